Context: an optimization exercise on an open-source flow, tuned for small area. The choices shown serve that exercise and are no tape-out recipe.
At most, simulation tests tie the RTL to the original design; equivalence was not proved.
Runs are listed by start time; runs that overlapped did not see each other's results, and the first one shown may already differ from the original design.
Not every run is shown, and edits may drop behaviour that the tests do not exercise.
The RTL of runs 2, 4 to 12 and 22 was laid out without a check of its function.
The clock port is modelled as an ideal driver; clocking choices that lean on that would not hold on a real chip.
Power is estimated from default activity; no workload was simulated.

==> flow/design.v <==
module Module_HighPassFilter	(	qzt_clk,
					rst,
					clk_in,
					k,
					Vin,
					Vout);
input		qzt_clk;
input		rst;
input		clk_in;
input	[3:0]	k;
input	[19:0]	Vin;
output	[19:0]	Vout;
reg	[19:0]	Vout;
reg	[19:0]	tmp;
reg	[19:0]	old;
reg		clk_in_old;
always @(posedge qzt_clk) begin
	if (rst) begin
		Vout <= 0;
		tmp <= 0;
		old <= 0;
		clk_in_old <= 0;
	end else begin
		if (clk_in & !clk_in_old) begin
			tmp<=Vin + ~ (Vin[19]? ({25'b1111111111111111111111111,Vin}>>(k+1)): Vin>>(k+1)) + 1;
			Vout<= old + Vin + ~ (Vin[19]? ({25'b1111111111111111111111111,Vin}>>(k+1)): Vin>>(k+1)) + 1 + ~tmp+1;  
			old<= Vout + ~ (Vout[19]? ({25'b1111111111111111111111111,Vout}>>(k)): Vout>>(k)) + 1;                   
		end
		clk_in_old <= clk_in;
	end
end  
endmodule
module Module_LowPassFilter	(	qzt_clk,
					rst,
					clk_in,
					k,
					Vin,
					Vout);
input		qzt_clk;
input		rst;
input		clk_in;
input	[3:0]	k;
input	[19:0]	Vin;
output	[19:0]	Vout;
reg	[19:0]	Vout;
reg	[19:0]	tmp;
reg	[19:0]	old;
reg		clk_in_old;
always @(posedge qzt_clk) begin
	if (rst) begin
		Vout <= 0;
		tmp <= 0;
		old <= 0;
		clk_in_old <= 0;
	end else begin
		if (clk_in & !clk_in_old) begin
			tmp<=Vin[19]? ({25'b1111111111111111111111111,Vin}>>(k+1)): Vin>>(k+1);
			Vout<= old + tmp; 
			old<= Vout + ~(Vout[19]? ({25'b1111111111111111111111111,Vout}>>(k)): Vout>>(k))+1+ tmp; 
		end
		clk_in_old <= clk_in;
	end
end  
endmodule
module Comparing	(	qzt_clk,
					rst,
					Vin,
					Thr,
					overthr);
input		qzt_clk;
input		rst;
input	[19:0]	Vin;
input	[19:0]	Thr;  
output	overthr;
reg	overthr;
always @(posedge qzt_clk) begin
	if (rst)
		overthr <= 0;
	else
		overthr <= (Vin>Thr)? 1 : 0;
end
endmodule
module	Module_Counter_8_bit	(	clk_in,
					rst,
					limit,
					out,
					carry);
input		clk_in;
input		rst;
input	[7:0]	limit;
output	[7:0]	out;
output		carry;
reg	[7:0]	out;
reg		carry;
always @(posedge clk_in) begin
	if (rst) begin
		out <= 0;
		carry <= 0;
	end else if (out >= (limit - 8'b00000001)) begin
		out <= 0;
		carry <= 1;
	end else if (out == 0) begin
		out <= 1;
		carry <= 0;
	end else
		out <= out + 1;
end
endmodule
module	Module_FrequencyDivider	(	clk_in,
					rst,
					period,
					clk_out);
input		clk_in;
input		rst;
input	[29:0]	period;
output		clk_out;
reg		clk_out;
reg	[29:0]	counter;
always @(posedge clk_in) begin
	if (rst) begin
		counter <= 0;
		clk_out <= 0;
	end else if (counter >= (period - 1)) begin
		counter <= 0;
		clk_out <= ~clk_out;
	end else
		counter <= counter + 1;
end
endmodule
module	Module_SynchroCounter_8_bit_SR	(	qzt_clk,
						rst,
						clk_in,
						set,
						reset,
						presetValue,
						limit,
						out,
						carry);
input		qzt_clk;
input		rst;
input		clk_in;
input		set;
input		reset;
input	[7:0]	presetValue;
input	[7:0]	limit;
output	[7:0]	out;
output		carry;
reg	[7:0]	out;
reg		carry;
reg		clk_in_old;
always @(posedge qzt_clk) begin
	if (rst) begin
		out <= 0;
		carry <= 0;
	end else if (reset) begin
		out <= 0;
		carry <= 0;
	end else if (set) begin
		out <= presetValue;
		carry <= 0;
	end else if (!clk_in_old & clk_in) begin
		if (out >= (limit - 8'b00000001)) begin
			out <= 0;
			carry <= 1;
		end else if (out == 0) begin
			out <= 1;
			carry <= 0;
		end else
			out <= out + 1;
	end
	if (rst)
		clk_in_old <= 0;
	else
		clk_in_old <= clk_in;
end
endmodule
module Module_Monostable	(	clk_in,
					rst,
					monostable_input,
					N,
					monostable_output);
input		clk_in;
input		rst;
input		monostable_input;
input	[27:0]	N;
output		monostable_output;
reg		monostable_output;
reg		monostable_input_old;
reg 	[27:0]	counter;
always @(posedge clk_in) begin
	if (rst) begin
		counter <= 0;
		monostable_output <= 0;
		monostable_input_old <= 0;
	end else begin
		if (counter == 0) begin
			if (!monostable_input_old & monostable_input) begin
				counter <=((N)? N : 28'b111101000010010000) - 1;
				monostable_output <= 1;
			end else
				monostable_output <= 0;
		end else
			counter <= counter - 1;
		monostable_input_old <= monostable_input;
	end
end	
endmodule
module Module_ToggleFlipFlop	(	clk_in,
					rst,
					ff_input,
					ff_output);
input		clk_in;
input		rst;
input		ff_input;
output		ff_output;
reg		ff_output;
reg		ff_input_previous;
always @(posedge clk_in) begin
	if (rst) begin
		ff_output <= 0;
		ff_input_previous <= 0;
	end else begin
		if (!ff_input_previous & ff_input) begin
			ff_output <= ~ff_output;
		end
		ff_input_previous <= ff_input;
	end
end	
endmodule
module Module_Buffer_16bit_sync	(	qtz_clk,
					rst,
					clk_in,
					buff_input,
					buff_output);
input		qtz_clk;
input		rst;
input		clk_in;
input		[15:0] buff_input;
output	[15:0] buff_output;
reg		[15:0] buff_output;
reg		old_clk; 
always @(posedge qtz_clk) begin
	if (rst) begin
		buff_output <= 0;
		old_clk <= 0;
	end else begin
		if (!old_clk & clk_in) begin
			buff_output <= buff_input;
		end
		old_clk<=clk_in;
	end
end	
endmodule
module Module_HR_Detection (qzt_clk,
					rst,
					clk_in,
					counter,
					HR);
input		qzt_clk;
input		rst;
input		clk_in; 
input		[15:0] counter;  
output	[15:0] HR;  
reg	[15:0]	HR;
reg	[15:0]	Q;
reg	[15:0]   minute;
reg   count_flag;
reg	old_clk_in;
reg	[15:0]	HR_n;
reg	[15:0]	Q_n;
reg	[15:0]	minute_n;
reg	count_flag_n;
always @ (posedge qzt_clk) begin
if (rst) begin
	HR <= 0;
	Q <= 0;
	minute <= 0;
	count_flag <= 0;
	old_clk_in <= 0;
end else begin
	HR_n = HR;
	Q_n = Q;
	minute_n = minute;
	count_flag_n = count_flag;
	if(clk_in & !old_clk_in) begin 
		count_flag_n=1;
		Q_n=0;
		minute_n = 16'b1110101001100000;
	end
	if (count_flag_n) begin
		if(minute_n<counter) begin
		count_flag_n=0 ;
		HR_n=Q_n;
		end else begin
		minute_n = minute_n + ~counter +1;
		Q_n=Q_n+1;
		end
	end
	HR <= HR_n;
	Q <= Q_n;
	minute <= minute_n;
	count_flag <= count_flag_n;
	old_clk_in <=clk_in;
end
end
endmodule
 module bin2bcd_8_bit(
    bin,
     bcd
    );
    input [7:0] bin;
    output [11:0] bcd;
    reg [11 : 0] bcd; 
     reg [3:0] i;   
     always @(bin)
        begin
            bcd = 0;  
            for (i = 0; i < 8; i = i+1)  
            begin
                bcd = {bcd[10:0],bin[7-i]};  
                if(i < 7 && bcd[3:0] > 4) 
                    bcd[3:0] = bcd[3:0] + 3;
                if(i < 7 && bcd[7:4] > 4)
                    bcd[7:4] = bcd[7:4] + 3;
                if(i < 7 && bcd[11:8] > 4)
                    bcd[11:8] = bcd[11:8] + 3;  
            end
        end     
endmodule
module ecg_hr	(	clk,
				rst,
				sample_clk,
				adc_va,
				adc_vb,
				spi_sck,
				dac_a,
				beat,
				led,
				hr_bcd);
input		clk;
input		rst;
input		sample_clk;
input	[13:0]	adc_va;
input	[13:0]	adc_vb;
output		spi_sck;
output	[11:0]	dac_a;
output		beat;
output	[7:0]	led;
output	[11:0]	hr_bcd;
wire 		overthr;
wire 		monover;
wire 		beat_period;
wire 		clk_un_k;
wire 		c_counter_1;
wire		[13:0]	wb_Va;
wire		[13:0]	wb_Vb;
wire		[19:0]	wb_V_HPF;
wire		[19:0]	wb_Va_filtered;
wire		[15:0]   period_count;
wire		[15:0]   b_period;
wire		[15:0]   HR_to_conv;
wire		[11:0]   HR_show;
assign wb_Va = adc_va;
assign wb_Vb = adc_vb;
Module_Counter_8_bit	SPI_SCK_generator	(	.clk_in(clk),
							.rst(rst),
							.limit(8'd10),
							.carry(spi_sck));
Module_HighPassFilter	HPF		(	.qzt_clk(clk),
						.rst(rst),
						.clk_in(sample_clk),
						.k(4'b1011),
						.Vin({wb_Va,6'b000000}),
						.Vout(wb_V_HPF));
Module_LowPassFilter	LPF		(	.qzt_clk(clk),
						.rst(rst),
						.clk_in(sample_clk),
						.k(4'b1000),
						.Vin(wb_V_HPF),
						.Vout(wb_Va_filtered));
Comparing overt   (	.qzt_clk(clk),
					.rst(rst),
					.Vin({!wb_Va_filtered[19],wb_Va_filtered[18:0]}),
					.Thr({!wb_Vb[13], wb_Vb[12:0], 6'b000000}),
					.overthr(overthr));
Module_Monostable  monov (	.clk_in(clk),
					.rst(rst),
					.monostable_input(overthr),
					.N(28'd5000),
					.monostable_output(monover));
Module_ToggleFlipFlop beat_toggle	(	.clk_in(clk),
					.rst(rst),
					.ff_input(monover),
					.ff_output(beat_period));
Module_FrequencyDivider Clock_1kHz	(	.clk_in(clk),
					.rst(rst),
					.period({2'b00, 28'd25}),
					.clk_out(clk_un_k));
Module_SynchroCounter_8_bit_SR counter_1 	(	.qzt_clk(clk),
						.rst(rst),
						.clk_in(clk_un_k & beat_period),
						.set(1'b0),
						.reset(!monover & !beat_period),
						.presetValue(8'd0),
						.limit(8'd0),
						.out(period_count[7:0]),
						.carry(c_counter_1));
Module_SynchroCounter_8_bit_SR counter_2 	(	.qzt_clk(clk),
						.rst(rst),
						.clk_in(c_counter_1),
						.set(1'b0),
						.reset(!monover & !beat_period),
						.presetValue(8'd0),
						.limit(8'd0),
						.out(period_count[15:8]));
assign led = period_count[9:2];
Module_Buffer_16bit_sync display_buff	(	.qtz_clk(clk),
					.rst(rst),
					.clk_in(!beat_period),
					.buff_input(period_count),
					.buff_output(b_period));
Module_HR_Detection frequency (.qzt_clk(clk),
					.rst(rst),
					.clk_in(!beat_period),
					.counter(b_period),
					.HR(HR_to_conv));
bin2bcd_8_bit decimal_conv(						.bin(HR_to_conv[7:0]),
						.bcd(HR_show));
assign hr_bcd = HR_show;
assign beat = monover;
assign dac_a = {!wb_Va_filtered[19], wb_Va_filtered[18:8]};
endmodule
==> flow/run.sh <==
#!/bin/bash
# synth_recipe.tcl (not shown) runs the flow's synth.tcl, then flattens the netlist and writes it again
# the make line also repeats each setting of config.mk as NAME=value (left out here)
make -C /OpenROAD-flow-scripts/flow DESIGN_CONFIG=/design/flow/config.mk WORK_HOME=/design/flow/orfs CLKGATE_MAP_FILE= SYNTH_SCRIPT=/design/flow/synth_recipe.tcl finish
==> flow/config.mk <==
export PLATFORM = sky130hd
export DESIGN_NAME = ecg_hr
export DESIGN_NICKNAME = ecg_hr
export VERILOG_FILES = /design/flow/design.v
export SDC_FILE = /design/flow/constraint.sdc
export NUM_CORES = 4
export LEC_CHECK = 0
export CAP_MARGIN = 20
export CORE_MARGIN = 2
export CORE_UTILIZATION = 40
export SLEW_MARGIN = 20
==> flow/constraint.sdc <==
create_clock -name core_clock -period 10.0 [get_ports {clk}]
set_input_delay 2.0000 -clock core_clock [delete_from_list [all_inputs] [get_ports {clk}]]
set_output_delay 2.0000 -clock core_clock [all_outputs]
set_load 0.01 [all_outputs]
==> results of run 1 <==
==> worst max-delay path, stage by stage (launching register included) <==
cell and delay (ns):
dfxtp_1 0.42, inv_1 0.10, ha_1 0.24, inv_1 0.07
ha_1 0.31, xor2_2 0.57, a22oi_1 0.17, or3_1 0.33
o311ai_1 0.14, a21o_1 0.20, ha_1 0.32, o211ai_1 0.22
xnor2_2 0.26, ha_1 0.32, inv_1 0.11, or3_2 0.45
a21oi_1 0.14, a221o_1 0.14, clkdlybuf4s50_1 0.55
==> path summary, 6_finish.rpt <==
check	slack, ns	startpoint	endpoint
worst max-delay path	2.37	frequency.HR[5]	hr_bcd[3]
worst min-delay path	0.45	HPF.tmp[14]	HPF.tmp[14]
worst max register to register	5.86	beat_toggle.ff_output	frequency.Q[7]
worst min register to register	0.45	HPF.tmp[14]	HPF.tmp[14]
==> metal layers <==
layer  global-route usage [%]  vias up
li1                         -     7113
met3                     2.03       55
met2                     32.3      180
met1                     22.6     6634
met4                     4.26        0
met5                        0        -
==> flip-flops by register name, summed over array words and instances, names as in the netlist, 11 cells and up <==
signal	cells
LPF.old	20
display_buff.buff_output	16
HPF.tmp	20
HPF.old	20
frequency.minute	16
HPF.Vout	20
Clock_1kHz.counter	30
LPF.tmp	11
LPF.Vout	20
monov.counter	28
==> power groups by stage <==
| stage | registers [mW] | clock network [mW] | logic (mW) |
|---|---|---|---|
| floorplan | 1.33 | 0 | 1.97 |
| global placement | 1.39 | 0 | 2.38 |
| detailed placement | 1.39 | 0 | 2.42 |
| CTS | 1.37 | 1.22 | 2.44 |
| finish | 1.37 | 1.18 | 2.43 |
| global route | 1.39 | 1.26 | 2.77 |
==> kinds of logic after synthesis <==
group / after synthesis / synth area share (%)
AO/OA/AOI/OAI: 511 / 19.5
XOR/XNOR: 111 / 5.88
adder cells (fa/ha/maj): 200 / 17.3
buffers and inverters: 301 / 7.43
flip-flops: 254 / 30.3
multiplexers: 10 / 0.640
other: 1 / 0.0223
AND/OR/NAND/NOR: 663 / 18.9
==> cell type report <==
cell class | count | area, um2
clock buffers | 34 | 785
clock inverters | 20 | 292
fillers | 4196 | 22700
inverters | 212 | 796
multi-input cells | 1526 | 10600
flip-flops and latches | 254 | 5080
well taps | 539 | 674
repair buffers | 70 | 682
==> layout by cell type (no fill, tap or decap), types with 13 or more instances in the layout <==
cell             instances
a31oi_1                 18
and3_1                  18
o31ai_1                 17
clkbuf_16               29
nor2_1                 145
and2_1                  21
or3_1                   15
or2_2                   14
conb_1                  31
clkdlybuf4s50_1         61
xor2_1                  52
ha_1                   144
a21oi_1                195
nor4_1                  13
o21a_1                  25
inv_1                  212
nand3_1                 41
dfxtp_1                254
nor2b_1                 22
a211oi_1                34
xnor2_1                 57
o21ai_0                 82
a21o_1                  31
nand2_1                239
nor3_1                  40
nand4_1                 24
o211ai_1                13
nand2b_1                22
fa_1                    55
==> results.json, run 1 <==
{
  "path_class": "reg -> out",
  "drive_gt1_share_pct": 5.06,
  "synth-main-ff-cell": "dfxtp_1",
  "dp_cells": 2601,
  "place_area_um2": 17800,
  "drc": 0,
  "antenna_cells": 0,
  "grtUsageTotal_pct": 17.8,
  "ys_ff_latch": 254,
  "io_buffers": 62,
  "floorplan.rows": 75,
  "power_mw": 4.99,
  "htreeDepth": 1,
  "ctsHoldBuffers": 0,
  "netlist_area_um2": 16800,
  "grt_overflow_total": 0,
  "wirelength_um": 38900,
  "p_seq_share_pct": 27.4,
  "setup_ws_ns": 2.37,
  "startpoint_type": "register",
  "dieArea_um2": 43700,
  "cts_tree": "done",
  "route.met2.wl_um": 19200,
  "synth_commonest_cells": "dfxtp_1 (254), nand2_1 (239), inv_1 (212)",
  "critPathRequiredTime_ns": 8.00,
  "setup_violations": 0,
  "rsz0062_at_grt": "false",
  "reg2reg_depth": 12,
  "syn2layout_area_growth_pct": 12.6,
  "switching_share_pct": 40.0,
  "fin_crit_ns": 7.63,
  "numCtsBuffers": 29,
  "grt_pass1_wl_um": 65700,
  "dr_total_vias": 14000,
  "antenna_found_initial": 0,
  "viasPerCell": 5.27,
  "fin_skew_ns": 0.0162,
  "timing.hold.ws_ns": 0.452,
  "p_clk_share_pct": 23.8,
  "finalInstanceArea_um2": 18900,
  "yosysSeqAreaShare_pct": 30.3,
  "p_int_mw": 2.99,
  "yosysUniqueCellTypes": 90,
  "final_util_pct": 45.4,
  "clk_pin_slew_worst_paths_ns": 0.07,
  "wl_met3_um": 972,
  "worstSkewPairLatency_ns": 0.56,
  "die_x_um": 209,
  "async_reset_ff_share_pct": 0,
  "dpl.hpwl_um": 27900,
  "synth_top_area_share_pct": 30.3,
  "worstMarginPinSlew_ns": 0.978,
  "synthTopCellsByArea": "dfxtp_1 (30%), ha_1 (11%), fa_1 (6.6%)",
  "place_ws_ns": 3.00,
  "cts_buffer_depth": 3,
  "initialDrtViolationCount": 621,
  "cts_sinks": 254,
  "post_cts_resize_count": 0,
  "final-instance-count-excl-fill": 2655,
  "grt_max_degree": 88,
  "ios": 65,
  "hold_path_class": "reg -> reg",
  "wirelength_met1_um": 18000,
  "min_path_cells": 2,
  "ir_drop_uv": 206,
  "status": "timing/DRC/antenna clean",
  "synth.most_common_cell": "dfxtp_1",
  "p_sw_mw": 1.99,
  "synthCells": 2051,
  "cp.arrival_ns": 5.63,
  "final_hold_viol_count": 0,
  "routabilityCongestion": 0.869,
  "root_buffer": "clkbuf_16",
  "leakage_nw": 7.72,
  "drv_cap": 0,
  "post-cts-setup-buffers": 0,
  "fin_crit_sh_pct": 76.3,
  "crit_fanout": 15,
  "slew_headroom_pct": 34.8,
  "wl_per_cell_um": 14.7,
  "fmax_ghz": 0.131,
  "fin_setup_tns_ns": 0,
  "p_per_area_nw_per_um2": 264,
  "highest_layer": "met4",
  "slew_viol_final": 0,
  "power_frac_comb_pct": 48.8,
  "end_kind": "output pin",
  "grt_pass1_vias": 13800,
  "die_h_um": 209,
  "synth_edf_count": 0,
  "syn_area_per_cell_um2": 8.19,
  "start_util_pct": 40.3,
  "ant_nets": 0,
  "yosys_warnings": 11,
  "synth_top_cell_by_area": "dfxtp_1",
  "core_um2": 41700,
  "firstDrtPassIters": 5,
  "final_nets": 2323
}
==> run 2, diff against run 1 <==
==> flow/design.v (replaced) <==
module rca #(parameter N = 8) (a, b, ci, s, co);
input  [N-1:0] a, b;
input          ci;
output [N-1:0] s;
output         co;
wire   [N:0]   c;
assign c[0] = ci;
genvar i;
generate for (i = 0; i < N; i = i + 1) begin : g
	assign s[i]   = a[i] ^ b[i] ^ c[i];
	assign c[i+1] = (a[i] & b[i]) | (c[i] & (a[i] ^ b[i]));
end endgenerate
assign co = c[N];
endmodule
module csa #(parameter N = 8) (a, b, c, s, cy);
input  [N-1:0] a, b, c;
output [N-1:0] s, cy;
assign s  = a ^ b ^ c;
assign cy = (a & b) | (c & (a ^ b));
endmodule
module inc #(parameter N = 8) (a, ci, s);
input  [N-1:0] a;
input          ci;
output [N-1:0] s;
wire   [N:0]   c;
assign c[0] = ci;
genvar i;
generate for (i = 0; i < N; i = i + 1) begin : g
	assign s[i]   = a[i] ^ c[i];
	assign c[i+1] = a[i] & c[i];
end endgenerate
endmodule
module ecg_hr (clk, rst, sample_clk, adc_va, adc_vb,
               spi_sck, dac_a, beat, led, hr_bcd);
input         clk;
input         rst;
input         sample_clk;
input  [13:0] adc_va;
input  [13:0] adc_vb;
output        spi_sck;
output [11:0] dac_a;
output        beat;
output [7:0]  led;
output [11:0] hr_bcd;
reg [5:0] tb;
always @(posedge clk)
	if (rst) tb <= 6'd0;
	else     tb <= (tb == 6'd50) ? 6'd1 : tb + 6'd1;
assign spi_sck = (tb == 6'd10) | (tb == 6'd20) | (tb == 6'd30) |
                 (tb == 6'd40) | (tb == 6'd50);
wire tick = (tb >= 6'd25) & (tb <= 6'd49);
reg s_old;
wire ev = sample_clk & ~s_old;
wire [19:0] V  = {adc_va, 6'b0};
wire [19:0] nvs = ~{{12{adc_va[13]}}, adc_va[13:6]};
reg  [19:0] H, Y;
wire [19:0] ymh, hp_s, hp_c, Hn, Yn;
rca #(20) u_ymh (.a(Y), .b(~H), .ci(1'b1), .s(ymh), .co());
csa #(20) u_hcs (.a(ymh), .b(V), .c(nvs), .s(hp_s), .cy(hp_c));
rca #(20) u_hn  (.a(hp_s), .b({hp_c[18:0], 1'b1}), .ci(1'b0), .s(Hn), .co());
rca #(20) u_yn  (.a(Y), .b(~{{11{H[19]}}, H[19:11]}), .ci(1'b1), .s(Yn), .co());
reg  [19:0] L, M;
reg  [10:0] T;
wire [11:0] th;
wire [19:0] lp_s, lp_c, Mn;
rca #(12) u_th (.a({T[10], T}), .b({H[19], H[19:9]}), .ci(1'b0), .s(th), .co());
csa #(20) u_lcs (.a(L), .b(~{{8{L[19]}}, L[19:8]}), .c({{8{th[11]}}, th}), .s(lp_s), .cy(lp_c));
rca #(20) u_mn  (.a(lp_s), .b({lp_c[18:0], 1'b1}), .ci(1'b0), .s(Mn), .co());
always @(posedge clk)
	if (rst) begin
		s_old <= 1'b0;
		H <= 20'd0; Y <= 20'd0;
		L <= 20'd0; M <= 20'd0; T <= 11'd0;
	end else begin
		s_old <= sample_clk;
		if (ev) begin
			H <= Hn;
			Y <= Yn;
			L <= M;
			M <= Mn;
			T <= H[19:9];
		end
	end
assign dac_a = {~L[19], L[18:8]};
wire gt;
rca #(14) u_cmp (.a({~L[19], L[18:6]}), .b(~{~adc_vb[13], adc_vb[12:0]}), .ci(|L[5:0]), .s(), .co(gt));
reg overthr, ot_old, mono, mono_old, bp;
reg [12:0] mcnt;
always @(posedge clk)
	if (rst) begin
		overthr <= 1'b0; ot_old <= 1'b0; mono <= 1'b0; mono_old <= 1'b0;
		bp <= 1'b0; mcnt <= 13'd0;
	end else begin
		overthr <= gt;
		ot_old <= overthr;
		if (mcnt == 13'd0) begin
			if (overthr & ~ot_old) begin
				mcnt <= 13'd4999;
				mono <= 1'b1;
			end else
				mono <= 1'b0;
		end else
			mcnt <= mcnt - 13'd1;
		mono_old <= mono;
		if (mono & ~mono_old) bp <= ~bp;
	end
assign beat = mono;
reg c1_old, pend;
reg [7:0] c1, c2;
wire cclr = ~mono & ~bp;
wire cin = tick & bp;
wire cedge = cin & ~c1_old;
always @(posedge clk)
	if (rst) begin
		c1_old <= 1'b0; pend <= 1'b0; c1 <= 8'd0; c2 <= 8'd0;
	end else begin
		c1_old <= cin;
		if (cclr) begin
			c1 <= 8'd0; c2 <= 8'd0; pend <= 1'b0;
		end else begin
			pend <= cedge & (c1 == 8'hff);
			if (cedge) c1 <= c1 + 8'd1;
			if (pend) c2 <= c2 + 8'd1;
		end
	end
assign led = {c2[1:0], c1[7:2]};
reg nbp_old;
wire hev = ~bp & ~nbp_old;
reg [15:0] bper;
reg [15:0] minute;
reg [7:0] Q, HR;
reg busy;
wire [15:0] mn = hev ? 16'd60000 : minute;
wire [16:0] diff = {1'b0, mn} - {1'b0, bper};
always @(posedge clk)
	if (rst) begin
		nbp_old <= 1'b0; HR <= 8'd0;
	end else begin
		nbp_old <= ~bp;
		if (hev | busy) begin
			if (diff[16])
				HR <= hev ? 8'd0 : Q;
		end
	end
always @(posedge clk) begin
	if (hev) bper <= {c2, c1};
	if (hev | busy) begin
		busy <= ~diff[16];
		minute <= diff[15:0];
		Q <= (hev ? 8'd0 : Q) + 8'd1;
	end
end
reg [11:0] bcd;
integer i;
always @(*) begin
	bcd = 12'd0;
	for (i = 0; i < 8; i = i + 1) begin
		bcd = {bcd[10:0], HR[7-i]};
		if (i < 7 && bcd[3:0] > 4) bcd[3:0] = bcd[3:0] + 4'd3;
		if (i < 7 && bcd[7:4] > 4) bcd[7:4] = bcd[7:4] + 4'd3;
		if (i < 7 && bcd[11:8] > 4) bcd[11:8] = bcd[11:8] + 4'd3;
	end
end
assign hr_bcd = bcd;
endmodule
==> run 2 against run 1 <==
Sequential share of layout area grew 4.3 points. Flip-flop and latch count decreased by 70. Worst setup slack worse by 2.0 ns. Still clean. Critical endpoint is now H[19].
==> results.json, run 2 <==
{
  "status": "timing/DRC/antenna clean",
  "final_util_pct": 45.8,
  "fmax_ghz": 0.103,
  "synthTopCellsByArea": "dfxtp_1 (25%), fa_1 (20%), edfxtp_1 (11%)",
  "layout_common_cells": "inv_1 (190), nand2_1 (160), dfxtp_1 (143)",
  "hold_path_class": "reg -> reg",
  "crit_top_cell": "fa_2",
  "grtUsageTotal_pct": 15.7,
  "ios": 65,
  "core_um2": 28700,
  "cp.arrival_ns": 10.05,
  "synth_top_area_share_pct": 24.6,
  "path_class": "in -> reg",
  "end_kind": "register",
  "worstMarginPinSlew_ns": 1.00,
  "crit_fanout": 2,
  "synth.most_common_cell": "inv_1",
  "crit_buf_inv": 4,
  "slew_viol_final": 0,
  "slowest_delay_ns": 0.45,
  "slew_headroom_pct": 33.2,
  "grt_overflow_total": 0,
  "fin_crit_ns": 9.68,
  "io_buffers": 62,
  "final_nets": 1475,
  "cp_slowest_cell": "clkdlybuf4s50_1",
  "ys_ff_latch": 184,
  "grt_pass1_wl_um": 39400,
  "routabilityCongestion": 0.765,
  "setup_violations": 0,
  "yosysUniqueCellTypes": 58,
  "wirelength_um": 22300,
  "fin_skew_ns": 0.0161,
  "syn_area_per_cell_um2": 9.41,
  "critPathTopFamily": "adder cells",
  "synth_top_cell_by_area": "dfxtp_1",
  "firstDrtPassIters": 4,
  "wl_per_cell_um": 13.4,
  "netlist_area_um2": 11600,
  "fin_crit_sh_pct": 96.8,
  "htreeDepth": 4,
  "root_buffer": "clkbuf_16",
  "cp.depth": 27,
  "ir_drop_uv": 120,
  "clk_pin_slew_worst_paths_ns": 0.08,
  "drv_cap": 0,
  "syn2layout_area_growth_pct": 12.9,
  "antenna_found_initial": 0,
  "ant_nets": 0,
  "place_ws_ns": -0.572,
  "synth_commonest_cells": "inv_1 (190), nand2_1 (160), dfxtp_1 (143)",
  "dieArea_um2": 30500,
  "cts_sinks": 184,
  "setup_ws_ns": 0.322,
  "startpoint_type": "input pin",
  "die_h_um": 175,
  "drive_gt1_share_pct": 6.88,
  "antenna_cells": 0,
  "grt_max_degree": 111,
  "drc": 0,
  "numCtsBuffers": 17,
  "seqCellArea_um2": 4090,
  "synth_edf_count": 41,
  "leakage_nw": 5.19,
  "async_reset_ff_share_pct": 0,
  "cts_buffer_depth": 2,
  "synthCells": 1237,
  "fillers": 2781,
  "dpl.hpwl_um": 16200,
  "initialDrtViolationCount": 401,
  "worstSkewPairLatency_ns": 0.44,
  "start_util_pct": 40.6,
  "grt_pass1_vias": 8193,
  "yosysSeqAreaShare_pct": 35.2,
  "final_common_cell": "inv_1",
  "cts_tree": "done",
  "multiInputGateArea_um2": 6560,
  "p_per_area_nw_per_um2": 273,
  "synth-main-ff-cell": "dfxtp_1",
  "reg2reg_depth": 29,
  "critPathRequiredTime_ns": 10.37,
  "min_path_cells": 0,
  "die_x_um": 175,
  "yosys_warnings": 1,
  "final_hold_viol_count": 0,
  "dr_total_vias": 8017,
  "viasPerCell": 4.82,
  "rsz0062_at_grt": "false",
  "floorplan.rows": 62
}
==> run 2: cell count changes in the layout (fill, tap and decap cells not counted), moves of 50 or more <==
cell | previous run | this run
a21oi_1 | 195 | 110
fa_1 | 55 | 105
nand2_1 | 239 | 160
nor2_1 | 145 | 72
ha_1 | 144 | 62
dfxtp_1 | 254 | 143
o21ai_0 | 82 | 28
==> run 2: final timing paths <==
| kind | from | end | slack, ns |
|---|---|---|---|
| setup reg to reg | Y[0] | H[19] | 0.57 |
| setup / recovery | adc_va[6] | H[19] | 0.32 |
| hold / removal | c2[7] | bper[15] | 0.45 |
| hold reg to reg | c2[7] | bper[15] | 0.45 |
==> run 2: cell type report <==
cell class | count | area share, %
tap | 384 | 3.66
inverter | 190 | 5.43
clock inverter | 14 | 1.12
multi-input combinational | 801 | 49.9
timing repair buffer | 73 | 5.36
sequential | 184 | 31.2
clock buffer | 18 | 3.34
==> run 2: cell families (layout without fill, tap and decap cells) <==
group / Yosys count / in the layout / synth area share, %
simple gates: 352 / 352 / 14.0
buf+inv: 253 / 295 / 8.93
compound gates: 207 / 207 / 10.4
flops: 184 / 184 / 35.2
fa+ha+maj: 177 / 177 / 26.4
xor+xnor: 46 / 46 / 3.46
mux: 17 / 17 / 1.53
other cells: 1 / 2 / 0.0322
==> run 2: per-layer routing <==
metal | vias to the layer above | global-route usage (%) | part of all wire (%)
met5 | - | 0 | 0
met4 | 0 | 3.68 | 1.3
met3 | 24 | 2.44 | 2.1
met2 | 76 | 28.3 | 51
met1 | 3898 | 19.9 | 45
li1 | 4019 | - | -
==> run 2: where the power goes <==
part / total [mW] / internal, mW / switching (mW)
clock: 0.679 / 0.378 / 0.302
sequential: 1.07 / 0.951 / 0.119
combinational: 1.84 / 0.874 / 0.967
total: 3.59 / 2.20 / 1.39
==> run 2: metrics by stage <==
stage	total power [mW]	std cells	cell area, um2	setup TNS (ns)	hold WS (ns)
6_report	3.59	1664	13100	0	0.448
5_1_grt	4.02	1664	13100	0	0.467
4_1_cts	3.62	1664	13100	0	0.449
3_5_place_dp	2.91	1632	12500	-0.720	0.433
3_3_place_gp	2.85	1632	12500	-0.441	0.431
2_1_floorplan	2.48	1238	11600	0	0.417
==> run 2: timing repair <==
item / CTS / global route
hold buffers: 0 / 0
pin swaps: 1 / 0
gates resized for setup: 3 / 9
endpoints found under the setup margin: 1 / 1
buffers inserted: 0 / 0
==> run 3, diff against run 2 <==
==> flow/design.v (replaced) <==
module rca #(parameter N = 8) (a, b, ci, s, co);
input  [N-1:0] a, b;
input          ci;
output [N-1:0] s;
output         co;
wire   [N:0]   c;
assign c[0] = ci;
genvar i;
generate for (i = 0; i < N; i = i + 1) begin : g
	assign s[i]   = a[i] ^ b[i] ^ c[i];
	assign c[i+1] = (a[i] & b[i]) | (c[i] & (a[i] ^ b[i]));
end endgenerate
assign co = c[N];
endmodule
module csa #(parameter N = 8) (a, b, c, s, cy);
input  [N-1:0] a, b, c;
output [N-1:0] s, cy;
assign s  = a ^ b ^ c;
assign cy = (a & b) | (c & (a ^ b));
endmodule
module inc #(parameter N = 8) (a, ci, s);
input  [N-1:0] a;
input          ci;
output [N-1:0] s;
wire   [N:0]   c;
assign c[0] = ci;
genvar i;
generate for (i = 0; i < N; i = i + 1) begin : g
	assign s[i]   = a[i] ^ c[i];
	assign c[i+1] = a[i] & c[i];
end endgenerate
endmodule
module ecg_tbase (clk, rst, spi, tick, tick_rise);
input  clk, rst;
output spi, tick, tick_rise;
reg [5:0] tb;
always @(posedge clk)
	if (rst) tb <= 6'd0;
	else     tb <= (tb == 6'd50) ? 6'd1 : tb + 6'd1;
assign spi  = (tb == 6'd10) | (tb == 6'd20) | (tb == 6'd30) |
              (tb == 6'd40) | (tb == 6'd50);
assign tick = (tb >= 6'd25) & (tb <= 6'd49);
assign tick_rise = (tb == 6'd25);
endmodule
module ecg_filt (clk, rst, sample_clk, adc_va, L);
input         clk, rst, sample_clk;
input  [13:0] adc_va;
output [19:0] L;
reg s_old;
wire ev = sample_clk & ~s_old;
wire [19:0] V   = {adc_va, 6'b0};
wire [19:0] nvs = ~{{12{adc_va[13]}}, adc_va[13:6]};
reg  [19:0] H, Y;
wire [19:0] ymh, hp_s, hp_c, Hn, Yn;
rca #(20) u_ymh (.a(Y), .b(~H), .ci(1'b1), .s(ymh), .co());
csa #(20) u_hcs (.a(ymh), .b(V), .c(nvs), .s(hp_s), .cy(hp_c));
rca #(20) u_hn  (.a(hp_s), .b({hp_c[18:0], 1'b1}), .ci(1'b0), .s(Hn), .co());
rca #(20) u_yn  (.a(Y), .b(~{{11{H[19]}}, H[19:11]}), .ci(1'b1), .s(Yn), .co());
reg  [19:0] L, M;
reg  [10:0] T;
wire [11:0] th;
wire [19:0] lp_s, lp_c, Mn;
rca #(12) u_th (.a({T[10], T}), .b({H[19], H[19:9]}), .ci(1'b0), .s(th), .co());
csa #(20) u_lcs (.a(L), .b(~{{8{L[19]}}, L[19:8]}), .c({{8{th[11]}}, th}), .s(lp_s), .cy(lp_c));
rca #(20) u_mn  (.a(lp_s), .b({lp_c[18:0], 1'b1}), .ci(1'b0), .s(Mn), .co());
always @(posedge clk)
	if (rst) begin
		s_old <= 1'b0;
		H <= 20'd0; Y <= 20'd0;
		L <= 20'd0; M <= 20'd0; T <= 11'd0;
	end else begin
		s_old <= sample_clk;
		if (ev) begin
			H <= Hn;
			Y <= Yn;
			L <= M;
			M <= Mn;
			T <= H[19:9];
		end
	end
endmodule
module ecg_beat (clk, rst, L, adc_vb, mono, bp);
input         clk, rst;
input  [19:0] L;
input  [13:0] adc_vb;
output        mono, bp;
wire gt;
rca #(14) u_cmp (.a({~L[19], L[18:6]}), .b(~{~adc_vb[13], adc_vb[12:0]}), .ci(|L[5:0]), .s(), .co(gt));
reg overthr, ot_old, mono, mono_old, bp;
reg  [12:0] mc;
wire mz   = (mc == 13'd0);
wire mfb  = mc[12] ^ mc[3] ^ mc[2] ^ mc[0] ^ (mc[11:0] == 12'd0);
wire trig = overthr & ~ot_old;
always @(posedge clk)
	if (rst) begin
		overthr <= 1'b0; ot_old <= 1'b0; mono <= 1'b0; mono_old <= 1'b0;
		bp <= 1'b0; mc <= 13'd0;
	end else begin
		overthr <= gt;
		ot_old <= overthr;
		if (mz) begin
			mc <= trig ? 13'd6368 : 13'd0;
			mono <= trig;
		end else
			mc <= {mc[11:0], mfb};
		mono_old <= mono;
		if (mono & ~mono_old) bp <= ~bp;
	end
endmodule
module ecg_pcnt (clk, rst, clr, cedge, pc);
input         clk, rst, clr, cedge;
output [15:0] pc;
reg pend;
reg [7:0] c1, c2;
wire [7:0] c1n, c2n;
inc #(8) u_c1 (.a(c1), .ci(cedge), .s(c1n));
inc #(8) u_c2 (.a(c2), .ci(pend), .s(c2n));
always @(posedge clk)
	if (rst | clr) begin
		pend <= 1'b0; c1 <= 8'd0; c2 <= 8'd0;
	end else begin
		pend <= cedge & (&c1);
		c1 <= c1n;
		c2 <= c2n;
	end
assign pc = {c2, c1};
endmodule
module ecg_hrdiv (clk, rst, hev, pc, hr_bcd);
input         clk, rst, hev;
input  [15:0] pc;
output [11:0] hr_bcd;
reg [15:0] bper, mb;
reg [1:0]  qh, hh;
reg [3:0]  qt, qu, ht, hu;
reg        busy;
wire [15:0] mbx = hev ? ~16'd60000 : mb;
wire [15:0] dsum;
wire        brw;
rca #(16) u_div (.a(mbx), .b(bper), .ci(1'b0), .s(dsum), .co(brw));
wire [1:0] xh = hev ? 2'd0 : qh;
wire [3:0] xt = hev ? 4'd0 : qt;
wire [3:0] xu = hev ? 4'd0 : qu;
wire u9   = (xu == 4'd9);
wire t9   = (xt == 4'd9);
wire w255 = (xh == 2'd2) & (xt == 4'd5) & (xu == 4'd5);
wire act = hev | busy;
always @(posedge clk) begin
	if (hev) bper <= pc;
	mb <= dsum;
	busy <= act & ~brw;
	if (w255) begin
		qh <= 2'd0; qt <= 4'd0; qu <= 4'd0;
	end else begin
		qu <= u9 ? 4'd0 : xu + 4'd1;
		qt <= u9 ? (t9 ? 4'd0 : xt + 4'd1) : xt;
		qh <= (u9 & t9) ? xh + 2'd1 : xh;
	end
end
always @(posedge clk)
	if (rst) begin
		hh <= 2'd0; ht <= 4'd0; hu <= 4'd0;
	end else if (act & brw) begin
		hh <= xh; ht <= xt; hu <= xu;
	end
assign hr_bcd = {2'b00, hh, ht, hu};
endmodule
module ecg_hr (clk, rst, sample_clk, adc_va, adc_vb,
               spi_sck, dac_a, beat, led, hr_bcd);
input         clk;
input         rst;
input         sample_clk;
input  [13:0] adc_va;
input  [13:0] adc_vb;
output        spi_sck;
output [11:0] dac_a;
output        beat;
output [7:0]  led;
output [11:0] hr_bcd;
wire tick, tick_rise, mono, bp;
wire [19:0] L;
wire [15:0] pc;
ecg_tbase u_tb (.clk(clk), .rst(rst), .spi(spi_sck), .tick(tick), .tick_rise(tick_rise));
ecg_filt  u_f  (.clk(clk), .rst(rst), .sample_clk(sample_clk), .adc_va(adc_va), .L(L));
ecg_beat  u_b  (.clk(clk), .rst(rst), .L(L), .adc_vb(adc_vb), .mono(mono), .bp(bp));
reg nbp_old;
always @(posedge clk)
	if (rst) nbp_old <= 1'b0;
	else     nbp_old <= ~bp;
wire hev = ~bp & ~nbp_old;
wire cedge = bp & (tick_rise | (tick & nbp_old));
ecg_pcnt  u_pc (.clk(clk), .rst(rst), .clr(~mono & ~bp), .cedge(cedge), .pc(pc));
ecg_hrdiv u_hr (.clk(clk), .rst(rst), .hev(hev), .pc(pc), .hr_bcd(hr_bcd));
assign dac_a = {~L[19], L[18:8]};
assign beat  = mono;
assign led   = pc[9:2];
endmodule
==> run 3 against run 2 <==
Via count is 16% lower. Critical path depth is the same. First-iteration DRC count is 20% lower. Cell count decreased by 13%. Still clean on timing, DRC and antenna.
==> results.json, run 3 <==
{
  "status": "timing/DRC/antenna clean",
  "slew_viol_final": 0,
  "htreeDepth": 4,
  "cts_tree": "done",
  "worstSkewPairLatency_ns": 0.44,
  "grt_max_degree": 90,
  "firstDrtPassIters": 5,
  "netlist_area_um2": 10400,
  "synth.most_common_cell": "inv_1",
  "grt_pass1_vias": 6862,
  "dieArea_um2": 27400,
  "final_common_cell": "inv_1",
  "wl_per_cell_um": 13.4,
  "rsz0062_at_grt": "false",
  "async_reset_ff_share_pct": 0,
  "layout_common_cells": "inv_1 (182), dfxtp_1 (171), nand2_1 (151)",
  "final-instance-count-excl-fill": 1440,
  "syn2layout_area_growth_pct": 13.8,
  "yosys_warnings": 6,
  "slew_headroom_pct": 40.5,
  "io_buffers": 62,
  "root_buffer": "clkbuf_16",
  "antenna_found_initial": 0,
  "antenna_cells": 0,
  "final_util_pct": 46.0,
  "final_nets": 1298,
  "path_class": "in -> reg",
  "synth_commonest_cells": "inv_1 (182), dfxtp_1 (171), nand2_1 (151)",
  "hold_path_class": "reg -> reg",
  "setup_violations": 0,
  "ys_ff_latch": 187,
  "synth_top_cell_by_area": "dfxtp_1",
  "routabilityCongestion": 0.767,
  "synthCells": 1064,
  "wirelength_um": 19200,
  "grt_pass1_wl_um": 34200,
  "fin_crit_sh_pct": 97.1,
  "initialDrtViolationCount": 319,
  "synth_top_area_share_pct": 32.8,
  "synthTopCellsByArea": "dfxtp_1 (33%), fa_1 (25%), inv_1 (6.5%)",
  "core_um2": 25800,
  "end_kind": "register",
  "dp_cells": 1408,
  "drive_gt1_share_pct": 7.96,
  "die_h_um": 166,
  "finalInstanceArea_um2": 11900,
  "fin_setup_tns_ns": 0,
  "leakage_nw": 4.85,
  "ir_drop_uv": 139,
  "dpl.hpwl_um": 13900,
  "startpoint_type": "input pin",
  "grt_overflow_total": 0,
  "cts_sinks": 187,
  "yosysUniqueCellTypes": 48,
  "crit_fanout": 2,
  "clk_pin_slew_worst_paths_ns": 0.07,
  "cp_slowest_cell": "clkdlybuf4s50_1",
  "worstMarginPinSlew_ns": 0.893,
  "ios": 65,
  "post-cts-setup-buffers": 0,
  "timing.hold.ws_ns": 0.432,
  "slowest_delay_ns": 0.45,
  "ant_nets": 0,
  "dr_total_vias": 6774,
  "final_hold_viol_count": 0,
  "numCtsBuffers": 17,
  "place_area_um2": 11300,
  "viasPerCell": 4.70,
  "syn_area_per_cell_um2": 9.82,
  "die_x_um": 166,
  "fmax_ghz": 0.103,
  "synth_edf_count": 16,
  "floorplan.rows": 59,
  "critPathRequiredTime_ns": 10.36,
  "fin_skew_ns": 0.0112,
  "start_util_pct": 40.4,
  "drc": 0,
  "drv_cap": 0,
  "p_per_area_nw_per_um2": 271,
  "grtUsageTotal_pct": 15.3,
  "yosysSeqAreaShare_pct": 37.4,
  "fin_crit_ns": 9.71,
  "cts_buffer_depth": 2,
  "ctsHoldBuffers": 0,
  "synth-main-ff-cell": "dfxtp_1",
  "cp.arrival_ns": 10.08
}
[run 3: per-stage QoR]
step                      worst slack (ns)  power, mW
after floorplan                     0.0414       2.21
after global placement              -0.426       2.54
after detailed placement            -0.610       2.60
after CTS                           0.0486       3.27
after global routing               0.00665       3.62
final                                0.286       3.22
[run 3: cell families (layout without fill, tap and decap cells)]
family	count (synthesis)	after routing	synth area share [%]
xor+xnor	20	20	1.68
fa+ha+maj	175	175	30.2
compound gates	133	133	7.27
mux	8	8	0.790
flops	187	187	37.4
other cells	1	2	0.0359
buf+inv	248	288	9.69
simple gates	292	292	13.0
[run 3: cell type report]
type	count	area, um2
fill	2463	13900
sequential	187	3900
clock inverter	14	113
clock buffer	18	429
tap	335	419
inverter	182	683
multi-input combinational	630	5630
timing repair buffer	74	708
[run 3: routing by layer]
layer  vias up  share of wire [%]  wire length, um  track usage (%)
met5         -                  0                0                0
met4         0               0.97              187             3.55
met3        18                3.2              613             3.18
met2        99                 49             9490             25.3
met1      3317                 47             8950             20.8
li1       3340                  -                -                -
[run 3: critical path, delay by kind of cell]
| kind | cells | cell delay, ns |
|---|---|---|
| adders and majority gates | 19 | 6.68 |
| xor gates and xnor gates | 2 | 0.28 |
| AOI/OAI and AO/OA | 1 | 0.15 |
| and+or+nand+nor | 1 | 0.31 |
| buffers and inverters | 4 | 0.64 |
[run 3: report_power, final]
part           internal [mW]  switching [mW]
Combinational          0.736           0.840
Clock                  0.325           0.313
Sequential             0.911          0.0985
Total                   1.97            1.25
[run 3: path summary, 6_finish.rpt]
kind | startpoint | endpoint | slack [ns] | depth (start not counted)
setup / recovery | adc_va[6] | u_f.H[19] | 0.29 | 27
hold / removal | u_pc.c2[3] | u_hr.bper[11] | 0.43 | 0
setup reg to reg | u_f.Y[0] | u_f.H[19] | 0.33 | 29
hold reg to reg | u_pc.c2[3] | u_hr.bper[11] | 0.43 | 0
[run 3: what timing repair did]
action,in CTS,in global routing
pin swaps,1,4
endpoints found under the setup margin,1,4
gates resized for setup,9,16
==> run 4, diff against run 3 <==
--- a/flow/design.v
+++ b/flow/design.v
@@ -84,25 +84,31 @@
 input  [19:0] L;
 input  [13:0] adc_vb;
 output        mono, bp;
-wire gt;
-rca #(14) u_cmp (.a({~L[19], L[18:6]}), .b(~{~adc_vb[13], adc_vb[12:0]}), .ci(|L[5:0]), .s(), .co(gt));
-reg overthr, ot_old, mono, mono_old, bp;
+wire [13:0] ca = {~L[19], L[18:6]};
+wire [13:0] cb = {adc_vb[13], ~adc_vb[12:0]};
+wire [14:0] cc;
+assign cc[0] = |L[5:0];
+genvar i;
+generate for (i = 0; i < 14; i = i + 1) begin : g_cmp
+	assign cc[i+1] = (ca[i] & cb[i]) | (cc[i] & (ca[i] | cb[i]));
+end endgenerate
+wire gt = cc[14];
+reg overthr, ot_old, mono_old, bp;
 reg  [12:0] mc;
-wire mz   = (mc == 13'd0);
-wire mfb  = mc[12] ^ mc[3] ^ mc[2] ^ mc[0] ^ (mc[11:0] == 12'd0);
+wire mz   = (mc[11:0] == 12'd0);
 wire trig = overthr & ~ot_old;
+assign mono = mc[12] | ~mz;
 always @(posedge clk)
 	if (rst) begin
-		overthr <= 1'b0; ot_old <= 1'b0; mono <= 1'b0; mono_old <= 1'b0;
+		overthr <= 1'b0; ot_old <= 1'b0; mono_old <= 1'b0;
 		bp <= 1'b0; mc <= 13'd0;
 	end else begin
 		overthr <= gt;
 		ot_old <= overthr;
-		if (mz) begin
-			mc <= trig ? 13'd6368 : 13'd0;
-			mono <= trig;
-		end else
-			mc <= {mc[11:0], mfb};
+		if (mz)
+			mc <= trig ? 13'd3184 : 13'd0;
+		else
+			mc <= {mc[11:0], mc[12] ^ mc[3] ^ mc[2] ^ mc[0]};
 		mono_old <= mono;
 		if (mono & ~mono_old) bp <= ~bp;
 	end
--- a/flow/config.mk
+++ b/flow/config.mk
@@ -8,4 +8,5 @@
 export CAP_MARGIN = 20
 export CORE_MARGIN = 2
 export CORE_UTILIZATION = 40
+export CTS_BUF_LIST = sky130_fd_sc_hd__clkbuf_8
 export SLEW_MARGIN = 20
==> run 4 against run 3 <==
Sequential share of layout area is 0.44 points higher. Synthesized cell count is 0.28% lower. Design area is 1.8% lower. Via count is 2.3% lower. Worst setup slack worse by 0.010 ns. Critical path type unchanged. Largest power group unchanged. Highest routed layer unchanged.
==> results.json, run 4 <==
{
  "status": "timing/DRC/antenna clean",
  "r2r-end": "u_f.H[19]",
  "p_per_area_nw_per_um2": 279,
  "yosysUniqueCellTypes": 57,
  "synth-main-ff-cell": "dfxtp_1",
  "ys_ff_latch": 186,
  "cp.arrival_ns": 10.14,
  "grt_overflow_total": 0,
  "synthTopCellsByArea": "dfxtp_1 (33%), fa_1 (25%), inv_1 (6.4%)",
  "cts_sinks": 186,
  "yosysSeqAreaShare_pct": 37.7,
  "start_util_pct": 40.8,
  "startpoint_type": "input pin",
  "drive_gt1_share_pct": 8.87,
  "slowest_delay_ns": 0.45,
  "antenna_cells": 0,
  "reg2reg_depth": 29,
  "setup_violations": 0,
  "crit_fanout": 2,
  "power_frac_comb_pct": 51.9,
  "p_clk_share_pct": 16.3,
  "synthCells": 1061,
  "yosys.area_share.simple_pct": 13.4,
  "hp-start": "u_b.mc[10]",
  "slew_viol_final": 0,
  "clk_pin_slew_worst_paths_ns": 0.12,
  "ant_nets": 0,
  "cp_slowest_cell": "clkdlybuf4s50_1",
  "grt_pass1_wl_um": 32400,
  "die_h_um": 164,
  "dr_total_vias": 6617,
  "fin_setup_tns_ns": 0,
  "min_to": "u_b.mc[11]",
  "netlist_area_um2": 10300,
  "post-cts-setup-buffers": 0,
  "crit_buf_inv": 4,
  "fillers": 2400,
  "synth_fa_ha_area_share_pct": 29.2,
  "fin_skew_ns": 0.0214,
  "io_buffers": 62,
  "synth_top_cell_by_area": "dfxtp_1",
  "wirelength_um": 18600,
  "rr_startpoint": "u_f.Y[0]",
  "grt_pass1_vias": 6598,
  "slew_headroom_pct": 31.0,
  "syn_area_per_cell_um2": 9.71,
  "numCtsBuffers": 17,
  "switching_share_pct": 41.1,
  "final_common_cell": "inv_1",
  "root_buffer": "clkbuf_8",
  "end_kind": "register",
  "syn2layout_area_growth_pct": 13.3,
  "ios": 65,
  "path_class": "in -> reg",
  "grt_max_degree": 112,
  "grtUsageTotal_pct": 15.2,
  "cts_buffer_depth": 2,
  "synth_xor_area_share_pct": 1.70,
  "routabilityCongestion": 0.815,
  "floorplan.rows": 58,
  "rsz0062_at_grt": "false",
  "firstDrtPassIters": 4,
  "final_nets": 1284,
  "final_hold_viol_count": 0,
  "r2r_setup_slack_ns": 0.37,
  "antenna_found_initial": 0,
  "ir_drop_uv": 152,
  "synth_top_family_by_area": "adder cells",
  "cts_tree": "done",
  "synth_commonest_cells": "inv_1 (177), dfxtp_1 (170), nand2_1 (156)",
  "critPathTopFamily": "adder cells",
  "min_path_cells": 2,
  "layout_common_cells": "inv_1 (177), dfxtp_1 (170), nand2_1 (156)",
  "synth_top_area_share_pct": 33.0,
  "drv_cap": 0,
  "core_um2": 25300,
  "p_sw_mw": 1.34,
  "fin_crit_sh_pct": 97.2,
  "async_reset_ff_share_pct": 0,
  "yosys_warnings": 6,
  "dpl.hpwl_um": 13400,
  "p_seq_share_pct": 31.8,
  "wl_per_cell_um": 13.0,
  "p_int_mw": 1.92,
  "worstSkewPairLatency_ns": 0.47,
  "fmax_ghz": 0.103,
  "synth_edf_count": 16,
  "synth.most_common_cell": "inv_1",
  "leakage_nw": 4.73,
  "fin_crit_ns": 9.72,
  "initialDrtViolationCount": 326,
  "worstMarginPinSlew_ns": 1.03,
  "drc": 0,
  "viasPerCell": 4.61,
  "power_mw": 3.25,
  "critPathRequiredTime_ns": 10.42,
  "dieArea_um2": 27100,
  "synth_mux_area_share_pct": 0.352,
  "die_x_um": 164,
  "synth-compound-area-share_pct": 7.86,
  "hold_path_class": "reg -> reg",
  "htreeDepth": 4
}
==> run 4: cell count changes after synthesis, moves of 3 or more <==
cell and delta:
nor2_1 +7, nand2b_1 +3, inv_1 -5, ha_1 -14, nand2_1 +5, buf_1 -3, mux2i_1 -5, maj3_1 +3
o21ai_1 +3
==> run 4: cells by family after synthesis <==
| logic type | after synthesis |
|---|---|
| xor gates and xnor gates | 20 |
| muxes | 3 |
| buffers and inverters | 243 |
| DFF | 186 |
| other | 1 |
| AOI/OAI and AO/OA | 140 |
| and+or+nand+nor | 304 |
| adders and majority gates | 164 |
==> run 4: worst max path at each step <==
stage	from	endpoint	cells past startpoint
after floorplan	u_f.Y[0]	u_f.H[19]	29
after global placement	adc_va[6]	u_f.H[19]	27
after detailed placement	adc_va[6]	u_f.H[19]	27
after CTS	adc_va[6]	u_f.H[19]	27
after global routing	adc_va[6]	u_f.H[19]	27
final	adc_va[6]	u_f.H[19]	27
==> run 4: power groups by stage <==
stage	registers, mW	logic [mW]	clock network [mW]
6_report	1.03	1.69	0.530
5_1_grt	1.06	2.01	0.583
4_1_cts	1.04	1.69	0.549
3_5_place_dp	1.05	1.65	0
3_3_place_gp	1.05	1.60	0
2_1_floorplan	1.02	1.27	0
==> run 4: worst min-delay path, delay by kind of cell (launching register included) <==
kind | cells | cell delay [ns]
compound gates | 1 | 0.05
flops | 1 | 0.33
buf+inv | 1 | 0.05
==> run 4: per-stage QoR <==
step	setup slack, ns	cells	cell area (um2)	utilization, %	hold WS, ns
2_1_floorplan	0.0414	1062	10300	-	0.415
4_1_cts	0.00788	1434	11600	45.9	0.445
3_3_place_gp	-0.500	1402	11100	44.1	0.418
5_1_grt	0.00205	1435	11700	46.2	0.465
6_report	0.276	1435	11700	46.2	0.439
3_5_place_dp	-0.579	1402	11100	44.1	0.422
==> run 4: timing repair <==
action                     in CTS  in global routing
hold endpoints to repair        0                  0
hold buffers                    0                  0
gates resized for setup         8                 21
pin swaps                       1                  4
setup endpoints to repair       2                  4
==> run 4: per-layer routing <==
metal  routed length (um)  vias up  GRT usage [%]
met4                  241        0           4.11
met5                    0        -              0
li1                     -     3315              -
met3                  524       14           2.94
met2                 8850       87           24.6
met1                 9000     3201           20.9
==> run 4: final cells by class <==
type / instances / area, um2 / area share, %
clock buffers: 17 / 234 / 2.00
clock inverters: 15 / 209 / 1.79
inverters: 178 / 668 / 5.72
multi-input cells: 633 / 5540 / 47.4
flip-flops and latches: 186 / 3880 / 33.3
well taps: 330 / 413 / 3.54
repair buffers: 76 / 727 / 6.23
==> run 5, diff against run 4 <==
--- a/flow/design.v
+++ b/flow/design.v
@@ -51,10 +51,16 @@
 wire [19:0] V   = {adc_va, 6'b0};
 wire [19:0] nvs = ~{{12{adc_va[13]}}, adc_va[13:6]};
 reg  [19:0] H, Y;
-wire [19:0] ymh, hp_s, hp_c, Hn, Yn;
+reg         hc;
+wire [19:0] ymh, hp_s, hp_c, Yn;
+wire [13:0] Hn_lo;
+wire [5:0]  Hn_hi, H_hi_inc;
+wire        c14;
 rca #(20) u_ymh (.a(Y), .b(~H), .ci(1'b1), .s(ymh), .co());
 csa #(20) u_hcs (.a(ymh), .b(V), .c(nvs), .s(hp_s), .cy(hp_c));
-rca #(20) u_hn  (.a(hp_s), .b({hp_c[18:0], 1'b1}), .ci(1'b0), .s(Hn), .co());
+rca #(14) u_hlo (.a(hp_s[13:0]), .b({hp_c[12:0], 1'b1}), .ci(1'b0), .s(Hn_lo), .co(c14));
+rca #(6)  u_hhi (.a(hp_s[19:14]), .b(hp_c[18:13]), .ci(1'b0), .s(Hn_hi), .co());
+inc #(6)  u_hfx (.a(H[19:14]), .ci(hc), .s(H_hi_inc));
 rca #(20) u_yn  (.a(Y), .b(~{{11{H[19]}}, H[19:11]}), .ci(1'b1), .s(Yn), .co());
 reg  [19:0] L, M;
 reg  [10:0] T;
@@ -65,13 +71,17 @@
 rca #(20) u_mn  (.a(lp_s), .b({lp_c[18:0], 1'b1}), .ci(1'b0), .s(Mn), .co());
 always @(posedge clk)
 	if (rst) begin
-		s_old <= 1'b0;
+		s_old <= 1'b0; hc <= 1'b0;
 		H <= 20'd0; Y <= 20'd0;
 		L <= 20'd0; M <= 20'd0; T <= 11'd0;
 	end else begin
 		s_old <= sample_clk;
+		hc <= ev & c14;
+		if (ev)
+			H <= {Hn_hi, Hn_lo};
+		else
+			H[19:14] <= H_hi_inc;
 		if (ev) begin
-			H <= Hn;
 			Y <= Yn;
 			L <= M;
 			M <= Mn;
--- a/flow/config.mk
+++ b/flow/config.mk
@@ -8,5 +8,4 @@
 export CAP_MARGIN = 20
 export CORE_MARGIN = 2
 export CORE_UTILIZATION = 40
-export CTS_BUF_LIST = sky130_fd_sc_hd__clkbuf_8
 export SLEW_MARGIN = 20
==> run 5 against run 4 <==
Design area up 2.5%. Clock power up 36%. Cell count up 0.21%. Hold slack got worse by 0.011 ns. Register-to-register slack improved by 0.04 ns. Clock skew barely moved. Largest cell class unchanged. Combinational power about the same. Wire length rose by 2.5%. Die area is 1.2% higher. Still clean on timing, DRC and antenna. Flip-flop and latch count grew 1.
==> results.json, run 5 <==
{
  "grtUsageTotal_pct": 15.5,
  "crit_end": "u_f.Y[19]",
  "drive_gt1_share_pct": 8.07,
  "finalInstanceArea_um2": 12000,
  "setup_violations": 0,
  "startpoint_type": "register",
  "worstMarginPinSlew_ns": 0.813,
  "fmax_ghz": 0.104,
  "dr_total_vias": 6727,
  "wl_per_cell_um": 13.3,
  "p_per_area_nw_per_um2": 286,
  "dp_cells": 1405,
  "place_area_um2": 11200,
  "fillers": 2452,
  "grt_pass1_vias": 6872,
  "initialDrtViolationCount": 304,
  "routabilityCongestion": 0.764,
  "post-cts-setup-buffers": 0,
  "cts_sinks": 187,
  "critPathLaunch": "u_f.Y[0]",
  "cts_buffer_depth": 2,
  "async_reset_ff_share_pct": 0,
  "r2r-end": "u_f.Y[19]",
  "rsz0062_at_grt": "false",
  "leakage_nw": 4.86,
  "synthTopCellsByArea": "dfxtp_1 (33%), fa_1 (25%), inv_1 (6.3%)",
  "netlist_area_um2": 10400,
  "slew_headroom_pct": 45.7,
  "floorplan.rows": 59,
  "rr_startpoint": "u_f.Y[0]",
  "antenna_found_initial": 0,
  "core_um2": 25800,
  "reg2reg_depth": 24,
  "ys_ff_latch": 187,
  "die_h_um": 165,
  "crit_fanout": 2,
  "io_buffers": 62,
  "wirelength_um": 19100,
  "viasPerCell": 4.68,
  "start_util_pct": 40.4,
  "slew_viol_final": 0,
  "synth_commonest_cells": "inv_1 (176), dfxtp_1 (171), nand2_1 (137)",
  "synth_edf_count": 16,
  "grt_pass1_wl_um": 33100,
  "critPathRequiredTime_ns": 10.37,
  "final_nets": 1287,
  "ctsHoldBuffers": 0,
  "antenna_cells": 0,
  "worstSkewPairLatency_ns": 0.45,
  "ios": 65,
  "dpl.hpwl_um": 13900,
  "ant_nets": 0,
  "drv_cap": 0,
  "layout_common_cells": "inv_1 (176), dfxtp_1 (171), nand2_1 (137)",
  "status": "timing/DRC/antenna clean",
  "multiInputGateArea_um2": 5600,
  "end_kind": "register",
  "synthCells": 1062,
  "path_class": "reg -> reg",
  "grt_overflow_total": 0,
  "syn_area_per_cell_um2": 9.82,
  "cts_tree": "done",
  "fin_crit_sh_pct": 95.9,
  "cp.arrival_ns": 9.96,
  "synth-main-ff-cell": "dfxtp_1",
  "drc": 0,
  "synth_top_cell_by_area": "dfxtp_1",
  "hold_path_class": "reg -> reg",
  "htreeDepth": 4,
  "syn2layout_area_growth_pct": 14.6,
  "final-instance-count-excl-fill": 1438,
  "seqCellArea_um2": 3900,
  "synth.most_common_cell": "inv_1",
  "firstDrtPassIters": 5,
  "yosys_warnings": 6,
  "fin_skew_ns": 0.0209,
  "yosysSeqAreaShare_pct": 37.4,
  "fin_crit_ns": 9.59,
  "final_hold_viol_count": 0,
  "synth_top_area_share_pct": 32.8,
  "clk_pin_slew_worst_paths_ns": 0.08,
  "yosysUniqueCellTypes": 59,
  "root_buffer": "clkbuf_16",
  "dieArea_um2": 27400,
  "grt_max_degree": 67,
  "numCtsBuffers": 17,
  "r2r_setup_slack_ns": 0.41,
  "die_x_um": 165,
  "final_common_cell": "inv_1",
  "ir_drop_uv": 148
}
run 5: cell types whose count changed after synthesis, moves of 6 or more:
cell / previous run / this run
xnor2_1: 11 / 17
nor2_1: 64 / 70
buf_1: 2 / 9
clkbuf_1: 39 / 28
nand2_1: 156 / 137
ha_1: 32 / 38
xor2_1: 9 / 3
run 5: worst min-delay path by stage:
stage | slack, ns | end | cells past startpoint | start
2_1_floorplan | 0.41 | u_hr.bper[10] | 0 | u_pc.c2[2]
3_3_place_gp | 0.42 | u_hr.bper[11] | 0 | u_pc.c2[3]
3_5_place_dp | 0.42 | u_hr.bper[10] | 0 | u_pc.c2[2]
4_1_cts | 0.43 | u_hr.bper[14] | 0 | u_pc.c2[6]
5_1_grt | 0.45 | u_hr.bper[14] | 0 | u_pc.c2[6]
6_report | 0.43 | u_hr.bper[14] | 0 | u_pc.c2[6]
run 5: logic make-up after synthesis:
logic type,synth area share [%]
xor+xnor,1.68
buf+inv,9.71
other cells,0.0359
compound gates,7.66
simple gates,13.4
mux,0.432
fa+ha+maj,29.6
flops,37.4
run 5: final cells by class:
type	instances	area share, %
multi-input combinational	633	46.9
clock buffer	17	3.56
tap	335	3.51
inverter	177	5.56
clock inverter	15	1.78
sequential	187	32.6
timing repair buffer	74	6.09
run 5: critical path: stages, from the launching register on:
cell and delay [ns]:
dfxtp_1 0.33, inv_1 0.05, buf_4 0.12, ha_1 0.20
fa_1 0.46, fa_2 0.43, fa_1 0.46, fa_1 0.47
fa_1 0.46, fa_1 0.47, fa_2 0.44, fa_1 0.46
fa_1 0.46, fa_1 0.48, fa_2 0.41, fa_1 0.46
fa_1 0.47, fa_1 0.47, fa_1 0.46, fa_1 0.46
fa_1 0.46, fa_1 0.44, xnor2_1 0.14, or3_1 0.31
a21oi_1 0.13
run 5: layer usage:
layer	share of wire (%)	routed length, um	GRT usage [%]
met5	0	0	0
met4	0.98	187	4.70
met3	2.5	468	2.75
met2	51	9720	26.9
met1	46	8720	19.6
run 5: where the power goes:
| group | switching [mW] | internal [mW] |
|---|---|---|
| clock network | 0.369 | 0.353 |
| logic | 0.894 | 0.770 |
| registers | 0.0997 | 0.930 |
| total | 1.36 | 2.05 |
run 5: repair_timing:
item | CTS | global route
pin swaps | 1 | 1
gates resized for setup | 6 | 17
endpoints found under the setup margin | 1 | 4
run 5: metrics by stage:
step	worst slack (ns)	TNS [ns]	power, mW	hold WS [ns]	util (%)
floorplan	0.0267	0	2.28	0.415	-
global placement	-0.218	-0.218	2.63	0.417	43.4
detailed placement	-0.276	-0.276	2.70	0.423	43.4
CTS	0.0403	0	3.45	0.434	46.0
global route	0.0398	0	3.81	0.452	46.3
finish	0.413	0	3.42	0.427	46.3
==> run 6, diff against run 5 <==
--- a/flow/design.v
+++ b/flow/design.v
@@ -48,44 +48,43 @@
 output [19:0] L;
 reg s_old;
 wire ev = sample_clk & ~s_old;
-wire [19:0] V   = {adc_va, 6'b0};
+reg  [19:0] Hb, Y, L, M;
+reg  [10:0] Tb;
+reg         hc;
 wire [19:0] nvs = ~{{12{adc_va[13]}}, adc_va[13:6]};
-reg  [19:0] H, Y;
-reg         hc;
-wire [19:0] ymh, hp_s, hp_c, Yn;
+wire [19:0] s1, c1, s2, c2;
+csa #(20) u_h1 (.a(Y), .b(Hb), .c({adc_va, 6'b000001}), .s(s1), .cy(c1));
+csa #(20) u_h2 (.a(s1), .b({c1[18:0], 1'b1}), .c(nvs), .s(s2), .cy(c2));
 wire [13:0] Hn_lo;
-wire [5:0]  Hn_hi, H_hi_inc;
+wire [5:0]  Hn_hi;
 wire        c14;
-rca #(20) u_ymh (.a(Y), .b(~H), .ci(1'b1), .s(ymh), .co());
-csa #(20) u_hcs (.a(ymh), .b(V), .c(nvs), .s(hp_s), .cy(hp_c));
-rca #(14) u_hlo (.a(hp_s[13:0]), .b({hp_c[12:0], 1'b1}), .ci(1'b0), .s(Hn_lo), .co(c14));
-rca #(6)  u_hhi (.a(hp_s[19:14]), .b(hp_c[18:13]), .ci(1'b0), .s(Hn_hi), .co());
-inc #(6)  u_hfx (.a(H[19:14]), .ci(hc), .s(H_hi_inc));
-rca #(20) u_yn  (.a(Y), .b(~{{11{H[19]}}, H[19:11]}), .ci(1'b1), .s(Yn), .co());
-reg  [19:0] L, M;
-reg  [10:0] T;
-wire [11:0] th;
-wire [19:0] lp_s, lp_c, Mn;
-rca #(12) u_th (.a({T[10], T}), .b({H[19], H[19:9]}), .ci(1'b0), .s(th), .co());
-csa #(20) u_lcs (.a(L), .b(~{{8{L[19]}}, L[19:8]}), .c({{8{th[11]}}, th}), .s(lp_s), .cy(lp_c));
-rca #(20) u_mn  (.a(lp_s), .b({lp_c[18:0], 1'b1}), .ci(1'b0), .s(Mn), .co());
+rca #(14) u_hlo (.a(s2[13:0]), .b({c2[12:0], 1'b0}), .ci(1'b0), .s(Hn_lo), .co(c14));
+rca #(6)  u_hhi (.a(s2[19:14]), .b(c2[18:13]), .ci(1'b0), .s(Hn_hi), .co());
+wire [5:0]  Hb_fix = Hb[19:14] - {5'd0, hc};
+wire [19:0] Yn;
+rca #(20) u_yn (.a(Y), .b({{11{Hb[19]}}, Hb[19:11]}), .ci(1'b1), .s(Yn), .co());
+wire [13:0] z1, zc, Z;
+csa #(14) u_z1 (.a({{2{L[19]}}, L[19:8]}), .b({{3{Tb[10]}}, Tb}), .c({{3{Hb[19]}}, Hb[19:9]}), .s(z1), .cy(zc));
+rca #(14) u_z2 (.a(z1), .b({zc[12:0], 1'b1}), .ci(1'b1), .s(Z), .co());
+wire [19:0] Mn;
+rca #(20) u_mn (.a(L), .b(~{{6{Z[13]}}, Z}), .ci(1'b1), .s(Mn), .co());
 always @(posedge clk)
 	if (rst) begin
 		s_old <= 1'b0; hc <= 1'b0;
-		H <= 20'd0; Y <= 20'd0;
-		L <= 20'd0; M <= 20'd0; T <= 11'd0;
+		Hb <= 20'hfffff; Y <= 20'd0;
+		L <= 20'd0; M <= 20'd0; Tb <= 11'h7ff;
 	end else begin
 		s_old <= sample_clk;
 		hc <= ev & c14;
 		if (ev)
-			H <= {Hn_hi, Hn_lo};
+			Hb <= ~{Hn_hi, Hn_lo};
 		else
-			H[19:14] <= H_hi_inc;
+			Hb[19:14] <= Hb_fix;
 		if (ev) begin
 			Y <= Yn;
 			L <= M;
 			M <= Mn;
-			T <= H[19:9];
+			Tb <= Hb[19:9];
 		end
 	end
 endmodule
--- a/flow/config.mk
+++ b/flow/config.mk
@@ -5,6 +5,7 @@
 export SDC_FILE = /design/flow/constraint.sdc
 export NUM_CORES = 4
 export LEC_CHECK = 0
+export ABC_AREA = 1
 export CAP_MARGIN = 20
 export CORE_MARGIN = 2
 export CORE_UTILIZATION = 40
==> run 6 against run 5 <==
Global-route usage shrank 0.43 points. Largest power group unchanged. Via count shrank 3.0%. Core utilization up 0.39 points. Combinational power barely moved. Largest cell class unchanged. Register-to-register slack gained 0.21 ns.
==> results.json, run 6 <==
{
  "status": "timing/DRC/antenna clean",
  "cts_tree": "done",
  "dieArea_um2": 26200,
  "grtUsageTotal_pct": 15.0,
  "netlist_area_um2": 9970,
  "start_util_pct": 40.9,
  "place_ws_ns": 0.575,
  "p_sw_mw": 1.37,
  "grt_pass1_wl_um": 31700,
  "cp.arrival_ns": 9.71,
  "p_int_mw": 2.05,
  "antenna_found_initial": 0,
  "syn2layout_area_growth_pct": 14.1,
  "ir_drop_uv": 162,
  "p_clk_share_pct": 20.7,
  "synthTopCellsByArea": "dfxtp_1 (34%), fa_1 (24%), inv_1 (7.0%)",
  "io_buffers": 62,
  "final_hold_viol_count": 0,
  "fin_crit_sh_pct": 93.7,
  "p_seq_share_pct": 31.8,
  "place_area_um2": 10800,
  "routabilityCongestion": 0.765,
  "htreeDepth": 4,
  "synth.most_common_cell": "inv_1",
  "slew_headroom_pct": 40.8,
  "post-cts-setup-buffers": 0,
  "yosysUniqueCellTypes": 37,
  "fillers": 2349,
  "syn_area_per_cell_um2": 9.48,
  "rsz0062_at_grt": "false",
  "yosysSeqAreaShare_pct": 39.1,
  "worstMarginPinSlew_ns": 0.887,
  "crit_fanout": 4,
  "fin_skew_ns": 0.0146,
  "switching_share_pct": 40.0,
  "drive_gt1_share_pct": 4.57,
  "fin_setup_tns_ns": 0,
  "setup_ws_ns": 0.626,
  "drc": 0,
  "synth_edf_count": 16,
  "ant_nets": 0,
  "timing.hold.ws_ns": 0.429,
  "root_buffer": "clkbuf_16",
  "die_h_um": 162,
  "core_um2": 24400,
  "layout_common_cells": "inv_1 (183), dfxtp_1 (171), nor2_1 (155)",
  "path_class": "reg -> reg",
  "cts_buffer_depth": 2,
  "die_x_um": 162,
  "power_frac_comb_pct": 47.5,
  "viasPerCell": 4.60,
  "numCtsBuffers": 17,
  "synth_commonest_cells": "inv_1 (185), dfxtp_1 (171), nor2_1 (156)",
  "grt_pass1_vias": 6533,
  "firstDrtPassIters": 6,
  "post_cts_resize_count": 0,
  "finalInstanceArea_um2": 11400,
  "slew_viol_final": 0,
  "drv_cap": 0,
  "end_kind": "register",
  "setup_violations": 0,
  "hold_path_class": "reg -> reg",
  "initialDrtViolationCount": 392,
  "antenna_cells": 0,
  "startpoint_type": "register",
  "dpl.hpwl_um": 13000,
  "ios": 65,
  "ctsHoldBuffers": 0,
  "grt_overflow_total": 0,
  "critPathRequiredTime_ns": 10.34,
  "r2r_setup_slack_ns": 0.63,
  "floorplan.rows": 57,
  "final_common_cell": "inv_1",
  "final_nets": 1271,
  "dr_total_vias": 6528,
  "fmax_ghz": 0.107,
  "clk_pin_slew_worst_paths_ns": 0.08,
  "p_per_area_nw_per_um2": 300,
  "leakage_nw": 4.97,
  "wirelength_um": 18100,
  "final_util_pct": 46.7,
  "synth-main-ff-cell": "dfxtp_1",
  "synthCells": 1052,
  "worstSkewPairLatency_ns": 0.44,
  "wl_per_cell_um": 12.8,
  "synth_top_area_share_pct": 34.3,
  "synth_top_cell_by_area": "dfxtp_1",
  "cts_sinks": 187,
  "fin_crit_ns": 9.37,
  "yosys_warnings": 6,
  "async_reset_ff_share_pct": 0,
  "grt_max_degree": 86,
  "ys_ff_latch": 187
}
## run 6: cell type report
class                      instances  area (um2)  share of cell area, %
multi-input combinational        622        5080                   44.7
sequential                       187        3900                   34.3
inverter                         186         699                   6.14
timing repair buffer              68         666                   5.85
clock buffer                      17         425                   3.74
tap                              324         405                   3.56
clock inverter                    15         201                   1.77
## run 6: cells by family (layout without fill, tap and decap cells)
| logic type | Yosys count | in the layout | share of synthesized area [%] |
|---|---|---|---|
| simple gates | 269 | 269 | 10.9 |
| xor+xnor | 14 | 14 | 1.23 |
| buf+inv | 244 | 286 | 10.1 |
| other cells | 1 | 2 | 0.0376 |
| fa+ha+maj | 158 | 158 | 28.9 |
| compound gates | 179 | 179 | 9.73 |
| flops | 187 | 187 | 39.1 |
## run 6: metal layers
layer	track usage [%]	vias up	wire length [um]
met5	0	-	0
met4	3.98	0	179
met3	3.22	11	532
met2	24.5	96	8590
met1	20.4	3108	8810
li1	-	3313	-
## run 6: critical path, stage by stage, from the launching register on
cell,delay [ns]
dfxtp_1,0.36
inv_1,0.09
ha_1,0.15
inv_1,0.06
fa_1,0.44
fa_1,0.46
fa_1,0.46
fa_1,0.46
fa_1,0.46
fa_1,0.47
fa_1,0.46
fa_1,0.48
fa_1,0.47
fa_1,0.46
fa_1,0.48
fa_1,0.47
fa_1,0.47
fa_1,0.46
fa_1,0.46
fa_1,0.46
fa_1,0.46
fa_1,0.44
xnor2_1,0.13
o21ai_0,0.15
inv_1,0.05
## run 6: final timing paths
| kind | depth (start not counted) | end | start |
|---|---|---|---|
| max reg2reg | 24 | u_f.Y[19] | u_f.Hb[11] |
| min reg2reg | 2 | u_b.mc[7] | u_b.mc[6] |
| min | 2 | u_b.mc[7] | u_b.mc[6] |
| max | 24 | u_f.Y[19] | u_f.Hb[11] |
## run 6: metrics by stage
stage          power [mW]  cells
6_report             3.42   1419
5_1_grt              3.80   1419
4_1_cts              3.48   1419
3_5_place_dp         2.75   1387
3_3_place_gp         2.70   1387
2_1_floorplan        2.34   1053
## run 6: power by group through the flow
stage          clock, mW  combinational, mW  sequential (mW)
5_1_grt            0.757               1.92             1.11
4_1_cts            0.727               1.66             1.09
3_5_place_dp           0               1.64             1.11
6_report           0.706               1.63             1.09
3_3_place_gp           0               1.60             1.10
2_1_floorplan          0               1.26             1.08
==> run 7, diff against run 6 <==
--- a/flow/config.mk
+++ b/flow/config.mk
@@ -5,7 +5,6 @@
 export SDC_FILE = /design/flow/constraint.sdc
 export NUM_CORES = 4
 export LEC_CHECK = 0
-export ABC_AREA = 1
 export CAP_MARGIN = 20
 export CORE_MARGIN = 2
 export CORE_UTILIZATION = 40
==> run 7 against run 6 <==
Critical path type unchanged. Count of clock-buffer cells in the layout unchanged. Clock power decreased by 2%. Wire length grew 3.7%. Worst setup slack got worse by 0.13 ns. Highest routed layer unchanged. Largest power group unchanged. Still clean. Synthesized cell count decreased by 4.3%. Clock skew up 0.00050 ns.
==> results.json, run 7 <==
{
  "status": "timing/DRC/antenna clean",
  "place_ws_ns": 0.345,
  "startpoint_type": "register",
  "setup_violations": 0,
  "core_um2": 25000,
  "drv_cap": 0,
  "yosysSeqAreaShare_pct": 38.8,
  "slew_viol_final": 0,
  "initialDrtViolationCount": 372,
  "reg2reg_depth": 24,
  "netlist_area_um2": 10100,
  "leakage_nw": 4.73,
  "antenna_found_initial": 0,
  "post-cts-setup-buffers": 0,
  "grt_pass1_wl_um": 32600,
  "crit_fanout": 4,
  "r2r-end": "u_f.Y[19]",
  "worstSkewPairLatency_ns": 0.43,
  "fin_crit_sh_pct": 95.1,
  "final_hold_viol_count": 0,
  "fin_setup_tns_ns": 0,
  "routabilityCongestion": 0.796,
  "firstDrtPassIters": 4,
  "start_util_pct": 40.3,
  "grt_max_degree": 99,
  "async_reset_ff_share_pct": 0,
  "fin_crit_ns": 9.51,
  "die_x_um": 163,
  "drc": 0,
  "ios": 65,
  "floorplan.rows": 58,
  "grt_pass1_vias": 6490,
  "wirelength_um": 18800,
  "timing.hold.ws_ns": 0.438,
  "setup_ws_ns": 0.494,
  "hp-start": "u_pc.c2[3]",
  "min_to": "u_hr.bper[11]",
  "synth.most_common_cell": "nand2_1",
  "synth_edf_count": 16,
  "place_area_um2": 10800,
  "synthCells": 1007,
  "fmax_ghz": 0.105,
  "final_nets": 1222,
  "layout_common_cells": "nand2_1 (180), dfxtp_1 (171), fa_1 (120)",
  "min_path_cells": 0,
  "viasPerCell": 4.70,
  "ir_drop_uv": 212,
  "clk_pin_slew_worst_paths_ns": 0.08,
  "ant_nets": 0,
  "ctsHoldBuffers": 0,
  "drive_gt1_share_pct": 5.07,
  "end_kind": "register",
  "wl_per_cell_um": 13.6,
  "fin_skew_ns": 0.0151,
  "yosys_warnings": 6,
  "finalInstanceArea_um2": 11400,
  "ys_ff_latch": 187,
  "synth_top_area_share_pct": 34.0,
  "root_buffer": "clkbuf_16",
  "slew_headroom_pct": 43.7,
  "rsz0062_at_grt": "false",
  "yosysUniqueCellTypes": 54,
  "numCtsBuffers": 17,
  "cts_sinks": 187,
  "final_common_cell": "nand2_1",
  "p_per_area_nw_per_um2": 311,
  "dr_total_vias": 6462,
  "die_h_um": 163,
  "synth_top_cell_by_area": "dfxtp_1",
  "cp.arrival_ns": 9.86,
  "grt_overflow_total": 0,
  "critPathRequiredTime_ns": 10.36,
  "hold_path_class": "reg -> reg",
  "cts_buffer_depth": 2,
  "rr_startpoint": "u_f.Hb[11]",
  "synth-main-ff-cell": "dfxtp_1",
  "post_cts_resize_count": 0,
  "synthTopCellsByArea": "dfxtp_1 (34%), fa_1 (24%), nand2_1 (6.7%)",
  "worstMarginPinSlew_ns": 0.843,
  "grtUsageTotal_pct": 15.5,
  "syn2layout_area_growth_pct": 13.8,
  "cts_tree": "done",
  "io_buffers": 62,
  "power_mw": 3.56,
  "r2r_setup_slack_ns": 0.49,
  "antenna_cells": 0,
  "dieArea_um2": 26400,
  "path_class": "reg -> reg",
  "synth_commonest_cells": "nand2_1 (180), dfxtp_1 (171), fa_1 (121)",
  "dpl.hpwl_um": 13400,
  "htreeDepth": 4,
  "syn_area_per_cell_um2": 9.99
}
[run 7: cell types whose count changed after synthesis, sizes merged, moves of 17 or more]
cell	before	now
nor2	158	39
nand2	78	180
o21ai	100	20
inv	186	116
and2	0	24
a21oi	53	76
nor2b	0	17
[run 7: report_power, final]
part / total (mW) / leakage (nW) / switching (mW) / internal (mW)
clock: 0.689 / 0.298 / 0.345 / 0.344
combinational: 1.75 / 2.87 / 0.945 / 0.810
sequential: 1.11 / 1.57 / 0.157 / 0.955
total: 3.56 / 4.73 / 1.45 / 2.11
[run 7: how the worst max path moves through the flow]
stage               startpoint        end  slack [ns]  cells after the start
finish              u_f.Hb[11]  u_f.Y[19]        0.49                     24
floorplan           u_f.Hb[11]  u_f.Y[19]        0.66                     24
CTS                 u_f.Hb[11]  u_f.Y[19]        0.35                     24
global route        u_f.Hb[11]  u_f.Y[19]        0.03                     24
detailed placement  u_f.Hb[11]  u_f.Y[19]        0.35                     24
global placement    u_f.Hb[11]  u_f.Y[19]        0.55                     24
[run 7: logic make-up (layout without fill, tap and decap cells)]
group	after synthesis	count (layout)	share of synthesized area, %
xor+xnor	22	22	1.91
flops	187	187	38.8
simple gates	322	322	14.8
other cells	1	2	0.0373
buf+inv	179	217	7.76
mux	2	2	0.199
fa+ha+maj	160	160	28.9
compound gates	134	134	7.63
[run 7: critical path: stages, from the launching register on]
cell and delay (ns):
dfxtp_1 0.36, inv_1 0.09, ha_1 0.14, inv_1 0.05, fa_1 0.45, fa_1 0.46, fa_2 0.42, fa_1 0.46
fa_1 0.46, fa_1 0.46, fa_1 0.47, fa_1 0.46, fa_1 0.47, fa_1 0.46, fa_1 0.46, fa_1 0.46
fa_1 0.46, fa_1 0.46, fa_1 0.46, fa_1 0.46, fa_1 0.46, fa_1 0.44, xnor2_1 0.14, or3_1 0.31
a21oi_1 0.14
[run 7: metrics by stage]
| stage | util, % | cells |
|---|---|---|
| detailed placement | 43.3 | 1343 |
| floorplan | - | 1008 |
| finish | 45.9 | 1376 |
| CTS | 45.7 | 1375 |
| global placement | 43.3 | 1343 |
| global route | 45.9 | 1376 |
[run 7: layer usage]
layer	vias up	GRT usage [%]	part of all wire [%]
li1	3228	-	-
met1	3140	21.2	48
met2	85	25.7	48
met3	9	2.85	3.0
met4	0	3.26	0.78
met5	-	0	0
[run 7: area by class of cell]
type | instances | area, um2
clock buffers | 17 | 425
clock inverters | 15 | 184
fillers | 2405 | 13500
inverters | 117 | 439
multi-input cells | 642 | 5400
flip-flops and latches | 187 | 3900
well taps | 330 | 413
repair buffers | 68 | 683
==> run 8, diff against run 7 <==
==> flow/flow/run.sh (new file) <==
#!/bin/bash
# Layout flow: the standard synthesis and layout, with small port buffers
# (buf_1) and a clock tree of clkbuf_4/clkbuf_8 cells without dummy loads.
set -euo pipefail
bash standard.sh synth > synth.log 2>&1
bash standard.sh \
  "BUFFER_PORTS_ARGS=-buffer_cell sky130_fd_sc_hd__buf_1" \
  "CTS_ARGS=-sink_clustering_enable -repair_clock_nets -dont_use_dummy_load -buf_list {sky130_fd_sc_hd__clkbuf_4 sky130_fd_sc_hd__clkbuf_8}" \
  finish > layout.log 2>&1
==> flow/standard.sh (new file) <==
#!/bin/bash
# synth_recipe.tcl (not shown) runs the flow's synth.tcl, then flattens the netlist and writes it again
# the make line also repeats each setting of config.mk as NAME=value (left out here)
make -C /OpenROAD-flow-scripts/flow DESIGN_CONFIG=/design/flow/config.mk WORK_HOME=/design/flow/orfs CLKGATE_MAP_FILE= SYNTH_SCRIPT=/design/flow/synth_recipe.tcl "${@:-finish}"
removed: flow/run.sh
==> run 8 against run 7 <==
Still clean on timing, DRC and antenna. Core utilization shrank 3.0 points. Flip-flop and latch count is the same. Clock power shrank 44%. Maximum frequency grew 0.57%. Largest power group unchanged.
==> results.json, run 8 <==
{
  "crit_buf_inv": 2,
  "fillers": 2479,
  "multiInputGateArea_um2": 5400,
  "fmax_ghz": 0.106,
  "layout_common_cells": "nand2_1 (180), dfxtp_1 (171), fa_1 (119)",
  "synth_top_area_share_pct": 34.0,
  "synth_top_cell_by_area": "dfxtp_1",
  "start_util_pct": 40.3,
  "clk_pin_slew_worst_paths_ns": 0.09,
  "drv_cap": 0,
  "end_kind": "register",
  "startpoint_type": "register",
  "synth_edf_count": 16,
  "wirelength_um": 18300,
  "yosysSeqAreaShare_pct": 38.8,
  "leakage_nw": 4.41,
  "rsz0062_at_grt": "false",
  "synth_commonest_cells": "nand2_1 (180), dfxtp_1 (171), fa_1 (121)",
  "fin_skew_ns": 0.0410,
  "slew_viol_final": 0,
  "viasPerCell": 4.72,
  "async_reset_ff_share_pct": 0,
  "dp_cells": 1344,
  "critPathTopFamily": "adder cells",
  "dr_total_vias": 6423,
  "path_class": "reg -> reg",
  "syn2layout_area_growth_pct": 6.27,
  "final_nets": 1223,
  "r2r-end": "u_f.Y[19]",
  "initialDrtViolationCount": 394,
  "hp-start": "u_f.M[2]",
  "drive_gt1_share_pct": 3.88,
  "r2r_setup_slack_ns": 0.55,
  "post-cts-setup-buffers": 0,
  "die_x_um": 163,
  "hold_path_class": "reg -> reg",
  "p_per_area_nw_per_um2": 301,
  "slew_headroom_pct": 41.4,
  "rr_startpoint": "u_f.Hb[11]",
  "cts_tree": "done",
  "slowest_delay_ns": 0.46,
  "min_path_cells": 2,
  "worstSkewPairLatency_ns": 0.47,
  "final_common_cell": "nand2_1",
  "synth.most_common_cell": "nand2_1",
  "cp_cell_sequence": "inv_1 -> ha_1 -> inv_1 -> fa_1 -> fa_1 -> fa_1 -> fa_1 -> fa_1 -> fa_1 -> fa_1 -> fa_1 -> fa_1 -> fa_1 -> fa_1 -> fa_1 -> fa_1 -> fa_1 -> fa_2 -> fa_2 -> fa_1 -> fa_1 -> xnor2_1 -> or3_1 -> a21oi_1",
  "core_um2": 25000,
  "dpl.hpwl_um": 13300,
  "crit_fanout": 4,
  "min_to": "u_f.L[2]",
  "cp.arrival_ns": 9.81,
  "syn_area_per_cell_um2": 9.99,
  "cp_slowest_cell": "fa_1",
  "numCtsBuffers": 17,
  "ys_ff_latch": 187,
  "synthCells": 1007,
  "dieArea_um2": 26400,
  "status": "timing/DRC/antenna clean",
  "htreeDepth": 4,
  "antenna_cells": 0,
  "fin_setup_tns_ns": 0,
  "setup_violations": 0,
  "die_h_um": 163,
  "synth-compound-area-share_pct": 7.63,
  "ir_drop_uv": 251,
  "io_buffers": 62,
  "reg2reg_depth": 24,
  "routabilityCongestion": 0.777,
  "root_buffer": "clkbuf_8",
  "ios": 65,
  "yosysUniqueCellTypes": 54,
  "firstDrtPassIters": 5,
  "critPathRequiredTime_ns": 10.36,
  "ctsHoldBuffers": 0,
  "grt_pass1_wl_um": 31600,
  "grt_pass1_vias": 6373,
  "synthTopCellsByArea": "dfxtp_1 (34%), fa_1 (24%), nand2_1 (6.7%)",
  "drc": 0,
  "cts_buffer_depth": 2,
  "final_hold_viol_count": 0,
  "synth_top_family_by_area": "adder cells",
  "grtUsageTotal_pct": 15.0,
  "seqCellArea_um2": 3900,
  "antenna_found_initial": 0,
  "grt_overflow_total": 0,
  "final-instance-count-excl-fill": 1362,
  "netlist_area_um2": 10100,
  "fin_crit_sh_pct": 94.5,
  "synth_fa_ha_area_share_pct": 28.9,
  "fin_crit_ns": 9.45,
  "synth_xor_area_share_pct": 1.91,
  "final_util_pct": 42.8,
  "synth_mux_area_share_pct": 0.199,
  "yosys.area_share.simple_pct": 14.8,
  "cts_sinks": 187,
  "worstMarginPinSlew_ns": 0.878,
  "grt_max_degree": 99,
  "yosys_warnings": 6,
  "ant_nets": 0,
  "crit_top_cell": "fa_1",
  "wl_per_cell_um": 13.5,
  "floorplan.rows": 58,
  "synth-main-ff-cell": "dfxtp_1"
}
run 8: changes by cell type in the layout (fill, tap and decap cells not counted), moves of 6 or more:
cell,previous run,this run
buf_1,0,61
clkbuf_16,17,0
clkbuf_8,0,17
clkdlybuf4s50_1,61,0
inv_8,6,0
run 8: logic make-up (layout without fill, tap and decap cells):
group / after synthesis / after routing
adder cells (fa/ha/maj): 160 / 160
AO/OA/AOI/OAI: 134 / 134
AND/OR/NAND/NOR: 322 / 322
buffers and inverters: 179 / 203
flip-flops: 187 / 187
multiplexers: 2 / 2
XOR/XNOR: 22 / 22
other: 1 / 2
run 8: worst register-to-register path, cell delays in order (launching register included):
cell and delay [ns]:
dfxtp_1 0.35, inv_1 0.10, ha_1 0.15, inv_1 0.06, fa_1 0.45, fa_1 0.46, fa_1 0.46, fa_1 0.46
fa_1 0.46, fa_1 0.46, fa_1 0.46, fa_1 0.46, fa_1 0.47, fa_1 0.46, fa_1 0.46, fa_1 0.46
fa_1 0.46, fa_1 0.46, fa_2 0.41, fa_2 0.41, fa_1 0.45, fa_1 0.44, xnor2_1 0.14, or3_1 0.31
a21oi_1 0.14
run 8: area by class of cell:
type	count	area share (%)
Clock buffer	17	2.19
Inverter	117	4.11
Multi-Input combinational cell	642	50.5
Sequential cell	187	36.5
Tap cell	330	3.86
Timing Repair Buffer	69	2.82
run 8: worst max path at each step:
stage                          start        end  slack, ns  depth (start not counted)
final                     u_f.Hb[11]  u_f.Y[19]       0.55                         24
after global routing      u_f.Hb[11]  u_f.Y[19]       0.06                         24
after CTS                 u_f.Hb[11]  u_f.Y[19]       0.38                         24
after detailed placement  u_f.Hb[11]  u_f.Y[19]       0.39                         24
after global placement    u_f.Hb[11]  u_f.Y[19]       0.53                         24
after floorplan           u_f.Hb[11]  u_f.Y[19]       0.66                         24
run 8: per-layer routing:
metal	global-route usage (%)	vias up	wire, um
met3	2.90	18	596
met2	24.3	90	8620
met4	3.90	0	208
li1	-	3208	-
met1	20.8	3107	8920
met5	0	-	0
run 8: timing repair:
action,4_1_cts,5_1_grt
resized for setup,0,2
hold endpoints to repair,0,0
setup endpoints to repair,0,1
run 8: metrics by stage:
stage | worst slack, ns | hold WS, ns | power, mW | instance area [um2]
2_1_floorplan | 0.662 | 0.410 | 2.47 | 10100
3_3_place_gp | 0.529 | 0.415 | 2.84 | 10400
3_5_place_dp | 0.391 | 0.423 | 2.89 | 10400
4_1_cts | 0.377 | 0.436 | 3.29 | 10700
5_1_grt | 0.0609 | 0.459 | 3.66 | 10700
6_report | 0.548 | 0.437 | 3.22 | 10700
run 8: power breakdown:
part,internal (mW),switching [mW],leakage [nW]
Sequential,0.955,0.155,1.57
Clock,0.151,0.235,0.122
Combinational,0.789,0.939,2.72
Total,1.90,1.33,4.41
==> run 9, diff against run 8 <==
==> flow/flow/run.sh (replaced) <==
#!/bin/bash
# Layout flow: the standard synthesis and layout, with small port buffers
# (buf_1) and a clock tree of clkbuf_8 cells without dummy loads.
set -euo pipefail
bash standard.sh synth > synth.log 2>&1
bash standard.sh \
  "BUFFER_PORTS_ARGS=-buffer_cell sky130_fd_sc_hd__buf_1" \
  "CTS_ARGS=-sink_clustering_enable -repair_clock_nets -dont_use_dummy_load -buf_list {sky130_fd_sc_hd__clkbuf_8 sky130_fd_sc_hd__clkbuf_16}" \
  finish > layout.log 2>&1
==> run 9 against run 8 <==
Sequential share of layout area shrank 0.67 points. Total power rose by 5.1%. Worst setup slack lost 0.0036 ns. Hold slack gained 0.0013 ns. Flip-flop and latch count did not move. Still clean. First-iteration DRC count decreased by 2.8%. Largest cell class unchanged. Cell count unchanged. Critical path depth did not move. Combinational power is essentially flat. Die area stayed put.
==> results.json, run 9 <==
{
  "status": "timing/DRC/antenna clean",
  "startpoint_type": "register",
  "drv_cap": 0,
  "synth_top_family_by_area": "adder cells",
  "synth_edf_count": 16,
  "synth.most_common_cell": "nand2_1",
  "synth_top_cell_by_area": "dfxtp_1",
  "grtUsageTotal_pct": 15.2,
  "cp.arrival_ns": 9.79,
  "p_per_area_nw_per_um2": 311,
  "post-cts-setup-buffers": 0,
  "die_h_um": 163,
  "cts_sinks": 187,
  "end_kind": "register",
  "numCtsBuffers": 17,
  "cts_buffer_depth": 2,
  "floorplan.rows": 58,
  "ir_drop_uv": 251,
  "wl_per_cell_um": 13.5,
  "synth_xor_area_share_pct": 1.91,
  "antenna_cells": 0,
  "fin_skew_ns": 0.0260,
  "firstDrtPassIters": 5,
  "dr_total_vias": 6468,
  "slew_viol_final": 0,
  "viasPerCell": 4.75,
  "wirelength_um": 18400,
  "io_buffers": 62,
  "yosys.area_share.simple_pct": 14.8,
  "routabilityCongestion": 0.777,
  "cts_tree": "done",
  "path_class": "reg -> reg",
  "synth-compound-area-share_pct": 7.63,
  "min_path_cells": 0,
  "critPathLaunch": "u_f.Hb[11]",
  "synthTopCellsByArea": "dfxtp_1 (34%), fa_1 (24%), nand2_1 (6.7%)",
  "yosysSeqAreaShare_pct": 38.8,
  "final_util_pct": 43.6,
  "final_common_cell": "nand2_1",
  "dp_cells": 1344,
  "die_x_um": 163,
  "syn2layout_area_growth_pct": 8.24,
  "grt_pass1_vias": 6359,
  "synthCells": 1007,
  "core_um2": 25000,
  "ys_ff_latch": 187,
  "final_nets": 1223,
  "clk_pin_slew_worst_paths_ns": 0.06,
  "dieArea_um2": 26400,
  "drc": 0,
  "power_mw": 3.39,
  "worstSkewPairLatency_ns": 0.44,
  "fin_crit_ns": 9.46,
  "yosysUniqueCellTypes": 54,
  "setup_violations": 0,
  "ant_nets": 0,
  "initialDrtViolationCount": 383,
  "netlist_area_um2": 10100,
  "htreeDepth": 4,
  "fin_setup_tns_ns": 0,
  "ios": 65,
  "async_reset_ff_share_pct": 0,
  "drive_gt1_share_pct": 3.88,
  "synth_top_area_share_pct": 34.0,
  "syn_area_per_cell_um2": 9.99,
  "hold_path_class": "reg -> reg",
  "synth-main-ff-cell": "dfxtp_1",
  "reg2reg_depth": 24,
  "final-instance-count-excl-fill": 1362,
  "final_hold_viol_count": 0,
  "grt_max_degree": 99,
  "grt_overflow_total": 0,
  "rr_startpoint": "u_f.Hb[11]",
  "r2r_setup_slack_ns": 0.54,
  "fin_crit_sh_pct": 94.6,
  "antenna_found_initial": 0,
  "root_buffer": "clkbuf_16",
  "grt_pass1_wl_um": 31700,
  "worstMarginPinSlew_ns": 0.878,
  "crit_fanout": 4,
  "synth_commonest_cells": "nand2_1 (180), dfxtp_1 (171), fa_1 (121)",
  "fmax_ghz": 0.106,
  "yosys_warnings": 6,
  "synth_fa_ha_area_share_pct": 28.9,
  "slew_headroom_pct": 41.5,
  "dpl.hpwl_um": 13300,
  "hp-start": "u_pc.c2[5]",
  "layout_common_cells": "nand2_1 (180), dfxtp_1 (171), fa_1 (119)",
  "start_util_pct": 40.3,
  "synth_mux_area_share_pct": 0.199,
  "rsz0062_at_grt": "false",
  "critPathRequiredTime_ns": 10.34,
  "leakage_nw": 4.50
}
## run 9: cell counts after synthesis
Identical to the previous run, type by type.
## run 9: routing by layer
metal | track usage [%] | share of wire, % | vias to the layer above
li1 | - | - | 3219
met2 | 24.1 | 47 | 94
met3 | 3.13 | 3.2 | 18
met4 | 4.18 | 1.3 | 0
met5 | 0 | 0 | -
met1 | 21.1 | 49 | 3137
## run 9: cells by family (layout without fill, tap and decap cells)
family	count (synthesis)	in the layout
flip-flops	187	187
other	1	2
multiplexers	2	2
AND/OR/NAND/NOR	322	322
adder cells (fa/ha/maj)	160	160
XOR/XNOR	22	22
buffers and inverters	179	203
AO/OA/AOI/OAI	134	134
## run 9: final cells by class
type | instances | area (um2)
fill | 2452 | 14100
multi-input combinational | 642 | 5400
sequential | 187 | 3900
inverter | 117 | 439
clock buffer | 17 | 425
tap | 330 | 413
timing repair buffer | 69 | 309
## run 9: stage by stage
| step | cell area, um2 | worst slack (ns) | hold WS (ns) |
|---|---|---|---|
| after floorplan | 10100 | 0.662 | 0.410 |
| after global placement | 10400 | 0.529 | 0.415 |
| after detailed placement | 10400 | 0.391 | 0.423 |
| after CTS | 10900 | 0.376 | 0.439 |
| after global routing | 10900 | 0.0606 | 0.452 |
| final | 10900 | 0.544 | 0.438 |
## run 9: where the power goes
part | leakage, nW | switching, mW | internal (mW)
Clock | 0.209 | 0.253 | 0.296
Sequential | 1.57 | 0.156 | 0.956
Combinational | 2.72 | 0.938 | 0.789
## run 9: final timing paths
| path | end |
|---|---|
| max | u_f.Y[19] |
| max reg2reg | u_f.Y[19] |
| min reg2reg | u_hr.bper[13] |
| min | u_hr.bper[13] |
## run 9: timing repair
item / 4_1_cts / 5_1_grt
setup endpoints to repair: 0 / 1
hold buffers: 0 / 0
gates resized for setup: 0 / 2
## run 9: worst max-delay path, cell delays in order (launching register included)
cell	delay (ns)
dfxtp_1	0.35
inv_1	0.10
ha_1	0.15
inv_1	0.05
fa_1	0.45
fa_1	0.46
fa_1	0.46
fa_1	0.46
fa_1	0.46
fa_1	0.46
fa_1	0.46
fa_1	0.46
fa_1	0.46
fa_1	0.46
fa_1	0.46
fa_1	0.46
fa_1	0.46
fa_1	0.46
fa_2	0.41
fa_2	0.41
fa_1	0.45
fa_1	0.44
xnor2_1	0.14
or3_1	0.31
a21oi_1	0.14
==> run 10, diff against run 9 <==
==> flow/flow/run.sh (replaced) <==
#!/bin/bash
# Layout flow: the standard synthesis and layout, with small port buffers
# (buf_1) and a clock tree of clkbuf_8 cells without dummy loads.
set -euo pipefail
bash standard.sh synth > synth.log 2>&1
bash standard.sh \
  "BUFFER_PORTS_ARGS=-buffer_cell sky130_fd_sc_hd__buf_1" \
  "CTS_ARGS=-sink_clustering_enable -repair_clock_nets -dont_use_dummy_load -sink_clustering_size 12 -buf_list {sky130_fd_sc_hd__clkbuf_8}" \
  finish > layout.log 2>&1
==> run 10 against run 9 <==
Clock skew up 0.015 ns. First-iteration DRC count up 2.9%. Count of clock-buffer cells in the layout unchanged. Highest routed layer unchanged.
==> results.json, run 10 <==
{
  "reg2reg_depth": 24,
  "dr_total_vias": 6423,
  "final_hold_viol_count": 0,
  "fin_crit_ns": 9.45,
  "synth_mux_area_share_pct": 0.199,
  "numCtsBuffers": 17,
  "die_h_um": 163,
  "worstMarginPinSlew_ns": 0.878,
  "yosys_warnings": 6,
  "synth_edf_count": 16,
  "fin_skew_ns": 0.0410,
  "yosysUniqueCellTypes": 54,
  "floorplan.rows": 58,
  "htreeDepth": 4,
  "fin_crit_sh_pct": 94.5,
  "grt_pass1_wl_um": 31600,
  "initialDrtViolationCount": 394,
  "cts_buffer_depth": 2,
  "die_x_um": 163,
  "fmax_ghz": 0.106,
  "rsz0062_at_grt": "false",
  "critPathLaunch": "u_f.Hb[11]",
  "final_common_cell": "nand2_1",
  "timing.hold.ws_ns": 0.437,
  "synth-main-ff-cell": "dfxtp_1",
  "fillers": 2479,
  "async_reset_ff_share_pct": 0,
  "syn_area_per_cell_um2": 9.99,
  "post-cts-setup-buffers": 0,
  "crit_fanout": 4,
  "synth_top_cell_by_area": "dfxtp_1",
  "hold_path_class": "reg -> reg",
  "ys_ff_latch": 187,
  "antenna_cells": 0,
  "antenna_found_initial": 0,
  "synth_xor_area_share_pct": 1.91,
  "synthTopCellsByArea": "dfxtp_1 (34%), fa_1 (24%), nand2_1 (6.7%)",
  "drive_gt1_share_pct": 3.88,
  "routabilityCongestion": 0.777,
  "grt_pass1_vias": 6373,
  "ant_nets": 0,
  "startpoint_type": "register",
  "drv_cap": 0,
  "synth_commonest_cells": "nand2_1 (180), dfxtp_1 (171), fa_1 (121)",
  "firstDrtPassIters": 5,
  "rr_startpoint": "u_f.Hb[11]",
  "synth.most_common_cell": "nand2_1",
  "cts_tree": "done",
  "wl_per_cell_um": 13.5,
  "clk_pin_slew_worst_paths_ns": 0.09,
  "start_util_pct": 40.3,
  "root_buffer": "clkbuf_8",
  "power_frac_comb_pct": 53.6,
  "p_clk_share_pct": 12.0,
  "final_nets": 1223,
  "setup_violations": 0,
  "yosys.area_share.simple_pct": 14.8,
  "status": "timing/DRC/antenna clean",
  "worstSkewPairLatency_ns": 0.47,
  "synth_top_area_share_pct": 34.0,
  "io_buffers": 62,
  "crit_end": "u_f.Y[19]",
  "post_cts_resize_count": 0,
  "p_seq_share_pct": 34.4,
  "viasPerCell": 4.72,
  "cts_sinks": 187,
  "grt_overflow_total": 0,
  "syn2layout_area_growth_pct": 6.27,
  "wirelength_um": 18300,
  "yosysSeqAreaShare_pct": 38.8,
  "dieArea_um2": 26400,
  "core_um2": 25000,
  "slew_headroom_pct": 41.4,
  "p_per_area_nw_per_um2": 301,
  "synthCells": 1007,
  "netlist_area_um2": 10100,
  "critPathRequiredTime_ns": 10.36,
  "r2r-end": "u_f.Y[19]",
  "layout_common_cells": "nand2_1 (180), dfxtp_1 (171), fa_1 (119)",
  "grt_max_degree": 99,
  "synth_fa_ha_area_share_pct": 28.9,
  "path_class": "reg -> reg",
  "fin_setup_tns_ns": 0,
  "r2r_setup_slack_ns": 0.55,
  "ios": 65,
  "p_int_mw": 1.90,
  "cp.arrival_ns": 9.81,
  "grtUsageTotal_pct": 15.0,
  "end_kind": "register",
  "drc": 0,
  "ctsHoldBuffers": 0,
  "slew_viol_final": 0,
  "switching_share_pct": 41.2,
  "synth_top_family_by_area": "adder cells",
  "dpl.hpwl_um": 13300,
  "synth-compound-area-share_pct": 7.63,
  "ir_drop_uv": 251,
  "leakage_nw": 4.41,
  "p_sw_mw": 1.33
}
==> run 10: cell count changes in the layout (fill, tap and decap cells not counted) <==
cell / previous run / this run
buf_12: 0 / 1
buf_16: 1 / 0
clkbuf_16: 17 / 0
clkbuf_8: 0 / 17
==> run 10: worst min path at each step <==
stage | cells after the start | endpoint | slack, ns | start
floorplan | 1 | u_f.hc | 0.41 | u_f.s_old
global placement | 0 | u_hr.bper[14] | 0.42 | u_pc.c2[6]
detailed placement | 0 | u_hr.bper[13] | 0.42 | u_pc.c2[5]
CTS | 2 | u_f.L[2] | 0.44 | u_f.M[2]
global route | 0 | u_hr.bper[14] | 0.46 | u_pc.c2[6]
finish | 2 | u_f.L[2] | 0.44 | u_f.M[2]
==> run 10: through the flow <==
stage	cell area, um2	worst slack, ns	utilization (%)	power [mW]	instances
2_1_floorplan	10100	0.662	-	2.47	1008
3_3_place_gp	10400	0.529	41.8	2.84	1344
3_5_place_dp	10400	0.391	41.8	2.89	1344
4_1_cts	10700	0.377	42.7	3.29	1361
5_1_grt	10700	0.0609	42.8	3.66	1362
6_report	10700	0.548	42.8	3.22	1362
==> run 10: final cells by class <==
type / instances / area (um2) / area share (%)
sequential: 187 / 3900 / 36.5
clock buffer: 17 / 234 / 2.19
multi-input combinational: 642 / 5400 / 50.5
tap: 330 / 413 / 3.86
timing repair buffer: 69 / 302 / 2.82
inverter: 117 / 439 / 4.11
==> run 10: kinds of logic after synthesis <==
group                      after synthesis
AOI/OAI and AO/OA                      134
xor gates and xnor gates                22
adders and majority gates              160
buffers and inverters                  179
DFF                                    187
muxes                                    2
other                                    1
and+or+nand+nor                        322
==> run 10: worst max-delay path, stage by stage (launching register included) <==
cell and delay, ns:
dfxtp_1 0.35, inv_1 0.10, ha_1 0.15, inv_1 0.05, fa_1 0.45, fa_1 0.46
fa_1 0.46, fa_1 0.46, fa_1 0.46, fa_1 0.46, fa_1 0.46, fa_1 0.46
fa_1 0.46, fa_1 0.46, fa_1 0.46, fa_1 0.46, fa_1 0.46, fa_1 0.46
fa_2 0.41, fa_2 0.41, fa_1 0.45, fa_1 0.44, xnor2_1 0.14, or3_1 0.31
a21oi_1 0.14
==> run 10: power groups by stage <==
stage               combinational, mW  clock [mW]  sequential [mW]
floorplan                        1.39           0             1.09
global placement                 1.72           0             1.12
detailed placement               1.76           0             1.13
CTS                              1.78       0.405             1.11
global route                     2.08       0.433             1.14
finish                           1.73       0.386             1.11
==> run 10: per-layer routing <==
layer | routed length, um | track usage [%]
met5 | 0 | 0
met4 | 208 | 3.90
met3 | 596 | 2.90
met2 | 8620 | 24.3
met1 | 8920 | 20.8
==> run 11, diff against run 10 <==
==> flow/flow/run.sh (replaced) <==
#!/bin/bash
# Layout flow: the standard synthesis and layout, with small port buffers
# (buf_1) and a clock tree of clkbuf_4/clkbuf_8 cells without dummy loads.
set -euo pipefail
bash standard.sh synth > synth.log 2>&1
bash standard.sh \
  "BUFFER_PORTS_ARGS=-buffer_cell sky130_fd_sc_hd__buf_1" \
  "CTS_ARGS=-sink_clustering_enable -repair_clock_nets -dont_use_dummy_load -buf_list {sky130_fd_sc_hd__clkbuf_4 sky130_fd_sc_hd__clkbuf_8}" \
  finish > layout.log 2>&1
--- a/flow/config.mk
+++ b/flow/config.mk
@@ -7,5 +7,5 @@
 export LEC_CHECK = 0
 export CAP_MARGIN = 20
 export CORE_MARGIN = 2
-export CORE_UTILIZATION = 40
+export CORE_UTILIZATION = 60
 export SLEW_MARGIN = 20
==> run 11 against run 10 <==
Still clean. Design area decreased by 1.6%. Sequential share of layout area increased by 0.61 points. Global-route usage increased by 6.7 points. Wire length decreased by 3.3%. Area after synthesis unchanged. First-iteration DRC count decreased by 31%. Flip-flop and latch count unchanged. Combinational power about the same. Clock power decreased by 2%. Cell count decreased by 8.3%. Via count decreased by 0.20%. Synthesized cell count unchanged. Critical endpoint unchanged. Largest cell class unchanged.
==> results.json, run 11 <==
{
  "place_area_um2": 10300,
  "clk_pin_slew_worst_paths_ns": 0.11,
  "worstMarginPinSlew_ns": 1.05,
  "final_common_cell": "nand2_1",
  "ys_ff_latch": 187,
  "worstSkewPairLatency_ns": 0.47,
  "synth_commonest_cells": "nand2_1 (180), dfxtp_1 (171), fa_1 (121)",
  "critPathRequiredTime_ns": 10.36,
  "dr_total_vias": 6410,
  "io_buffers": 62,
  "fmax_ghz": 0.105,
  "cts_buffer_depth": 2,
  "yosys_warnings": 6,
  "cp_cell_sequence": "inv_1 -> ha_1 -> inv_1 -> fa_1 -> fa_1 -> fa_1 -> fa_1 -> fa_1 -> fa_1 -> fa_2 -> fa_1 -> fa_1 -> fa_1 -> fa_1 -> fa_1 -> fa_1 -> fa_1 -> fa_1 -> fa_1 -> fa_1 -> fa_1 -> xnor2_1 -> or3_1 -> a21oi_1",
  "rsz0062_at_grt": "false",
  "setup_violations": 0,
  "drc": 0,
  "numCtsBuffers": 17,
  "synth_top_family_by_area": "adder cells",
  "layout_common_cells": "nand2_1 (180), dfxtp_1 (171), fa_1 (120)",
  "fin_setup_tns_ns": 0,
  "met2_usage_pct": 36.8,
  "grt_pass1_vias": 6280,
  "synth_top_area_share_pct": 34.0,
  "yosysSeqAreaShare_pct": 38.8,
  "synth_fa_ha_area_share_pct": 28.9,
  "yosys.area_share.simple_pct": 14.8,
  "initialDrtViolationCount": 271,
  "wirelength_um": 17700,
  "r2r_setup_slack_ns": 0.46,
  "fillers": 1422,
  "crit_top_cell": "fa_1",
  "synthTopCellsByArea": "dfxtp_1 (34%), fa_1 (24%), nand2_1 (6.7%)",
  "synth_top_cell_by_area": "dfxtp_1",
  "drive_gt1_share_pct": 3.50,
  "grt_overflow_total": 0,
  "grtUsageTotal_pct": 21.7,
  "ios": 65,
  "fin_crit_sh_pct": 95.4,
  "ir_drop_uv": 231,
  "wl_per_cell_um": 14.2,
  "end_kind": "register",
  "cp_slowest_cell": "fa_1",
  "dieArea_um2": 17800,
  "path_class": "reg -> reg",
  "synth_mux_area_share_pct": 0.199,
  "startpoint_type": "register",
  "viasPerCell": 5.13,
  "top_usage_layer": "met2",
  "grt_max_degree": 99,
  "htreeDepth": 4,
  "slowest_delay_ns": 0.47,
  "drv_cap": 0,
  "met3_usage_pct": 3.81,
  "cts_tree": "done",
  "synthCells": 1007,
  "firstDrtPassIters": 4,
  "p_per_area_nw_per_um2": 307,
  "synth-compound-area-share_pct": 7.63,
  "cts_sinks": 187,
  "ant_nets": 0,
  "setup_ws_ns": 0.460,
  "leakage_nw": 4.39,
  "die_h_um": 134,
  "async_reset_ff_share_pct": 0,
  "die_x_um": 134,
  "yosysUniqueCellTypes": 54,
  "hold_path_class": "reg -> reg",
  "floorplan.rows": 47,
  "antenna_found_initial": 0,
  "fin_skew_ns": 0.0435,
  "root_buffer": "clkbuf_8",
  "synth_xor_area_share_pct": 1.91,
  "ctsHoldBuffers": 0,
  "routabilityCongestion": 0.797,
  "dpl.hpwl_um": 12800,
  "antenna_cells": 0,
  "use_met1_pct": 28.9,
  "synth.most_common_cell": "nand2_1",
  "finalInstanceArea_um2": 10500,
  "slew_headroom_pct": 30.3,
  "synth_edf_count": 16,
  "grt_pass1_wl_um": 30500,
  "status": "timing/DRC/antenna clean",
  "final_nets": 1220,
  "crit_fanout": 4,
  "core_um2": 16500,
  "fin_crit_ns": 9.54,
  "syn_area_per_cell_um2": 9.99,
  "netlist_area_um2": 10100,
  "start_util_pct": 61.1,
  "synth-main-ff-cell": "dfxtp_1",
  "final_hold_viol_count": 0,
  "syn2layout_area_growth_pct": 4.53,
  "slew_viol_final": 0,
  "place_ws_ns": 0.357,
  "cp.arrival_ns": 9.90
}
-- run 11: path summary, 6_finish.rpt --
| kind | from | cells after the start | to |
|---|---|---|---|
| setup / recovery | u_f.Hb[11] | 24 | u_f.Y[19] |
| setup reg to reg | u_f.Hb[11] | 24 | u_f.Y[19] |
| hold / removal | u_f.M[7] | 2 | u_f.L[7] |
| hold reg to reg | u_f.M[7] | 2 | u_f.L[7] |
-- run 11: logic make-up (layout without fill, tap and decap cells) --
kind of cell	after synthesis	in the layout
and+or+nand+nor	322	322
DFF	187	187
buffers and inverters	179	200
adders and majority gates	160	160
AOI/OAI and AO/OA	134	134
xor gates and xnor gates	22	22
muxes	2	2
other	1	2
-- run 11: per-layer routing --
metal | vias to the layer above | routed length, um
met4 | 0 | 286
met2 | 78 | 8730
met5 | - | 0
met1 | 3111 | 8260
met3 | 20 | 454
li1 | 3201 | -
-- run 11: report_power, final --
part / total [mW] / internal [mW] / switching [mW]
sequential: 1.12 / 0.955 / 0.160
combinational: 1.73 / 0.789 / 0.943
clock: 0.377 / 0.151 / 0.226
-- run 11: area by class of cell --
| type | instances | area [um2] | share of cell area (%) |
|---|---|---|---|
| clock buffer | 17 | 234 | 2.22 |
| sequential | 187 | 3900 | 37.1 |
| multi-input combinational | 642 | 5400 | 51.3 |
| inverter | 117 | 439 | 4.18 |
| timing repair buffer | 66 | 267 | 2.53 |
| tap | 220 | 275 | 2.62 |
-- run 11: worst max-delay path, delay by kind of cell, from the launching register on --
kind,cells,cell delay [ns]
AO/OA/AOI/OAI,1,0.14
XOR/XNOR,1,0.14
adder cells (fa/ha/maj),19,8.35
buffers and inverters,2,0.15
flip-flops,1,0.36
AND/OR/NAND/NOR,1,0.34
-- run 11: repair_timing --
| item | 4_1_cts | 5_1_grt |
|---|---|---|
| resized for setup | 0 | 1 |
| buffers inserted | 0 | 0 |
| hold endpoints to repair | 0 | 0 |
| endpoints found under the setup margin | 0 | 1 |
-- run 11: stage by stage --
step	util (%)	hold slack (ns)	std cells	power, mW
global placement	62.4	0.417	1232	2.87
floorplan	-	0.410	1008	2.47
finish	63.9	0.414	1249	3.22
global route	63.9	0.442	1249	3.62
CTS	63.9	0.415	1249	3.30
detailed placement	62.4	0.423	1232	2.91
==> run 12, diff against run 11 <==
--- a/flow/config.mk
+++ b/flow/config.mk
@@ -7,5 +7,6 @@
 export LEC_CHECK = 0
 export CAP_MARGIN = 20
 export CORE_MARGIN = 2
-export CORE_UTILIZATION = 60
+export CORE_UTILIZATION = 70
+export PLACE_DENSITY = 0.8
 export SLEW_MARGIN = 20
==> run 12 against run 11 <==
Non-clock buffer count is the same. Register-to-register slack hardly changed. Via count grew 2.5%. First-iteration DRC count grew 75%. Clock power about the same. Cell count decreased by 3.2%. Worst setup slack got worse by 0.0064 ns. Largest cell class unchanged. Highest routed layer unchanged.
==> results.json, run 12 <==
{
  "setup_ws_ns": 0.454,
  "grt_pass1_wl_um": 30000,
  "routabilityCongestion": 0.832,
  "multiInputGateArea_um2": 5400,
  "hold_path_class": "reg -> reg",
  "end_kind": "register",
  "fin_crit_sh_pct": 95.5,
  "synth-main-ff-cell": "dfxtp_1",
  "startpoint_type": "register",
  "yosys_warnings": 6,
  "drive_gt1_share_pct": 3.50,
  "final_nets": 1220,
  "floorplan.rows": 43,
  "worstMarginPinSlew_ns": 1.01,
  "r2r_setup_slack_ns": 0.45,
  "grt_overflow_total": 0,
  "ir_drop_uv": 258,
  "rr_startpoint": "u_f.Hb[11]",
  "layout_common_cells": "nand2_1 (180), dfxtp_1 (171), fa_1 (120)",
  "yosysSeqAreaShare_pct": 38.8,
  "grtUsageTotal_pct": 25.5,
  "r2r-end": "u_f.Y[19]",
  "numCtsBuffers": 17,
  "firstDrtPassIters": 5,
  "dpl.hpwl_um": 12600,
  "synth_commonest_cells": "nand2_1 (180), dfxtp_1 (171), fa_1 (121)",
  "worstSkewPairLatency_ns": 0.47,
  "start_util_pct": 71.9,
  "cp.arrival_ns": 9.93,
  "crit_end": "u_f.Y[19]",
  "netlist_area_um2": 10100,
  "initialDrtViolationCount": 474,
  "async_reset_ff_share_pct": 0,
  "syn2layout_area_growth_pct": 4.03,
  "synthTopCellsByArea": "dfxtp_1 (34%), fa_1 (24%), nand2_1 (6.7%)",
  "synth_edf_count": 16,
  "yosysUniqueCellTypes": 54,
  "antenna_cells": 0,
  "cts_tree": "done",
  "seqCellArea_um2": 3900,
  "fin_skew_ns": 0.0247,
  "fin_crit_ns": 9.55,
  "clk_pin_slew_worst_paths_ns": 0.10,
  "ant_nets": 0,
  "critPathLaunch": "u_f.Hb[11]",
  "ios": 65,
  "antenna_found_initial": 0,
  "rsz0062_at_grt": "false",
  "fillers": 1008,
  "cts_sinks": 187,
  "synth_top_area_share_pct": 34.0,
  "wl_per_cell_um": 14.5,
  "place_ws_ns": 0.323,
  "slew_viol_final": 0,
  "htreeDepth": 4,
  "io_buffers": 62,
  "final_common_cell": "nand2_1",
  "syn_area_per_cell_um2": 9.99,
  "path_class": "reg -> reg",
  "ys_ff_latch": 187,
  "synth_top_cell_by_area": "dfxtp_1",
  "status": "timing/DRC/antenna clean",
  "leakage_nw": 4.39,
  "drc": 0,
  "setup_violations": 0,
  "die_h_um": 124,
  "cts_buffer_depth": 2,
  "wirelength_um": 17600,
  "p_per_area_nw_per_um2": 310,
  "crit_fanout": 4,
  "fin_setup_tns_ns": 0,
  "final_hold_viol_count": 0,
  "drv_cap": 0,
  "core_um2": 14000,
  "viasPerCell": 5.43,
  "die_x_um": 124,
  "slew_headroom_pct": 32.7,
  "grt_pass1_vias": 6421,
  "reg2reg_depth": 24,
  "synth.most_common_cell": "nand2_1",
  "synthCells": 1007,
  "dieArea_um2": 15400,
  "fmax_ghz": 0.105,
  "critPathRequiredTime_ns": 10.38,
  "dr_total_vias": 6568,
  "root_buffer": "clkbuf_8",
  "grt_max_degree": 99
}
==> run 12: cell counts after synthesis <==
No cell type changed its count.
==> run 12: report_power, final <==
group          internal (mW)  total, mW  switching (mW)
registers              0.956       1.12           0.162
clock network          0.150      0.379           0.228
logic                  0.798       1.75           0.954
total                   1.90       3.25            1.34
==> run 12: cells by family after synthesis <==
group	synth area share [%]
AND/OR/NAND/NOR	14.8
flip-flops	38.8
buffers and inverters	7.76
adder cells (fa/ha/maj)	28.9
AO/OA/AOI/OAI	7.63
XOR/XNOR	1.91
multiplexers	0.199
other	0.0373
==> run 12: per-stage QoR <==
step / hold slack [ns] / total power, mW / util (%) / cells / cell area [um2]
global placement: 0.417 / 2.80 / 73.1 / 1192 / 10200
detailed placement: 0.425 / 2.91 / 73.1 / 1192 / 10200
CTS: 0.433 / 3.30 / 74.8 / 1209 / 10500
floorplan: 0.410 / 2.47 / - / 1008 / 10100
global route: 0.448 / 3.66 / 74.8 / 1209 / 10500
finish: 0.437 / 3.25 / 74.8 / 1209 / 10500
==> run 12: final cells by class <==
type / instances / area share (%)
multi-input combinational: 642 / 51.6
timing repair buffer: 66 / 2.55
tap: 180 / 2.15
inverter: 117 / 4.20
clock buffer: 17 / 2.23
sequential: 187 / 37.3
==> run 12: metal layers <==
layer  vias to the layer above  track usage, %  wire length [um]
met3                        23            5.49               716
met1                      3217            32.7              7490
met5                         -               0                 0
met2                       126            43.9              9090
met4                         0            7.58               281
li1                       3202               -                 -
==> run 12: repair_timing <==
item / 4_1_cts / 5_1_grt
setup endpoints to repair: 0 / 1
setup buffers: 0 / 0
gates resized for setup: 0 / 1
hold buffers: 0 / 0
==> run 12: critical path: stages (launching register included) <==
cell	delay, ns
dfxtp_1	0.35
inv_1	0.09
ha_1	0.16
inv_1	0.06
fa_1	0.44
fa_1	0.46
fa_1	0.46
fa_1	0.46
fa_1	0.46
fa_1	0.47
fa_1	0.46
fa_1	0.48
fa_1	0.46
fa_1	0.46
fa_1	0.46
fa_1	0.46
fa_2	0.42
fa_1	0.46
fa_1	0.47
fa_1	0.46
fa_1	0.46
fa_1	0.44
xnor2_1	0.14
or3_1	0.34
a21oi_1	0.14
==> run 12: worst min-delay path by stage <==
stage,startpoint,end,cells after the start
global placement,u_pc.c2[2],u_hr.bper[10],0
global route,u_b.overthr,u_b.ot_old,1
floorplan,u_f.s_old,u_f.hc,1
finish,u_f.M[6],u_f.L[6],2
CTS,u_f.M[6],u_f.L[6],2
detailed placement,u_pc.c2[5],u_hr.bper[13],0
==> run 13, diff against run 12 <==
--- a/flow/design.v
+++ b/flow/design.v
@@ -48,7 +48,7 @@
 output [19:0] L;
 reg s_old;
 wire ev = sample_clk & ~s_old;
-reg  [19:0] Hb, Y, L, M;
+reg  [19:0] Hb, Y, Lb, Mb;
 reg  [10:0] Tb;
 reg         hc;
 wire [19:0] nvs = ~{{12{adc_va[13]}}, adc_va[13:6]};
@@ -64,15 +64,16 @@
 wire [19:0] Yn;
 rca #(20) u_yn (.a(Y), .b({{11{Hb[19]}}, Hb[19:11]}), .ci(1'b1), .s(Yn), .co());
 wire [13:0] z1, zc, Z;
-csa #(14) u_z1 (.a({{2{L[19]}}, L[19:8]}), .b({{3{Tb[10]}}, Tb}), .c({{3{Hb[19]}}, Hb[19:9]}), .s(z1), .cy(zc));
+csa #(14) u_z1 (.a(~{{2{Lb[19]}}, Lb[19:8]}), .b({{3{Tb[10]}}, Tb}), .c({{3{Hb[19]}}, Hb[19:9]}), .s(z1), .cy(zc));
 rca #(14) u_z2 (.a(z1), .b({zc[12:0], 1'b1}), .ci(1'b1), .s(Z), .co());
-wire [19:0] Mn;
-rca #(20) u_mn (.a(L), .b(~{{6{Z[13]}}, Z}), .ci(1'b1), .s(Mn), .co());
+wire [19:0] Mbn;
+rca #(20) u_mn (.a(Lb), .b({{6{Z[13]}}, Z}), .ci(1'b0), .s(Mbn), .co());
+assign L = ~Lb;
 always @(posedge clk)
 	if (rst) begin
 		s_old <= 1'b0; hc <= 1'b0;
 		Hb <= 20'hfffff; Y <= 20'd0;
-		L <= 20'd0; M <= 20'd0; Tb <= 11'h7ff;
+		Lb <= 20'hfffff; Mb <= 20'hfffff; Tb <= 11'h7ff;
 	end else begin
 		s_old <= sample_clk;
 		hc <= ev & c14;
@@ -82,8 +83,8 @@
 			Hb[19:14] <= Hb_fix;
 		if (ev) begin
 			Y <= Yn;
-			L <= M;
-			M <= Mn;
+			Lb <= Mb;
+			Mb <= Mbn;
 			Tb <= Hb[19:9];
 		end
 	end
==> run 13 against run 12 <==
Clock power is 1% lower. Largest cell class unchanged. Non-clock buffer count did not move. Largest power group unchanged. Total power shrank 1.6%.
==> results.json, run 13 <==
{
  "slew_headroom_pct": 37.8,
  "power_mw": 3.20,
  "wl_per_cell_um": 15.3,
  "cts_sinks": 187,
  "viasPerCell": 5.56,
  "drive_gt1_share_pct": 4.74,
  "final_common_cell": "dfxtp_1",
  "min_to": "u_hr.bper[14]",
  "synth_edf_count": 16,
  "wirelength_um": 17700,
  "grt_pass1_wl_um": 30300,
  "ant_nets": 0,
  "clk_pin_slew_worst_paths_ns": 0.08,
  "hold_path_class": "reg -> reg",
  "ios": 65,
  "ys_ff_latch": 187,
  "fillers": 983,
  "min_path_cells": 0,
  "path_class": "reg -> reg",
  "fin_skew_ns": 0.0227,
  "floorplan.rows": 43,
  "synthCells": 942,
  "critPathRequiredTime_ns": 10.34,
  "start_util_pct": 71.8,
  "cp.arrival_ns": 9.94,
  "p_per_area_nw_per_um2": 305,
  "crit_top_cell": "fa_1",
  "drv_cap": 0,
  "dpl.hpwl_um": 12900,
  "fmax_ghz": 0.104,
  "place_ws_ns": 0.255,
  "ir_drop_uv": 229,
  "drc": 0,
  "grt_max_degree": 95,
  "syn2layout_area_growth_pct": 4.64,
  "root_buffer": "clkbuf_8",
  "initialDrtViolationCount": 566,
  "multiInputGateArea_um2": 5420,
  "slowest_delay_ns": 0.46,
  "antenna_cells": 0,
  "cts_buffer_depth": 2,
  "io_buffers": 62,
  "synth_commonest_cells": "dfxtp_1 (171), fa_1 (121), inv_1 (113)",
  "grt_overflow_total": 0,
  "numCtsBuffers": 17,
  "synth_top_area_share_pct": 34.2,
  "startpoint_type": "register",
  "synth_top_cell_by_area": "dfxtp_1",
  "antenna_found_initial": 0,
  "hp-start": "u_pc.c2[6]",
  "layout_common_cells": "dfxtp_1 (169), fa_1 (118), inv_1 (113)",
  "crit_fanout": 4,
  "final_nets": 1162,
  "die_x_um": 124,
  "yosysUniqueCellTypes": 56,
  "yosysSeqAreaShare_pct": 39.0,
  "final_util_pct": 75.2,
  "setup_violations": 0,
  "dp_cells": 1134,
  "final_hold_viol_count": 0,
  "grtUsageTotal_pct": 25.8,
  "ctsHoldBuffers": 0,
  "fin_crit_ns": 9.60,
  "reg2reg_depth": 25,
  "grt_pass1_vias": 6458,
  "synth-main-ff-cell": "dfxtp_1",
  "final-instance-count-excl-fill": 1151,
  "cts_tree": "done",
  "rr_startpoint": "u_f.Hb[10]",
  "synthTopCellsByArea": "dfxtp_1 (34%), fa_1 (24%), a211o_1 (5.5%)",
  "r2r_setup_slack_ns": 0.40,
  "dr_total_vias": 6403,
  "firstDrtPassIters": 5,
  "r2r-end": "u_f.Mb[19]",
  "syn_area_per_cell_um2": 10.6,
  "seqCellArea_um2": 3910,
  "slew_viol_final": 0,
  "rsz0062_at_grt": "false",
  "htreeDepth": 4,
  "cp_slowest_cell": "fa_1",
  "status": "timing/DRC/antenna clean",
  "synth.most_common_cell": "dfxtp_1",
  "netlist_area_um2": 10000,
  "setup_ws_ns": 0.397,
  "post-cts-setup-buffers": 0,
  "end_kind": "register",
  "async_reset_ff_share_pct": 0,
  "die_h_um": 124,
  "fin_crit_sh_pct": 96.0,
  "routabilityCongestion": 0.835,
  "worstSkewPairLatency_ns": 0.45,
  "leakage_nw": 4.64,
  "worstMarginPinSlew_ns": 0.933,
  "yosys_warnings": 6,
  "core_um2": 13900,
  "dieArea_um2": 15300,
  "fin_setup_tns_ns": 0
}
[run 13: cell type report]
cell class	instances	area share, %
sequential	187	37.3
inverter	113	4.05
clock buffer	17	2.23
multi-input combinational	588	51.7
tap	180	2.15
timing repair buffer	66	2.54
[run 13: worst max-delay path by stage]
stage | endpoint | slack [ns] | from
floorplan | u_f.Mb[19] | 0.57 | u_f.Hb[10]
global placement | u_f.Mb[19] | 0.41 | u_f.Hb[10]
detailed placement | u_f.Mb[19] | 0.25 | u_f.Hb[10]
CTS | u_f.Mb[19] | 0.21 | u_f.Lb[9]
global route | u_f.Mb[19] | 0.02 | u_f.Hb[10]
finish | u_f.Mb[19] | 0.40 | u_f.Hb[10]
[run 13: power breakdown]
part	leakage, nW	internal, mW	total (mW)	switching (mW)
registers	1.57	0.951	1.10	0.145
logic	2.95	0.800	1.73	0.926
clock network	0.122	0.151	0.374	0.223
total	4.64	1.90	3.20	1.29
[run 13: repair_timing]
action                                  CTS  global route
gates resized for setup                   0             5
endpoints found under the hold margin     0             0
endpoints found under the setup margin    0             2
[run 13: logic make-up (layout without fill, tap and decap cells)]
logic type	count (synthesis)	in the layout	synth area share, %
AND/OR/NAND/NOR	263	263	12.7
flip-flops	187	187	39.0
buffers and inverters	168	196	7.02
adder cells (fa/ha/maj)	158	158	28.8
AO/OA/AOI/OAI	138	138	9.99
XOR/XNOR	24	24	2.10
multiplexers	3	3	0.300
other	1	2	0.0375
[run 13: critical path: cells and delay by family (launching register included)]
family                     cells  cell delay, ns
adders and majority gates     20            8.43
DFF                            1            0.36
xor gates and xnor gates       2            0.31
AOI/OAI and AO/OA              1            0.29
buffers and inverters          1            0.07
and+or+nand+nor                1            0.05
[run 13: routing by layer]
metal	wire, um	vias to the layer above	part of all wire, %	GRT usage, %
met5	0	-	0	0
met3	883	29	5.0	5.95
met1	7460	3142	42	32.9
met4	323	0	1.8	8.17
li1	-	3078	-	-
met2	8990	154	51	44.0
[run 13: metrics by stage]
step	hold slack (ns)	cell area [um2]
6_report	0.445	10500
3_3_place_gp	0.416	10200
3_5_place_dp	0.427	10200
2_1_floorplan	0.415	10000
4_1_cts	0.447	10500
5_1_grt	0.459	10500
==> run 14, diff against run 13 <==
==> flow/flow/run.sh (replaced) <==
#!/bin/bash
# Layout flow: the standard synthesis and layout, with small port buffers
# (buf_1) and a clock tree of clkbuf_4/clkbuf_8 cells without dummy loads.
set -euo pipefail
bash standard.sh synth > synth.log 2>&1
bash standard.sh \
  "BUFFER_PORTS_ARGS=-buffer_cell sky130_fd_sc_hd__buf_1" \
  "CTS_ARGS=-sink_clustering_enable -repair_clock_nets -dont_use_dummy_load -buf_list {sky130_fd_sc_hd__clkbuf_4 sky130_fd_sc_hd__clkbuf_8} -root_buf sky130_fd_sc_hd__clkbuf_8 -sink_clustering_buffer sky130_fd_sc_hd__clkbuf_4" \
  finish > layout.log 2>&1
==> run 14 against run 13 <==
Combinational power about the same. Area after synthesis unchanged. Die area is the same. Design area stayed put. Critical endpoint unchanged.
==> results.json, run 14 <==
{
  "post-cts-setup-buffers": 0,
  "synth_top_cell_by_area": "dfxtp_1",
  "crit_top_cell": "fa_1",
  "clk_pin_slew_worst_paths_ns": 0.08,
  "root_buffer": "clkbuf_8",
  "synth_commonest_cells": "dfxtp_1 (171), fa_1 (121), inv_1 (113)",
  "place_area_um2": 10200,
  "ant_nets": 0,
  "cp_slowest_cell": "fa_1",
  "synthCells": 942,
  "antenna_found_initial": 0,
  "floorplan.rows": 43,
  "yosys_warnings": 6,
  "synth.most_common_cell": "dfxtp_1",
  "htreeDepth": 4,
  "final_util_pct": 75.2,
  "path_class": "reg -> reg",
  "cts_sinks": 187,
  "fin_crit_sh_pct": 96.0,
  "viasPerCell": 5.56,
  "grt_max_degree": 95,
  "fin_crit_ns": 9.60,
  "cp.depth": 25,
  "die_x_um": 124,
  "ys_ff_latch": 187,
  "fmax_ghz": 0.104,
  "final_common_cell": "dfxtp_1",
  "io_buffers": 62,
  "synth_edf_count": 16,
  "syn_area_per_cell_um2": 10.6,
  "ir_drop_uv": 229,
  "status": "timing/DRC/antenna clean",
  "drive_gt1_share_pct": 4.74,
  "wirelength_um": 17700,
  "start_util_pct": 71.8,
  "fillers": 983,
  "yosysUniqueCellTypes": 56,
  "power_mw": 3.20,
  "cp.arrival_ns": 9.94,
  "fin_skew_ns": 0.0227,
  "synth-main-ff-cell": "dfxtp_1",
  "crit_fanout": 4,
  "slowest_delay_ns": 0.46,
  "firstDrtPassIters": 5,
  "drv_cap": 0,
  "setup_violations": 0,
  "ios": 65,
  "p_per_area_nw_per_um2": 305,
  "end_kind": "register",
  "netlist_area_um2": 10000,
  "synth_top_area_share_pct": 34.2,
  "slew_viol_final": 0,
  "dpl.hpwl_um": 12900,
  "multiInputGateArea_um2": 5420,
  "cts_buffer_depth": 2,
  "worstSkewPairLatency_ns": 0.45,
  "reg2reg_depth": 25,
  "die_h_um": 124,
  "cts_tree": "done",
  "layout_common_cells": "dfxtp_1 (169), fa_1 (118), inv_1 (113)",
  "yosysSeqAreaShare_pct": 39.0,
  "worstMarginPinSlew_ns": 0.933,
  "core_um2": 13900,
  "final_hold_viol_count": 0,
  "rsz0062_at_grt": "false",
  "antenna_cells": 0,
  "grt_pass1_wl_um": 30300,
  "synthTopCellsByArea": "dfxtp_1 (34%), fa_1 (24%), a211o_1 (5.5%)",
  "drc": 0,
  "fin_setup_tns_ns": 0,
  "numCtsBuffers": 17,
  "syn2layout_area_growth_pct": 4.64,
  "crit_buf_inv": 1,
  "grtUsageTotal_pct": 25.8,
  "routabilityCongestion": 0.835,
  "startpoint_type": "register",
  "finalInstanceArea_um2": 10500,
  "critPathRequiredTime_ns": 10.34,
  "min_path_cells": 0,
  "leakage_nw": 4.64,
  "grt_pass1_vias": 6458,
  "dr_total_vias": 6403,
  "dieArea_um2": 15300,
  "grt_overflow_total": 0,
  "slew_headroom_pct": 37.8,
  "final_nets": 1162,
  "wl_per_cell_um": 15.3,
  "seqCellArea_um2": 3910,
  "async_reset_ff_share_pct": 0,
  "hold_path_class": "reg -> reg",
  "initialDrtViolationCount": 566,
  "critPathTopFamily": "adder cells"
}
-- run 14: routing by layer --
layer	share of wire [%]	global-route usage [%]	vias to the layer above
li1	-	-	3078
met1	42	32.9	3142
met2	51	44.0	154
met3	5.0	5.95	29
met4	1.8	8.17	0
met5	0	0	-
-- run 14: cell families (layout without fill, tap and decap cells) --
kind of cell	Yosys count	after routing	share of synthesized area, %
multiplexers	3	3	0.300
flip-flops	187	187	39.0
other	1	2	0.0375
XOR/XNOR	24	24	2.10
adder cells (fa/ha/maj)	158	158	28.8
AND/OR/NAND/NOR	263	263	12.7
buffers and inverters	168	196	7.02
AO/OA/AOI/OAI	138	138	9.99
-- run 14: layout make-up --
cell class                 count  share of cell area (%)
tap                          180                    2.15
clock buffer                  17                    2.23
inverter                     113                    4.05
sequential                   187                    37.3
multi-input combinational    588                    51.7
timing repair buffer          66                    2.54
-- run 14: per-stage QoR --
step,cells,hold slack (ns),setup WS (ns)
after floorplan,943,0.415,0.574
after global placement,1134,0.416,0.413
after detailed placement,1134,0.427,0.255
after CTS,1151,0.447,0.215
after global routing,1151,0.459,0.0226
final,1151,0.445,0.397
-- run 14: repair_timing --
item / 4_1_cts / 5_1_grt
gates resized for setup: 0 / 5
hold buffers: 0 / 0
setup endpoints to repair: 0 / 2
-- run 14: worst register-to-register path, stage by stage (launching register included) --
cell     delay (ns)
dfxtp_2        0.36
inv_1          0.07
fa_1           0.46
ha_1           0.34
fa_1           0.45
fa_1           0.42
fa_1           0.42
fa_1           0.42
fa_1           0.42
fa_1           0.42
fa_1           0.42
fa_1           0.42
fa_1           0.42
fa_1           0.42
fa_1           0.46
fa_2           0.39
fa_1           0.42
fa_1           0.43
fa_1           0.43
fa_1           0.43
fa_1           0.43
fa_1           0.41
xor2_1         0.16
xnor2_1        0.15
nor2_1         0.05
a211o_1        0.29
-- run 14: power by group --
part | total (mW) | switching [mW] | leakage, nW | internal [mW]
clock network | 0.374 | 0.223 | 0.122 | 0.151
registers | 1.10 | 0.145 | 1.57 | 0.951
logic | 1.73 | 0.926 | 2.95 | 0.800
total | 3.20 | 1.29 | 4.64 | 1.90
-- run 14: path summary, 6_finish.rpt --
path,start,end,slack [ns]
hold reg to reg,u_pc.c2[6],u_hr.bper[14],0.45
hold / removal,u_pc.c2[6],u_hr.bper[14],0.45
setup reg to reg,u_f.Hb[10],u_f.Mb[19],0.40
setup / recovery,u_f.Hb[10],u_f.Mb[19],0.40
==> run 15, diff against run 14 <==
==> flow/flow/run.sh (replaced) <==
#!/bin/bash
# Layout flow: the standard synthesis and layout, with small port buffers
# (buf_1) and a clock tree of clkbuf_4/clkbuf_8 cells without dummy loads.
set -euo pipefail
bash standard.sh synth > synth.log 2>&1
bash standard.sh \
  "BUFFER_PORTS_ARGS=-buffer_cell sky130_fd_sc_hd__buf_1" \
  "CTS_ARGS=-sink_clustering_enable -repair_clock_nets -dont_use_dummy_load -buf_list {sky130_fd_sc_hd__clkbuf_4 sky130_fd_sc_hd__clkbuf_8}" \
  finish > layout.log 2>&1
--- a/flow/config.mk
+++ b/flow/config.mk
@@ -5,6 +5,7 @@
 export SDC_FILE = /design/flow/constraint.sdc
 export NUM_CORES = 4
 export LEC_CHECK = 0
+export ABC_AREA = 1
 export CAP_MARGIN = 20
 export CORE_MARGIN = 2
 export CORE_UTILIZATION = 70
==> run 15 against run 14 <==
Still clean on timing, DRC and antenna. Register-to-register slack improved by 0.20 ns. Total power decreased by 5.1%. Core utilization up 0.19 points. Die area down 1.1%.
==> results.json, run 15 <==
{
  "firstDrtPassIters": 5,
  "grtUsageTotal_pct": 25.4,
  "routabilityCongestion": 0.822,
  "htreeDepth": 4,
  "netlist_area_um2": 9900,
  "io_buffers": 62,
  "slew_headroom_pct": 40.3,
  "hp-start": "u_b.overthr",
  "top_usage_layer": "met2",
  "slowest_delay_ns": 0.44,
  "syn2layout_area_growth_pct": 5.26,
  "cts_sinks": 187,
  "fmax_ghz": 0.106,
  "crit_top_cell": "fa_1",
  "wirelength_um": 17500,
  "grt_overflow_total": 0,
  "startpoint_type": "register",
  "path_class": "reg -> reg",
  "critPathRequiredTime_ns": 10.38,
  "fin_crit_sh_pct": 94.0,
  "fin_crit_ns": 9.40,
  "fillers": 979,
  "cts_tree": "done",
  "crit_fanout": 4,
  "cts_buffer_depth": 2,
  "viasPerCell": 5.31,
  "synth_commonest_cells": "dfxtp_1 (171), inv_1 (168), nor2_1 (123)",
  "ant_nets": 0,
  "worstMarginPinSlew_ns": 0.896,
  "final_nets": 1251,
  "dieArea_um2": 15100,
  "antenna_cells": 0,
  "synth.most_common_cell": "dfxtp_1",
  "synth-main-ff-cell": "dfxtp_1",
  "antenna_found_initial": 0,
  "drv_cap": 0,
  "rsz0062_at_grt": "false",
  "ios": 65,
  "post_cts_resize_count": 0,
  "dp_cells": 1223,
  "leakage_nw": 4.72,
  "clk_pin_slew_worst_paths_ns": 0.09,
  "root_buffer": "clkbuf_8",
  "initialDrtViolationCount": 523,
  "syn_area_per_cell_um2": 9.69,
  "crit_buf_inv": 1,
  "met2_usage_pct": 43.7,
  "r2r-end": "u_f.Mb[19]",
  "synth_top_area_share_pct": 34.6,
  "wl_per_cell_um": 14.1,
  "hold_path_class": "reg -> reg",
  "ctsHoldBuffers": 0,
  "seqCellArea_um2": 3900,
  "die_x_um": 123,
  "post-cts-setup-buffers": 0,
  "critPathTopFamily": "adder cells",
  "synth_edf_count": 16,
  "floorplan.rows": 43,
  "synth_top_cell_by_area": "dfxtp_1",
  "met3_usage_pct": 5.40,
  "synthCells": 1022,
  "use_met1_pct": 31.8,
  "slew_viol_final": 0,
  "yosys_warnings": 6,
  "yosysSeqAreaShare_pct": 39.4,
  "rr_startpoint": "u_f.Hb[10]",
  "reg2reg_depth": 25,
  "dpl.hpwl_um": 13000,
  "status": "timing/DRC/antenna clean",
  "core_um2": 13800,
  "async_reset_ff_share_pct": 0,
  "final_hold_viol_count": 0,
  "fin_skew_ns": 0.0248,
  "layout_common_cells": "dfxtp_1 (171), inv_1 (167), nor2_1 (122)",
  "multiInputGateArea_um2": 5130,
  "ir_drop_uv": 304,
  "die_h_um": 123,
  "grt_pass1_wl_um": 29500,
  "numCtsBuffers": 17,
  "p_per_area_nw_per_um2": 291,
  "min_to": "u_b.ot_old",
  "min_path_cells": 2,
  "grt_pass1_vias": 6421,
  "final-instance-count-excl-fill": 1240,
  "grt_max_degree": 94,
  "cp_slowest_cell": "fa_1",
  "start_util_pct": 71.6,
  "synthTopCellsByArea": "dfxtp_1 (35%), fa_1 (24%), inv_1 (6.4%)",
  "final_common_cell": "dfxtp_1",
  "end_kind": "register",
  "worstSkewPairLatency_ns": 0.47,
  "r2r_setup_slack_ns": 0.60,
  "drive_gt1_share_pct": 4.62,
  "yosysUniqueCellTypes": 38,
  "drc": 0,
  "dr_total_vias": 6581,
  "setup_violations": 0,
  "ys_ff_latch": 187,
  "fin_setup_tns_ns": 0,
  "cp.arrival_ns": 9.78
}
-- run 15: cell count changes after synthesis, moves of 15 or more --
cell	change
o21ai_0	+64
a211o_1	-63
inv_1	+55
o211ai_1	+32
nor2_1	+27
nand2_1	+26
a21oi_1	+18
and2_1	-17
buf_2	-15
-- run 15: worst max path at each step --
stage          startpoint          to  cells past startpoint
2_1_floorplan  u_f.Hb[10]  u_f.Mb[19]                     25
3_3_place_gp   u_f.Hb[10]  u_f.Mb[19]                     25
3_5_place_dp   u_f.Hb[10]  u_f.Mb[19]                     25
4_1_cts        u_f.Hb[10]  u_f.Mb[19]                     25
5_1_grt        u_f.Hb[10]  u_f.Mb[19]                     25
6_report       u_f.Hb[10]  u_f.Mb[19]                     25
-- run 15: stage by stage --
step                      setup WS (ns)  power [mW]  utilization, %  cell area [um2]  hold WS, ns
after floorplan                   0.833        2.31               -             9900        0.396
after global placement            0.676        2.61            73.7            10200        0.400
after detailed placement          0.591        2.70            73.7            10200        0.405
after CTS                         0.526        3.09            75.4            10400        0.417
after global routing             0.0348        3.42            75.4            10400        0.425
final                             0.597        3.03            75.4            10400        0.417
-- run 15: cell families (layout without fill, tap and decap cells) --
group                    after synthesis  count (layout)  share of synthesized area (%)
adder cells (fa/ha/maj)              158             158                           29.1
XOR/XNOR                              14              14                           1.24
AND/OR/NAND/NOR                      270             270                           11.3
other                                  1               2                         0.0379
buffers and inverters                220             257                           8.92
AO/OA/AOI/OAI                        172             172                           9.90
flip-flops                           187             187                           39.4
-- run 15: metal layers --
metal / vias up / routed length, um
li1: 3252 / -
met1: 3163 / 7410
met2: 132 / 9000
met3: 34 / 669
met4: 0 / 396
met5: - / 0
-- run 15: where the power goes --
group | leakage, nW | internal [mW] | switching, mW
clock | 0.122 | 0.150 | 0.227
sequential | 1.58 | 0.951 | 0.128
combinational | 3.02 | 0.705 | 0.874
total | 4.72 | 1.81 | 1.23
-- run 15: final cells by class --
type / instances / share of cell area, %
clock buffers: 17 / 2.25
multi-input cells: 616 / 49.2
repair buffers: 69 / 2.75
well taps: 180 / 2.16
flip-flops and latches: 187 / 37.5
inverters: 171 / 6.16
-- run 15: worst register-to-register path: stages (launching register included) --
cell and delay [ns]:
dfxtp_1 0.39, inv_1 0.07, fa_1 0.43, ha_1 0.33, fa_1 0.45, fa_1 0.42
fa_1 0.42, fa_1 0.42, fa_1 0.42, fa_1 0.42, fa_1 0.43, fa_1 0.42
fa_1 0.42, fa_1 0.43, fa_1 0.42, fa_1 0.42, fa_1 0.42, fa_1 0.44
fa_1 0.44, fa_1 0.42, fa_1 0.42, fa_1 0.41, xor2_1 0.16, nand2_1 0.08
nand2_1 0.04, o21ai_0 0.15
==> run 16, diff against run 15 <==
==> flow/flow/run.sh (replaced) <==
#!/bin/bash
# Layout flow: the standard synthesis; then an inverter-reduction pass on
# the synthesized netlist (flow/polopt.py: full adders built on complemented
# signals where that saves inverters, registers untouched); then the standard flow's
# standard layout with small port buffers (buf_1) and a clock tree of
# clkbuf_4/clkbuf_8 cells without dummy loads.
set -euo pipefail
bash standard.sh synth > synth.log 2>&1
R=orfs/results/sky130hd/ecg_hr/base
cp $R/1_2_yosys.v 1_2_yosys.std.v
python3 flow/polopt.py 1_2_yosys.std.v $R/1_2_yosys.v > polopt.log 2>&1
rm -f $R/1_synth.odb
bash standard.sh \
  "BUFFER_PORTS_ARGS=-buffer_cell sky130_fd_sc_hd__buf_1" \
  "CTS_ARGS=-sink_clustering_enable -repair_clock_nets -dont_use_dummy_load -buf_list {sky130_fd_sc_hd__clkbuf_4 sky130_fd_sc_hd__clkbuf_8}" \
  finish > layout.log 2>&1
==> flow/flow/polopt.py (new file) <==
#!/usr/bin/env python3
"""Inverter reduction on a mapped sky130hd netlist (one flat module).

Full adders are self-dual: complementing all three inputs complements both
outputs.  This pass chooses, for every fa cell, whether to build it on the
complemented signals, and for every xor/xnor cell which of the two to use, so
that as few inverters as possible are needed.  Inverter and buffer chains are
collapsed first; a single inverter per signal then provides its complement
where one is still needed.  Registers and every other cell are left as they
are.

usage: polopt2.py IN.v OUT.v
"""
import re
import sys
import collections

src = open(sys.argv[1]).read()
m = re.search(r'^(.*?\bmodule\b.*?;)(.*?)(\bendmodule\b.*)$', src, re.S)
head, body, tail = m.group(1), m.group(2), m.group(3)

# split body into declarations and instances
inst_re = re.compile(r'^\s*(sky130_fd_sc_hd__\w+)\s+(\S+)\s*\((.*?)\);\s*$', re.S | re.M)
insts = []
for mm in inst_re.finditer(body):
    typ, name, pb = mm.group(1), mm.group(2), mm.group(3)
    pins = [(p, n.strip()) for p, n in re.findall(r'\.(\w+)\(([^()]*)\)', pb)]
    insts.append({'type': typ[17:], 'name': name, 'pins': pins})
decl = inst_re.sub('', body)
if re.search(r'\bassign\b', decl):
    sys.exit('assign statements not supported')

OUT = {'X', 'Y', 'Q', 'Q_N', 'SUM', 'COUT', 'HI', 'LO'}
ports_out = set()
for mm in re.finditer(r'^\s*output\s+(\[(\d+):(\d+)\]\s*)?(\w+)\s*;', decl, re.M):
    if mm.group(1):
        hi, lo = int(mm.group(2)), int(mm.group(3))
        for i in range(min(hi, lo), max(hi, lo) + 1):
            ports_out.add('%s[%d]' % (mm.group(4), i))
    else:
        ports_out.add(mm.group(4))


def norm(n):
    return n[1:] if n.startswith('\\') else n


def is_inv(t): return re.match(r'(inv|clkinv)_\d+$', t) is not None
def is_buf(t): return re.match(r'(buf|clkbuf)_\d+$', t) is not None
def is_fa(t): return re.match(r'fa_\d+$', t) is not None
def is_xor(t): return re.match(r'x(n)?or[23]_\d+$', t) is not None


drv = {}
for i, c in enumerate(insts):
    for p, n in c['pins']:
        if p in OUT:
            drv[n] = (i, p)

memo = {}


def base(n):
    """(base net, parity) of net n through inverter and buffer chains."""
    if n in memo:
        return memo[n]
    d = drv.get(n)
    r = (n, 0)
    if d is not None:
        c = insts[d[0]]
        if is_inv(c['type']) or is_buf(c['type']):
            a = dict(c['pins'])['A']
            if a != 'clk':
                b, p = base(a)
                r = (b, p ^ (1 if is_inv(c['type']) else 0))
    memo[n] = r
    return r


chain = set(i for i, c in enumerate(insts)
            if (is_inv(c['type']) or is_buf(c['type'])) and dict(c['pins'])['A'] != 'clk')
# an output port driven by a chain cell keeps that cell (its input is rewired)
keep = set()
for n in ports_out:
    d = drv.get(n)
    if d is not None and d[0] in chain:
        keep.add(d[0])

fa = [i for i, c in enumerate(insts) if is_fa(c['type'])]
faset = set(fa)
xo = set(i for i, c in enumerate(insts) if is_xor(c['type']))
# fa cells whose outputs are output ports stay as they are
fixed = set(i for i in fa if any(n in ports_out for p, n in insts[i]['pins'] if p in OUT))

# consumers: (cell index, pin, base, parity) ; chain cells other than kept ones vanish
cons = collections.defaultdict(list)
for i, c in enumerate(insts):
    if i in chain and i not in keep:
        continue
    for p, n in c['pins']:
        if p in OUT or p == 'CLK':
            continue
        if i in keep:
            b, par = base(n)
            cons[b].append((i, p, par))
            continue
        b, par = base(n)
        cons[b].append((i, p, par))
for n in ports_out:
    d = drv.get(n)
    if d is None or d[0] not in chain:
        b, par = base(n)
        cons[b].append((None, n, par))

flip = {i: 0 for i in fa}
xpol = {}  # xor cell index -> output polarity chosen (0 as mapped)


def provided(b):
    d = drv.get(b)
    if d is None:
        return 0
    if d[0] in faset:
        return flip[d[0]]
    if d[0] in xo:
        return xpol.get(d[0], 0)
    return 0


def need(b, i, par):
    if i is not None and i in faset:
        return par ^ flip[i]
    if i is not None and i in xo:
        return None  # any polarity
    return par


def cost(b):
    pv = provided(b)
    ns = set(need(b, i, par) for i, p, par in cons[b])
    ns.discard(None)
    return 1 if any(x != pv for x in ns) else 0


touch = {i: set() for i in fa}
for i in fa:
    for p, n in insts[i]['pins']:
        if p in OUT:
            touch[i].add(n)
        elif p != 'CLK':
            touch[i].add(base(n)[0])
# bases touched by xor inputs matter for xor output choice only via its output
allb = set(cons.keys())


def xor_choose():
    for i in xo:
        outn = [n for p, n in insts[i]['pins'] if p in OUT][0]
        if outn in ports_out:
            xpol[i] = 0
            continue
        ns = [need(outn, j, par) for j, p, par in cons[outn]]
        ns = [x for x in ns if x is not None]
        xpol[i] = 1 if ns and all(x == 1 for x in ns) else 0


xor_choose()
before = sum(cost(b) for b in allb)
for it in range(20):
    changed = False
    for i in fa:
        if i in fixed:
            continue
        tb = set(touch[i])
        c0 = sum(cost(b) for b in tb)
        flip[i] ^= 1
        c1 = sum(cost(b) for b in tb)
        if c1 < c0:
            changed = True
        else:
            flip[i] ^= 1
    xor_choose()
    if not changed:
        break
after = sum(cost(b) for b in allb)

# ---------------------------------------------------------------- rewrite
newwires = []
newinsts = []
cnt = [0]


def fresh():
    cnt[0] += 1
    n = 'pol_n%d' % cnt[0]
    newwires.append(n)
    return n


netfor = {}  # (base, polarity) -> net


def get_net(b, pol):
    key = (b, pol)
    if key in netfor:
        return netfor[key]
    pv = provided(b)
    if pol == pv:
        raise RuntimeError('provided net missing for %s' % b)
    src = netfor[(b, pv)]
    if pol == 0:
        n = b  # the true value keeps the original name
    else:
        n = fresh()
    cnt[0] += 1
    newinsts.append(('inv_1', 'pol_i%d' % cnt[0], [('A', src), ('Y', n)]))
    netfor[key] = n
    return n


# provided nets
for b in allb | set(drv.keys()):
    d = drv.get(b)
    if d is not None and d[0] in chain:
        continue
    pv = provided(b)
    if pv == 0:
        netfor[(b, 0)] = b
    else:
        netfor[(b, 1)] = fresh()
# inputs (no driver)
for b in allb:
    if b not in drv:
        netfor[(b, 0)] = b

out = []
for i, c in enumerate(insts):
    if i in chain and i not in keep:
        continue
    t = c['type']
    pins = []
    for p, n in c['pins']:
        if p == 'CLK':
            pins.append((p, n))
        elif p in OUT:
            if i in keep:
                pins.append((p, n))
            elif (i in faset and flip[i]) or (i in xo and xpol.get(i, 0)):
                pins.append((p, netfor[(n, 1)]))
            else:
                pins.append((p, n))
        else:
            b, par = base(n)
            if i in keep:
                pins.append((p, get_net(b, par)))
            elif i in faset:
                pins.append((p, get_net(b, par ^ flip[i])))
            elif i in xo:
                pv = provided(b)
                pins.append((p, get_net(b, pv)))
            else:
                pins.append((p, get_net(b, par)))
    if i in xo:
        # parity of the input complements taken, plus the chosen output polarity
        flips = 0
        for p, n in c['pins']:
            if p in OUT or p == 'CLK':
                continue
            b, par = base(n)
            flips ^= par ^ provided(b)
        flips ^= xpol.get(i, 0)
        if flips:
            mm2 = re.match(r'x(n?)or([23])_(\d+)$', t)
            t = ('xor' if mm2.group(1) else 'xnor') + mm2.group(2) + '_' + mm2.group(3)
            if mm2.group(2) == '2':
                op = 'X' if t.startswith('xor') else 'Y'
                pins = [((op if p in ('X', 'Y') else p), n) for p, n in pins]
    out.append((t, c['name'], pins))
# output ports read straight from a base
for b in allb:
    for i, p, par in cons[b]:
        if i is None:
            if netfor.get((b, par)) != p:
                n = get_net(b, par)
                if n != p:
                    cnt[0] += 1
                    newinsts.append(('buf_1', 'pol_b%d' % cnt[0], [('A', n), ('X', p)]))

lines = []
for t, name, pins in out + newinsts:
    pl = ',\n'.join('    .%s(%s%s)' % (p, n, ' ' if n.startswith('\\') else '') for p, n in pins)
    lines.append('  sky130_fd_sc_hd__%s %s (\n%s\n  );\n' % (t, name, pl))
wdecl = ''.join('  wire %s;\n' % w for w in newwires)
decl_lines = decl.rstrip() + '\n' + wdecl
open(sys.argv[2], 'w').write(head + decl_lines + ''.join(lines) + tail)
nin = sum(1 for c in insts if is_inv(c['type']))
nbuf = sum(1 for c in insts if is_buf(c['type']))
nin2 = sum(1 for t, n, p in out + newinsts if is_inv(t))
nbuf2 = sum(1 for t, n, p in out + newinsts if is_buf(t))
sys.stderr.write('polopt: cost %d -> %d, inverters %d -> %d, buffers %d -> %d, fa flipped %d\n'
                 % (before, after, nin, nin2, nbuf, nbuf2, sum(flip.values())))
==> run 16 against run 15 <==
Critical path type unchanged. Largest cell class unchanged. Flip-flop and latch count did not move. Sequential share of layout area rose by 0.36 points. Synthesized cell count fell by 5.9%. Sequential power barely moved. Clock skew fell by 0.0097 ns.
==> results.json, run 16 <==
{
  "status": "timing/DRC/antenna clean",
  "final_util_pct": 77.3,
  "fin_crit_sh_pct": 94.4,
  "cts_tree": "done",
  "cp.arrival_ns": 9.77,
  "critPathLaunch": "u_f.Hb[11]",
  "rsz0062_at_grt": "false",
  "power_frac_comb_pct": 52.0,
  "syn2layout_area_growth_pct": 6.78,
  "routabilityCongestion": 0.822,
  "wirelength_um": 17600,
  "dieArea_um2": 14800,
  "netlist_area_um2": 9670,
  "p_seq_share_pct": 35.7,
  "synthCells": 962,
  "ant_nets": 0,
  "io_buffers": 62,
  "p_clk_share_pct": 12.3,
  "path_class": "reg -> reg",
  "timing.hold.ws_ns": 0.414,
  "root_buffer": "clkbuf_8",
  "fillers": 963,
  "final_common_cell": "dfxtp_1",
  "switching_share_pct": 40.2,
  "fmax_ghz": 0.106,
  "hp-start": "u_b.overthr",
  "start_util_pct": 72.4,
  "htreeDepth": 4,
  "dp_cells": 1195,
  "clk_pin_slew_worst_paths_ns": 0.08,
  "setup_violations": 0,
  "die_h_um": 122,
  "antenna_cells": 0,
  "antenna_found_initial": 0,
  "dpl.hpwl_um": 12600,
  "leakage_nw": 4.64,
  "post-cts-setup-buffers": 0,
  "slew_headroom_pct": 40.8,
  "firstDrtPassIters": 5,
  "grt_pass1_vias": 6469,
  "die_x_um": 122,
  "p_per_area_nw_per_um2": 296,
  "ir_drop_uv": 211,
  "p_int_mw": 1.83,
  "fin_setup_tns_ns": 0,
  "yosys_warnings": 6,
  "seqCellArea_um2": 3900,
  "grt_pass1_wl_um": 30300,
  "floorplan.rows": 42,
  "fin_skew_ns": 0.0150,
  "drc": 0,
  "post_cts_resize_count": 0,
  "grt_max_degree": 93,
  "slew_viol_final": 0,
  "place_ws_ns": 0.506,
  "final_hold_viol_count": 0,
  "worstSkewPairLatency_ns": 0.45,
  "fin_crit_ns": 9.44,
  "wirelength_met1_um": 7540,
  "viasPerCell": 5.40,
  "layout_common_cells": "dfxtp_1 (171), inv_1 (146), nor2_1 (122)",
  "end_kind": "register",
  "dr_total_vias": 6542,
  "cts_buffer_depth": 2,
  "multiInputGateArea_um2": 5130,
  "crit_fanout": 4,
  "highest_layer": "met4",
  "worstMarginPinSlew_ns": 0.889,
  "hold_path_class": "reg -> reg",
  "ctsHoldBuffers": 0,
  "ios": 65,
  "grt_overflow_total": 0,
  "wl_per_cell_um": 14.5,
  "drive_gt1_share_pct": 4.44,
  "numCtsBuffers": 17,
  "critPathRequiredTime_ns": 10.33,
  "initialDrtViolationCount": 507,
  "setup_ws_ns": 0.560,
  "rr_startpoint": "u_f.Hb[11]",
  "wl_met3_um": 890,
  "drv_cap": 0,
  "final_nets": 1227,
  "grtUsageTotal_pct": 26.4,
  "syn_area_per_cell_um2": 10.0,
  "p_sw_mw": 1.23,
  "final-instance-count-excl-fill": 1212,
  "cts_sinks": 187,
  "route.met2.wl_um": 8860,
  "core_um2": 13300,
  "startpoint_type": "register"
}
-- run 16: path summary, 6_finish.rpt --
path	depth (start not counted)	slack (ns)	end
hold / removal	2	0.41	u_b.ot_old
setup reg to reg	24	0.56	u_f.Y[19]
hold reg to reg	2	0.41	u_b.ot_old
setup / recovery	24	0.56	u_f.Y[19]
-- run 16: critical path, cell delays in order, from the launching register on --
cell,delay (ns)
dfxtp_1,0.35
inv_1,0.12
ha_1,0.16
inv_1,0.05
fa_1,0.45
fa_1,0.46
fa_1,0.46
fa_1,0.46
fa_1,0.46
fa_1,0.46
fa_1,0.50
fa_1,0.48
fa_1,0.46
fa_1,0.46
fa_1,0.46
fa_1,0.47
fa_1,0.46
fa_1,0.47
fa_1,0.47
fa_1,0.46
fa_1,0.47
fa_1,0.45
xnor2_1,0.13
o21ai_0,0.14
inv_1,0.05
-- run 16: metrics by stage --
stage / total power [mW] / area, um2
2_1_floorplan: 2.29 / 9670
3_3_place_gp: 2.62 / 10100
3_5_place_dp: 2.70 / 10100
4_1_cts: 3.11 / 10300
5_1_grt: 3.44 / 10300
6_report: 3.06 / 10300
-- run 16: layout make-up --
| type | count | share of cell area, % |
|---|---|---|
| Tap cell | 176 | 2.13 |
| Timing Repair Buffer | 68 | 2.70 |
| Multi-Input combinational cell | 616 | 49.7 |
| Sequential cell | 187 | 37.8 |
| Clock buffer | 17 | 2.27 |
| Inverter | 148 | 5.38 |
-- run 16: per-layer routing --
layer,up-vias,GRT usage [%]
li1,3219,-
met1,3144,34.6
met2,154,44.1
met3,25,6.53
met4,0,7.69
met5,-,0
-- run 16: power by group through the flow --
stage,Combinational (mW),Sequential [mW],Clock (mW)
after floorplan,1.21,1.08,0
after global placement,1.52,1.10,0
after detailed placement,1.59,1.11,0
after CTS,1.63,1.09,0.387
after global routing,1.90,1.12,0.417
final,1.59,1.09,0.375
==> run 17, diff against run 16 <==
==> flow/flow/run.sh (replaced) <==
#!/bin/bash
# Layout flow.
#  1. the standard synthesis (bash standard.sh synth).
#  2. flow/polopt.py: full adders built on complemented signals where that
#     saves inverters; inverter and buffer chains collapsed.
#  3. Yosys/ABC area re-mapping of the plain logic gates only: registers,
#     full and half adders and tie cells are kept as they are (same instances,
#     same names), everything else is re-mapped with ORFS's ABC area script.
#  4. flow/polopt.py again, then the standard layout from this netlist,
#     with small port buffers (buf_1) and a clock tree of clkbuf_4/clkbuf_8
#     cells without dummy loads.
set -euo pipefail
LIB=$FLOW_HOME/platforms/sky130hd/lib/sky130_fd_sc_hd__tt_025C_1v80.lib
YOSYS=$(command -v yosys || echo "$FLOW_HOME/../tools/install/yosys/bin/yosys")
R=orfs/results/sky130hd/ecg_hr/base

bash standard.sh synth > synth.log 2>&1
cp $R/1_2_yosys.v 1_2_yosys.std.v
python3 flow/polopt.py 1_2_yosys.std.v net_pol1.v > polopt1.log 2>&1

DONT=$(sed -n '/DONT_USE_CELLS += /,/^#/p' $FLOW_HOME/platforms/sky130hd/config.mk | grep -o 'sky130_fd_sc_hd__[a-z0-9_]*' | sed 's/^/-dont_use /' | tr '\n' ' ')
KEEP="sky130_fd_sc_hd__fa_1 sky130_fd_sc_hd__fa_2 sky130_fd_sc_hd__fa_4 sky130_fd_sc_hd__ha_1 sky130_fd_sc_hd__ha_2 sky130_fd_sc_hd__ha_4 sky130_fd_sc_hd__dfxtp_1 sky130_fd_sc_hd__edfxtp_1 sky130_fd_sc_hd__conb_1"
cat > remap.ys <<EOY
read_liberty -ignore_miss_func $LIB
setattr -mod -set keep_hierarchy 1 $KEEP
read_verilog net_pol1.v
hierarchy -top ecg_hr
flatten
opt -purge
abc -liberty $LIB $DONT -dont_use sky130_fd_sc_hd__fa_1 -dont_use sky130_fd_sc_hd__fa_2 -dont_use sky130_fd_sc_hd__fa_4 -dont_use sky130_fd_sc_hd__ha_1 -dont_use sky130_fd_sc_hd__ha_2 -dont_use sky130_fd_sc_hd__ha_4 -script $FLOW_HOME/scripts/abc_area.script
opt_clean -purge
rename -hide w:_*_.*
splitnets
opt_clean -purge
insbuf -buf sky130_fd_sc_hd__buf_1 A X
select ecg_hr
write_verilog -noattr -nohex -nodec -selected net_remap.v
EOY
$YOSYS -s remap.ys > remap.log 2>&1
python3 flow/polopt.py net_remap.v net_pol2.v > polopt2.log 2>&1
cp net_pol2.v $R/1_2_yosys.v
rm -f $R/1_synth.odb
bash standard.sh \
  "BUFFER_PORTS_ARGS=-buffer_cell sky130_fd_sc_hd__buf_1" \
  "CTS_ARGS=-sink_clustering_enable -repair_clock_nets -dont_use_dummy_load -buf_list {sky130_fd_sc_hd__clkbuf_4 sky130_fd_sc_hd__clkbuf_8}" \
  finish > layout.log 2>&1
==> run 17 against run 16 <==
The flow now stops in global routing (5_1_grt). Area after synthesis decreased by 13%. Synthesized cell count decreased by 13%.
==> results.json, run 17 <==
{
  "io_buffers": 62,
  "syn_area_per_cell_um2": 10.0,
  "root_buffer": "clkbuf_8",
  "yosys_warnings": 6,
  "htreeDepth": 4,
  "synthCells": 836,
  "numCtsBuffers": 17,
  "start_util_pct": 72.6,
  "post_cts_resize_count": 0,
  "netlist_area_um2": 8390,
  "routabilityCongestion": 0.837,
  "stop_stage": "global routing (5_1_grt)",
  "post-cts-setup-buffers": 0,
  "die_x_um": 114,
  "die_h_um": 114,
  "grt_max_degree": 65,
  "ios": 65,
  "error": "[ERROR RSZ-0074] Failed to build tree from global routes for pin '_1675_/SUM' and net 'pol_n25' at grid (93150, 79350): found route to 2 pins, expected 3",
  "status": "stopped before the end",
  "dpl.hpwl_um": 12800,
  "floorplan.rows": 39,
  "cts_buffer_depth": 2,
  "ctsHoldBuffers": 0
}
[run 17: worst max path at each step]
stage                endpoint
global placement    u_f.Y[19]
floorplan           u_f.Y[19]
detailed placement  u_f.Y[19]
CTS                 u_f.Y[19]
[run 17: metrics by stage]
stage | power, mW | hold WS, ns | setup slack [ns] | cell area (um2) | instances
after detailed placement | 2.42 | 0.422 | 0.380 | 8870 | 1048
after CTS | 2.78 | 0.442 | 0.316 | 9100 | 1065
after global placement | 2.31 | 0.419 | 0.489 | 8870 | 1048
after floorplan | 2.04 | 0.410 | 0.725 | 8400 | 837
[run 17: power groups by stage]
stage | Combinational (mW) | Sequential (mW) | Clock [mW]
3_5_place_dp | 1.50 | 0.925 | 0
3_3_place_gp | 1.40 | 0.914 | 0
4_1_cts | 1.51 | 0.912 | 0.356
2_1_floorplan | 1.13 | 0.912 | 0
==> run 18, diff against run 17 <==
==> flow/flow/run.sh (replaced) <==
#!/bin/bash
# Layout flow.
#  1. the standard synthesis (bash standard.sh synth).
#  2. flow/polopt.py: full adders built on complemented signals where that
#     saves inverters; inverter and buffer chains collapsed.
#  3. Yosys/ABC area re-mapping of the plain logic gates only
#     (flow/abc_remap.script): registers, full and half adders and tie cells
#     are kept as they are (same instances, same names).
#  4. the standard layout from this netlist, with small port buffers
#     (buf_1) and a clock tree of clkbuf_4/clkbuf_8 cells without dummy loads.
# Each tool writes its full output to a log file here.
set -euo pipefail
LIB=$FLOW_HOME/platforms/sky130hd/lib/sky130_fd_sc_hd__tt_025C_1v80.lib
YOSYS=$(command -v yosys || echo "$FLOW_HOME/../tools/install/yosys/bin/yosys")
R=orfs/results/sky130hd/ecg_hr/base

bash standard.sh synth > synth.log 2>&1
cp $R/1_2_yosys.v 1_2_yosys.std.v
python3 flow/polopt.py 1_2_yosys.std.v net_pol.v > polopt.log 2>&1

DONT=$(sed -n '/DONT_USE_CELLS += /,/^#/p' $FLOW_HOME/platforms/sky130hd/config.mk | grep -o 'sky130_fd_sc_hd__[a-z0-9_]*' | sed 's/^/-dont_use /' | tr '\n' ' ')
KEEP="sky130_fd_sc_hd__fa_1 sky130_fd_sc_hd__fa_2 sky130_fd_sc_hd__fa_4 sky130_fd_sc_hd__ha_1 sky130_fd_sc_hd__ha_2 sky130_fd_sc_hd__ha_4 sky130_fd_sc_hd__dfxtp_1 sky130_fd_sc_hd__edfxtp_1 sky130_fd_sc_hd__conb_1"
cat > remap.ys <<EOY
read_liberty -ignore_miss_func $LIB
setattr -mod -set keep_hierarchy 1 $KEEP
read_verilog net_pol.v
hierarchy -top ecg_hr
flatten
opt -purge
abc -liberty $LIB $DONT -dont_use sky130_fd_sc_hd__fa_1 -dont_use sky130_fd_sc_hd__fa_2 -dont_use sky130_fd_sc_hd__fa_4 -dont_use sky130_fd_sc_hd__ha_1 -dont_use sky130_fd_sc_hd__ha_2 -dont_use sky130_fd_sc_hd__ha_4 -script $PWD/flow/abc_remap.script
opt_clean -purge
rename -hide w:_*_.*
splitnets
opt_clean -purge
insbuf -buf sky130_fd_sc_hd__buf_1 A X
select ecg_hr
write_verilog -noattr -nohex -nodec -selected net_remap.v
EOY
$YOSYS -s remap.ys > remap.log 2>&1
cp net_remap.v $R/1_2_yosys.v
rm -f $R/1_synth.odb
bash standard.sh \
  "BUFFER_PORTS_ARGS=-buffer_cell sky130_fd_sc_hd__buf_1" \
  "CTS_ARGS=-sink_clustering_enable -repair_clock_nets -dont_use_dummy_load -buf_list {sky130_fd_sc_hd__clkbuf_4 sky130_fd_sc_hd__clkbuf_8}" \
  finish > layout.log 2>&1
==> flow/flow/abc_remap.script (new file) <==
strash
&get -n
&dch -f
&nf -R 1000 -p
&put
strash
&get -n
&dch -f
&nf -R 1000 -p
&put
topo
stime -c
--- a/flow/flow/polopt.py
+++ b/flow/flow/polopt.py
@@ -190,9 +190,14 @@
 cnt = [0]
 
 
+pfx = 'pol'
+while re.search(r'\b' + pfx + r'_[ni]\d', src):
+    pfx += 'x'
+
+
 def fresh():
     cnt[0] += 1
-    n = 'pol_n%d' % cnt[0]
+    n = pfx + '_n%d' % cnt[0]
     newwires.append(n)
     return n
 
@@ -213,7 +218,7 @@
     else:
         n = fresh()
     cnt[0] += 1
-    newinsts.append(('inv_1', 'pol_i%d' % cnt[0], [('A', src), ('Y', n)]))
+    newinsts.append(('inv_1', pfx + '_i%d' % cnt[0], [('A', src), ('Y', n)]))
     netfor[key] = n
     return n
 
@@ -284,7 +289,7 @@
                 n = get_net(b, par)
                 if n != p:
                     cnt[0] += 1
-                    newinsts.append(('buf_1', 'pol_b%d' % cnt[0], [('A', n), ('X', p)]))
+                    newinsts.append(('buf_1', pfx + '_b%d' % cnt[0], [('A', n), ('X', p)]))
 
 lines = []
 for t, name, pins in out + newinsts:
==> run 18 against run 17 <==
Area after synthesis up 8.1%. Synthesized cell count down 7.9%. The run now finishes clean.
==> results.json, run 18 <==
{
  "netlist_area_um2": 9070,
  "grt_max_degree": 66,
  "io_buffers": 62,
  "hold_path_class": "reg -> reg",
  "post-cts-setup-buffers": 0,
  "leakage_nw": 3.82,
  "min_to": "u_hr.bper[11]",
  "fin_crit_ns": 9.56,
  "grt_pass1_vias": 6172,
  "antenna_found_initial": 0,
  "place_ws_ns": 0.301,
  "reg2reg_depth": 24,
  "syn_area_per_cell_um2": 11.8,
  "synthCells": 770,
  "die_h_um": 118,
  "r2r-end": "u_f.Mb[19]",
  "worstSkewPairLatency_ns": 0.46,
  "syn2layout_area_growth_pct": 8.25,
  "fin_setup_tns_ns": 0,
  "clk_pin_slew_worst_paths_ns": 0.09,
  "antenna_cells": 0,
  "start_util_pct": 71.9,
  "dr_total_vias": 5823,
  "initialDrtViolationCount": 291,
  "floorplan.rows": 41,
  "rsz0062_at_grt": "false",
  "core_um2": 12600,
  "slew_viol_final": 0,
  "cp.arrival_ns": 9.95,
  "hp-start": "u_pc.c2[3]",
  "grt_pass1_wl_um": 29500,
  "end_kind": "register",
  "ant_nets": 0,
  "cts_buffer_depth": 2,
  "drv_cap": 0,
  "grt_overflow_total": 0,
  "numCtsBuffers": 17,
  "ios": 65,
  "fmax_ghz": 0.105,
  "path_class": "reg -> reg",
  "status": "timing/DRC/antenna clean",
  "rr_startpoint": "u_f.Hb[10]",
  "p_per_area_nw_per_um2": 297,
  "yosys_warnings": 6,
  "crit_fanout": 3,
  "layout_common_cells": "dfxtp_1 (171), fa_1 (120), nor2_1 (86)",
  "fin_crit_sh_pct": 95.6,
  "worstMarginPinSlew_ns": 0.879,
  "setup_ws_ns": 0.441,
  "grtUsageTotal_pct": 27.0,
  "setup_violations": 0,
  "viasPerCell": 5.67,
  "slew_headroom_pct": 41.4,
  "cts_tree": "done",
  "drc": 0,
  "firstDrtPassIters": 4,
  "r2r_setup_slack_ns": 0.44,
  "dp_cells": 1010,
  "final-instance-count-excl-fill": 1027,
  "fillers": 837,
  "final_nets": 1046,
  "final_common_cell": "dfxtp_1",
  "min_path_cells": 0,
  "routabilityCongestion": 0.861,
  "fin_skew_ns": 0.0226,
  "dieArea_um2": 13900,
  "ir_drop_uv": 218,
  "root_buffer": "clkbuf_8",
  "dpl.hpwl_um": 12900,
  "wirelength_um": 16900,
  "die_x_um": 118,
  "htreeDepth": 4,
  "startpoint_type": "register",
  "critPathRequiredTime_ns": 10.39,
  "cts_sinks": 187,
  "power_mw": 2.92,
  "drive_gt1_share_pct": 3.39,
  "wl_per_cell_um": 16.4,
  "final_hold_viol_count": 0
}
[run 18: area by class of cell]
| cell class | count | area, um2 | share of cell area [%] |
|---|---|---|---|
| multi-input cells | 519 | 4950 | 50.4 |
| repair buffers | 68 | 279 | 2.84 |
| well taps | 172 | 215 | 2.19 |
| clock buffers | 17 | 234 | 2.38 |
| inverters | 64 | 240 | 2.45 |
| flip-flops and latches | 187 | 3900 | 39.7 |
[run 18: routing by layer]
| metal | vias to the layer above | GRT usage [%] | wire length [um] |
|---|---|---|---|
| met5 | - | 0 | 0 |
| met4 | 0 | 10.2 | 336 |
| met3 | 34 | 5.18 | 945 |
| met2 | 160 | 43.6 | 8310 |
| met1 | 2867 | 36.8 | 7270 |
| li1 | 2762 | - | - |
[run 18: power breakdown]
group | switching [mW] | internal (mW) | leakage, nW | total, mW
registers | 0.114 | 0.945 | 1.57 | 1.06
clock network | 0.222 | 0.150 | 0.122 | 0.373
logic | 0.793 | 0.695 | 2.13 | 1.49
[run 18: worst max-delay path by stage]
stage,startpoint,end,slack (ns),cells after the start
3_3_place_gp,u_f.Lb[8],u_f.Mb[19],0.56,25
6_report,u_f.Hb[10],u_f.Mb[19],0.44,24
3_5_place_dp,u_f.Lb[8],u_f.Mb[19],0.30,25
5_1_grt,u_f.Hb[10],u_f.Mb[19],0.01,24
4_1_cts,u_f.Lb[8],u_f.Mb[19],0.30,25
2_1_floorplan,u_f.Lb[8],u_f.Mb[19],0.70,25
[run 18: per-stage QoR]
step | instance area [um2] | utilization [%] | hold WS [ns]
2_1_floorplan | 9080 | - | 0.415
3_3_place_gp | 9580 | 75.9 | 0.417
3_5_place_dp | 9580 | 75.9 | 0.422
4_1_cts | 9820 | 77.8 | 0.441
5_1_grt | 9820 | 77.8 | 0.462
6_report | 9820 | 77.8 | 0.437
[run 18: worst max-delay path, stage by stage, from the launching register on]
cell and delay (ns):
dfxtp_1 0.37, clkinv_1 0.14, fa_1 0.46, ha_1 0.33, fa_1 0.45, fa_1 0.44
fa_1 0.42, fa_1 0.42, fa_1 0.42, fa_1 0.44, fa_1 0.43, fa_1 0.43
fa_2 0.39, fa_1 0.43, fa_1 0.43, fa_1 0.42, fa_1 0.42, fa_1 0.43
fa_1 0.43, fa_1 0.45, fa_1 0.44, fa_1 0.41, xor2_1 0.18, xnor2_1 0.15
o21ai_0 0.15
[run 18: repair_timing]
action	4_1_cts	5_1_grt
hold buffers	0	0
gates resized for setup	0	2
setup endpoints to repair	0	1
==> run 19, diff against run 18 <==
--- a/flow/flow/run.sh
+++ b/flow/flow/run.sh
@@ -41,5 +41,5 @@
 rm -f $R/1_synth.odb
 bash standard.sh \
   "BUFFER_PORTS_ARGS=-buffer_cell sky130_fd_sc_hd__buf_1" \
-  "CTS_ARGS=-sink_clustering_enable -repair_clock_nets -dont_use_dummy_load -buf_list {sky130_fd_sc_hd__clkbuf_4 sky130_fd_sc_hd__clkbuf_8}" \
+  "CTS_ARGS=-sink_clustering_enable -repair_clock_nets -dont_use_dummy_load -buf_list {sky130_fd_sc_hd__clkbuf_8} -sink_clustering_size 24 -sink_clustering_max_diameter 60" \
   finish > layout.log 2>&1
==> run 19 against run 18 <==
Still clean. Combinational power is essentially flat. Non-clock buffer count is the same. Sequential share of layout area is the same. First-iteration DRC count grew 48%. Maximum frequency grew 0.60%. Register-to-register slack gained 0.06 ns. Core utilization is the same. Design area is the same. Via count shrank 0.29%. Critical endpoint unchanged. Largest cell class unchanged.
==> results.json, run 19 <==
{
  "status": "timing/DRC/antenna clean",
  "post_cts_resize_count": 0,
  "cts_sinks": 187,
  "fin_crit_sh_pct": 95.0,
  "final_hold_viol_count": 0,
  "r2r-end": "u_f.Mb[19]",
  "setup_violations": 0,
  "root_buffer": "clkbuf_8",
  "worstMarginPinSlew_ns": 0.956,
  "grt_pass1_wl_um": 29700,
  "grt_max_degree": 66,
  "ir_drop_uv": 227,
  "dieArea_um2": 13900,
  "yosys_warnings": 6,
  "final-instance-count-excl-fill": 1027,
  "grt_overflow_total": 0,
  "highest_layer": "met4",
  "ctsHoldBuffers": 0,
  "dr_total_vias": 5806,
  "wl_met3_um": 799,
  "worstSkewPairLatency_ns": 0.46,
  "fillers": 851,
  "htreeDepth": 4,
  "crit_fanout": 2,
  "die_h_um": 118,
  "syn2layout_area_growth_pct": 8.25,
  "dpl.hpwl_um": 12900,
  "p_int_mw": 1.79,
  "leakage_nw": 3.83,
  "route.met2.wl_um": 8200,
  "synthCells": 770,
  "switching_share_pct": 38.7,
  "p_clk_share_pct": 12.8,
  "netlist_area_um2": 9070,
  "path_class": "reg -> reg",
  "slew_headroom_pct": 36.3,
  "r2r_setup_slack_ns": 0.50,
  "seqCellArea_um2": 3900,
  "antenna_cells": 0,
  "wirelength_um": 16900,
  "rr_startpoint": "u_f.Tb[1]",
  "grt_pass1_vias": 6219,
  "cts_buffer_depth": 2,
  "firstDrtPassIters": 5,
  "start_util_pct": 71.9,
  "power_frac_comb_pct": 51.0,
  "wirelength_met1_um": 7500,
  "dp_cells": 1010,
  "min_path_cells": 0,
  "min_to": "u_hr.bper[11]",
  "cts_tree": "done",
  "final_common_cell": "dfxtp_1",
  "syn_area_per_cell_um2": 11.8,
  "numCtsBuffers": 17,
  "hold_path_class": "reg -> reg",
  "io_buffers": 62,
  "rsz0062_at_grt": "false",
  "startpoint_type": "register",
  "p_seq_share_pct": 36.2,
  "fin_crit_ns": 9.50,
  "critPathRequiredTime_ns": 10.38,
  "hp-start": "u_pc.c2[3]",
  "fin_skew_ns": 0.0253,
  "multiInputGateArea_um2": 4950,
  "post-cts-setup-buffers": 0,
  "critPathLaunch": "u_f.Tb[1]",
  "drv_cap": 0,
  "ios": 65,
  "fin_setup_tns_ns": 0,
  "end_kind": "register",
  "routabilityCongestion": 0.861,
  "floorplan.rows": 41,
  "final_nets": 1046,
  "cp.arrival_ns": 9.88,
  "clk_pin_slew_worst_paths_ns": 0.09,
  "grtUsageTotal_pct": 27.1,
  "core_um2": 12600,
  "slew_viol_final": 0,
  "power_mw": 2.92,
  "p_per_area_nw_per_um2": 298,
  "reg2reg_depth": 24,
  "viasPerCell": 5.65,
  "layout_common_cells": "dfxtp_1 (171), fa_1 (120), nor2_1 (86)",
  "antenna_found_initial": 0,
  "die_x_um": 118,
  "fmax_ghz": 0.105,
  "p_sw_mw": 1.13,
  "initialDrtViolationCount": 431,
  "drc": 0,
  "drive_gt1_share_pct": 3.51,
  "ant_nets": 0,
  "wl_per_cell_um": 16.4
}
-- run 19: per-layer routing --
metal | vias to the layer above | track usage, %
met2 | 170 | 43.3
met5 | - | 0
li1 | 2752 | -
met4 | 0 | 10.0
met3 | 39 | 4.84
met1 | 2845 | 37.6
-- run 19: how the worst max path moves through the flow --
| stage | end |
|---|---|
| final | u_f.Mb[19] |
| after global routing | u_f.Mb[19] |
| after CTS | u_f.Mb[19] |
| after detailed placement | u_f.Mb[19] |
| after global placement | u_f.Mb[19] |
| after floorplan | u_f.Mb[19] |
-- run 19: cell type report --
class                   count  area share (%)
flip-flops and latches    187            39.7
well taps                 172            2.19
repair buffers             68            2.84
multi-input cells         519            50.4
clock buffers              17            2.38
inverters                  64            2.45
-- run 19: stage by stage --
stage               worst slack [ns]  hold slack (ns)  util (%)  instance area (um2)
floorplan                      0.705            0.415         -                 9080
global placement               0.562            0.417      75.9                 9580
detailed placement             0.305            0.422      75.9                 9580
CTS                            0.289            0.445      77.8                 9820
global route                  0.0129            0.467      77.8                 9820
finish                         0.498            0.446      77.8                 9820
-- run 19: worst max-delay path, cell delays in order (launching register included) --
cell and delay, ns:
dfxtp_1 0.32, clkinv_1 0.10, fa_1 0.50, ha_1 0.33, fa_1 0.46, fa_1 0.44
fa_1 0.42, fa_1 0.42, fa_1 0.42, fa_1 0.44, fa_1 0.43, fa_1 0.43
fa_2 0.39, fa_1 0.43, fa_1 0.42, fa_1 0.42, fa_1 0.42, fa_1 0.43
fa_1 0.43, fa_1 0.45, fa_1 0.44, fa_1 0.41, xor2_1 0.18, xnor2_1 0.15
o21ai_0 0.15
-- run 19: power groups by stage --
stage,sequential (mW),clock [mW],combinational [mW]
2_1_floorplan,1.06,0,1.13
3_3_place_gp,1.06,0,1.39
3_5_place_dp,1.07,0,1.51
4_1_cts,1.06,0.385,1.52
5_1_grt,1.08,0.409,1.76
6_report,1.06,0.374,1.49
==> run 20, diff against run 19 <==
--- a/flow/flow/run.sh
+++ b/flow/flow/run.sh
@@ -41,5 +41,6 @@
 rm -f $R/1_synth.odb
 bash standard.sh \
   "BUFFER_PORTS_ARGS=-buffer_cell sky130_fd_sc_hd__buf_1" \
-  "CTS_ARGS=-sink_clustering_enable -repair_clock_nets -dont_use_dummy_load -buf_list {sky130_fd_sc_hd__clkbuf_8} -sink_clustering_size 24 -sink_clustering_max_diameter 60" \
+  "CTS_ARGS=-sink_clustering_enable -repair_clock_nets -dont_use_dummy_load -buf_list {sky130_fd_sc_hd__clkbuf_4 sky130_fd_sc_hd__clkbuf_8}" \
+  "RECOVER_POWER=100" \
   finish > layout.log 2>&1
--- a/flow/flow/polopt.py
+++ b/flow/flow/polopt.py
@@ -291,8 +291,32 @@
                     cnt[0] += 1
                     newinsts.append(('buf_1', pfx + '_b%d' % cnt[0], [('A', n), ('X', p)]))
 
+# half and full adders with an unused output become smaller gates
+allc = out + newinsts
+used = collections.Counter()
+for t, name, pins in allc:
+    for p, n in pins:
+        if p not in OUT:
+            used[n] += 1
+for n in ports_out:
+    used[n] += 1
+shrunk = 0
+for k, (t, name, pins) in enumerate(allc):
+    d = dict(pins)
+    if re.match(r'ha_\d+$', t):
+        if used[d['SUM']] == 0:
+            allc[k] = ('and2_1', name, [('A', d['A']), ('B', d['B']), ('X', d['COUT'])])
+            shrunk += 1
+        elif used[d['COUT']] == 0:
+            allc[k] = ('xor2_1', name, [('A', d['A']), ('B', d['B']), ('X', d['SUM'])])
+            shrunk += 1
+    elif re.match(r'fa_\d+$', t):
+        if used[d['SUM']] == 0:
+            allc[k] = ('maj3_1', name, [('A', d['A']), ('B', d['B']), ('C', d['CIN']), ('X', d['COUT'])])
+            shrunk += 1
+
 lines = []
-for t, name, pins in out + newinsts:
+for t, name, pins in allc:
     pl = ',\n'.join('    .%s(%s%s)' % (p, n, ' ' if n.startswith('\\') else '') for p, n in pins)
     lines.append('  sky130_fd_sc_hd__%s %s (\n%s\n  );\n' % (t, name, pl))
 wdecl = ''.join('  wire %s;\n' % w for w in newwires)
@@ -302,5 +326,5 @@
 nbuf = sum(1 for c in insts if is_buf(c['type']))
 nin2 = sum(1 for t, n, p in out + newinsts if is_inv(t))
 nbuf2 = sum(1 for t, n, p in out + newinsts if is_buf(t))
-sys.stderr.write('polopt: cost %d -> %d, inverters %d -> %d, buffers %d -> %d, fa flipped %d\n'
-                 % (before, after, nin, nin2, nbuf, nbuf2, sum(flip.values())))
+sys.stderr.write('polopt: cost %d -> %d, inverters %d -> %d, buffers %d -> %d, fa flipped %d, adders shrunk %d\n'
+                 % (before, after, nin, nin2, nbuf, nbuf2, sum(flip.values()), shrunk))
==> run 20 against run 19 <==
Now fails the layout checks on max-capacitance violations, max-slew violations. Flip-flop and latch count unchanged. Worst setup slack worse by 0.035 ns. Hold slack worse by 0.0024 ns. Critical path type unchanged. Critical endpoint unchanged. Highest routed layer unchanged.
==> results.json, run 20 <==
{
  "status": "finished with violations",
  "failed_checks": "max-capacitance violations, max-slew violations",
  "fillers": 853,
  "die_h_um": 117,
  "route.met2.wl_um": 9040,
  "root_buffer": "clkbuf_8",
  "fin_crit_sh_pct": 95.4,
  "core_um2": 12600,
  "syn2layout_area_growth_pct": 8.22,
  "htreeDepth": 4,
  "firstDrtPassIters": 5,
  "floorplan.rows": 41,
  "cts_buffer_depth": 2,
  "wl_per_cell_um": 16.8,
  "dr_total_vias": 5762,
  "grt_max_degree": 67,
  "hold_path_class": "reg -> reg",
  "fin_skew_ns": 0.0201,
  "dpl.hpwl_um": 12900,
  "fin_setup_tns_ns": 0,
  "crit_fanout": 4,
  "fin_crit_ns": 9.54,
  "dp_cells": 1002,
  "grtUsageTotal_pct": 27.5,
  "rsz0062_at_grt": "false",
  "dieArea_um2": 13800,
  "routabilityCongestion": 0.850,
  "path_class": "reg -> reg",
  "worstSkewPairLatency_ns": 0.45,
  "viasPerCell": 5.65,
  "cts_sinks": 187,
  "place_ws_ns": 0.206,
  "netlist_area_um2": 8990,
  "synthCells": 761,
  "place_area_um2": 9510,
  "setup_ws_ns": 0.463,
  "end_kind": "register",
  "ios": 65,
  "antenna_cells": 0,
  "ant_nets": 0,
  "slew_viol_final": 140,
  "grt_overflow_total": 0,
  "io_buffers": 62,
  "wirelength_um": 17100,
  "layout_common_cells": "dfxtp_1 (171), fa_1 (119), nor2_1 (82)",
  "drc": 0,
  "r2r_setup_slack_ns": 0.46,
  "drive_gt1_share_pct": 3.07,
  "start_util_pct": 71.6,
  "clk_pin_slew_worst_paths_ns": 0.08,
  "die_x_um": 117,
  "wirelength_met1_um": 7080,
  "fmax_ghz": 0.105,
  "highest_layer": "met4",
  "multiInputGateArea_um2": 4870,
  "ir_drop_uv": 222,
  "leakage_nw": 3.75,
  "p_per_area_nw_per_um2": 311,
  "post-cts-setup-buffers": 0,
  "slew_headroom_pct": -97.8,
  "startpoint_type": "register",
  "numCtsBuffers": 17,
  "grt_pass1_vias": 6230,
  "syn_area_per_cell_um2": 11.8,
  "cp.arrival_ns": 9.88,
  "seqCellArea_um2": 3900,
  "ctsHoldBuffers": 0,
  "wl_met3_um": 691,
  "cts_tree": "done",
  "antenna_found_initial": 0,
  "drv_cap": 3,
  "initialDrtViolationCount": 392,
  "finalInstanceArea_um2": 9730,
  "final-instance-count-excl-fill": 1019,
  "setup_violations": 0,
  "worstMarginPinSlew_ns": 2.97,
  "yosys_warnings": 6,
  "grt_pass1_wl_um": 29800,
  "final_common_cell": "dfxtp_1",
  "final_hold_viol_count": 0,
  "final_nets": 1033,
  "critPathRequiredTime_ns": 10.34
}
run 20: final timing paths:
| path | depth (start not counted) | endpoint | from |
|---|---|---|---|
| max | 26 | u_f.Mb[19] | u_f.Lb[8] |
| min | 2 | u_f.Hb[0] | u_f.Hb[0] |
| max reg2reg | 26 | u_f.Mb[19] | u_f.Lb[8] |
| min reg2reg | 2 | u_f.Hb[0] | u_f.Hb[0] |
run 20: repair_timing:
action / 4_1_cts / 5_1_grt
endpoints found under the hold margin: 0 / 0
gates resized for setup: 0 / 4
endpoints found under the setup margin: 0 / 1
run 20: metrics by stage:
step / util (%) / hold WS (ns) / power [mW]
after floorplan: - / 0.415 / 2.24
after global placement: 75.7 / 0.418 / 2.55
after detailed placement: 75.7 / 0.424 / 2.68
after CTS: 77.5 / 0.446 / 3.06
after global routing: 77.4 / 0.469 / 3.34
final: 77.4 / 0.443 / 3.03
run 20: metal layers:
| layer | vias up | global-route usage [%] |
|---|---|---|
| met5 | - | 0 |
| met4 | 0 | 9.79 |
| met3 | 26 | 4.82 |
| met2 | 147 | 47.4 |
| met1 | 2854 | 35.2 |
| li1 | 2735 | - |
run 20: power breakdown:
group | switching (mW) | internal (mW) | leakage [nW]
Clock | 0.223 | 0.151 | 0.122
Combinational | 0.829 | 0.739 | 2.06
Sequential | 0.129 | 0.955 | 1.57
Total | 1.18 | 1.84 | 3.75
run 20: worst max-delay path: stages, from the launching register on:
cell      delay [ns]
dfxtp_1         0.36
inv_1           0.13
fa_1            0.45
clkinv_1        0.08
ha_1            0.25
fa_1            0.45
fa_1            0.43
fa_1            0.43
fa_1            0.43
fa_1            0.43
fa_1            0.42
fa_1            0.43
fa_1            0.44
fa_2            0.38
fa_1            0.42
fa_1            0.44
fa_1            0.43
fa_1            0.42
fa_1            0.42
fa_1            0.44
fa_2            0.39
fa_1            0.42
fa_1            0.41
xnor2_1         0.15
a21oi_1         0.16
o21ai_0         0.10
o21a_1          0.11
run 20: layout make-up:
type                    count  area share, %
multi-input cells         509           50.0
repair buffers             69           2.75
well taps                 172           2.21
clock buffers              17           2.40
flip-flops and latches    187           40.1
inverters                  65           2.51
==> run 21, diff against run 20 <==
--- a/flow/flow/run.sh
+++ b/flow/flow/run.sh
@@ -42,5 +42,5 @@
 bash standard.sh \
   "BUFFER_PORTS_ARGS=-buffer_cell sky130_fd_sc_hd__buf_1" \
   "CTS_ARGS=-sink_clustering_enable -repair_clock_nets -dont_use_dummy_load -buf_list {sky130_fd_sc_hd__clkbuf_4 sky130_fd_sc_hd__clkbuf_8}" \
-  "RECOVER_POWER=100" \
+  "POST_CTS_TCL=$PWD/flow/clkdown.tcl" \
   finish > layout.log 2>&1
==> flow/flow/clkdown.tcl (new file) <==
# Run after clock tree synthesis (POST_CTS_TCL): each clkbuf_8 of the clock
# tree is tried as a clkbuf_4 and kept as one if the worst flip-flop clock-pin
# slew (placement parasitics) stays under the target.
proc my_clk_pin_worst_slew {} {
  set w 0
  foreach pin [all_registers -clock_pins -edge_triggered] {
    foreach edge {rise fall} {
      foreach a {min max} {
        set s [get_property $pin slew_${a}_$edge]
        set ps [expr {[sta::time_ui_sta $s] * 1e12}]
        if {$ps > $w} { set w $ps }
      }
    }
  }
  return $w
}
set target 100.0
estimate_parasitics -placement
puts "clkdown: worst clock-pin slew before [my_clk_pin_worst_slew] ps"
set n 0
foreach inst [get_cells *] {
  if {[get_property $inst ref_name] ne "sky130_fd_sc_hd__clkbuf_8"} { continue }
  replace_cell $inst sky130_fd_sc_hd__clkbuf_4
  estimate_parasitics -placement
  set w [my_clk_pin_worst_slew]
  if {$w > $target} {
    replace_cell $inst sky130_fd_sc_hd__clkbuf_8
    estimate_parasitics -placement
  } else {
    incr n
  }
}
puts "clkdown: $n clock buffers now clkbuf_4, worst clock-pin slew [my_clk_pin_worst_slew] ps"
==> run 21 against run 20 <==
The run now finishes clean. Sequential power is essentially flat. Hold slack lost 0.0042 ns. Die area is the same. First-iteration DRC count grew 17%. Cell count is essentially flat. Via count grew 0.66%. Global-route usage shrank 0.30 points. Maximum frequency is essentially flat. Largest cell class unchanged.
==> results.json, run 21 <==
{
  "cts_tree": "done",
  "place_area_um2": 9510,
  "critPathTopFamily": "adder cells",
  "power_mw": 3.02,
  "firstDrtPassIters": 6,
  "p_clk_share_pct": 12.1,
  "r2r_setup_slack_ns": 0.47,
  "path_class": "reg -> reg",
  "slowest_delay_ns": 0.50,
  "fin_skew_ns": 0.0343,
  "drc": 0,
  "fmax_ghz": 0.105,
  "synthCells": 761,
  "fin_setup_tns_ns": 0,
  "power_frac_comb_pct": 52.1,
  "final_common_cell": "dfxtp_1",
  "viasPerCell": 5.69,
  "crit_top_cell": "fa_1",
  "crit_fanout": 2,
  "fillers": 820,
  "drive_gt1_share_pct": 3.78,
  "io_buffers": 62,
  "syn2layout_area_growth_pct": 8.32,
  "slew_headroom_pct": 48.9,
  "p_int_mw": 1.84,
  "grtUsageTotal_pct": 27.2,
  "fin_crit_ns": 9.53,
  "clk_pin_slew_worst_paths_ns": 0.09,
  "r2r-end": "u_f.Mb[19]",
  "switching_share_pct": 39.2,
  "setup_violations": 0,
  "reg2reg_depth": 25,
  "slew_viol_final": 0,
  "crit_buf_inv": 1,
  "p_seq_share_pct": 35.8,
  "die_x_um": 117,
  "wirelength_um": 17100,
  "cp_slowest_cell": "fa_1",
  "wl_per_cell_um": 16.8,
  "final_util_pct": 77.5,
  "routabilityCongestion": 0.850,
  "leakage_nw": 3.76,
  "crit_end": "u_f.Mb[19]",
  "worstSkewPairLatency_ns": 0.61,
  "rsz0062_at_grt": "false",
  "cp.arrival_ns": 10.02,
  "p_per_area_nw_per_um2": 310,
  "initialDrtViolationCount": 460,
  "final_hold_viol_count": 0,
  "fin_crit_sh_pct": 95.3,
  "antenna_found_initial": 1,
  "grt_max_degree": 67,
  "floorplan.rows": 41,
  "rr_startpoint": "u_f.Tb[1]",
  "ant_nets": 0,
  "cts_sinks": 187,
  "drv_cap": 0,
  "syn_area_per_cell_um2": 11.8,
  "worstMarginPinSlew_ns": 0.761,
  "critPathRequiredTime_ns": 10.49,
  "status": "timing/DRC/antenna clean",
  "end_kind": "register",
  "dieArea_um2": 13800,
  "dr_total_vias": 5800,
  "dpl.hpwl_um": 12900,
  "core_um2": 12600,
  "grt_overflow_total": 0,
  "ios": 65,
  "critPathLaunch": "u_f.Tb[1]",
  "grt_pass1_wl_um": 29400,
  "layout_common_cells": "dfxtp_1 (171), fa_1 (119), nor2_1 (82)",
  "finalInstanceArea_um2": 9740,
  "start_util_pct": 71.6,
  "ir_drop_uv": 233,
  "cp.depth": 25,
  "netlist_area_um2": 8990,
  "final_nets": 1033,
  "timing.hold.ws_ns": 0.439,
  "yosys_warnings": 6,
  "hold_path_class": "reg -> reg",
  "die_h_um": 117,
  "startpoint_type": "register",
  "grt_pass1_vias": 6112,
  "p_sw_mw": 1.18
}
-- run 21: cell count changes in the layout (fill, tap and decap cells not counted), sizes merged --
cell / change
buf: +5
clkbuf: -5
diode: +1
-- run 21: worst register-to-register path: cells and delay by family (launching register included) --
family,cells,cell delay [ns]
AO/OA/AOI/OAI,3,0.34
flip-flops,1,0.32
adder cells (fa/ha/maj),20,8.50
buffers and inverters,1,0.11
XOR/XNOR,1,0.15
-- run 21: metrics by stage --
stage	cells	setup slack, ns
after global placement	1002	0.492
final	1020	0.466
after detailed placement	1002	0.238
after global routing	1020	0.0418
after floorplan	762	0.618
-- run 21: final cells by class --
cell class                      count  area [um2]  area share [%]
Timing Repair Buffer               69         287            2.94
Multi-Input combinational cell    509        4870            50.0
Antenna cell                        1        2.50          0.0257
Inverter                           65         244            2.50
Tap cell                          172         215            2.21
Clock buffer                       17         221            2.27
Sequential cell                   187        3900            40.1
-- run 21: worst min-delay path by stage --
stage	cells after the start	to	startpoint	slack, ns
2_1_floorplan	0	u_hr.bper[10]	u_pc.c2[2]	0.41
3_3_place_gp	0	u_hr.bper[10]	u_pc.c2[2]	0.42
3_5_place_dp	0	u_hr.bper[10]	u_pc.c2[2]	0.42
5_1_grt	0	u_hr.bper[10]	u_pc.c2[2]	0.45
6_report	0	u_hr.bper[10]	u_pc.c2[2]	0.44
-- run 21: power groups by stage --
stage | Combinational, mW | Sequential [mW] | Clock [mW]
final | 1.57 | 1.08 | 0.366
after global routing | 1.84 | 1.11 | 0.400
after detailed placement | 1.58 | 1.10 | 0
after global placement | 1.46 | 1.09 | 0
after floorplan | 1.17 | 1.07 | 0
-- run 21: metal layers --
layer	vias to the layer above	global-route usage (%)	part of all wire [%]	routed length, um
li1	2737	-	-	-
met1	2867	34.8	42	7120
met2	163	47.2	52	8920
met3	33	4.62	3.9	667
met4	0	9.26	2.4	408
met5	-	0	0	0
==> run 22, diff against run 21 <==
--- a/flow/design.v
+++ b/flow/design.v
@@ -49,7 +49,8 @@
 reg s_old;
 wire ev = sample_clk & ~s_old;
 reg  [19:0] Hb, Y, Lb, Mb;
-reg  [10:0] Tb;
+reg  [10:0] T;
+wire [10:0] Tb = ~T;
 reg         hc;
 wire [19:0] nvs = ~{{12{adc_va[13]}}, adc_va[13:6]};
 wire [19:0] s1, c1, s2, c2;
@@ -73,7 +74,7 @@
 	if (rst) begin
 		s_old <= 1'b0; hc <= 1'b0;
 		Hb <= 20'hfffff; Y <= 20'd0;
-		Lb <= 20'hfffff; Mb <= 20'hfffff; Tb <= 11'h7ff;
+		Lb <= 20'hfffff; Mb <= 20'hfffff; T <= 11'd0;
 	end else begin
 		s_old <= sample_clk;
 		hc <= ev & c14;
@@ -85,7 +86,7 @@
 			Y <= Yn;
 			Lb <= Mb;
 			Mb <= Mbn;
-			Tb <= Hb[19:9];
+			T <= ~Hb[19:9];
 		end
 	end
 endmodule
--- a/flow/flow/clkdown.tcl
+++ b/flow/flow/clkdown.tcl
@@ -14,7 +14,7 @@
   }
   return $w
 }
-set target 100.0
+set target 115.0
 estimate_parasitics -placement
 puts "clkdown: worst clock-pin slew before [my_clk_pin_worst_slew] ps"
 set n 0
--- a/flow/flow/polopt.py
+++ b/flow/flow/polopt.py
@@ -166,22 +166,52 @@
 
 xor_choose()
 before = sum(cost(b) for b in allb)
-for it in range(20):
-    changed = False
-    for i in fa:
-        if i in fixed:
-            continue
-        tb = set(touch[i])
-        c0 = sum(cost(b) for b in tb)
-        flip[i] ^= 1
-        c1 = sum(cost(b) for b in tb)
-        if c1 < c0:
-            changed = True
-        else:
+
+
+def descend():
+    for it in range(50):
+        changed = False
+        for i in fa:
+            if i in fixed:
+                continue
+            tb = set(touch[i])
+            c0 = sum(cost(b) for b in tb)
             flip[i] ^= 1
+            c1 = sum(cost(b) for b in tb)
+            if c1 < c0:
+                changed = True
+            else:
+                flip[i] ^= 1
+        xor_choose()
+        if not changed:
+            break
+    return sum(cost(b) for b in allb)
+
+
+import random
+rng = random.Random(1)
+best = descend()
+bestflip = dict(flip)
+for restart in range(200):
+    # perturb: flip a random connected group of full adders around a seed
+    flip.update(bestflip)
+    seed = rng.choice(fa)
+    group = {seed}
+    for _ in range(rng.randint(1, 12)):
+        j = rng.choice(list(group))
+        nb = [k for b in touch[j] for k in fa if b in touch[k]] if False else None
+        cand = [k for k in fa if touch[k] & touch[j]]
+        group.add(rng.choice(cand))
+    for j in group:
+        if j not in fixed:
+            flip[j] ^= 1
     xor_choose()
-    if not changed:
-        break
+    c = descend()
+    if c < best:
+        best = c
+        bestflip = dict(flip)
+flip.update(bestflip)
+xor_choose()
 after = sum(cost(b) for b in allb)
 
 # ---------------------------------------------------------------- rewrite
==> run 22 against run 21 <==
Area after synthesis shrank 0.18%. Die area shrank 0.18%. Largest cell class unchanged. Highest routed layer unchanged. Wire length shrank 0.63%. Non-clock buffer count is the same. Clock skew grew 0.0015 ns. Hold slack gained 0.0020 ns. Sequential power is essentially flat. Cell count grew 0.39%. Total power shrank 2.4%.
==> results.json, run 22 <==
{
  "status": "timing/DRC/antenna clean",
  "initialDrtViolationCount": 359,
  "die_h_um": 117,
  "fmax_ghz": 0.105,
  "rsz0062_at_grt": "false",
  "cp.arrival_ns": 10.02,
  "min_path_cells": 0,
  "place_area_um2": 9490,
  "crit_buf_inv": 1,
  "dieArea_um2": 13700,
  "fin_skew_ns": 0.0358,
  "end_kind": "register",
  "dpl.hpwl_um": 13000,
  "worstSkewPairLatency_ns": 0.60,
  "final_nets": 1037,
  "slew_viol_final": 0,
  "viasPerCell": 5.65,
  "use_met1_pct": 34.0,
  "drv_cap": 0,
  "cp_cell_sequence": "clkinv_1 -> fa_1 -> ha_1 -> fa_1 -> fa_1 -> fa_1 -> fa_1 -> fa_1 -> fa_1 -> fa_1 -> fa_1 -> fa_1 -> fa_1 -> fa_1 -> fa_1 -> fa_1 -> fa_1 -> fa_1 -> fa_1 -> fa_1 -> fa_1 -> xor2_1 -> xnor2_1 -> o21ai_0",
  "drive_gt1_share_pct": 3.29,
  "crit_fanout": 3,
  "syn_area_per_cell_um2": 11.7,
  "timing.hold.ws_ns": 0.441,
  "dr_total_vias": 5788,
  "cts_sinks": 187,
  "met2_usage_pct": 46.9,
  "min_to": "u_hr.bper[10]",
  "finalInstanceArea_um2": 9690,
  "antenna_found_initial": 1,
  "fin_crit_ns": 9.56,
  "slew_headroom_pct": 35.4,
  "wl_per_cell_um": 16.6,
  "reg2reg_depth": 24,
  "start_util_pct": 71.4,
  "die_x_um": 117,
  "final_hold_viol_count": 0,
  "firstDrtPassIters": 4,
  "p_per_area_nw_per_um2": 304,
  "leakage_nw": 3.74,
  "netlist_area_um2": 8980,
  "yosys_warnings": 6,
  "grtUsageTotal_pct": 27.5,
  "critPathRequiredTime_ns": 10.46,
  "r2r-end": "u_f.Mb[19]",
  "grt_pass1_wl_um": 28400,
  "setup_violations": 0,
  "synthCells": 765,
  "critPathLaunch": "u_f.Hb[10]",
  "cts_tree": "done",
  "layout_common_cells": "dfxtp_1 (171), fa_1 (121), nor2_1 (85)",
  "floorplan.rows": 41,
  "grt_overflow_total": 0,
  "path_class": "reg -> reg",
  "final_common_cell": "dfxtp_1",
  "clk_pin_slew_worst_paths_ns": 0.08,
  "ios": 65,
  "syn2layout_area_growth_pct": 7.97,
  "fin_setup_tns_ns": 0,
  "crit_top_cell": "fa_1",
  "core_um2": 12600,
  "routabilityCongestion": 0.850,
  "grt_max_degree": 57,
  "top_usage_layer": "met2",
  "startpoint_type": "register",
  "ir_drop_uv": 261,
  "cp_slowest_cell": "fa_1",
  "ant_nets": 0,
  "met3_usage_pct": 6.59,
  "fin_crit_sh_pct": 95.6,
  "rr_startpoint": "u_f.Hb[10]",
  "hold_path_class": "reg -> reg",
  "io_buffers": 62,
  "worstMarginPinSlew_ns": 0.967,
  "drc": 0,
  "critPathTopFamily": "adder cells",
  "slowest_delay_ns": 0.46,
  "wirelength_um": 17000,
  "r2r_setup_slack_ns": 0.44,
  "grt_pass1_vias": 6153,
  "hp-start": "u_pc.c2[2]"
}
==> run 22: where the power goes <==
part,internal (mW),switching [mW],leakage [nW],total (mW)
logic,0.717,0.818,2.07,1.53
clock network,0.124,0.220,0.107,0.344
registers,0.950,0.122,1.57,1.07
==> run 22: cell type report <==
cell class / count / area, um2
Sequential cell: 187 / 3900
Fill cell: 823 / 2880
Tap cell: 172 / 215
Inverter: 54 / 203
Timing Repair Buffer: 69 / 287
Clock buffer: 17 / 196
Multi-Input combinational cell: 524 / 4890
Antenna cell: 1 / 2.50
==> run 22: through the flow <==
stage	utilization (%)	cells	power [mW]	setup slack (ns)
finish	77.1	1024	2.95	0.439
global route	77.1	1024	3.26	0.0128
detailed placement	75.5	1006	2.65	0.396
global placement	75.5	1006	2.52	0.579
floorplan	-	766	2.22	0.707
==> run 22: worst max path at each step <==
stage / end / depth (start not counted)
6_report: u_f.Mb[19] / 24
2_1_floorplan: u_f.Mb[19] / 25
5_1_grt: u_f.Mb[19] / 24
3_3_place_gp: u_f.Mb[19] / 25
3_5_place_dp: u_f.Mb[19] / 25
==> run 22: layer usage <==
metal  part of all wire, %  up-vias
met5                     0        -
met4                   2.9        0
met3                   4.2       35
met2                    52      147
met1                    41     2862
li1                      -     2744
==> run 23, diff against run 22 <==
--- a/flow/design.v
+++ b/flow/design.v
@@ -109,18 +109,20 @@
 wire mz   = (mc[11:0] == 12'd0);
 wire trig = overthr & ~ot_old;
 assign mono = mc[12] | ~mz;
+always @(posedge clk) begin
+	ot_old <= overthr;
+	mono_old <= mono;
+end
 always @(posedge clk)
 	if (rst) begin
-		overthr <= 1'b0; ot_old <= 1'b0; mono_old <= 1'b0;
+		overthr <= 1'b0;
 		bp <= 1'b0; mc <= 13'd0;
 	end else begin
 		overthr <= gt;
-		ot_old <= overthr;
 		if (mz)
 			mc <= trig ? 13'd3184 : 13'd0;
 		else
 			mc <= {mc[11:0], mc[12] ^ mc[3] ^ mc[2] ^ mc[0]};
-		mono_old <= mono;
 		if (mono & ~mono_old) bp <= ~bp;
 	end
 endmodule
==> run 23 against run 22 <==
Area after synthesis hardly changed. First-iteration DRC count rose by 16%. Register-to-register slack hardly changed. Worst setup slack better by 0.0045 ns. Sequential power about the same. Critical path depth increased by 1. Hold slack got worse by 0.089 ns. Clock power about the same. Total power decreased by 1.7%. Maximum frequency about the same. Global-route usage shrank 0.18 points. Flip-flop and latch count unchanged. Largest cell class unchanged. Largest power group unchanged.
==> results.json, run 23 <==
{
  "power_frac_comb_pct": 51.4,
  "start_util_pct": 71.5,
  "worstMarginPinSlew_ns": 0.851,
  "final_common_cell": "dfxtp_1",
  "grt_max_degree": 56,
  "initialDrtViolationCount": 418,
  "timing.hold.ws_ns": 0.352,
  "grtUsageTotal_pct": 27.3,
  "drive_gt1_share_pct": 3.53,
  "grt_pass1_vias": 6006,
  "clk_pin_slew_worst_paths_ns": 0.10,
  "drv_cap": 0,
  "status": "timing/DRC/antenna clean",
  "final-instance-count-excl-fill": 1021,
  "critPathRequiredTime_ns": 10.46,
  "rsz0062_at_grt": "false",
  "floorplan.rows": 41,
  "layout_common_cells": "dfxtp_1 (170), fa_1 (120), nor2_1 (86)",
  "fin_crit_sh_pct": 95.6,
  "hold_path_class": "reg -> reg",
  "p_per_area_nw_per_um2": 299,
  "firstDrtPassIters": 5,
  "cts_tree": "done",
  "worstSkewPairLatency_ns": 0.59,
  "slew_viol_final": 0,
  "core_um2": 12600,
  "viasPerCell": 5.64,
  "wl_per_cell_um": 16.4,
  "final_nets": 1035,
  "grt_overflow_total": 0,
  "leakage_nw": 3.74,
  "fmax_ghz": 0.105,
  "fin_crit_ns": 9.56,
  "ant_nets": 0,
  "drc": 0,
  "antenna_found_initial": 0,
  "slew_headroom_pct": 43.3,
  "antenna_cells": 0,
  "routabilityCongestion": 0.889,
  "wirelength_um": 16700,
  "final_hold_viol_count": 0,
  "die_x_um": 117,
  "ir_drop_uv": 217,
  "switching_share_pct": 39.0,
  "cts_sinks": 187,
  "dpl.hpwl_um": 12700,
  "die_h_um": 117,
  "dp_cells": 1004,
  "dr_total_vias": 5754,
  "crit_fanout": 3,
  "end_kind": "register",
  "p_sw_mw": 1.13,
  "io_buffers": 62,
  "netlist_area_um2": 8980,
  "fin_setup_tns_ns": 0,
  "grt_pass1_wl_um": 28500,
  "p_int_mw": 1.77,
  "setup_violations": 0,
  "path_class": "reg -> reg",
  "p_seq_share_pct": 36.9,
  "p_clk_share_pct": 11.8,
  "syn_area_per_cell_um2": 11.8,
  "yosys_warnings": 6,
  "dieArea_um2": 13800,
  "syn2layout_area_growth_pct": 7.86,
  "startpoint_type": "register",
  "ios": 65,
  "synthCells": 764,
  "cp.arrival_ns": 10.01,
  "fin_skew_ns": 0.0351
}
==> run 23: changes by cell type in the layout (fill, tap and decap cells not counted), sizes merged, moves of 3 or more <==
cell,change
nand4,+3
nor2b,+3
nor3,-5
a211oi,+3
==> run 23: final cells by class <==
type | instances | area, um2
Multi-Input combinational cell | 522 | 4890
Sequential cell | 187 | 3910
Fill cell | 863 | 2880
Timing Repair Buffer | 68 | 279
Tap cell | 172 | 215
Inverter | 55 | 206
Clock buffer | 17 | 190
==> run 23: worst paths after layout <==
kind	startpoint	slack [ns]	endpoint	depth (start not counted)
worst max-delay path	u_f.Hb[10]	0.44	u_f.Mb[19]	25
worst min-delay path	u_b.overthr	0.35	u_b.ot_old	0
worst max register to register	u_f.Hb[10]	0.44	u_f.Mb[19]	25
worst min register to register	u_b.overthr	0.35	u_b.ot_old	0
==> run 23: metal layers <==
metal / track usage (%) / vias to the layer above / share of wire (%)
met2: 42.7 / 185 / 48
met5: 0 / - / 0
li1: - / 2726 / -
met1: 39.3 / 2819 / 45
met3: 5.56 / 24 / 5.6
met4: 8.55 / 0 / 1.3
==> run 23: worst max-delay path, stage by stage (launching register included) <==
cell and delay, ns:
dfxtp_2 0.36, clkinv_1 0.09, fa_1 0.46, ha_1 0.34
fa_1 0.45, fa_1 0.42, fa_1 0.43, fa_1 0.42
fa_1 0.42, fa_1 0.43, fa_2 0.38, fa_1 0.43
fa_1 0.44, fa_1 0.42, fa_1 0.42, fa_1 0.42
fa_1 0.43, fa_1 0.42, fa_1 0.43, fa_1 0.43
fa_1 0.43, fa_1 0.42, xnor2_1 0.16, a21oi_1 0.17
o21ai_0 0.10, o21a_1 0.13
==> run 23: per-stage QoR <==
stage / area (um2) / utilization [%] / setup slack, ns / total power [mW]
final: 9690 / 77.1 / 0.444 / 2.90
after global routing: 9690 / 77.1 / 0.0145 / 3.23
after detailed placement: 9490 / 75.5 / 0.250 / 2.59
after global placement: 9490 / 75.5 / 0.505 / 2.47
after floorplan: 8980 / - / 0.617 / 2.20
==> run 23: power groups by stage <==
stage | Combinational, mW | Sequential [mW] | Clock [mW]
final | 1.49 | 1.07 | 0.341
after global routing | 1.76 | 1.09 | 0.371
after detailed placement | 1.51 | 1.09 | 0
after global placement | 1.40 | 1.08 | 0
after floorplan | 1.13 | 1.07 | 0
==> run 24, diff against run 23 <==
--- a/flow/flow/clkdown.tcl
+++ b/flow/flow/clkdown.tcl
@@ -14,7 +14,7 @@
   }
   return $w
 }
-set target 115.0
+set target 120.0
 estimate_parasitics -placement
 puts "clkdown: worst clock-pin slew before [my_clk_pin_worst_slew] ps"
 set n 0
--- a/flow/config.mk
+++ b/flow/config.mk
@@ -8,6 +8,6 @@
 export ABC_AREA = 1
 export CAP_MARGIN = 20
 export CORE_MARGIN = 2
-export CORE_UTILIZATION = 70
-export PLACE_DENSITY = 0.8
+export CORE_UTILIZATION = 75
+export PLACE_DENSITY = 0.85
 export SLEW_MARGIN = 20
==> run 24 against run 23 <==
Clock skew up 0.0051 ns. Non-clock buffer count unchanged. Total power up 2.3%. Flip-flop and latch count unchanged. Global-route usage up 4.3 points. Design area down 0.35%. Largest cell class unchanged. Largest power group unchanged.
==> results.json, run 24 <==
{
  "final_hold_viol_count": 0,
  "ios": 65,
  "cp.arrival_ns": 10.07,
  "crit_top_cell": "fa_1",
  "switching_share_pct": 39.7,
  "final_util_pct": 83.5,
  "grt_max_degree": 56,
  "p_sw_mw": 1.18,
  "floorplan.rows": 39,
  "finalInstanceArea_um2": 9650,
  "drc": 0,
  "critPathRequiredTime_ns": 10.51,
  "grtUsageTotal_pct": 31.6,
  "die_x_um": 113,
  "syn2layout_area_growth_pct": 7.48,
  "rsz0062_at_grt": "false",
  "p_int_mw": 1.79,
  "synthCells": 764,
  "power_frac_comb_pct": 52.5,
  "p_seq_share_pct": 36.2,
  "seqCellArea_um2": 3900,
  "p_per_area_nw_per_um2": 307,
  "place_area_um2": 9450,
  "core_um2": 11600,
  "io_buffers": 62,
  "cts_tree": "done",
  "drv_cap": 0,
  "grt_overflow_total": 0,
  "worstSkewPairLatency_ns": 0.61,
  "firstDrtPassIters": 5,
  "netlist_area_um2": 8980,
  "dr_total_vias": 5938,
  "fin_setup_tns_ns": 0,
  "slowest_delay_ns": 0.50,
  "ant_nets": 0,
  "antenna_cells": 0,
  "final_common_cell": "dfxtp_1",
  "crit_fanout": 3,
  "cts_sinks": 187,
  "path_class": "reg -> reg",
  "status": "timing/DRC/antenna clean",
  "cp_cell_sequence": "clkinv_1 -> ha_1 -> clkinv_1 -> fa_1 -> fa_1 -> fa_1 -> fa_1 -> fa_1 -> fa_1 -> fa_1 -> fa_1 -> fa_1 -> fa_1 -> fa_1 -> fa_1 -> fa_1 -> fa_1 -> fa_1 -> fa_1 -> fa_1 -> fa_1 -> xor2_1 -> a211oi_2",
  "ir_drop_uv": 234,
  "fin_crit_ns": 9.56,
  "end_kind": "register",
  "multiInputGateArea_um2": 4900,
  "leakage_nw": 3.74,
  "grt_pass1_wl_um": 31100,
  "fin_skew_ns": 0.0402,
  "grt_pass1_vias": 6466,
  "yosys_warnings": 6,
  "start_util_pct": 77.7,
  "syn_area_per_cell_um2": 11.8,
  "initialDrtViolationCount": 515,
  "final_nets": 1035,
  "wirelength_um": 17900,
  "startpoint_type": "register",
  "routabilityCongestion": 0.908,
  "fin_crit_sh_pct": 95.6,
  "dieArea_um2": 12900,
  "power_mw": 2.97,
  "timing.hold.ws_ns": 0.373,
  "worstMarginPinSlew_ns": 0.845,
  "slew_viol_final": 0,
  "wl_per_cell_um": 18.1,
  "setup_violations": 0,
  "fmax_ghz": 0.105,
  "viasPerCell": 5.99,
  "hold_path_class": "reg -> reg",
  "fillers": 671,
  "antenna_found_initial": 0,
  "slew_headroom_pct": 43.6,
  "dpl.hpwl_um": 13400,
  "layout_common_cells": "dfxtp_1 (171), fa_1 (118), nor2_1 (86)",
  "die_h_um": 113,
  "clk_pin_slew_worst_paths_ns": 0.11,
  "cp_slowest_cell": "fa_1",
  "drive_gt1_share_pct": 3.77,
  "p_clk_share_pct": 11.3
}
-- run 24: through the flow --
| step | std cells | setup slack [ns] |
|---|---|---|
| 2_1_floorplan | 765 | 0.617 |
| 3_3_place_gp | 975 | 0.507 |
| 3_5_place_dp | 975 | 0.199 |
| 5_1_grt | 992 | 0.0367 |
| 6_report | 992 | 0.440 |
-- run 24: area by class of cell --
class	instances	share of cell area [%]
Clock buffer	17	1.91
Inverter	55	2.14
Multi-Input combinational cell	522	50.8
Sequential cell	187	40.4
Tap cell	143	1.85
Timing Repair Buffer	68	2.89
-- run 24: path summary, 6_finish.rpt --
kind	from	to	slack (ns)	cells past startpoint
worst max-delay path	u_f.Hb[11]	u_f.Y[19]	0.44	23
worst min-delay path	u_b.overthr	u_b.ot_old	0.37	0
worst max register to register	u_f.Hb[11]	u_f.Y[19]	0.44	23
worst min register to register	u_b.overthr	u_b.ot_old	0.37	0
-- run 24: routing by layer --
layer | track usage [%] | part of all wire [%] | vias to the layer above | wire, um
li1 | - | - | 2723 | -
met1 | 41.2 | 40 | 2943 | 7250
met2 | 51.7 | 50 | 240 | 8990
met3 | 9.62 | 8.0 | 32 | 1430
met4 | 10.3 | 1.5 | 0 | 275
met5 | 0 | 0 | - | 0
-- run 24: power groups by stage --
stage / sequential, mW / clock [mW] / combinational, mW
floorplan: 1.07 / 0 / 1.13
global placement: 1.07 / 0 / 1.39
detailed placement: 1.09 / 0 / 1.54
global route: 1.10 / 0.367 / 1.83
finish: 1.07 / 0.336 / 1.56
-- run 24: worst max-delay path, delay by kind of cell, from the launching register on --
kind	cells	cell delay [ns]
fa+ha+maj	19	8.56
compound gates	1	0.23
xor+xnor	1	0.18
flops	1	0.35
buf+inv	2	0.19
==> run 25, diff against run 24 <==
--- a/flow/flow/clkdown.tcl
+++ b/flow/flow/clkdown.tcl
@@ -14,7 +14,7 @@
   }
   return $w
 }
-set target 120.0
+set target 115.0
 estimate_parasitics -placement
 puts "clkdown: worst clock-pin slew before [my_clk_pin_worst_slew] ps"
 set n 0
--- a/flow/config.mk
+++ b/flow/config.mk
@@ -8,6 +8,6 @@
 export ABC_AREA = 1
 export CAP_MARGIN = 20
 export CORE_MARGIN = 2
-export CORE_UTILIZATION = 75
-export PLACE_DENSITY = 0.85
+export CORE_UTILIZATION = 80
+export PLACE_DENSITY = 0.9
 export SLEW_MARGIN = 20
==> run 25 against run 24 <==
Register-to-register slack got worse by 0.07 ns. Maximum frequency down 0.68%. Combinational power up 4%. Total power is 3.5% higher. Global-route usage up 5.7 points. Count of clock-buffer cells in the layout stayed put. Flip-flop and latch count unchanged. Die area down 6.0%. Highest routed layer unchanged.
==> results.json, run 25 <==
{
  "status": "timing/DRC/antenna clean",
  "hp-start": "u_b.overthr",
  "final_hold_viol_count": 0,
  "path_class": "reg -> reg",
  "grt_pass1_vias": 6604,
  "final_common_cell": "dfxtp_1",
  "start_util_pct": 82.5,
  "wl_per_cell_um": 20.6,
  "p_seq_share_pct": 35.7,
  "routabilityCongestion": 0.913,
  "rsz0062_at_grt": "false",
  "timing.hold.ws_ns": 0.359,
  "initialDrtViolationCount": 619,
  "slew_viol_final": 0,
  "antenna_cells": 0,
  "cts_sinks": 187,
  "place_area_um2": 9440,
  "end_kind": "register",
  "hold_path_class": "reg -> reg",
  "drive_gt1_share_pct": 3.89,
  "wirelength_um": 20400,
  "die_x_um": 110,
  "rr_startpoint": "u_f.Hb[11]",
  "synthCells": 764,
  "power_frac_comb_pct": 53.2,
  "grtUsageTotal_pct": 37.4,
  "dieArea_um2": 12100,
  "drc": 0,
  "fin_setup_tns_ns": 0,
  "setup_violations": 0,
  "final_nets": 1034,
  "antenna_found_initial": 0,
  "p_sw_mw": 1.25,
  "syn2layout_area_growth_pct": 7.36,
  "layout_common_cells": "dfxtp_1 (169), fa_1 (117), nor2_1 (86)",
  "critPathLaunch": "u_f.Hb[11]",
  "syn_area_per_cell_um2": 11.8,
  "worstMarginPinSlew_ns": 0.861,
  "clk_pin_slew_worst_paths_ns": 0.11,
  "dr_total_vias": 6288,
  "dpl.hpwl_um": 14600,
  "startpoint_type": "register",
  "fin_crit_ns": 9.63,
  "io_buffers": 62,
  "fin_crit_sh_pct": 96.3,
  "leakage_nw": 3.73,
  "cts_tree": "done",
  "p_per_area_nw_per_um2": 318,
  "ios": 65,
  "ant_nets": 0,
  "grt_overflow_total": 0,
  "finalInstanceArea_um2": 9640,
  "cp.arrival_ns": 10.13,
  "fin_skew_ns": 0.0408,
  "crit_fanout": 3,
  "floorplan.rows": 38,
  "grt_pass1_wl_um": 32900,
  "final_util_pct": 88.6,
  "slew_headroom_pct": 42.5,
  "viasPerCell": 6.36,
  "yosys_warnings": 6,
  "power_mw": 3.07,
  "die_h_um": 110,
  "firstDrtPassIters": 8,
  "drv_cap": 0,
  "grt_max_degree": 56,
  "netlist_area_um2": 8980,
  "switching_share_pct": 40.8,
  "ir_drop_uv": 232,
  "p_int_mw": 1.82,
  "core_um2": 10900,
  "p_clk_share_pct": 11.1,
  "worstSkewPairLatency_ns": 0.60,
  "fmax_ghz": 0.104,
  "critPathRequiredTime_ns": 10.50
}
-- run 25: cell types whose count changed in the layout (fill, tap and decap cells not counted), sizes merged --
cell,change
buf,-1
-- run 25: worst paths after layout --
kind	endpoint	slack, ns	depth (start not counted)
hold reg to reg	u_b.ot_old	0.36	0
setup / recovery	u_f.Y[19]	0.37	23
setup reg to reg	u_f.Y[19]	0.37	23
hold / removal	u_b.ot_old	0.36	0
-- run 25: cell type report --
type | instances | area [um2]
clock buffer | 17 | 184
fill | 470 | 1250
inverter | 55 | 206
multi-input combinational | 522 | 4900
sequential | 187 | 3910
tap | 140 | 175
timing repair buffer | 67 | 272
-- run 25: through the flow --
| stage | worst slack [ns] | instances |
|---|---|---|
| floorplan | 0.617 | 765 |
| global placement | 0.509 | 971 |
| finish | 0.374 | 988 |
| detailed placement | 0.178 | 971 |
| global route | 0.0152 | 988 |
-- run 25: power groups by stage --
| stage | sequential [mW] | clock (mW) | combinational [mW] |
|---|---|---|---|
| floorplan | 1.07 | 0 | 1.13 |
| global placement | 1.09 | 0 | 1.37 |
| detailed placement | 1.10 | 0 | 1.58 |
| global route | 1.12 | 0.366 | 1.83 |
| finish | 1.10 | 0.340 | 1.63 |
-- run 25: critical path, cell delays in order (launching register included) --
cell	delay, ns
dfxtp_1	0.36
clkinv_1	0.10
ha_1	0.17
clkinv_1	0.10
fa_1	0.45
fa_1	0.46
fa_1	0.46
fa_1	0.46
fa_1	0.49
fa_1	0.47
fa_1	0.48
fa_2	0.45
fa_1	0.48
fa_1	0.46
fa_1	0.47
fa_1	0.46
fa_1	0.46
fa_1	0.47
fa_1	0.49
fa_1	0.47
fa_1	0.47
fa_1	0.44
xor2_1	0.17
a211oi_1	0.25
-- run 25: per-layer routing --
metal / global-route usage (%) / up-vias / part of all wire [%]
li1: - / 2724 / -
met1: 46.5 / 3093 / 37
met2: 61.6 / 367 / 51
met3: 8.89 / 104 / 8.0
met4: 18.4 / 0 / 4.5
met5: 0 / - / 0
==> run 26, diff against run 25 <==
--- a/flow/flow/run.sh
+++ b/flow/flow/run.sh
@@ -4,7 +4,7 @@
 #  2. flow/polopt.py: full adders built on complemented signals where that
 #     saves inverters; inverter and buffer chains collapsed.
 #  3. Yosys/ABC area re-mapping of the plain logic gates only
-#     (flow/abc_remap.script): registers, full and half adders and tie cells
+#     (flow/abc_remap.script): registers, full adders and tie cells
 #     are kept as they are (same instances, same names).
 #  4. the standard layout from this netlist, with small port buffers
 #     (buf_1) and a clock tree of clkbuf_4/clkbuf_8 cells without dummy loads.
@@ -19,7 +19,7 @@
 python3 flow/polopt.py 1_2_yosys.std.v net_pol.v > polopt.log 2>&1
 
 DONT=$(sed -n '/DONT_USE_CELLS += /,/^#/p' $FLOW_HOME/platforms/sky130hd/config.mk | grep -o 'sky130_fd_sc_hd__[a-z0-9_]*' | sed 's/^/-dont_use /' | tr '\n' ' ')
-KEEP="sky130_fd_sc_hd__fa_1 sky130_fd_sc_hd__fa_2 sky130_fd_sc_hd__fa_4 sky130_fd_sc_hd__ha_1 sky130_fd_sc_hd__ha_2 sky130_fd_sc_hd__ha_4 sky130_fd_sc_hd__dfxtp_1 sky130_fd_sc_hd__edfxtp_1 sky130_fd_sc_hd__conb_1"
+KEEP="sky130_fd_sc_hd__fa_1 sky130_fd_sc_hd__fa_2 sky130_fd_sc_hd__fa_4 sky130_fd_sc_hd__dfxtp_1 sky130_fd_sc_hd__edfxtp_1 sky130_fd_sc_hd__conb_1"
 cat > remap.ys <<EOY
 read_liberty -ignore_miss_func $LIB
 setattr -mod -set keep_hierarchy 1 $KEEP
--- a/flow/config.mk
+++ b/flow/config.mk
@@ -8,6 +8,6 @@
 export ABC_AREA = 1
 export CAP_MARGIN = 20
 export CORE_MARGIN = 2
-export CORE_UTILIZATION = 80
-export PLACE_DENSITY = 0.9
+export CORE_UTILIZATION = 70
+export PLACE_DENSITY = 0.8
 export SLEW_MARGIN = 20
==> run 26 against run 25 <==
Area after synthesis decreased by 1.4%. Clock power increased by 1%. Cell count increased by 5.5%. First-iteration DRC count decreased by 24%. Non-clock buffer count increased by 2. Via count decreased by 3.8%. Combinational power decreased by 6%. Critical endpoint is now u_f.Mb[19].
==> results.json, run 26 <==
{
  "path_class": "reg -> reg",
  "viasPerCell": 5.81,
  "dp_cells": 1024,
  "place_area_um2": 9370,
  "grt_overflow_total": 0,
  "fmax_ghz": 0.105,
  "hold_path_class": "reg -> reg",
  "fin_skew_ns": 0.0426,
  "ios": 65,
  "dr_total_vias": 6052,
  "final-instance-count-excl-fill": 1042,
  "die_x_um": 116,
  "crit_top_cell": "fa_1",
  "crit_buf_inv": 1,
  "slowest_delay_ns": 0.51,
  "cp_cell_sequence": "clkinv_1 -> fa_1 -> nor2b_2 -> fa_1 -> fa_1 -> fa_1 -> fa_1 -> fa_1 -> fa_1 -> fa_1 -> fa_1 -> fa_1 -> fa_1 -> fa_1 -> fa_1 -> fa_1 -> fa_1 -> fa_1 -> fa_1 -> fa_2 -> fa_1 -> xor2_1 -> xnor2_1 -> o22ai_1",
  "place_ws_ns": 0.337,
  "syn2layout_area_growth_pct": 8.23,
  "yosys_warnings": 6,
  "cp.arrival_ns": 9.96,
  "worstMarginPinSlew_ns": 0.918,
  "critPathTopFamily": "adder cells",
  "fin_setup_tns_ns": 0,
  "hp-start": "u_b.overthr",
  "ant_nets": 0,
  "syn_area_per_cell_um2": 11.3,
  "final_hold_viol_count": 0,
  "dieArea_um2": 13600,
  "start_util_pct": 71.0,
  "cp_slowest_cell": "fa_1",
  "rr_startpoint": "u_f.Hb[10]",
  "wirelength_um": 17200,
  "core_um2": 12500,
  "critPathLaunch": "u_f.Hb[10]",
  "grt_max_degree": 60,
  "wl_per_cell_um": 16.5,
  "status": "timing/DRC/antenna clean",
  "startpoint_type": "register",
  "layout_common_cells": "dfxtp_1 (169), fa_1 (120), nor2_1 (104)",
  "end_kind": "register",
  "floorplan.rows": 41,
  "initialDrtViolationCount": 473,
  "io_buffers": 62,
  "slew_headroom_pct": 38.7,
  "cts_tree": "done",
  "grt_pass1_wl_um": 28500,
  "slew_viol_final": 0,
  "setup_ws_ns": 0.488,
  "leakage_nw": 3.56,
  "drc": 0,
  "drv_cap": 0,
  "setup_violations": 0,
  "worstSkewPairLatency_ns": 0.61,
  "synthCells": 783,
  "grtUsageTotal_pct": 27.8,
  "fin_crit_sh_pct": 95.1,
  "finalInstanceArea_um2": 9580,
  "rsz0062_at_grt": "false",
  "ir_drop_uv": 203,
  "netlist_area_um2": 8850,
  "critPathRequiredTime_ns": 10.45,
  "grt_pass1_vias": 6175,
  "p_per_area_nw_per_um2": 312,
  "crit_fanout": 3,
  "fillers": 847,
  "cts_sinks": 187,
  "final_util_pct": 76.9,
  "dpl.hpwl_um": 12800,
  "firstDrtPassIters": 5,
  "routabilityCongestion": 0.805,
  "final_nets": 1023,
  "fin_crit_ns": 9.51,
  "final_common_cell": "dfxtp_1",
  "antenna_found_initial": 1,
  "clk_pin_slew_worst_paths_ns": 0.12,
  "die_h_um": 116,
  "drive_gt1_share_pct": 3.91
}
==> run 26: layout make-up <==
| class | instances | area [um2] | area share (%) |
|---|---|---|---|
| Inverter | 44 | 165 | 1.72 |
| Clock buffer | 17 | 196 | 2.05 |
| Tap cell | 172 | 215 | 2.25 |
| Antenna cell | 1 | 2.50 | 0.0261 |
| Sequential cell | 187 | 3910 | 40.8 |
| Multi-Input combinational cell | 552 | 4810 | 50.2 |
| Timing Repair Buffer | 69 | 287 | 2.99 |
==> run 26: through the flow <==
| stage | hold WS [ns] | total power, mW |
|---|---|---|
| final | 0.362 | 2.99 |
| after global routing | 0.374 | 3.30 |
| after detailed placement | 0.351 | 2.67 |
| after global placement | 0.334 | 2.56 |
| after floorplan | 0.323 | 2.27 |
==> run 26: power breakdown <==
part,total (mW),internal [mW],switching [mW]
Combinational,1.54,0.728,0.816
Clock,0.344,0.124,0.220
Sequential,1.10,0.954,0.148
==> run 26: worst paths after layout <==
check                             endpoint  slack [ns]  cells after the start
worst max-delay path            u_f.Mb[19]        0.49                     24
worst min-delay path            u_b.ot_old        0.36                      0
worst max register to register  u_f.Mb[19]        0.49                     24
worst min register to register  u_b.ot_old        0.36                      0
==> run 26: layer usage <==
layer / GRT usage [%] / share of wire [%]
met5: 0 / 0
met3: 6.90 / 5.0
met4: 9.92 / 2.1
met1: 34.5 / 41
met2: 47.7 / 52
==> run 26: worst register-to-register path, cell delays in order (launching register included) <==
cell and delay [ns]:
dfxtp_2 0.37, clkinv_1 0.09, fa_1 0.51, nor2b_2 0.16
fa_1 0.45, fa_1 0.45, fa_1 0.43, fa_1 0.44
fa_1 0.43, fa_1 0.42, fa_1 0.43, fa_1 0.43
fa_1 0.42, fa_1 0.43, fa_1 0.42, fa_1 0.42
fa_1 0.42, fa_1 0.45, fa_1 0.45, fa_1 0.44
fa_2 0.38, fa_1 0.41, xor2_1 0.18, xnor2_1 0.21
o22ai_1 0.10
==> run 27, diff against run 26 <==
==> flow/flow/clkdown.tcl (replaced) <==
# Run after clock tree synthesis (POST_CTS_TCL): each clock-tree buffer is
# tried one size smaller (clkbuf_8 -> clkbuf_4 -> clkbuf_2) and kept smaller
# while the worst flip-flop clock-pin slew (placement parasitics) stays under
# the target.
proc my_clk_pin_worst_slew {} {
  set w 0
  foreach pin [all_registers -clock_pins -edge_triggered] {
    foreach edge {rise fall} {
      foreach a {min max} {
        set s [get_property $pin slew_${a}_$edge]
        set ps [expr {[sta::time_ui_sta $s] * 1e12}]
        if {$ps > $w} { set w $ps }
      }
    }
  }
  return $w
}
set target 115.0
set smaller [dict create sky130_fd_sc_hd__clkbuf_8 sky130_fd_sc_hd__clkbuf_4 \
                         sky130_fd_sc_hd__clkbuf_4 sky130_fd_sc_hd__clkbuf_2]
estimate_parasitics -placement
puts "clkdown: worst clock-pin slew before [my_clk_pin_worst_slew] ps"
set n 0
foreach pass {1 2} {
  foreach inst [get_cells *] {
    set ref [get_property $inst ref_name]
    if {![dict exists $smaller $ref]} { continue }
    set net [get_nets -of_objects [get_pins -of_objects $inst -filter "direction == output"]]
    if {![string match "clknet*" [get_full_name $net]]} { continue }
    replace_cell $inst [dict get $smaller $ref]
    estimate_parasitics -placement
    if {[my_clk_pin_worst_slew] > $target} {
      replace_cell $inst $ref
      estimate_parasitics -placement
    } else {
      incr n
    }
  }
}
puts "clkdown: $n clock buffer downsizings, worst clock-pin slew [my_clk_pin_worst_slew] ps"
==> run 27 against run 26 <==
Via count hardly changed. First-iteration DRC count is 5.9% higher. Sequential share of layout area is 0.067 points higher. Clock skew is 0.0010 ns higher. Critical path type unchanged.
==> results.json, run 27 <==
{
  "seqCellArea_um2": 3910,
  "cp_cell_sequence": "clkinv_1 -> fa_1 -> nor2b_1 -> fa_1 -> fa_1 -> fa_1 -> fa_1 -> fa_1 -> fa_1 -> fa_1 -> fa_1 -> fa_1 -> fa_1 -> fa_1 -> fa_1 -> fa_1 -> fa_1 -> fa_1 -> fa_1 -> fa_1 -> fa_1 -> xor2_1 -> xnor2_1 -> o22ai_1",
  "layout_common_cells": "dfxtp_1 (170), fa_1 (121), nor2_1 (104)",
  "fin_crit_ns": 9.53,
  "fin_skew_ns": 0.0436,
  "worstSkewPairLatency_ns": 0.60,
  "initialDrtViolationCount": 501,
  "multiInputGateArea_um2": 4800,
  "firstDrtPassIters": 4,
  "reg2reg_depth": 24,
  "min_path_cells": 0,
  "yosys_warnings": 6,
  "place_ws_ns": 0.351,
  "die_h_um": 116,
  "start_util_pct": 71.0,
  "ios": 65,
  "critPathRequiredTime_ns": 10.44,
  "netlist_area_um2": 8850,
  "ant_nets": 0,
  "dpl.hpwl_um": 12700,
  "wl_met3_um": 791,
  "antenna_found_initial": 1,
  "path_class": "reg -> reg",
  "hold_path_class": "reg -> reg",
  "viasPerCell": 5.81,
  "final_hold_viol_count": 0,
  "synthCells": 783,
  "wl_per_cell_um": 16.4,
  "startpoint_type": "register",
  "drc": 0,
  "syn2layout_area_growth_pct": 8.01,
  "fin_setup_tns_ns": 0,
  "crit_top_cell": "fa_1",
  "highest_layer": "met4",
  "leakage_nw": 3.56,
  "cts_sinks": 187,
  "slowest_delay_ns": 0.51,
  "cts_tree": "done",
  "dr_total_vias": 6053,
  "setup_ws_ns": 0.471,
  "dieArea_um2": 13600,
  "fin_crit_sh_pct": 95.3,
  "routabilityCongestion": 0.805,
  "grt_pass1_vias": 6242,
  "grtUsageTotal_pct": 27.7,
  "route.met2.wl_um": 8750,
  "grt_overflow_total": 0,
  "syn_area_per_cell_um2": 11.3,
  "wirelength_um": 17000,
  "final_util_pct": 76.7,
  "wirelength_met1_um": 7130,
  "grt_max_degree": 60,
  "status": "timing/DRC/antenna clean",
  "final_nets": 1023,
  "die_x_um": 116,
  "rsz0062_at_grt": "false",
  "ir_drop_uv": 226,
  "end_kind": "register",
  "setup_violations": 0,
  "io_buffers": 62,
  "clk_pin_slew_worst_paths_ns": 0.11,
  "crit_fanout": 3,
  "p_per_area_nw_per_um2": 312,
  "cp.arrival_ns": 9.96,
  "drv_cap": 0,
  "slew_headroom_pct": 36.8,
  "worstMarginPinSlew_ns": 0.946,
  "cp_slowest_cell": "fa_1",
  "power_mw": 2.98,
  "grt_pass1_wl_um": 28600,
  "fillers": 863,
  "fmax_ghz": 0.105,
  "drive_gt1_share_pct": 3.57,
  "final_common_cell": "dfxtp_1",
  "slew_viol_final": 0,
  "core_um2": 12500,
  "floorplan.rows": 41
}
run 27: layer usage:
layer / vias to the layer above / global-route usage, %
met4: 0 / 12.1
met5: - / 0
li1: 2838 / -
met2: 178 / 47.0
met3: 29 / 5.71
met1: 3008 / 34.8
run 27: stage by stage:
step	instance area [um2]	hold slack [ns]	instances
floorplan	8860	0.323	784
global placement	9370	0.334	1024
detailed placement	9370	0.351	1024
global route	9560	0.369	1042
finish	9560	0.358	1042
run 27: power by group:
part           switching [mW]  internal [mW]  leakage (nW)
clock network           0.218          0.116         0.102
registers               0.147          0.953          1.57
logic                   0.817          0.730          1.89
run 27: final cells by class:
cell class	count	area share [%]
tap	172	2.25
inverter	44	1.73
multi-input combinational	552	50.2
timing repair buffer	69	3.00
sequential	187	40.8
antenna	1	0.0262
clock buffer	17	1.92
run 27: final timing paths:
path	start	to	slack (ns)
worst max-delay path	u_f.Hb[10]	u_f.Mb[19]	0.47
worst min-delay path	u_b.overthr	u_b.ot_old	0.36
worst max register to register	u_f.Hb[10]	u_f.Mb[19]	0.47
worst min register to register	u_b.overthr	u_b.ot_old	0.36
run 27: worst max-delay path: cells and delay by family, from the launching register on:
kind            cells  cell delay (ns)
simple gates        1             0.19
buf+inv             1             0.09
compound gates      1             0.10
fa+ha+maj          19             8.25
xor+xnor            2             0.37
flops               1             0.36
==> run 28, diff against run 27 <==
--- a/flow/flow/clkdown.tcl
+++ b/flow/flow/clkdown.tcl
@@ -15,7 +15,7 @@
   }
   return $w
 }
-set target 115.0
+set target 112.0
 set smaller [dict create sky130_fd_sc_hd__clkbuf_8 sky130_fd_sc_hd__clkbuf_4 \
                          sky130_fd_sc_hd__clkbuf_4 sky130_fd_sc_hd__clkbuf_2]
 estimate_parasitics -placement
==> run 28 against run 27 <==
Core utilization increased by 0.15 points. Sequential share of layout area down 0.080 points. Area after synthesis did not move. Global-route usage up 0.21 points. Wire length grew 0.39%. Die area stayed put. Critical endpoint unchanged. Largest cell class unchanged. Highest routed layer unchanged.
==> results.json, run 28 <==
{
  "status": "timing/DRC/antenna clean",
  "dieArea_um2": 13600,
  "netlist_area_um2": 8850,
  "ios": 65,
  "hp-start": "u_b.overthr",
  "setup_ws_ns": 0.452,
  "dr_total_vias": 6029,
  "core_um2": 12500,
  "synthCells": 783,
  "floorplan.rows": 41,
  "seqCellArea_um2": 3910,
  "min_to": "u_b.ot_old",
  "final_util_pct": 76.9,
  "grt_pass1_vias": 6191,
  "p_per_area_nw_per_um2": 313,
  "final_common_cell": "dfxtp_1",
  "place_ws_ns": 0.340,
  "worstSkewPairLatency_ns": 0.83,
  "leakage_nw": 3.57,
  "viasPerCell": 5.78,
  "crit_top_cell": "fa_1",
  "fin_crit_ns": 9.55,
  "grtUsageTotal_pct": 27.9,
  "drc": 0,
  "ant_nets": 0,
  "hold_path_class": "reg -> reg",
  "slowest_delay_ns": 0.52,
  "grt_max_degree": 60,
  "layout_common_cells": "dfxtp_1 (170), fa_1 (121), nor2_1 (104)",
  "cp_slowest_cell": "fa_1",
  "grt_overflow_total": 0,
  "wirelength_um": 17100,
  "final_nets": 1023,
  "fmax_ghz": 0.105,
  "syn2layout_area_growth_pct": 8.23,
  "cts_sinks": 187,
  "slew_headroom_pct": 38.5,
  "rsz0062_at_grt": "false",
  "routabilityCongestion": 0.805,
  "clk_pin_slew_worst_paths_ns": 0.09,
  "die_h_um": 116,
  "start_util_pct": 71.0,
  "final_hold_viol_count": 0,
  "path_class": "reg -> reg",
  "die_x_um": 116,
  "grt_pass1_wl_um": 28700,
  "yosys_warnings": 6,
  "dp_cells": 1024,
  "drv_cap": 0,
  "initialDrtViolationCount": 422,
  "slew_viol_final": 0,
  "multiInputGateArea_um2": 4800,
  "cp.arrival_ns": 10.23,
  "fin_crit_sh_pct": 95.5,
  "crit_fanout": 5,
  "dpl.hpwl_um": 12700,
  "ir_drop_uv": 206,
  "rr_startpoint": "u_f.Hb[11]",
  "fin_setup_tns_ns": 0,
  "critPathRequiredTime_ns": 10.68,
  "min_path_cells": 0,
  "fillers": 865,
  "wl_per_cell_um": 16.4,
  "cts_tree": "done",
  "drive_gt1_share_pct": 3.57,
  "startpoint_type": "register",
  "end_kind": "register",
  "io_buffers": 62,
  "setup_violations": 0,
  "r2r_setup_slack_ns": 0.45,
  "reg2reg_depth": 23,
  "final-instance-count-excl-fill": 1043,
  "syn_area_per_cell_um2": 11.3,
  "cp_cell_sequence": "clkinv_1 -> fa_1 -> fa_1 -> fa_1 -> fa_1 -> fa_1 -> fa_1 -> fa_1 -> fa_1 -> fa_1 -> fa_1 -> fa_1 -> fa_1 -> fa_1 -> fa_1 -> fa_1 -> fa_1 -> fa_1 -> fa_1 -> fa_1 -> xor2_1 -> xnor2_1 -> o22ai_1",
  "firstDrtPassIters": 7,
  "worstMarginPinSlew_ns": 0.921,
  "antenna_found_initial": 1,
  "fin_skew_ns": 0.0370,
  "r2r-end": "u_f.Mb[19]"
}
[run 28: cell types whose count changed in the layout (fill, tap and decap cells not counted)]
cell      before  now
clkbuf_8       9   12
clkbuf_2       1    2
diode_2        1    2
clkbuf_4       8    4
[run 28: per-layer routing]
metal | part of all wire (%) | vias to the layer above | global-route usage [%] | wire length (um)
li1 | - | 2834 | - | -
met1 | 41 | 2990 | 34.9 | 6960
met2 | 52 | 176 | 47.6 | 8900
met3 | 5.0 | 29 | 6.43 | 856
met4 | 2.3 | 0 | 11.0 | 397
met5 | 0 | - | 0 | 0
[run 28: area by class of cell]
class,count,share of cell area [%]
multi-input cells,552,50.1
diodes,2,0.0522
flip-flops and latches,187,40.8
repair buffers,69,2.99
clock buffers,17,2.09
inverters,44,1.72
well taps,172,2.25
[run 28: power breakdown]
part	leakage [nW]	total (mW)	switching (mW)	internal, mW
Combinational	1.89	1.55	0.815	0.731
Sequential	1.57	1.10	0.147	0.953
Clock	0.109	0.349	0.223	0.126
[run 28: per-stage QoR]
stage          hold slack, ns  total power, mW  instance area, um2
2_1_floorplan           0.323             2.27                8860
3_3_place_gp            0.334             2.56                9370
3_5_place_dp            0.351             2.68                9370
5_1_grt                 0.372             3.32                9580
6_report                0.361             3.00                9580
[run 28: how the worst max path moves through the flow]
| stage | startpoint | endpoint | slack, ns |
|---|---|---|---|
| floorplan | u_f.Lb[8] | u_f.Mb[19] | 0.68 |
| global placement | u_f.Lb[8] | u_f.Mb[19] | 0.61 |
| detailed placement | u_f.Lb[8] | u_f.Mb[19] | 0.34 |
| global route | u_f.Hb[11] | u_f.Mb[19] | 0.0008 |
| finish | u_f.Hb[11] | u_f.Mb[19] | 0.45 |
[run 28: critical path, delay by kind of cell, from the launching register on]
| family | cells | cell delay [ns] |
|---|---|---|
| xor gates and xnor gates | 2 | 0.38 |
| DFF | 1 | 0.45 |
| AOI/OAI and AO/OA | 1 | 0.10 |
| adders and majority gates | 19 | 8.31 |
| buffers and inverters | 1 | 0.16 |

[port drivers added, routing unchanged]
No port has a modelled driver above. Below, the same layouts with a new extraction and two added sets of constraints. Step 1 assumes that a clkbuf_16 drives the clock port and a buf_2 every other input. Step 2 adds t to the input delays and takes it off the output delays; t is the mean of the earliest and latest rising clock arrival at the registers after step 1. Input paths then give back, and output paths get back, about the clock's delay inside the block. a / b / c = no drivers / after step 1 / after step 2; a / b = the first two.
run | shift t [ns] | setup WS [ns] | hold slack, ns | pins driven straight from the clock port
run 1 | 0.605 | 2.365 / 2.313 / 2.917 | 0.452 / 0.452 / 0.452 | 1
run 2 | 0.478 | 0.322 / 0.349 / -0.128 | 0.448 / 0.448 / 0.448 | 1
run 3 | 0.476 | 0.286 / 0.307 / -0.169 | 0.432 / 0.432 / 0.432 | 1
run 4 | 0.505 | 0.276 / 0.296 / -0.209 | 0.439 / 0.439 / 0.439 | 1
run 5 | 0.484 | 0.413 / 0.413 / 0.413 | 0.427 / 0.427 / 0.427 | 1
run 6 | 0.476 | 0.626 / 0.626 / 0.626 | 0.429 / 0.429 / 0.429 | 1
run 7 | 0.473 | 0.494 / 0.494 / 0.494 | 0.438 / 0.438 / 0.438 | 1
run 8 | 0.487 | 0.548 / 0.548 / 0.548 | 0.437 / 0.437 / 0.437 | 1
run 9 | 0.463 | 0.544 / 0.544 / 0.544 | 0.438 / 0.438 / 0.438 | 1
run 10 | 0.487 | 0.548 / 0.548 / 0.548 | 0.437 / 0.437 / 0.437 | 1
run 11 | 0.487 | 0.460 / 0.460 / 0.460 | 0.414 / 0.414 / 0.414 | 1
run 12 | 0.492 | 0.454 / 0.454 / 0.454 | 0.437 / 0.437 / 0.437 | 1
run 13 | 0.480 | 0.397 / 0.397 / 0.397 | 0.445 / 0.445 / 0.445 | 1
run 14 | 0.480 | 0.397 / 0.397 / 0.397 | 0.445 / 0.445 / 0.445 | 1
run 15 | 0.492 | 0.597 / 0.597 / 0.597 | 0.417 / 0.417 / 0.417 | 1
run 16 | 0.478 | 0.560 / 0.560 / 0.560 | 0.414 / 0.414 / 0.414 | 1
run 18 | 0.488 | 0.441 / 0.441 / 0.441 | 0.437 / 0.437 / 0.437 | 1
run 19 | 0.482 | 0.498 / 0.498 / 0.498 | 0.446 / 0.446 / 0.446 | 1
run 20 | 0.478 | 0.463 / 0.463 / 0.463 | 0.443 / 0.443 / 0.443 | 1
run 21 | 0.634 | 0.466 / 0.466 / 0.466 | 0.439 / 0.439 / 0.439 | 1
run 22 | 0.624 | 0.439 / 0.439 / 0.439 | 0.441 / 0.441 / 0.441 | 1
run 23 | 0.605 | 0.444 / 0.444 / 0.444 | 0.352 / 0.352 / 0.352 | 1
run 24 | 0.623 | 0.440 / 0.440 / 0.440 | 0.373 / 0.373 / 0.373 | 1
run 25 | 0.621 | 0.374 / 0.374 / 0.374 | 0.359 / 0.359 / 0.359 | 1
run 26 | 0.625 | 0.488 / 0.488 / 0.488 | 0.362 / 0.362 / 0.362 | 1
run 27 | 0.613 | 0.471 / 0.471 / 0.471 | 0.358 / 0.358 / 0.358 | 1
run 28 | 0.851 | 0.452 / 0.452 / 0.452 | 0.361 / 0.361 / 0.361 | 1
With both steps, setup timing fails in run 2, run 3 and run 4, where it was met with ideal ports. For run 4, which loses most, drivers alone change the setup slack by +0.020 ns; drivers and shift together by -0.485 ns.
